From an optimization exercise on the open Yosys and OpenROAD flow, aimed at small area; shortcuts taken in it are not production practice.
RTL that was checked went through simulation tests only; none was proved equivalent to the original.
Order is by start time. A run may have started before the one above it ended, and the first run may already hold edits.
Some runs may be left out. An edit can pass the tests and still lose a function that they never use.
Function not checked in runs 6 to 11 and 17: the RTL went through the layout flow alone.
In runs 2, 3 and 6 to 18 the design's own scripts or RTL, not TritonCTS, make the clock network.
No driver is modelled on the clock port, so clock power and skew are understated where the tree is cut down; a real chip needs a root buffer or a tree.
No activity file was given, so power comes from the tool's default toggle rates.

===== flow/run.sh =====
#!/bin/bash
# synth_recipe.tcl (not shown) runs the flow's synth.tcl, then flattens the netlist and writes it again
# the make line also repeats each setting of config.mk as NAME=value (left out here)
make -C /OpenROAD-flow-scripts/flow DESIGN_CONFIG=/design/flow/config.mk WORK_HOME=/design/flow/orfs CLKGATE_MAP_FILE= SYNTH_SCRIPT=/design/flow/synth_recipe.tcl finish

===== flow/config.mk =====
export PLATFORM = sky130hd
export DESIGN_NAME = top
export DESIGN_NICKNAME = top
export VERILOG_FILES = /design/flow/design.v
export SDC_FILE = /design/flow/constraint.sdc
export NUM_CORES = 4
export LEC_CHECK = 0
export CAP_MARGIN = 20
export CORE_MARGIN = 2
export CORE_UTILIZATION = 40
export SLEW_MARGIN = 20

===== flow/constraint.sdc =====
create_clock -name core_clock -period 40.0 [get_ports {clk}]
set_input_delay 8.0000 -clock core_clock [delete_from_list [all_inputs] [get_ports {clk}]]
set_output_delay 8.0000 -clock core_clock [all_outputs]
set_load 0.01 [all_outputs]

===== flow/design.v =====
module clock_divider (
    input wire clk,
    input wire rst,
    output wire game_tick
);
    reg [17:0] game_tick_counter;
    reg game_clk_in;
    always @(posedge clk)
    begin
        if (rst)
        begin
            game_tick_counter <= 18'b0;
            game_clk_in <= 1'b0;
        end
        else
        begin
            if (game_tick_counter == 208_332)
            begin
                game_tick_counter <= 18'b0;
                game_clk_in <= ~game_clk_in;
            end
            else
            begin
                game_tick_counter <= game_tick_counter + 18'b1;
            end
        end
    end
    assign game_tick = (game_tick_counter == 208_332) && !game_clk_in;
endmodule
module obstacle_generator (
    input wire clk,
    input wire rst,
    input wire game_tick,
    output wire [9:0] obstacle_x1,
    output wire [9:0] obstacle_x2
);
    localparam X1_RESET_POSITION     = 540;
    localparam X2_RESET_POSITION     = 750;
    localparam STAGGER_OFFSET        = 120;
    localparam VELOCITY               = 10;
    reg [9:0] x1_reg;
    reg [9:0] x2_reg;
    always @(posedge clk) begin
        if (rst)
        begin
            x1_reg <= X1_RESET_POSITION;
            x2_reg <= X2_RESET_POSITION;
        end
        else if (game_tick)
        begin
            if (x1_reg <= VELOCITY)
            begin
                x1_reg <= X1_RESET_POSITION;
            end
            else
            begin
                x1_reg <= x1_reg - VELOCITY;
            end
            if (x2_reg <= VELOCITY)
            begin
                if (x1_reg > X1_RESET_POSITION - STAGGER_OFFSET)
                begin
                    x2_reg <= X1_RESET_POSITION + STAGGER_OFFSET;
                end
                else
                begin
                    x2_reg <= X2_RESET_POSITION;
                end
            end
            else
            begin
                x2_reg <= x2_reg - VELOCITY;
            end
        end
    end
    assign obstacle_x1 = x1_reg;
    assign obstacle_x2 = x2_reg;
endmodule
module input_handler (
    input wire clk,
    input wire rst,
    input wire btn_jump,
    output reg jump_pressed
);
    reg [7:0] counter;
    always @ (posedge clk)
    begin
        if (rst)
        begin
            counter <= 8'b0;
        end
        else
        begin
            if (btn_jump)
            begin
                counter <= {counter[6:0], 1'b1};
            end
            else
            begin
                counter <= {counter[6:0], 1'b0};
            end
        end
    end
    always @ (posedge clk)
    begin
        if (rst)
        begin
            jump_pressed <= 1'b0;
        end
        else if (counter == 8'b11111111)
        begin
            jump_pressed <= 1'b1;
        end
        else if (counter == 8'b00000000)
        begin
            jump_pressed <= 1'b0;
        end
    end
endmodule
module game_fsm (
    input wire clk,
    input wire rst,
    input wire game_tick,
    input wire jump_pressed,
    input wire collision,
    output reg [9:0] dino_y,
    output reg game_over
);
    localparam IDLE      = 2'b00;
    localparam JUMPING   = 2'b01;
    localparam FALLING   = 2'b10;
    localparam GAME_OVER = 2'b11;
    reg [1:0] state, state_next;
    reg [5:0] velocity, velocity_next;
    reg [9:0] dino_y_next;
    localparam JUMP_STRENGTH = 40;
    localparam GRAVITY = 2;
    always @(posedge clk)
    begin
        if (rst)
        begin
            state <= IDLE;
            dino_y <= 0;
            velocity <= 0;
            game_over <= 0;
        end
        else if (game_tick)
        begin
            state <= state_next;
            dino_y <= dino_y_next;
            velocity <= velocity_next;
            game_over <= (state_next == GAME_OVER);
        end
    end
    always @(*)
    begin
        state_next = state;
        dino_y_next = dino_y;
        velocity_next = velocity;
        case (state)
            IDLE:
            begin
                if (collision)
                begin
                    state_next = GAME_OVER;
                end
                else if (jump_pressed)
                begin
                    state_next = JUMPING;
                    velocity_next = JUMP_STRENGTH;
                end
            end
            JUMPING:
            begin
                velocity_next = velocity - GRAVITY;
                dino_y_next = dino_y + velocity_next;
                if (velocity_next == 0)
                begin
                    state_next = FALLING;
                end
                if (collision)
                begin
                    state_next = GAME_OVER;
                end
            end
            FALLING:
            begin
                velocity_next = velocity + GRAVITY;
                dino_y_next = (dino_y > velocity_next) ? dino_y - velocity_next : 10'd0;
                if (dino_y_next == 0)
                begin
                    state_next = IDLE;
                    velocity_next = 0;
                end
                if (collision)
                begin
                    state_next = GAME_OVER;
                end
            end
            default:
            begin
                state_next = GAME_OVER;
            end
        endcase
    end
endmodule
module collision_detector (
    input wire [9:0] dino_y,
    input wire [9:0] obstacle_x1,
    input wire [9:0] obstacle_x2,
    output reg collision
);
    localparam OBSTACLE_HEIGHT = 150;
    localparam OBSTACLE_WIDTH  = 50;
    localparam DINO_HEIGHT     = 100;
    localparam DINO_WIDTH      = 50;
    localparam DINO_X          = 50;
    always@(*)
    begin
        if (dino_y >= OBSTACLE_HEIGHT)
        begin
            collision = 1'b0;
        end
        else if ((DINO_X < obstacle_x1 + OBSTACLE_WIDTH &&
                  DINO_X + DINO_WIDTH > obstacle_x1) ||
                 (DINO_X < obstacle_x2 + OBSTACLE_WIDTH &&
                  DINO_X + DINO_WIDTH > obstacle_x2)) begin
            collision = 1'b1;
        end
        else begin
            collision = 1'b0;
        end
    end
endmodule
module vga_controller (
    input wire clk,
    input wire rst,
    output reg [9:0] pixel_x,
    output reg [9:0] pixel_y,
    output reg hsync,
    output reg vsync,
    output wire display_area
);
    localparam H_VISIBLE = 640;
    localparam H_FRONT   = 16;
    localparam H_SYNC    = 96;
    localparam H_BACK    = 48;
    localparam H_TOTAL   = 800;
    localparam V_VISIBLE = 480;
    localparam V_FRONT   = 10;
    localparam V_SYNC    = 2;
    localparam V_BACK    = 33;
    localparam V_TOTAL   = 525;
    localparam SCREEN_WIDTH  = H_TOTAL - 1;
    localparam SCREEN_HEIGHT = V_TOTAL - 1;
    reg [9:0] h_counter;
    reg [9:0] v_counter;
    always@(posedge clk)
    begin
        if (rst)
        begin
            h_counter <= 10'b0;
            v_counter <= 10'b0;
        end
        else
        begin
            if (h_counter < SCREEN_WIDTH)
            begin
                h_counter <= h_counter + 1'b1;
            end
            else
            begin
                h_counter <= 10'b0;
                if (v_counter < SCREEN_HEIGHT)
                begin
                    v_counter <= v_counter + 1'b1;
                end
                else
                begin
                    v_counter <= 10'b0;
                end
            end
        end
    end
    always @(*) begin
        hsync = ~((h_counter >= H_VISIBLE + H_FRONT) && (h_counter < H_VISIBLE + H_FRONT + H_SYNC));
        vsync = ~((v_counter >= V_VISIBLE + V_FRONT) && (v_counter < V_VISIBLE + V_FRONT + V_SYNC));
    end
    always @(*) begin
        pixel_x = h_counter;
        pixel_y = v_counter;
    end
    assign display_area = (h_counter < H_VISIBLE) && (v_counter < V_VISIBLE);
endmodule
module graphics_engine (
    input wire clk,
    input wire rst,
    input wire [9:0] pixel_x,
    input wire [9:0] pixel_y,
    input wire display_area,
    input wire [9:0] dino_y,
    input wire [9:0] obstacle_x1,
    input wire [9:0] obstacle_x2,
    input wire game_over,
    output reg [3:0] red,
    output reg [3:0] green,
    output reg [3:0] blue
);
    localparam OBSTACLE_WIDTH  = 50;
    localparam OBSTACLE_HEIGHT = 150;
    localparam DINO_X          = 50;
    localparam DINO_WIDTH      = 50;
    localparam DINO_HEIGHT     = 100;
    wire pixel_in_obstacle1;
    wire pixel_in_obstacle2;
    wire in_body;
    wire in_head;
    wire in_legs;
    wire in_tail;
    wire in_eye;
    wire pixel_in_dino;
    assign pixel_in_obstacle1 = (pixel_x >= obstacle_x1) &&
                                (pixel_x <  obstacle_x1 + OBSTACLE_WIDTH) &&
                                (pixel_y >= 480 - OBSTACLE_HEIGHT) &&
                                (pixel_y <  480);
    assign pixel_in_obstacle2 = (pixel_x >= obstacle_x2) &&
                                (pixel_x <  obstacle_x2 + OBSTACLE_WIDTH) &&
                                (pixel_y >= 480 - OBSTACLE_HEIGHT) &&
                                (pixel_y <  480);
    assign in_body = (pixel_x >= DINO_X + 10) &&
                     (pixel_x <  DINO_X + 40) &&
                     (pixel_y >= 480 - dino_y - 60) &&
                     (pixel_y <  480 - dino_y);
    assign in_head = (pixel_x >= DINO_X + 35) &&
                     (pixel_x <  DINO_X + 48) &&
                     (pixel_y >= 480 - dino_y - 80) &&
                     (pixel_y <  480 - dino_y - 60);
    assign in_legs = ((pixel_x >= DINO_X + 12 && pixel_x < DINO_X + 18) ||
                      (pixel_x >= DINO_X + 32 && pixel_x < DINO_X + 38)) &&
                     (pixel_y >= 480 - dino_y && pixel_y < 480 - dino_y + 10);
    assign in_tail = (pixel_x >= DINO_X) &&
                     (pixel_x <  DINO_X + 10) &&
                     (pixel_y >= 480 - dino_y - 30) &&
                     (pixel_y <  480 - dino_y + 10);
    assign in_eye  = (pixel_x == DINO_X + 45) &&
                     (pixel_y == 480 - dino_y - 75);
    assign pixel_in_dino = in_body || in_head || in_legs || in_tail || in_eye;
    always @(posedge clk)
    begin
        if (rst)
        begin
            red   <= 4'd0;
            green <= 4'd0;
            blue  <= 4'd0;
        end
        else if (display_area)
        begin
            if (pixel_in_obstacle1 || pixel_in_obstacle2 || pixel_in_dino)
            begin
                red   <= 4'd8;
                green <= 4'd8;
                blue  <= 4'd8;
            end
            else
            begin
                red   <= 4'd15;
                green <= 4'd15;
                blue  <= 4'd15;
            end
        end
        else
        begin
            red   <= 4'd0;
            green <= 4'd0;
            blue  <= 4'd0;
        end
    end
endmodule
module top (
    input  wire        clk,
    input  wire        rst,
    input  wire        btn_jump,
    output wire        hsync,
    output wire        vsync,
    output wire [3:0]  red,
    output wire [3:0]  green,
    output wire [3:0]  blue
);
    wire        game_tick;
    wire        jump_pressed;
    wire [9:0]  dino_y;
    wire        game_over;
    wire [9:0]  obstacle_x1;
    wire [9:0]  obstacle_x2;
    wire        collision;
    wire [9:0]  pixel_x;
    wire [9:0]  pixel_y;
    wire        display_area;
    clock_divider u_clk_div (
        .clk      (clk),
        .rst      (rst),
        .game_tick(game_tick)
    );
    obstacle_generator u_obstacles (
        .clk        (clk),
        .rst        (rst),
        .game_tick  (game_tick),
        .obstacle_x1(obstacle_x1),
        .obstacle_x2(obstacle_x2)
    );
    input_handler u_input (
        .clk         (clk),
        .rst         (rst),
        .btn_jump    (btn_jump),
        .jump_pressed(jump_pressed)
    );
    game_fsm u_fsm (
        .clk         (clk),
        .rst         (rst),
        .game_tick   (game_tick),
        .jump_pressed(jump_pressed),
        .collision   (collision),
        .dino_y      (dino_y),
        .game_over   (game_over)
    );
    collision_detector u_collision (
        .dino_y     (dino_y),
        .obstacle_x1(obstacle_x1),
        .obstacle_x2(obstacle_x2),
        .collision  (collision)
    );
    vga_controller u_vga (
        .clk         (clk),
        .rst         (rst),
        .pixel_x     (pixel_x),
        .pixel_y     (pixel_y),
        .hsync       (hsync),
        .vsync       (vsync),
        .display_area(display_area)
    );
    graphics_engine u_gfx (
        .clk         (clk),
        .rst         (rst),
        .pixel_x     (pixel_x),
        .pixel_y     (pixel_y),
        .display_area(display_area),
        .dino_y      (dino_y),
        .obstacle_x1 (obstacle_x1),
        .obstacle_x2 (obstacle_x2),
        .game_over   (game_over),
        .red         (red),
        .green       (green),
        .blue        (blue)
    );
endmodule

==> results.cfg, run 1 <==
[pwr]
ir_drop_uv = 16.2
p_leak_nw = 4.00
power_density_nw_per_um2 = 18.5

[cts]
cts_setup_buffers = 0
cts_made_buffers = 9
root_buffer = clkbuf_16
cts_resized = 0
cts_tree = built
clock-sinks = 85
clock_path_buffers = 2
postCtsHoldBufs = 0
h-tree-depth = 3
cts.reportedPaths.clkPinSlew_ns = 0.06
worstSkewPairLatency_ns = 0.36

[final_layout]
fill_cells = 2274
fin_util_pct = 43.1
largest_reg_flops = 18
seq_area_um2 = 1700
multi_input_comb_area_um2 = 6920
layout_common_cells = ha_1 (147), nand2_1 (98), nor2_1 (94)
regMostFlops = u_clk_div.game_tick_counter
nets = 1274
final_common_cell = ha_1
syn2layout_area_growth_pct = 6.80
num_antenna_cells = 0
layout-drive-gt1-share_pct = 5.05

[die]
die_w_um = 155
io_pins = 17
fp.dieH_um = 155
initial_core_util_pct = 40.4
core_area_um2 = 22500
row_count = 55
dieArea_um2 = 23900

[timing]
final.period_utilization_pct = 26.0
finalSetupViolCount = 0
clock_skew_ns = 0.0122
grt_setup_unrepaired = no
fmax_ghz = 0.0960
finalHoldViolCount = 0
tightestPinTransition_ns = 0.958
period_needed_ns = 10.41
whs_ns = 0.474
fin_setup_tns_ns = 0
max_slew_margin_pct = 34.5
slew_violations = 0

[placed_design]
gp_congestion = 0.934
io_buffers = 16
hpwl_mm = 17.9

[synth]
synth-warning-count = 7
avgSynthCellArea_um2 = 7.96
synth_edf_count = 0
synthFlopType = dfxtp_1
synth-seq-cells = 85
yosysUniqueCellTypes = 91
synth_nets = 1293
synth_cells = 1142
synthArstFlopShare_pct = 0
synth_area_um2 = 9090
yosysSeqAreaShare_pct = 18.7

[global_routing]
grt_pass1_vias = 7538
grt_usage_pct = 19.8
grt_pass1_wl_mm = 38.9
grt_max_degree = 39
antenna_found_initial = 0
grt_overflow = 0

[route]
vias = 7997
avgViaCountPerCell = 5.66
initialDrtViolationCount = 529
wl_per_cell_um = 16.4
dr.pass1.iters = 4
ant_nets = 0
routed_wl_mm = 23.1
drc_errors = 0

[worst_setup_path]
start_kind = flip-flop
cp-end-kind = primary output
path_max_fanout = 10
cpLargestDelayFamily = buffers and inverters
timing.critical_path.buf_inv = 2
path_class = reg2out
crit_chain = inv_1 -> nor3_1 -> nand4_1 -> clkdlybuf4s50_1
cpPeakStageDelay_ns = 0.61
cp_slowest_cell = dfxtp_1
required_ns = 32.00
worst_ep_arrival_time_ns = 2.41

[hold_path]
hp-class = reg2reg

[run]
maxCapViolations = 0

[run_status]
outcome = complete, no violations
final timing paths:
kind / start / endpoint / slack (ns) / depth (start not counted)
setup / recovery: u_vga.v_counter[7]$_SDFFE_PP0P_ / vsync / 29.59 / 4
hold / removal: u_clk_div.game_clk_in$_SDFFE_PP0N_ / u_clk_div.game_clk_in$_SDFFE_PP0N_ / 0.47 / 2
setup reg to reg: u_fsm.dino_y[0]$_SDFFE_PP0P_ / u_gfx.red[2]$_SDFF_PP0_ / 34.53 / 17
hold reg to reg: u_clk_div.game_clk_in$_SDFFE_PP0N_ / u_clk_div.game_clk_in$_SDFFE_PP0N_ / 0.47 / 2
power by group:
group | total, W | switching [W] | internal, W
Sequential | 0.0000868 | 0.00000144 | 0.0000854
Clock | 0.0000857 | 0.0000371 | 0.0000486
Combinational | 0.00000706 | 0.00000386 | 0.00000319
cells in the mapped netlist, types with 9 or more instances:
cell | n | share of area (%)
ha_1 | 147 | 20
nand2b_1 | 21 | 1.4
a21oi_1 | 56 | 3.1
nand4_1 | 25 | 1.7
a21o_1 | 14 | 1.2
nor2b_1 | 20 | 1.4
o211ai_1 | 13 | 1.1
xor2_1 | 43 | 4.1
nor3_1 | 33 | 1.8
a31oi_1 | 9 | 0.62
nand3_1 | 43 | 2.4
dfxtp_1 | 85 | 19
buf_4 | 10 | 0.83
and2_1 | 9 | 0.62
xnor2_1 | 62 | 6.0
and3_1 | 13 | 0.89
nor4_1 | 14 | 0.96
clkbuf_1 | 34 | 1.4
nor2_1 | 94 | 3.9
a211oi_1 | 17 | 1.4
inv_1 | 57 | 2.4
o21a_1 | 10 | 0.83
nand2_1 | 98 | 4.0
o21ai_0 | 50 | 2.8
per-stage QoR:
step                      power [W]  cells  worst slack, ns  instance area [um2]
after floorplan           0.0000934   1142            30.80                 9090
after global placement    0.0000957   1397            30.00                 9410
after detailed placement  0.0000959   1397            29.99                 9410
after CTS                  0.000182   1413            29.60                 9710
after global routing       0.000186   1413            29.41                 9710
final                      0.000180   1413            29.59                 9710
worst reg2reg max path, cell delays in order, from the launching register on:
cell       delay, ns
dfxtp_1         0.61
inv_1           0.18
ha_1            0.28
xnor2_1         0.52
inv_1           0.30
ha_1            0.27
o21a_1          0.20
o31ai_1         0.67
a21o_1          0.37
nand2_1         0.10
ha_1            0.30
nor4_1          0.25
and4b_1         0.21
nand3_1         0.08
nor4_1          0.34
o2111ai_1       0.19
nor4_1          0.41
a211oi_2        0.06
area by class of cell:
type | instances | share of cell area [%]
repair buffers | 22 | 2.11
flip-flops and latches | 85 | 17.5
multi-input cells | 945 | 71.3
well taps | 285 | 3.67
inverters | 60 | 2.32
clock inverters | 7 | 0.773
clock buffers | 9 | 2.32
metal layers:
layer  vias up  share of wire [%]  global-route usage (%)
met1      3760                 50                    28.3
met5         -                  0                       0
met3        19                4.1                    3.33
met4         0                1.1                    3.57
met2       126                 45                    31.6
li1       4092                  -                       -
cell families after synthesis:
group | Yosys count | synth area share (%)
AND/OR/NAND/NOR | 437 | 25.7
AO/OA/AOI/OAI | 246 | 18.6
adder cells (fa/ha/maj) | 148 | 20.5
buffers and inverters | 112 | 5.16
XOR/XNOR | 108 | 10.7
flip-flops | 85 | 18.7
multiplexers | 5 | 0.564
other | 1 | 0.0413
==> run 2, diff against run 1 <==
==> flow/design.v (replaced) <==
module clock_divider (
    input wire clk,
    input wire rst,
    output wire game_tick
);
    localparam [17:0] LAST = 18'h13c49;
    reg [17:0] s;
    reg half;
    wire last = (s == LAST);
    wire clr = rst | last;
    assign game_tick = last & ~half;
    always @(posedge clk)
    begin
        s <= ~({s[16:0], s[17] ^ s[10]} | {18{clr}});
        half <= ~rst & (half ^ last);
    end
endmodule
module obstacle_generator (
    input wire clk,
    input wire rst,
    input wire game_tick,
    output reg [5:0] nk1,
    output reg [6:0] nk2
);
    wire [6:0] c1;
    wire [7:0] c2;
    assign c1[0] = game_tick;
    assign c2[0] = game_tick;
    genvar i;
    generate
        for (i = 0; i < 6; i = i + 1) begin : g1
            assign c1[i+1] = nk1[i] & c1[i];
        end
        for (i = 0; i < 7; i = i + 1) begin : g2
            assign c2[i+1] = nk2[i] & c2[i];
        end
    endgenerate
    wire [5:0] nk1_inc = nk1 ^ c1[5:0];
    wire [6:0] nk2_inc = nk2 ^ c2[6:0];
    wire wrap1 = c1[6];
    wire wrap2 = c2[7];
    wire near1 = (nk1 < 6'd22);
    always @(posedge clk) begin
        if (rst | wrap1)
            nk1 <= 6'd10;                             
        else
            nk1 <= nk1_inc;
        if (rst | (wrap2 & ~near1))
            nk2 <= 7'd53;                             
        else if (wrap2)
            nk2 <= 7'd62;                             
        else
            nk2 <= nk2_inc;
    end
endmodule
module input_handler (
    input wire clk,
    input wire rst,
    input wire btn_jump,
    output reg jump_pressed
);
    reg       last;
    reg [2:0] run;
    always @(posedge clk)
    begin
        last <= ~rst & btn_jump;
        if (rst)
        begin
            run <= 3'd7;
            jump_pressed <= 1'b0;
        end
        else
        begin
            if (run == 3'd7)
                jump_pressed <= last;
            if (btn_jump != last)
                run <= 3'd0;
            else if (run != 3'd7)
                run <= {run[2] | (run[1] & run[0]), run[1] ^ run[0], ~run[0]};
        end
    end
endmodule
module game_fsm (
    input wire clk,
    input wire rst,
    input wire game_tick,
    input wire jump_pressed,
    input wire collision,
    output wire [4:0] dino_m,
    output wire low
);
    reg [5:0] phase;
    reg       game_over;
    localparam [5:0] IDLE  = 6'b010011;    
    localparam [5:0] START = 6'b101100;    
    assign dino_m = phase[4:0] ^ {5{phase[5]}};
    assign low = dino_m[4] | (&dino_m[3:0]);
    wire idle = (phase == IDLE);
    wire step = game_tick & ~game_over;
    wire [6:0] c;
    assign c[0] = step & ~idle;
    genvar i;
    generate
        for (i = 0; i < 6; i = i + 1) begin : g
            assign c[i+1] = phase[i] & c[i];
        end
    endgenerate
    always @(posedge clk)
    begin
        if (rst)
            phase <= IDLE;
        else if (step & idle & jump_pressed & ~collision)
            phase <= START;
        else
            phase <= phase ^ c[5:0];
        game_over <= ~rst & (game_over | (game_tick & collision));
    end
endmodule
module collision_detector (
    input wire low,
    input wire [5:0] nk1,
    input wire [6:0] nk2,
    output wire collision
);
    assign collision = low && (nk1 >= 6'd55 || nk2 >= 7'd119);
endmodule
module vga_controller (
    input wire clk,
    input wire rst,
    output reg [6:0] hq,
    output reg [3:0] hr,
    output reg [9:0] v,
    output wire hsync,
    output wire vsync,
    output wire display_area
);
    wire hr_end = hr[3] & hr[0];                          
    wire hq_end = hq[6] & (&hq[3:0]);                     
    wire v_end  = v[9] & v[3] & v[2];                     
    wire [6:0] hc = {hq[5:0] & hc[5:0], hr_end};
    wire [9:0] vc = {v[8:0] & vc[8:0], hr_end & hq_end};
    always @(posedge clk)
    begin
        hr <= (rst | hr_end) ? 4'd0 : {hr[3] ^ (&hr[2:0]), hr[2] ^ (&hr[1:0]), hr[1] ^ hr[0], ~hr[0]};
        hq <= (rst | (hr_end & hq_end)) ? 7'd0 : hq ^ hc;
        v  <= (rst | (hr_end & hq_end & v_end)) ? 10'd0 : v ^ vc;
    end
    assign hsync = ~((hq == 7'd65 && hr >= 4'd6) ||
                     (hq >= 7'd66 && hq <= 7'd74) ||
                     (hq == 7'd75 && hr <= 4'd1));
    assign vsync = ~(v[9:1] == 9'd245);
    assign display_area = ~hq[6] && (v < 10'd480);
endmodule
module graphics_engine (
    input wire clk,
    input wire rst,
    input wire [6:0] hq,
    input wire [3:0] hr,
    input wire [9:0] v,
    input wire display_area,
    input wire [4:0] dino_m,
    input wire [5:0] nk1,
    input wire [6:0] nk2,
    output reg on,
    output reg white
);
    wire [6:0] a1;
    wire [7:0] a2;
    wire [5:0] d1;
    wire [6:0] d2;
    assign a1[0] = 1'b0;
    assign a2[0] = 1'b0;
    genvar i;
    generate
        for (i = 0; i < 6; i = i + 1) begin : g1
            assign d1[i] = hq[i] ^ nk1[i] ^ a1[i];
            assign a1[i+1] = (hq[i] & nk1[i]) | (a1[i] & (hq[i] ^ nk1[i]));
        end
        for (i = 0; i < 6; i = i + 1) begin : g2
            assign d2[i] = hq[i] ^ nk2[i] ^ a2[i];
            assign a2[i+1] = (hq[i] & nk2[i]) | (a2[i] & (hq[i] ^ nk2[i]));
        end
    endgenerate
    assign d2[6] = nk2[6] ^ a2[6];
    wire obs_row = (v >= 10'd330);
    wire in_obs = obs_row && ((d1 < 6'd5) || (d2 < 7'd5));
    reg [8:0] rtm;
    always @(*)
    begin
        case (dino_m)
            5'd0: rtm = 9'd502;
            5'd1: rtm = 9'd501;
            5'd2: rtm = 9'd499;
            5'd3: rtm = 9'd496;
            5'd4: rtm = 9'd492;
            5'd5: rtm = 9'd487;
            5'd6: rtm = 9'd481;
            5'd7: rtm = 9'd474;
            5'd8: rtm = 9'd466;
            5'd9: rtm = 9'd457;
            5'd10: rtm = 9'd447;
            5'd11: rtm = 9'd436;
            5'd12: rtm = 9'd424;
            5'd13: rtm = 9'd411;
            5'd14: rtm = 9'd397;
            5'd15: rtm = 9'd382;
            5'd16: rtm = 9'd366;
            5'd17: rtm = 9'd349;
            5'd18: rtm = 9'd331;
            default: rtm = 9'd312;
        endcase
    end
    wire [8:0] vh = v[9:1];
    wire [8:0] a3;
    wire [8:0] e;
    assign a3[0] = 1'b0;
    generate
        for (i = 0; i < 8; i = i + 1) begin : g3
            assign e[i] = vh[i] ^ rtm[i] ^ a3[i];
            assign a3[i+1] = (vh[i] & rtm[i]) | (a3[i] & (vh[i] ^ rtm[i]));
        end
    endgenerate
    assign e[8] = vh[8] ^ rtm[8] ^ a3[8];
    wire row_head = (e < 9'd10);
    wire row_body = (e >= 9'd10) && (e < 9'd25);
    wire row_tail = (e >= 9'd25) && (e < 9'd40);
    wire row_legs = (e >= 9'd40) && (e < 9'd45);
    wire hr_2_7 = (hr >= 4'd2) && (hr <= 4'd7);
    wire in_dino =
        (row_head && ((hq == 7'd8 && hr >= 4'd5) || (hq == 7'd9 && hr <= 4'd7))) ||
        (row_body && (hq >= 7'd6 && hq <= 7'd8)) ||
        (row_tail && (hq >= 7'd5 && hq <= 7'd8)) ||
        (row_legs && (hq == 7'd5 || ((hq == 7'd6 || hq == 7'd8) && hr_2_7)));
    always @(posedge clk)
    begin
        on <= ~rst & display_area;
        white <= ~rst & display_area & ~(in_obs | in_dino);
    end
endmodule
module top (
    input  wire        clk,
    input  wire        rst,
    input  wire        btn_jump,
    output wire        hsync,
    output wire        vsync,
    output wire [3:0]  red,
    output wire [3:0]  green,
    output wire [3:0]  blue
);
    wire        game_tick;
    wire        jump_pressed;
    wire [4:0]  dino_m;
    wire        low;
    wire [5:0]  nk1;
    wire [6:0]  nk2;
    wire        collision;
    wire [6:0]  hq;
    wire [3:0]  hr;
    wire [9:0]  v;
    wire        display_area;
    wire        on;
    wire        white;
    clock_divider u_clk_div (
        .clk      (clk),
        .rst      (rst),
        .game_tick(game_tick)
    );
    obstacle_generator u_obstacles (
        .clk        (clk),
        .rst        (rst),
        .game_tick  (game_tick),
        .nk1(nk1),
        .nk2(nk2)
    );
    input_handler u_input (
        .clk         (clk),
        .rst         (rst),
        .btn_jump    (btn_jump),
        .jump_pressed(jump_pressed)
    );
    game_fsm u_fsm (
        .clk         (clk),
        .rst         (rst),
        .game_tick   (game_tick),
        .jump_pressed(jump_pressed),
        .collision   (collision),
        .dino_m      (dino_m),
        .low         (low)
    );
    collision_detector u_collision (
        .low        (low),
        .nk1(nk1),
        .nk2(nk2),
        .collision  (collision)
    );
    vga_controller u_vga (
        .clk         (clk),
        .rst         (rst),
        .hq          (hq),
        .hr          (hr),
        .v           (v),
        .hsync       (hsync),
        .vsync       (vsync),
        .display_area(display_area)
    );
    graphics_engine u_gfx (
        .clk         (clk),
        .rst         (rst),
        .hq          (hq),
        .hr          (hr),
        .v           (v),
        .display_area(display_area),
        .dino_m      (dino_m),
        .nk1 (nk1),
        .nk2 (nk2),
        .on          (on),
        .white       (white)
    );
    assign red   = {on, white, white, white};
    assign green = {on, white, white, white};
    assign blue  = {on, white, white, white};
endmodule
==> flow/flow/run.sh (new file) <==
#!/bin/bash
# Standard ORFS layout with two changes:
#  - ports buffered with buf_1 instead of the default buffer
#  - after CTS, the clock tree is replaced by a small one (post_cts.tcl)
set -euo pipefail
export BUFFER_PORTS_ARGS="-buffer_cell sky130_fd_sc_hd__buf_1"
export MY_NCLK=3
export MY_CLKBUF=sky130_fd_sc_hd__clkbuf_16
export POST_CTS_TCL="$PWD/flow/post_cts.tcl"
bash standard.sh > standard.log 2>&1
==> flow/flow/post_cts.tcl (new file) <==
# Replace the clock tree that clock_tree_synthesis built with a small one:
# the flip-flops are split into NCLK groups by position, each driven by one
# clock buffer placed at the group's centre; clk drives the NCLK buffers.
set nclk 2
set bufcell sky130_fd_sc_hd__clkbuf_8
if { [info exists ::env(MY_NCLK)] } { set nclk $::env(MY_NCLK) }
if { [info exists ::env(MY_CLKBUF)] } { set bufcell $::env(MY_CLKBUF) }

set db [ord::get_db]
set block [ord::get_db_block]
set clk_net [$block findNet clk]

set sinks {}
foreach inst [$block getInsts] {
  if { [[$inst getMaster] isSequential] } {
    foreach it [$inst getITerms] {
      if { [[$it getMTerm] getName] eq "CLK" } { lappend sinks $it }
    }
  }
}
set old {}
foreach inst [$block getInsts] {
  if { [regexp {^(clkbuf_|clkload)} [$inst getName]] } { lappend old $inst }
}
foreach it $sinks { $it disconnect }
foreach inst $old { odb::dbInst_destroy $inst }
foreach net [$block getNets] {
  if { [string match "clknet_*" [$net getName]] } { odb::dbNet_destroy $net }
}
puts "post_cts: removed [llength $old] clock tree cells, [llength $sinks] sinks"

# order the sinks along x, then cut into nclk groups
set pts {}
foreach it $sinks {
  set inst [$it getInst]
  set bb [$inst getBBox]
  lappend pts [list [expr {([$bb xMin] + [$bb xMax]) / 2}] [expr {([$bb yMin] + [$bb yMax]) / 2}] $it]
}
set pts [lsort -integer -index 0 $pts]
set n [llength $pts]
set master [$db findMaster $bufcell]
for { set g 0 } { $g < $nclk } { incr g } {
  set lo [expr {$g * $n / $nclk}]
  set hi [expr {($g + 1) * $n / $nclk - 1}]
  set grp [lrange $pts $lo $hi]
  set sx 0; set sy 0
  foreach p $grp { incr sx [lindex $p 0]; incr sy [lindex $p 1] }
  set cx [expr {$sx / [llength $grp]}]
  set cy [expr {$sy / [llength $grp]}]
  set net [odb::dbNet_create $block "clknet_my_$g"]
  $net setSigType CLOCK
  set buf [odb::dbInst_create $block $master "clkbuf_my_$g"]
  [$buf findITerm A] connect $clk_net
  [$buf findITerm X] connect $net
  foreach p $grp { [lindex $p 2] connect $net }
  $buf setLocation $cx $cy
  $buf setPlacementStatus PLACED
  puts "post_cts: clkbuf_my_$g drives [llength $grp] sinks at $cx $cy"
}
detailed_placement
check_placement -verbose
estimate_parasitics -placement
report_clock_skew
==> flow/standard.sh (new file) <==
#!/bin/bash
# synth_recipe.tcl (not shown) runs the flow's synth.tcl, then flattens the netlist and writes it again
# the make line also repeats each setting of config.mk as NAME=value (left out here)
make -C /OpenROAD-flow-scripts/flow DESIGN_CONFIG=/design/flow/config.mk WORK_HOME=/design/flow/orfs CLKGATE_MAP_FILE= SYNTH_SCRIPT=/design/flow/synth_recipe.tcl "${@:-finish}"
--- a/flow/config.mk
+++ b/flow/config.mk
@@ -7,5 +7,6 @@
 export LEC_CHECK = 0
 export CAP_MARGIN = 20
 export CORE_MARGIN = 2
-export CORE_UTILIZATION = 40
+export CORE_UTILIZATION = 70
+export PLACE_DENSITY = 0.8
 export SLEW_MARGIN = 20
removed: flow/run.sh
==> run 2 against run 1 <==
Net effect: critical endpoint is now hsync; still clean; synthesized cell count shrank 65%; combinational power shrank 17%; highest routed layer unchanged; global-route usage grew 4.8 points.
==> results.cfg, run 2 <==
[worst_setup_path]
cp-end-kind = primary output
cpLargestDelayFamily = compound AO/OA/AOI/OAI gates
path_class = reg2out
worst_ep_arrival_time_ns = 1.83
start_kind = flip-flop
timing.critical_path.buf_inv = 2
cp_slowest_cell = a2111oi_0
cpPeakStageDelay_ns = 0.44
required_ns = 32.00
path_max_fanout = 6
crit_chain = inv_1 -> ha_1 -> o21ai_0 -> nand2_1 -> a2111oi_0 -> a2111o_1 -> buf_1

[die]
io_pins = 17
dieArea_um2 = 6030
row_count = 26
fp.dieH_um = 77.7
die_w_um = 77.7
core_area_um2 = 5170
initial_core_util_pct = 73.4

[synth]
synth_nets = 469
yosysTopAreaCellShare_pct = 35.3
yosysSeqAreaShare_pct = 35.3
synth_common_cells = dfxtp_1 (67), ha_1 (47), nor2_1 (45)
synth_area_um2 = 3800
synth_xor_area_share_pct = 3.00
synth-warning-count = 6
yosysUniqueCellTypes = 52
synthArstFlopShare_pct = 0
synth-seq-cells = 67
synth.mux.area_fraction_pct = 1.05
synth.top_cells.by_area = dfxtp_1 (35%), ha_1 (15%), fa_1 (8.4%), nor2_1 (4.4%), and2_1 (4.0%)
synth_top_family_by_area = adder cells
synthFlopType = dfxtp_1
synth_edf_count = 0
synthAdderAreaFrac_pct = 23.9
avgSynthCellArea_um2 = 9.42
synth_cells = 403
synth_compound_area_share_pct = 11.8
synth.most_common_cell = dfxtp_1
synth_area_leader_cell = dfxtp_1
yosys.area_share.simple_pct = 18.3

[final_layout]
syn2layout_area_growth_pct = 2.11
top_regs = u_clk_div.s: 18 flops, u_vga.v: 10 flops
layout-drive-gt1-share_pct = 1.26
stdcell_count = 466
fin_util_pct = 75.0
final_common_cell = dfxtp_1
num_antenna_cells = 0
largest_reg_flops = 18
fill_cells = 392
layout_common_cells = dfxtp_1 (67), ha_1 (47), nor2_1 (45)
nets = 464
regMostFlops = u_clk_div.s
final_area_um2 = 3880

[route]
ant_nets = 0
drc_errors = 0
wl_per_cell_um = 14.4
routed_wl_mm = 6.70
dr.pass1.iters = 4
initialDrtViolationCount = 98
vias = 2628
avgViaCountPerCell = 5.64

[timing]
finalSetupViolCount = 0
period_needed_ns = 9.83
slew_violations = 0
max_slew_margin_pct = 51.8
fmax_ghz = 0.102
tightestPinTransition_ns = 0.713
grt_setup_unrepaired = no
finalHoldViolCount = 0
fin_setup_tns_ns = 0
clock_skew_ns = 0.00570
final.period_utilization_pct = 24.6

[pwr]
power_density_nw_per_um2 = 27.6
finalPower_w = 0.000107
ir_drop_uv = 35.3
p_leak_nw = 1.73

[run_status]
outcome = complete, no violations

[global_routing]
grt_usage_pct = 24.6
grt_pass1_vias = 2629
antenna_found_initial = 0
grt_max_degree = 33
grt_pass1_wl_mm = 12.1
grt_overflow = 0

[placed_design]
dp_cells = 463
gp_congestion = 0.815
hpwl_mm = 5.05
io_buffers = 16
dpl_cell_area_um2 = 3800

[hold_path]
hp-class = reg2reg

[run]
maxCapViolations = 0

[cts]
cts.reportedPaths.clkPinSlew_ns = 0.09
clock-sinks = 67
worstSkewPairLatency_ns = 0.15
[run 2: logic make-up (layout without fill, tap and decap cells)]
kind of cell | after synthesis | count (layout)
AO/OA/AOI/OAI | 70 | 70
buffers and inverters | 54 | 47
adder cells (fa/ha/maj) | 63 | 63
flip-flops | 67 | 67
multiplexers | 4 | 4
XOR/XNOR | 13 | 13
AND/OR/NAND/NOR | 132 | 132
[run 2: layer usage]
| metal | global-route usage (%) | wire, um | vias to the layer above |
|---|---|---|---|
| li1 | - | - | 1354 |
| met1 | 33.4 | 3160 | 1240 |
| met2 | 42.6 | 3350 | 28 |
| met3 | 2.91 | 117 | 6 |
| met4 | 4.82 | 73 | 0 |
| met5 | 0 | 0 | - |
[run 2: area by class of cell]
type,instances,area [um2],area share (%)
plain buffers,3,75.1,1.94
inverters,27,101,2.61
multi-input cells,282,2200,56.9
flip-flops and latches,67,1340,34.6
well taps,70,87.6,2.26
repair buffers,17,67.6,1.74
[run 2: final timing paths]
kind,from,to,slack [ns],cells past startpoint
hold reg to reg,u_clk_div.s[3]$_DFF_P_,u_clk_div.s[4]$_DFF_P_,0.39,1
setup reg to reg,u_fsm.phase[5]$_SDFF_PP0_,u_gfx.white$_DFF_P_,34.86,13
setup / recovery,u_vga.hr[0]$_SDFF_PP0_,hsync,30.17,7
hold / removal,u_clk_div.s[3]$_DFF_P_,u_clk_div.s[4]$_DFF_P_,0.39,1
[run 2: power by group]
part             total, W  switching (W)  internal, W
combinational  0.00000585     0.00000343   0.00000242
clock           0.0000305      0.0000168    0.0000137
sequential      0.0000707     0.00000169    0.0000690
[run 2: per-stage QoR]
stage	hold WS, ns	worst slack [ns]
detailed placement	0.390	30.41
floorplan	0.378	30.64
global route	0.413	30.00
global placement	0.385	30.48
finish	0.395	30.17
==> run 3, diff against run 2 <==
==> flow/flow/run.sh (replaced) <==
#!/bin/bash
# Standard ORFS layout with two changes:
#  - ports buffered with buf_1 instead of the default buffer
#  - after CTS, the clock tree is replaced by a small one (post_cts.tcl)
set -euo pipefail
export BUFFER_PORTS_ARGS="-buffer_cell sky130_fd_sc_hd__buf_1"
export MY_NCLK=4
export POST_CTS_TCL="$PWD/flow/post_cts.tcl"
bash standard.sh > standard.log 2>&1
--- a/flow/config.mk
+++ b/flow/config.mk
@@ -7,6 +7,5 @@
 export LEC_CHECK = 0
 export CAP_MARGIN = 20
 export CORE_MARGIN = 2
-export CORE_UTILIZATION = 70
-export PLACE_DENSITY = 0.8
+export CORE_UTILIZATION = 40
 export SLEW_MARGIN = 20
==> run 3 against run 2 <==
Net effect: clock power fell by 14%; synthesized area did not move; wire length fell by 2.5%; worst hold slack improved by 0.0046 ns; die area rose by 71%; critical endpoint unchanged; largest power group unchanged; highest routed layer unchanged.
==> results.cfg, run 3 <==
[synth]
synth.most_common_cell = dfxtp_1
yosysUniqueCellTypes = 52
synthArstFlopShare_pct = 0
synth_edf_count = 0
synth_cells = 403
synth_area_um2 = 3800
synth_area_leader_cell = dfxtp_1
synth_common_cells = dfxtp_1 (67), ha_1 (47), nor2_1 (45)
yosysSeqAreaShare_pct = 35.3
synth.top_cells.by_area = dfxtp_1 (35%), ha_1 (15%), fa_1 (8.4%), nor2_1 (4.4%), and2_1 (4.0%)
synth-seq-cells = 67
synthFlopType = dfxtp_1
yosysTopAreaCellShare_pct = 35.3
synth-warning-count = 6
avgSynthCellArea_um2 = 9.42
synth_nets = 469

[worst_setup_path]
worstReg2RegStart = u_fsm.phase[5]$_SDFF_PP0_
start_kind = flip-flop
path_class = reg2out
crit_end = hsync
reg2reg_to = u_gfx.white$_DFF_P_
cp-end-kind = primary output
worst_ep_arrival_time_ns = 1.82
reg2reg_slack_ns = 34.87
required_ns = 32.00
cp-startpoint = u_vga.hr[0]$_SDFF_PP0_
path_max_fanout = 6
r2r_cells = 13

[global_routing]
grt_usage_pct = 13.8
grt_pass1_vias = 2607
grt_max_degree = 33
grt_pass1_wl_mm = 11.6
antenna_found_initial = 0
grt_overflow = 0

[cts]
cts.reportedPaths.clkPinSlew_ns = 0.10
worstSkewPairLatency_ns = 0.16
clock-sinks = 67

[final_layout]
syn2layout_area_growth_pct = 3.53
largest_reg_flops = 18
final_common_cell = dfxtp_1
nets = 465
regMostFlops = u_clk_div.s
layout-drive-gt1-share_pct = 1.51
num_antenna_cells = 0
top_regs = u_clk_div.s: 18 flops, u_vga.v: 10 flops
layout_common_cells = dfxtp_1 (67), ha_1 (47), nor2_1 (45)

[timing]
fin_setup_tns_ns = 0
fin_ws_ns = 30.18
clock_skew_ns = 0.0128
period_needed_ns = 9.82
grt_setup_unrepaired = no
slew_violations = 0
whs_ns = 0.399
finalHoldViolCount = 0
fmax_ghz = 0.102
max_slew_margin_pct = 55.3
tightestPinTransition_ns = 0.670
finalSetupViolCount = 0
final.period_utilization_pct = 24.5

[route]
vias = 2625
avgViaCountPerCell = 4.99
ant_nets = 0
dr.pass1.iters = 5
routed_wl_mm = 6.53
drc_errors = 0
wl_per_cell_um = 12.4
initialDrtViolationCount = 104

[pwr]
ir_drop_uv = 30.4
power_density_nw_per_um2 = 26.1
p_comb_share_pct = 5.7
p_leak_nw = 1.72
p_int_w = 0.0000807
clockPowerShare_pct = 25.5
power.switching_w = 0.0000217
swShare_pct = 21.2
seqPwrFrac_pct = 68.9
finalPower_w = 0.000102

[die]
dieArea_um2 = 10300
initial_core_util_pct = 41.1
core_area_um2 = 9240
fp.dieH_um = 101
io_pins = 17
row_count = 35
die_w_um = 101

[placed_design]
dp_worst_setup_slack_ns = 30.41
hpwl_mm = 5.09
gp_congestion = 0.781
io_buffers = 16

[run_status]
outcome = complete, no violations

[hold_path]
hp-class = reg2reg

[run]
maxCapViolations = 0
## run 3: changes by cell type in the layout (fill, tap and decap cells not counted)
| cell | change |
|---|---|
| clkbuf_8 | +4 |
| clkbuf_16 | -3 |
## run 3: cells by family after synthesis
group           after synthesis  synth area share (%)
compound gates               70                  11.8
xor+xnor                     13                  3.00
fa+ha+maj                    63                  23.9
buf+inv                      54                  6.62
flops                        67                  35.3
mux                           4                  1.05
simple gates                132                  18.3
## run 3: layer usage
metal | vias up | share of wire [%] | GRT usage, %
li1 | 1356 | - | -
met1 | 1241 | 48 | 17.5
met2 | 23 | 50 | 25.3
met3 | 5 | 1.8 | 2.28
met4 | 0 | 0.58 | 1.87
met5 | - | 0 | 0
## run 3: worst min-delay path by stage
| stage | slack, ns | endpoint | cells after the start | from |
|---|---|---|---|---|
| detailed placement | 0.39 | u_clk_div.s[4]$_DFF_P_ | 1 | u_clk_div.s[3]$_DFF_P_ |
| floorplan | 0.38 | u_clk_div.s[4]$_DFF_P_ | 1 | u_clk_div.s[3]$_DFF_P_ |
| global route | 0.41 | u_clk_div.s[15]$_DFF_P_ | 1 | u_clk_div.s[14]$_DFF_P_ |
| finish | 0.40 | u_clk_div.s[4]$_DFF_P_ | 1 | u_clk_div.s[3]$_DFF_P_ |
| global placement | 0.39 | u_clk_div.s[4]$_DFF_P_ | 1 | u_clk_div.s[3]$_DFF_P_ |
## run 3: stage by stage
step / utilization, % / instance area [um2] / cells
after floorplan: - / 3800 / 403
after global placement: 41.9 / 3880 / 522
after detailed placement: 41.9 / 3880 / 522
after global routing: 42.5 / 3930 / 526
final: 42.5 / 3930 / 526
## run 3: cell type report
cell class                      count  area, um2
Buffer                              4       55.1
Timing Repair Buffer               17       67.6
Inverter                           27        101
Tap cell                          129        161
Multi-Input combinational cell    282       2200
Sequential cell                    67       1340
Fill cell                         918       5310
## run 3: power groups by stage
stage | registers [W] | logic, W | clock network, W
global route | 0.0000709 | 0.00000683 | 0.0000297
global placement | 0.0000720 | 0.00000574 | 0
floorplan | 0.0000717 | 0.00000529 | 0
finish | 0.0000706 | 0.00000579 | 0.0000261
detailed placement | 0.0000721 | 0.00000593 | 0
## run 3: critical path, stage by stage, from the launching register on
cell and delay [ns]:
dfxtp_1 0.44, inv_1 0.09, ha_1 0.20, o21ai_0 0.15, nand2_1 0.07, a2111oi_0 0.41
a2111o_1 0.15, buf_1 0.15
==> run 4, diff against run 3 <==
--- a/flow/flow/run.sh
+++ b/flow/flow/run.sh
@@ -4,6 +4,6 @@
 #  - after CTS, the clock tree is replaced by a small one (post_cts.tcl)
 set -euo pipefail
 export BUFFER_PORTS_ARGS="-buffer_cell sky130_fd_sc_hd__buf_1"
-export MY_NCLK=4
+export MY_NCLK=3
 export POST_CTS_TCL="$PWD/flow/post_cts.tcl"
 bash standard.sh > standard.log 2>&1
--- a/flow/flow/post_cts.tcl
+++ b/flow/flow/post_cts.tcl
@@ -29,33 +29,59 @@
 }
 puts "post_cts: removed [llength $old] clock tree cells, [llength $sinks] sinks"
 
-# order the sinks along x, then cut into nclk groups
+# group the sinks: start from strips along x, then a few rounds of k-means
 set pts {}
 foreach it $sinks {
-  set inst [$it getInst]
-  set bb [$inst getBBox]
+  set bb [[$it getInst] getBBox]
   lappend pts [list [expr {([$bb xMin] + [$bb xMax]) / 2}] [expr {([$bb yMin] + [$bb yMax]) / 2}] $it]
 }
 set pts [lsort -integer -index 0 $pts]
 set n [llength $pts]
+set grp {}
+for { set i 0 } { $i < $n } { incr i } { lappend grp [expr {$i * $nclk / $n}] }
+for { set iter 0 } { $iter < 20 } { incr iter } {
+  for { set g 0 } { $g < $nclk } { incr g } { set sx($g) 0; set sy($g) 0; set cnt($g) 0 }
+  foreach p $pts g $grp {
+    set sx($g) [expr {$sx($g) + [lindex $p 0]}]
+    set sy($g) [expr {$sy($g) + [lindex $p 1]}]
+    incr cnt($g)
+  }
+  for { set g 0 } { $g < $nclk } { incr g } {
+    if { $cnt($g) > 0 } {
+      set cx($g) [expr {$sx($g) / $cnt($g)}]
+      set cy($g) [expr {$sy($g) / $cnt($g)}]
+    }
+  }
+  set newgrp {}
+  foreach p $pts {
+    set best 0; set bd -1
+    for { set g 0 } { $g < $nclk } { incr g } {
+      set d [expr {abs([lindex $p 0] - $cx($g)) + abs([lindex $p 1] - $cy($g))}]
+      if { $bd < 0 || $d < $bd } { set bd $d; set best $g }
+    }
+    lappend newgrp $best
+  }
+  set grp $newgrp
+}
 set master [$db findMaster $bufcell]
 for { set g 0 } { $g < $nclk } { incr g } {
-  set lo [expr {$g * $n / $nclk}]
-  set hi [expr {($g + 1) * $n / $nclk - 1}]
-  set grp [lrange $pts $lo $hi]
+  set members {}
   set sx 0; set sy 0
-  foreach p $grp { incr sx [lindex $p 0]; incr sy [lindex $p 1] }
-  set cx [expr {$sx / [llength $grp]}]
-  set cy [expr {$sy / [llength $grp]}]
+  foreach p $pts gg $grp {
+    if { $gg == $g } { lappend members [lindex $p 2]; incr sx [lindex $p 0]; incr sy [lindex $p 1] }
+  }
+  if { [llength $members] == 0 } { continue }
+  set cx [expr {$sx / [llength $members]}]
+  set cy [expr {$sy / [llength $members]}]
   set net [odb::dbNet_create $block "clknet_my_$g"]
   $net setSigType CLOCK
   set buf [odb::dbInst_create $block $master "clkbuf_my_$g"]
   [$buf findITerm A] connect $clk_net
   [$buf findITerm X] connect $net
-  foreach p $grp { [lindex $p 2] connect $net }
+  foreach it $members { $it connect $net }
   $buf setLocation $cx $cy
   $buf setPlacementStatus PLACED
-  puts "post_cts: clkbuf_my_$g drives [llength $grp] sinks at $cx $cy"
+  puts "post_cts: clkbuf_my_$g drives [llength $members] sinks at $cx $cy"
 }
 detailed_placement
 check_placement -verbose
--- a/flow/config.mk
+++ b/flow/config.mk
@@ -7,5 +7,6 @@
 export LEC_CHECK = 0
 export CAP_MARGIN = 20
 export CORE_MARGIN = 2
-export CORE_UTILIZATION = 40
+export CORE_UTILIZATION = 70
+export PLACE_DENSITY = 0.8
 export SLEW_MARGIN = 20
==> run 4 against run 3 <==
Net effect: the flow now stops in 4_1_cts; synthesized area unchanged; synthesized cell count unchanged.
==> results.cfg, run 4 <==
[synth]
synth_cells = 403
synth_area_um2 = 3800
synth_common_cells = dfxtp_1 (67), ha_1 (47), nor2_1 (45)
synth-seq-cells = 67
synth_area_leader_cell = dfxtp_1
synth.top_cells.by_area = dfxtp_1 (35%), ha_1 (15%), fa_1 (8.4%), nor2_1 (4.4%), and2_1 (4.0%)
yosysTopAreaCellShare_pct = 35.3
synth-warning-count = 6
synthArstFlopShare_pct = 0
synth.most_common_cell = dfxtp_1
synth_nets = 469
synthFlopType = dfxtp_1
yosysSeqAreaShare_pct = 35.3
avgSynthCellArea_um2 = 9.42
yosysUniqueCellTypes = 52
synth_edf_count = 0

[die]
die_w_um = 77.7
initial_core_util_pct = 73.4
row_count = 26
fp.dieH_um = 77.7
io_pins = 17

[placed_design]
io_buffers = 16
hpwl_mm = 5.05
dp_worst_setup_slack_ns = 30.41
gp_congestion = 0.815

[run_status]
tool.error = Error: cts.tcl, 90 can't set "sx": variable is array
outcome = aborted with a tool error
stop_stage = 4_1_cts

[cts]
clock-sinks = 67
==> run 4: cell counts after synthesis <==
Identical to the previous run, type by type.
==> run 4: how the worst max path moves through the flow <==
stage	start	endpoint	slack [ns]	depth (start not counted)
detailed placement	u_vga.hr[0]$_SDFF_PP0_	hsync	30.41	7
global placement	u_vga.hr[0]$_SDFF_PP0_	hsync	30.48	7
floorplan	u_vga.hr[0]$_SDFF_PP0_	hsync	30.64	6
==> run 4: stage by stage <==
stage | hold slack [ns] | total power (W) | util, % | std cells | area, um2
after floorplan | 0.378 | 0.0000770 | - | 403 | 3800
after detailed placement | 0.390 | 0.0000781 | 73.5 | 463 | 3800
after global placement | 0.385 | 0.0000777 | 73.5 | 463 | 3800
==> run 4: cells by family after synthesis <==
group                      share of synthesized area (%)
buffers and inverters                               6.62
and+or+nand+nor                                     18.3
AOI/OAI and AO/OA                                   11.8
adders and majority gates                           23.9
xor gates and xnor gates                            3.00
muxes                                               1.05
DFF                                                 35.3
==> run 4: power groups by stage <==
stage                     registers, W   logic (W)  clock network, W
after global placement       0.0000720  0.00000569                 0
after floorplan              0.0000717  0.00000529                 0
after detailed placement     0.0000722  0.00000590                 0
==> run 5, diff against run 4 <==
--- a/flow/flow/run.sh
+++ b/flow/flow/run.sh
@@ -4,6 +4,7 @@
 #  - after CTS, the clock tree is replaced by a small one (post_cts.tcl)
 set -euo pipefail
 export BUFFER_PORTS_ARGS="-buffer_cell sky130_fd_sc_hd__buf_1"
-export MY_NCLK=3
+export MY_NCLK=5
+export MY_CLKBUF=sky130_fd_sc_hd__clkbuf_4
 export POST_CTS_TCL="$PWD/flow/post_cts.tcl"
 bash standard.sh > standard.log 2>&1
--- a/flow/config.mk
+++ b/flow/config.mk
@@ -7,6 +7,5 @@
 export LEC_CHECK = 0
 export CAP_MARGIN = 20
 export CORE_MARGIN = 2
-export CORE_UTILIZATION = 70
-export PLACE_DENSITY = 0.8
+export CORE_UTILIZATION = 40
 export SLEW_MARGIN = 20
==> run 5 against run 4 <==
Net effect: the flow again stops in 4_1_cts; synthesized cell count is the same; synthesized area unchanged.
==> results.cfg, run 5 <==
[placed_design]
io_buffers = 16
hpwl_mm = 5.09
gp_congestion = 0.781

[die]
fp.dieH_um = 101
initial_core_util_pct = 41.1
io_pins = 17
row_count = 35
die_w_um = 101

[synth]
synthArstFlopShare_pct = 0
avgSynthCellArea_um2 = 9.42
synth_nets = 469
synth.top_cells.by_area = dfxtp_1 (35%), ha_1 (15%), fa_1 (8.4%), nor2_1 (4.4%), and2_1 (4.0%)
synth_area_leader_cell = dfxtp_1
synth-warning-count = 6
synthFlopType = dfxtp_1
yosysUniqueCellTypes = 52
synth_edf_count = 0
synth_area_um2 = 3800
yosysSeqAreaShare_pct = 35.3
synth.most_common_cell = dfxtp_1
synth_common_cells = dfxtp_1 (67), ha_1 (47), nor2_1 (45)
synth_cells = 403
yosysTopAreaCellShare_pct = 35.3
synth-seq-cells = 67

[run_status]
outcome = aborted with a tool error
stop_stage = 4_1_cts
tool.error = Error: cts.tcl, 90 can't set "sx": variable is array

[cts]
clock-sinks = 67
run 5: cell counts after synthesis:
Identical to the previous run, type by type.
run 5: kinds of logic after synthesis:
logic type	Yosys count	synth area share [%]
AOI/OAI and AO/OA	70	11.8
muxes	4	1.05
buffers and inverters	54	6.62
adders and majority gates	63	23.9
xor gates and xnor gates	13	3.00
and+or+nand+nor	132	18.3
DFF	67	35.3
run 5: worst max-delay path by stage:
| stage | depth (start not counted) | slack [ns] | start | endpoint |
|---|---|---|---|---|
| 2_1_floorplan | 6 | 30.64 | u_vga.hr[0]$_SDFF_PP0_ | hsync |
| 3_3_place_gp | 7 | 30.45 | u_vga.hr[0]$_SDFF_PP0_ | hsync |
| 3_5_place_dp | 7 | 30.41 | u_vga.hr[0]$_SDFF_PP0_ | hsync |
run 5: power groups by stage:
stage                     combinational, W  clock, W  sequential (W)
after floorplan                 0.00000529         0       0.0000717
after global placement          0.00000574         0       0.0000720
after detailed placement        0.00000593         0       0.0000721
run 5: through the flow:
step           total power, W  setup slack, ns  std cells  instance area (um2)
3_5_place_dp        0.0000781            30.41        522                 3880
3_3_place_gp        0.0000777            30.45        522                 3880
2_1_floorplan       0.0000770            30.64        403                 3800
==> run 6, diff against run 5 <==
--- a/flow/design.v
+++ b/flow/design.v
@@ -3,7 +3,7 @@
     input wire rst,
     output wire game_tick
 );
-    localparam [17:0] LAST = 18'h13c49;
+    localparam [17:0] LAST = 18'h1cd73;
     reg [17:0] s;
     reg half;
     wire last = (s == LAST);
@@ -11,7 +11,7 @@
     assign game_tick = last & ~half;
     always @(posedge clk)
     begin
-        s <= ~({s[16:0], s[17] ^ s[10]} | {18{clr}});
+        s <= ~({s[16:0], s[17] ^ s[6]} | {18{clr}});
         half <= ~rst & (half ^ last);
     end
 endmodule
@@ -61,23 +61,14 @@
 );
     reg       last;
     reg [2:0] run;
+    wire change = btn_jump ^ last;
+    wire full = ~(run[2] | run[1] | run[0]);
+    wire feed = run[0] ? ~run[2] : (run[2] & run[1]);
     always @(posedge clk)
     begin
         last <= ~rst & btn_jump;
-        if (rst)
-        begin
-            run <= 3'd7;
-            jump_pressed <= 1'b0;
-        end
-        else
-        begin
-            if (run == 3'd7)
-                jump_pressed <= last;
-            if (btn_jump != last)
-                run <= 3'd0;
-            else if (run != 3'd7)
-                run <= {run[2] | (run[1] & run[0]), run[1] ^ run[0], ~run[0]};
-        end
+        run <= rst ? 3'b000 : change ? 3'b001 : {run[1:0], feed};
+        jump_pressed <= ~rst & (full ? last : jump_pressed);
     end
 endmodule
 module game_fsm (
@@ -95,7 +86,7 @@
     localparam [5:0] START = 6'b101100;    
     assign dino_m = phase[4:0] ^ {5{phase[5]}};
     assign low = dino_m[4] | (&dino_m[3:0]);
-    wire idle = (phase == IDLE);
+    wire idle = ~phase[5] & phase[4] & phase[1] & phase[0];
     wire step = game_tick & ~game_over;
     wire [6:0] c;
     assign c[0] = step & ~idle;
@@ -145,9 +136,13 @@
         hq <= (rst | (hr_end & hq_end)) ? 7'd0 : hq ^ hc;
         v  <= (rst | (hr_end & hq_end & v_end)) ? 10'd0 : v ^ vc;
     end
-    assign hsync = ~((hq == 7'd65 && hr >= 4'd6) ||
-                     (hq >= 7'd66 && hq <= 7'd74) ||
-                     (hq == 7'd75 && hr <= 4'd1));
+    wire [3:0] l = hq[3:0];
+    wire hr_ge6 = hr[3] | (hr[2] & hr[1]);               
+    wire hr_le1 = ~(hr[3] | hr[2] | hr[1]);              
+    wire l_2_10 = (~l[3] & (l[2] | l[1])) | (l[3] & ~l[2] & ~(l[1] & l[0]));
+    wire l_1  = ~l[3] & ~l[2] & ~l[1] & l[0];
+    wire l_11 = l[3] & ~l[2] & l[1] & l[0];
+    assign hsync = ~(hq[6] & (l_2_10 | (l_1 & hr_ge6) | (l_11 & hr_le1)));
     assign vsync = ~(v[9:1] == 9'd245);
     assign display_area = ~hq[6] && (v < 10'd480);
 endmodule
==> flow/flow/run.sh (replaced) <==
#!/bin/bash
# Standard ORFS layout (standard.sh) with two changes:
#  - ports are buffered with buf_1 instead of the default buffer cell
#  - after CTS, the clock tree is replaced by a smaller one: the flip-flops
#    are split into 4 groups by position, each driven by one clkbuf_8 at the
#    group's centre, and clk drives the 4 buffers (flow/post_cts.tcl)
# The make output goes to standard.log; ORFS keeps each step's log under orfs/logs.
set -euo pipefail
export BUFFER_PORTS_ARGS="-buffer_cell sky130_fd_sc_hd__buf_1"
export POST_CTS_TCL="$PWD/flow/post_cts.tcl"
bash standard.sh > standard.log 2>&1
--- a/flow/flow/post_cts.tcl
+++ b/flow/flow/post_cts.tcl
@@ -1,7 +1,7 @@
 # Replace the clock tree that clock_tree_synthesis built with a small one:
 # the flip-flops are split into NCLK groups by position, each driven by one
 # clock buffer placed at the group's centre; clk drives the NCLK buffers.
-set nclk 2
+set nclk 4
 set bufcell sky130_fd_sc_hd__clkbuf_8
 if { [info exists ::env(MY_NCLK)] } { set nclk $::env(MY_NCLK) }
 if { [info exists ::env(MY_CLKBUF)] } { set bufcell $::env(MY_CLKBUF) }
@@ -66,22 +66,22 @@
 set master [$db findMaster $bufcell]
 for { set g 0 } { $g < $nclk } { incr g } {
   set members {}
-  set sx 0; set sy 0
+  set tx 0; set ty 0
   foreach p $pts gg $grp {
-    if { $gg == $g } { lappend members [lindex $p 2]; incr sx [lindex $p 0]; incr sy [lindex $p 1] }
+    if { $gg == $g } { lappend members [lindex $p 2]; incr tx [lindex $p 0]; incr ty [lindex $p 1] }
   }
   if { [llength $members] == 0 } { continue }
-  set cx [expr {$sx / [llength $members]}]
-  set cy [expr {$sy / [llength $members]}]
+  set bx [expr {$tx / [llength $members]}]
+  set by [expr {$ty / [llength $members]}]
   set net [odb::dbNet_create $block "clknet_my_$g"]
   $net setSigType CLOCK
   set buf [odb::dbInst_create $block $master "clkbuf_my_$g"]
   [$buf findITerm A] connect $clk_net
   [$buf findITerm X] connect $net
   foreach it $members { $it connect $net }
-  $buf setLocation $cx $cy
+  $buf setLocation $bx $by
   $buf setPlacementStatus PLACED
-  puts "post_cts: clkbuf_my_$g drives [llength $members] sinks at $cx $cy"
+  puts "post_cts: clkbuf_my_$g drives [llength $members] sinks at $bx $by"
 }
 detailed_placement
 check_placement -verbose
--- a/flow/config.mk
+++ b/flow/config.mk
@@ -9,3 +9,4 @@
 export CORE_MARGIN = 2
 export CORE_UTILIZATION = 40
 export SLEW_MARGIN = 20
+export SYNTH_HIERARCHICAL = 1
==> run 6 against run 5 <==
Net effect: now clean on timing, DRC and antenna; synthesized cell count down 8.7%; synthesized area shrank 1.4%.
==> results.cfg, run 6 <==
[run_status]
outcome = complete, no violations

[cts]
clock-sinks = 67
worstSkewPairLatency_ns = 0.17
cts.reportedPaths.clkPinSlew_ns = 0.11

[pwr]
p_leak_nw = 1.66
clockPowerShare_pct = 25.9
p_comb_share_pct = 4.0
power.switching_w = 0.0000204
p_int_w = 0.0000797
seqPwrFrac_pct = 70.1
ir_drop_uv = 22.4
swShare_pct = 20.4
finalPower_w = 0.000100
power_density_nw_per_um2 = 25.8

[global_routing]
grt_overflow = 0
grt_pass1_wl_mm = 10.8
grt_max_degree = 49
antenna_found_initial = 0
grt_usage_pct = 13.3
grt_pass1_vias = 2361

[synth]
synth_nets = 430
synth_edf_count = 0
synth_area_um2 = 3750
avgSynthCellArea_um2 = 10.2
synth.most_common_cell = dfxtp_1
synth_area_leader_cell = dfxtp_1
synth-seq-cells = 67
synthArstFlopShare_pct = 0
yosysSeqAreaShare_pct = 35.8
yosysTopAreaCellShare_pct = 35.8
synth_common_cells = dfxtp_1 (67), ha_1 (43), inv_1 (31)
synthFlopType = dfxtp_1
yosysUniqueCellTypes = 61
synth_cells = 368
synth-warning-count = 12
synth.top_cells.by_area = dfxtp_1 (36%), ha_1 (14%), fa_1 (8.6%), and2_1 (3.8%), inv_1 (3.1%)

[route]
routed_wl_mm = 6.15
dr.pass1.iters = 4
initialDrtViolationCount = 75
avgViaCountPerCell = 5.16
drc_errors = 0
vias = 2484
ant_nets = 0
wl_per_cell_um = 12.8

[timing]
period_needed_ns = 9.46
tightestPinTransition_ns = 0.995
final.period_utilization_pct = 23.6
grt_setup_unrepaired = no
finalHoldViolCount = 0
finalSetupViolCount = 0
whs_ns = 0.413
fin_setup_tns_ns = 0
fmax_ghz = 0.106
slew_violations = 0
clock_skew_ns = 0.0185
max_slew_margin_pct = 33.7

[hold_path]
hp-class = reg2reg

[worst_setup_path]
crit_end = hsync
required_ns = 32.00
worstReg2RegStart = u_fsm.phase[5]$_SDFF_PP0_
start_kind = flip-flop
path_class = reg2out
r2r_cells = 17
cp-startpoint = u_vga.hq[0]$_SDFF_PP0_
cp-end-kind = primary output
reg2reg_slack_ns = 34.98
reg2reg_to = u_gfx.white$_DFF_P_
path_max_fanout = 10
worst_ep_arrival_time_ns = 1.46

[final_layout]
largest_reg_flops = 18
num_antenna_cells = 0
syn2layout_area_growth_pct = 3.34
regMostFlops = u_clk_div.s
final_common_cell = dfxtp_1
final_area_um2 = 3870
nets = 434
top_regs = u_clk_div.s: 18 flops, u_vga.v: 10 flops
layout-drive-gt1-share_pct = 5.68
layout_common_cells = dfxtp_1 (67), ha_1 (43), inv_1 (31)

[die]
core_area_um2 = 9150
row_count = 35
fp.dieH_um = 101
io_pins = 17
dieArea_um2 = 10200
initial_core_util_pct = 40.9
die_w_um = 101

[placed_design]
dpl_cell_area_um2 = 3820
gp_congestion = 0.808
hpwl_mm = 4.66
io_buffers = 16

[run]
maxCapViolations = 0
## run 6: worst max-delay path: stages (launching register included)
cell,delay (ns)
dfxtp_1,0.55
and3_1,0.39
o31ai_1,0.12
nand4_1,0.09
buf_1,0.15
## run 6: kinds of logic (layout without fill, tap and decap cells)
kind of cell | count (synthesis) | in the layout | share of synthesized area [%]
AO/OA/AOI/OAI | 64 | 64 | 12.5
multiplexers | 3 | 3 | 0.802
adder cells (fa/ha/maj) | 59 | 59 | 22.9
buffers and inverters | 49 | 51 | 6.58
flip-flops | 67 | 67 | 35.8
XOR/XNOR | 13 | 13 | 3.44
AND/OR/NAND/NOR | 113 | 113 | 18.0
## run 6: power by group through the flow
| stage | Combinational [W] | Clock (W) | Sequential [W] |
|---|---|---|---|
| floorplan | 0.00000352 | 0 | 0.0000713 |
| global placement | 0.00000398 | 0 | 0.0000716 |
| detailed placement | 0.00000407 | 0 | 0.0000717 |
| global route | 0.00000457 | 0.0000294 | 0.0000704 |
| finish | 0.00000396 | 0.0000260 | 0.0000701 |
## run 6: layer usage
metal	global-route usage, %	vias to the layer above	part of all wire, %
li1	-	1276	-
met1	17.3	1160	49
met2	21.6	37	46
met3	4.09	11	3.5
met4	2.95	0	1.5
met5	0	-	0
## run 6: per-module statistics from Yosys, one instance, submodules excluded
module,cells,copies in the design,flip-flops and latches
obstacle_generator,48,1,13
collision_detector,5,1,0
vga_controller,83,1,21
top,12,1,0
game_fsm,37,1,7
graphics_engine,117,1,2
input_handler,16,1,5
clock_divider,50,1,19
## run 6: stage by stage
step           instances  util [%]  setup slack, ns
2_1_floorplan        368         -            31.04
3_3_place_gp         477      41.7            30.60
3_5_place_dp         477      41.7            30.58
5_1_grt              481      42.3            30.47
6_report             481      42.3            30.54
## run 6: layout make-up
| cell class | instances | area (um2) |
|---|---|---|
| fill | 887 | 5280 |
| multi-input combinational | 252 | 2160 |
| sequential | 67 | 1340 |
| tap | 111 | 139 |
| inverter | 31 | 116 |
| timing repair buffer | 16 | 61.3 |
| buffer | 4 | 55.1 |
## run 6: how the worst min path moves through the flow
stage | start | cells past startpoint | endpoint
final | u_clk_div.s[14]$_DFF_P_ | 1 | u_clk_div.s[15]$_DFF_P_
after global routing | u_clk_div.s[10]$_DFF_P_ | 1 | u_clk_div.s[11]$_DFF_P_
after detailed placement | u_clk_div.s[10]$_DFF_P_ | 1 | u_clk_div.s[11]$_DFF_P_
after global placement | u_clk_div.s[14]$_DFF_P_ | 1 | u_clk_div.s[15]$_DFF_P_
after floorplan | u_clk_div.s[11]$_DFF_P_ | 1 | u_clk_div.s[12]$_DFF_P_
==> run 7, diff against run 6 <==
--- a/flow/config.mk
+++ b/flow/config.mk
@@ -9,4 +9,3 @@
 export CORE_MARGIN = 2
 export CORE_UTILIZATION = 40
 export SLEW_MARGIN = 20
-export SYNTH_HIERARCHICAL = 1
==> run 7 against run 6 <==
Net effect: still clean; utilization rose by 0.13 points; synthesized area rose by 1.1%; clock skew rose by 0.017 ns; sequential share of layout area fell by 0.27 points; final area rose by 0.78%; wire length rose by 6.0%; worst setup slack improved by 0.14 ns; critical path depth rose by 1; highest routed layer unchanged.
==> results.cfg, run 7 <==
[run_status]
outcome = complete, no violations

[synth]
synth.top_cells.by_area = dfxtp_1 (35%), ha_1 (15%), fa_1 (8.5%), and2_1 (4.5%), nor2_1 (4.2%)
yosysSeqAreaShare_pct = 35.4
synth_nets = 464
synth-warning-count = 6
synth_cells = 399
synthArstFlopShare_pct = 0
synth.most_common_cell = dfxtp_1
synthFlopType = dfxtp_1
avgSynthCellArea_um2 = 9.49
synth_common_cells = dfxtp_1 (67), ha_1 (46), nor2_1 (42)
synth_area_um2 = 3790
synth_edf_count = 0
yosysTopAreaCellShare_pct = 35.4
yosysUniqueCellTypes = 50
synth-seq-cells = 67
synth_area_leader_cell = dfxtp_1

[pwr]
ir_drop_uv = 17.2
p_leak_nw = 1.71
power_density_nw_per_um2 = 25.7

[final_layout]
stdcell_count = 506
layout_common_cells = dfxtp_1 (67), ha_1 (46), nor2_1 (42)
final_area_um2 = 3900
regMostFlops = u_clk_div.s
top_regs = u_clk_div.s: 18 flops, u_vga.v: 10 flops
syn2layout_area_growth_pct = 3.04
final_common_cell = dfxtp_1
nets = 462
layout-drive-gt1-share_pct = 2.03
num_antenna_cells = 0
largest_reg_flops = 18

[route]
initialDrtViolationCount = 89
ant_nets = 0
drc_errors = 0
avgViaCountPerCell = 5.09
routed_wl_mm = 6.52
vias = 2575
dr.pass1.iters = 4
wl_per_cell_um = 12.9

[worst_setup_path]
path_max_fanout = 8
reg2reg_to = u_gfx.white$_DFF_P_
reg2reg_slack_ns = 34.50
cpPeakStageDelay_ns = 0.46
cp_slowest_cell = dfxtp_1
cp-end-kind = primary output
start_kind = flip-flop
r2r_cells = 17
required_ns = 32.00
worst_ep_arrival_time_ns = 1.32
path_class = reg2out
crit_chain = inv_1 -> nor3_1 -> o21ai_0 -> nand3_1 -> buf_1
worstReg2RegStart = u_fsm.phase[5]$_SDFF_PP0_
cp-startpoint = u_vga.hq[1]$_SDFF_PP0_
crit_end = hsync

[global_routing]
grt_usage_pct = 13.9
grt_max_degree = 34
antenna_found_initial = 0
grt_overflow = 0
grt_pass1_vias = 2514
grt_pass1_wl_mm = 11.4

[die]
io_pins = 17
initial_core_util_pct = 41.2
core_area_um2 = 9200
dieArea_um2 = 10300
die_w_um = 101
fp.dieH_um = 101
row_count = 35

[timing]
fmax_ghz = 0.107
grt_setup_unrepaired = no
fin_ws_ns = 30.68
finalHoldViolCount = 0
final.period_utilization_pct = 23.3
slew_violations = 0
tightestPinTransition_ns = 0.643
period_needed_ns = 9.32
finalSetupViolCount = 0
clock_skew_ns = 0.0357
fin_setup_tns_ns = 0
max_slew_margin_pct = 56.6

[placed_design]
dpl_cell_area_um2 = 3850
dp_cells = 502
io_buffers = 16
dp_worst_setup_slack_ns = 30.85
gp_congestion = 0.920
hpwl_mm = 5.01

[hold_path]
hp-class = reg2reg

[cts]
worstSkewPairLatency_ns = 0.17
cts.reportedPaths.clkPinSlew_ns = 0.12
clock-sinks = 67

[run]
maxCapViolations = 0
run 7: worst min path at each step:
stage | slack [ns] | to | startpoint | cells after the start
after global routing | 0.42 | u_clk_div.s[2]$_DFF_P_ | u_clk_div.s[1]$_DFF_P_ | 1
final | 0.41 | u_clk_div.s[15]$_DFF_P_ | u_clk_div.s[14]$_DFF_P_ | 1
after detailed placement | 0.39 | u_clk_div.s[16]$_DFF_P_ | u_clk_div.s[15]$_DFF_P_ | 1
after global placement | 0.38 | u_clk_div.s[1]$_DFF_P_ | u_clk_div.s[0]$_DFF_P_ | 1
after floorplan | 0.38 | u_clk_div.s[2]$_DFF_P_ | u_clk_div.s[1]$_DFF_P_ | 1
run 7: cells by family (layout without fill, tap and decap cells):
logic type                 Yosys count  after routing  share of synthesized area [%]
AOI/OAI and AO/OA                   68             68                           11.1
xor gates and xnor gates            11             11                           2.94
adders and majority gates           62             62                           23.7
buffers and inverters               53             49                           6.64
DFF                                 67             67                           35.4
muxes                                5              5                           1.35
and+or+nand+nor                    133            133                           18.9
run 7: layer usage:
layer  part of all wire [%]  track usage [%]  up-vias
met1                     48             17.9     1202
met2                     48             23.2       18
met3                    2.8             3.52        9
met5                      0                0        -
met4                    1.2             3.74        0
li1                       -                -     1346
run 7: critical path, delay by kind of cell, from the launching register on:
family	cells	cell delay (ns)
DFF	1	0.46
AOI/OAI and AO/OA	1	0.09
and+or+nand+nor	2	0.31
buffers and inverters	2	0.31
run 7: layout make-up:
cell class,count,area [um2]
plain buffers,4,55.1
fillers,942,5300
inverters,28,105
multi-input cells,279,2190
flip-flops and latches,67,1340
well taps,111,139
repair buffers,17,67.6
run 7: power breakdown:
group | internal [W] | switching (W)
sequential | 0.0000688 | 0.00000144
clock | 0.00000928 | 0.0000161
combinational | 0.00000202 | 0.00000265
total | 0.0000801 | 0.0000202
run 7: through the flow:
step | power (W) | utilization, % | hold WS (ns)
5_1_grt | 0.000105 | 42.4 | 0.423
2_1_floorplan | 0.0000758 | - | 0.378
3_3_place_gp | 0.0000764 | 41.8 | 0.383
3_5_place_dp | 0.0000765 | 41.8 | 0.389
6_report | 0.000100 | 42.4 | 0.406
==> run 8, diff against run 7 <==
--- a/flow/flow/post_cts.tcl
+++ b/flow/flow/post_cts.tcl
@@ -52,15 +52,25 @@
       set cy($g) [expr {$sy($g) / $cnt($g)}]
     }
   }
+  # assign each sink to its nearest centre that still has room, nearest pairs first
+  set cap [expr {($n + $nclk - 1) / $nclk}]
+  set pairs {}
+  set i 0
+  foreach p $pts {
+    for { set g 0 } { $g < $nclk } { incr g } {
+      lappend pairs [list [expr {abs([lindex $p 0] - $cx($g)) + abs([lindex $p 1] - $cy($g))}] $i $g]
+    }
+    incr i
+  }
+  set pairs [lsort -integer -index 0 $pairs]
+  for { set g 0 } { $g < $nclk } { incr g } { set room($g) $cap }
+  for { set i 0 } { $i < $n } { incr i } { set asg($i) -1 }
+  foreach pr $pairs {
+    set i [lindex $pr 1]; set g [lindex $pr 2]
+    if { $asg($i) < 0 && $room($g) > 0 } { set asg($i) $g; incr room($g) -1 }
+  }
   set newgrp {}
-  foreach p $pts {
-    set best 0; set bd -1
-    for { set g 0 } { $g < $nclk } { incr g } {
-      set d [expr {abs([lindex $p 0] - $cx($g)) + abs([lindex $p 1] - $cy($g))}]
-      if { $bd < 0 || $d < $bd } { set bd $d; set best $g }
-    }
-    lappend newgrp $best
-  }
+  for { set i 0 } { $i < $n } { incr i } { lappend newgrp $asg($i) }
   set grp $newgrp
 }
 set master [$db findMaster $bufcell]
==> run 8 against run 7 <==
Net effect: still clean; global-route usage rose by 0.12 points; clock power up 2%; final area stayed put; register-to-register slack hardly changed; first-iteration DRC count fell by 4.5%; critical path type unchanged.
==> results.cfg, run 8 <==
[route]
wl_met3_um = 178
wl_per_cell_um = 12.9
top_layer = met4
initialDrtViolationCount = 85
drt-met1-wl_mm = 3.17
drc_errors = 0
dr_wl_met2_mm = 3.12
ant_nets = 0
routed_wl_mm = 6.55
dr.pass1.iters = 4
vias = 2591
avgViaCountPerCell = 5.12

[worst_setup_path]
cp-end-kind = primary output
cp_slowest_cell = dfxtp_1
path_class = reg2out
worst-path-stages = 5
timing.critical_path.buf_inv = 2
path_max_fanout = 8
crit_chain = inv_1 -> nor3_1 -> o21ai_0 -> nand3_1 -> buf_1
r2r_cells = 17
worst_ep_arrival_time_ns = 1.35
cpLargestDelayFamily = flip-flops
start_kind = flip-flop
cpPeakStageDelay_ns = 0.47
required_ns = 32.00

[synth]
synth_edf_count = 0
synth_common_cells = dfxtp_1 (67), ha_1 (46), nor2_1 (42)
synth-warning-count = 6
synth_nets = 464
synthFlopType = dfxtp_1
synth.top_cells.by_area = dfxtp_1 (35%), ha_1 (15%), fa_1 (8.5%), and2_1 (4.5%), nor2_1 (4.2%)
synth.most_common_cell = dfxtp_1
yosysUniqueCellTypes = 50
synthArstFlopShare_pct = 0
synth-seq-cells = 67
avgSynthCellArea_um2 = 9.49
synth_area_um2 = 3790
yosysSeqAreaShare_pct = 35.4
synth_area_leader_cell = dfxtp_1
yosysTopAreaCellShare_pct = 35.4
synth_cells = 399

[timing]
finalSetupViolCount = 0
fin_setup_tns_ns = 0
clock_skew_ns = 0.0108
fmax_ghz = 0.107
tightestPinTransition_ns = 0.640
finalHoldViolCount = 0
grt_setup_unrepaired = no
slew_violations = 0
max_slew_margin_pct = 56.8
period_needed_ns = 9.35
final.period_utilization_pct = 23.4
fin_ws_ns = 30.65

[pwr]
clockPowerShare_pct = 25.8
p_int_w = 0.0000801
p_leak_nw = 1.71
finalPower_w = 0.000101
swShare_pct = 20.6
seqPwrFrac_pct = 69.6
ir_drop_uv = 20.7
power.switching_w = 0.0000208
power_density_nw_per_um2 = 25.9
p_comb_share_pct = 4.6

[die]
fp.dieH_um = 101
initial_core_util_pct = 41.2
io_pins = 17
core_area_um2 = 9200
dieArea_um2 = 10300
die_w_um = 101
row_count = 35

[final_layout]
final_common_cell = dfxtp_1
layout_common_cells = dfxtp_1 (67), ha_1 (46), nor2_1 (42)
largest_reg_flops = 18
top_regs = u_clk_div.s: 18 flops, u_vga.v: 10 flops
layout-drive-gt1-share_pct = 2.03
fill_cells = 943
regMostFlops = u_clk_div.s
syn2layout_area_growth_pct = 3.04
num_antenna_cells = 0
nets = 462

[hold_path]
hold_depth = 1
hp-class = reg2reg

[run]
maxCapViolations = 0

[placed_design]
hpwl_mm = 5.01
dp_worst_setup_slack_ns = 30.85
gp_congestion = 0.920
io_buffers = 16

[run_status]
outcome = complete, no violations

[cts]
worstSkewPairLatency_ns = 0.16
clock-sinks = 67
cts.reportedPaths.clkPinSlew_ns = 0.11

[global_routing]
grt_overflow = 0
grt_usage_pct = 14.0
grt_pass1_wl_mm = 11.5
grt_pass1_vias = 2512
antenna_found_initial = 0
grt_max_degree = 34
[run 8: final timing paths]
check	startpoint	to	slack [ns]
worst min register to register	u_clk_div.s[0]$_DFF_P_	u_clk_div.s[1]$_DFF_P_	0.40
worst max register to register	u_fsm.phase[5]$_SDFF_PP0_	u_gfx.white$_DFF_P_	34.51
worst max-delay path	u_vga.hq[1]$_SDFF_PP0_	hsync	30.65
worst min-delay path	u_clk_div.s[0]$_DFF_P_	u_clk_div.s[1]$_DFF_P_	0.40
[run 8: cell type report]
cell class | count | area, um2 | area share, %
tap | 111 | 139 | 3.56
sequential | 67 | 1340 | 34.4
multi-input combinational | 279 | 2190 | 56.2
timing repair buffer | 17 | 67.6 | 1.73
inverter | 28 | 105 | 2.69
buffer | 4 | 55.1 | 1.41
[run 8: cells by family after synthesis]
logic type / share of synthesized area, %
flip-flops: 35.4
XOR/XNOR: 2.94
multiplexers: 1.35
buffers and inverters: 6.64
AO/OA/AOI/OAI: 11.1
AND/OR/NAND/NOR: 18.9
adder cells (fa/ha/maj): 23.7
[run 8: metrics by stage]
stage	utilization [%]	area [um2]	std cells	hold WS, ns
final	42.4	3900	506	0.395
after global routing	42.4	3900	506	0.421
after detailed placement	41.8	3850	502	0.389
after global placement	41.8	3850	502	0.383
after floorplan	-	3790	399	0.378
[run 8: power groups by stage]
| stage | Combinational [W] | Sequential [W] | Clock (W) |
|---|---|---|---|
| after detailed placement | 0.00000478 | 0.0000717 | 0 |
| after global routing | 0.00000553 | 0.0000706 | 0.0000293 |
| final | 0.00000468 | 0.0000702 | 0.0000260 |
| after floorplan | 0.00000437 | 0.0000714 | 0 |
| after global placement | 0.00000472 | 0.0000717 | 0 |
[run 8: worst reg2reg max path: cells and delay by family, from the launching register on]
kind                       cells  cell delay, ns
xor gates and xnor gates       1            0.11
DFF                            1            0.74
buffers and inverters          2            0.31
and+or+nand+nor                1            0.16
adders and majority gates      9            3.29
AOI/OAI and AO/OA              4            0.82
[run 8: layer usage]
metal,vias up,track usage [%]
li1,1349,-
met1,1217,18.0
met2,17,23.5
met3,8,3.73
met4,0,3.43
met5,-,0
==> run 9, diff against run 8 <==
--- a/flow/config.mk
+++ b/flow/config.mk
@@ -9,3 +9,4 @@
 export CORE_MARGIN = 2
 export CORE_UTILIZATION = 40
 export SLEW_MARGIN = 20
+export SYNTH_HIERARCHICAL = 1
==> run 9 against run 8 <==
Net effect: sequential share of layout area increased by 0.27 points; total power increased by 0.50%; cell count decreased by 4.9%; largest cell class unchanged; highest routed layer unchanged; via count decreased by 4.0%; still clean on timing, DRC and antenna.
==> results.cfg, run 9 <==
[pwr]
clockPowerShare_pct = 26.9
p_leak_nw = 1.66
p_comb_share_pct = 3.9
ir_drop_uv = 25.2
seqPwrFrac_pct = 69.2
p_int_w = 0.0000797
power_density_nw_per_um2 = 26.2
swShare_pct = 21.4
power.switching_w = 0.0000216

[final_layout]
fill_cells = 887
syn2layout_area_growth_pct = 3.34
final_common_cell = dfxtp_1
largest_reg_flops = 18
stdcell_count = 481
layout-drive-gt1-share_pct = 5.68
layout_common_cells = dfxtp_1 (67), ha_1 (43), inv_1 (31)
num_antenna_cells = 0
top_regs = u_clk_div.s: 18 flops, u_vga.v: 10 flops
regMostFlops = u_clk_div.s
nets = 434

[global_routing]
grt_usage_pct = 13.4
grt_pass1_vias = 2387
grt_pass1_wl_mm = 11.0
antenna_found_initial = 0
grt_max_degree = 49
grt_overflow = 0

[hold_path]
hp-class = reg2reg

[synth]
synth_common_cells = dfxtp_1 (67), ha_1 (43), inv_1 (31)
synth.most_common_cell = dfxtp_1
avgSynthCellArea_um2 = 10.2
yosysTopAreaCellShare_pct = 35.8
yosysUniqueCellTypes = 61
synth_area_leader_cell = dfxtp_1
synth_area_um2 = 3750
synth_edf_count = 0
synth-warning-count = 12
yosysSeqAreaShare_pct = 35.8
synth_nets = 430
synthArstFlopShare_pct = 0
synth.top_cells.by_area = dfxtp_1 (36%), ha_1 (14%), fa_1 (8.6%), and2_1 (3.8%), inv_1 (3.1%)
synthFlopType = dfxtp_1
synth_cells = 368
synth-seq-cells = 67

[worst_setup_path]
worst_ep_arrival_time_ns = 1.48
crit_chain = and3_1 -> o31ai_1 -> nand4_1 -> buf_1
cp-end-kind = primary output
path_max_fanout = 10
path_class = reg2out
required_ns = 32.00
reg2reg_slack_ns = 34.98
start_kind = flip-flop
cp_slowest_cell = dfxtp_1
cpPeakStageDelay_ns = 0.56
timing.critical_path.buf_inv = 1
cpLargestDelayFamily = flip-flops

[timing]
final.period_utilization_pct = 23.7
fmax_ghz = 0.105
whs_ns = 0.391
grt_setup_unrepaired = no
slew_violations = 0
clock_skew_ns = 0.0230
finalSetupViolCount = 0
finalHoldViolCount = 0
period_needed_ns = 9.48
fin_setup_tns_ns = 0
tightestPinTransition_ns = 0.993
max_slew_margin_pct = 33.8
fin_ws_ns = 30.52

[placed_design]
dp_worst_setup_slack_ns = 30.58
dp_cells = 477
gp_congestion = 0.808
io_buffers = 16
hpwl_mm = 4.66

[die]
fp.dieH_um = 101
initial_core_util_pct = 40.9
core_area_um2 = 9150
row_count = 35
die_w_um = 101
dieArea_um2 = 10200
io_pins = 17

[route]
wl_per_cell_um = 12.9
drc_errors = 0
dr.pass1.iters = 4
avgViaCountPerCell = 5.17
initialDrtViolationCount = 73
ant_nets = 0
vias = 2487
routed_wl_mm = 6.19

[cts]
clock-sinks = 67
cts.reportedPaths.clkPinSlew_ns = 0.12
worstSkewPairLatency_ns = 0.17

[run_status]
outcome = complete, no violations

[run]
maxCapViolations = 0
## run 9: cell count changes after synthesis, sizes merged, moves of 4 or more
cell    before  now
nor2        42   27
nand2       13    9
nor3b        2    6
a21oi       20   16
clkbuf       9    2
o21ai       20   11
a211oi       1    9
## run 9: logic make-up after synthesis
group                    after synthesis  share of synthesized area, %
XOR/XNOR                              13                          3.44
adder cells (fa/ha/maj)               59                          22.9
AND/OR/NAND/NOR                      113                          18.0
buffers and inverters                 49                          6.58
AO/OA/AOI/OAI                         64                          12.5
flip-flops                            67                          35.8
multiplexers                           3                         0.802
## run 9: final cells by class
class | instances | area [um2] | area share [%]
multi-input combinational | 252 | 2160 | 55.8
sequential | 67 | 1340 | 34.6
tap | 111 | 139 | 3.59
inverter | 31 | 116 | 3.01
timing repair buffer | 16 | 61.3 | 1.58
buffer | 4 | 55.1 | 1.42
## run 9: worst paths after layout
path | startpoint | endpoint | depth (start not counted)
worst max-delay path | u_vga.hq[0]$_SDFF_PP0_ | hsync | 4
worst min-delay path | u_clk_div.s[7]$_DFF_P_ | u_clk_div.s[8]$_DFF_P_ | 1
worst max register to register | u_fsm.phase[5]$_SDFF_PP0_ | u_gfx.white$_DFF_P_ | 17
worst min register to register | u_clk_div.s[7]$_DFF_P_ | u_clk_div.s[8]$_DFF_P_ | 1
## run 9: stage by stage
stage | utilization (%) | area, um2 | total power (W)
floorplan | - | 3750 | 0.0000748
global placement | 41.7 | 3820 | 0.0000756
detailed placement | 41.7 | 3820 | 0.0000757
global route | 42.3 | 3870 | 0.000106
finish | 42.3 | 3870 | 0.000101
## run 9: Yosys stat by module, one instance, submodules excluded
| module | cell area (um2) | cells inside | flip-flops and latches |
|---|---|---|---|
| graphics_engine | 995 | 117 | 2 |
| vga_controller | 933 | 83 | 21 |
| clock_divider | 569 | 50 | 19 |
| top | 90.1 | 12 | 0 |
| game_fsm | 378 | 37 | 7 |
| input_handler | 181 | 16 | 5 |
| obstacle_generator | 569 | 48 | 13 |
| collision_detector | 30.0 | 5 | 0 |
## run 9: worst reg2reg max path, cell delays in order, from the launching register on
cell       delay [ns]
dfxtp_1          0.48
xor2_1           0.50
inv_1            0.21
nand2_1          0.12
a21oi_1          0.09
ha_1             0.21
fa_1             0.38
fa_1             0.39
fa_1             0.39
fa_1             0.40
fa_1             0.37
inv_1            0.07
fa_1             0.17
fa_1             0.41
nand3_1          0.14
nor2_1           0.07
a2111oi_2        0.38
o211a_1          0.20
## run 9: power by group through the flow
stage	combinational, W	sequential [W]	clock (W)
floorplan	0.00000352	0.0000713	0
global placement	0.00000398	0.0000716	0
detailed placement	0.00000407	0.0000717	0
global route	0.00000457	0.0000705	0.0000312
finish	0.00000396	0.0000701	0.0000273
## run 9: per-layer routing
metal | part of all wire, % | global-route usage (%) | routed length (um) | vias up
met4 | 1.4 | 3.06 | 84 | 0
met3 | 2.8 | 3.33 | 175 | 8
met1 | 49 | 17.5 | 3060 | 1169
met2 | 46 | 22.2 | 2870 | 33
met5 | 0 | 0 | 0 | -
li1 | - | - | - | 1277
==> run 10, diff against run 9 <==
--- a/flow/config.mk
+++ b/flow/config.mk
@@ -7,6 +7,6 @@
 export LEC_CHECK = 0
 export CAP_MARGIN = 20
 export CORE_MARGIN = 2
-export CORE_UTILIZATION = 40
+export CORE_UTILIZATION = 60
 export SLEW_MARGIN = 20
 export SYNTH_HIERARCHICAL = 1
==> run 10 against run 9 <==
Net effect: global-route usage grew 6.6 points; sequential share of layout area up 0.34 points; cell count decreased by 7.3%; utilization is 22 points higher; critical path type unchanged.
==> results.cfg, run 10 <==
[run_status]
outcome = complete, no violations

[pwr]
finalPower_w = 0.000100
power_density_nw_per_um2 = 26.2
p_leak_nw = 1.66
ir_drop_uv = 32.5

[timing]
tightestPinTransition_ns = 0.557
max_slew_margin_pct = 62.7
slew_violations = 0
fmax_ghz = 0.106
clock_skew_ns = 0.0145
finalSetupViolCount = 0
grt_setup_unrepaired = no
final.period_utilization_pct = 23.5
finalHoldViolCount = 0
fin_setup_tns_ns = 0
period_needed_ns = 9.40
whs_ns = 0.408

[worst_setup_path]
reg2reg_to = u_gfx.white$_DFF_P_
crit_chain = and3_1 -> o31ai_1 -> nand4_1 -> buf_1
timing.critical_path.buf_inv = 1
cpPeakStageDelay_ns = 0.52
reg2reg_slack_ns = 34.90
start_kind = flip-flop
cp-startpoint = u_vga.hq[0]$_SDFF_PP0_
path_max_fanout = 10
r2r_cells = 17
cpLargestDelayFamily = flip-flops
worstReg2RegStart = u_fsm.phase[5]$_SDFF_PP0_
cp-end-kind = primary output
cp_slowest_cell = dfxtp_1
required_ns = 32.00
worst_ep_arrival_time_ns = 1.40
path_class = reg2out

[final_layout]
layout-drive-gt1-share_pct = 5.93
num_antenna_cells = 0
largest_reg_flops = 18
top_regs = u_clk_div.s: 18 flops, u_vga.v: 10 flops
syn2layout_area_growth_pct = 2.34
fill_cells = 503
nets = 435
layout_common_cells = dfxtp_1 (67), ha_1 (43), inv_1 (31)
final_common_cell = dfxtp_1
regMostFlops = u_clk_div.s

[synth]
synth_edf_count = 0
synthFlopType = dfxtp_1
synth-warning-count = 12
yosysSeqAreaShare_pct = 35.8
synth_nets = 430
yosysUniqueCellTypes = 61
synth.most_common_cell = dfxtp_1
avgSynthCellArea_um2 = 10.2
yosysTopAreaCellShare_pct = 35.8
synth_cells = 368
synth_area_leader_cell = dfxtp_1
synthArstFlopShare_pct = 0
synth-seq-cells = 67
synth_common_cells = dfxtp_1 (67), ha_1 (43), inv_1 (31)
synth.top_cells.by_area = dfxtp_1 (36%), ha_1 (14%), fa_1 (8.6%), and2_1 (3.8%), inv_1 (3.1%)
synth_area_um2 = 3750

[hold_path]
min-delay-start = u_clk_div.s[11]$_DFF_P_
hold_depth = 1
hp-class = reg2reg
hold_end = u_clk_div.s[12]$_DFF_P_

[route]
routed_wl_mm = 6.44
wl_per_cell_um = 14.4
drc_errors = 0
avgViaCountPerCell = 5.53
vias = 2468
initialDrtViolationCount = 84
ant_nets = 0
dr.pass1.iters = 4

[global_routing]
grt_overflow = 0
antenna_found_initial = 0
grt_max_degree = 49
grt_pass1_wl_mm = 11.4
grt_usage_pct = 20.0
grt_pass1_vias = 2516

[die]
fp.dieH_um = 83.0
io_pins = 17
row_count = 28
dieArea_um2 = 6890
core_area_um2 = 5990
die_w_um = 83.0
initial_core_util_pct = 62.5

[placed_design]
hpwl_mm = 4.87
gp_congestion = 0.837
io_buffers = 16

[cts]
worstSkewPairLatency_ns = 0.16
clock-sinks = 67
cts.reportedPaths.clkPinSlew_ns = 0.11

[run]
maxCapViolations = 0
## run 10: cell counts after synthesis
No cell type changed its count.
## run 10: cell type report
| type | instances | area (um2) | area share, % |
|---|---|---|---|
| multi-input cells | 252 | 2160 | 56.3 |
| flip-flops and latches | 67 | 1340 | 35.0 |
| well taps | 75 | 93.8 | 2.45 |
| inverters | 31 | 116 | 3.04 |
| plain buffers | 4 | 55.1 | 1.44 |
| repair buffers | 17 | 68.8 | 1.80 |
## run 10: worst max-delay path by stage
stage                 end  slack (ns)  cells after the start
detailed placement  hsync       30.80                      4
global placement    hsync       30.84                      4
finish              hsync       30.60                      4
global route        hsync       30.43                      4
floorplan           hsync       31.04                      3
## run 10: cell families after synthesis
group,share of synthesized area (%)
simple gates,18.0
flops,35.8
compound gates,12.5
fa+ha+maj,22.9
buf+inv,6.58
xor+xnor,3.44
mux,0.802
## run 10: where the power goes
group | internal (W) | total (W) | leakage (nW) | switching, W
combinational | 0.00000173 | 0.00000411 | 1.08 | 0.00000238
sequential | 0.0000687 | 0.0000702 | 0.548 | 0.00000149
clock | 0.00000930 | 0.0000262 | 0.0288 | 0.0000169
## run 10: per-layer routing
layer | up-vias | global-route usage, % | share of wire (%)
li1 | 1284 | - | -
met1 | 1162 | 26.5 | 50
met2 | 14 | 33.5 | 47
met3 | 8 | 4.27 | 1.9
met4 | 0 | 4.77 | 1.4
met5 | - | 0 | 0
## run 10: per-stage QoR
stage                     instances  cell area (um2)  util, %  setup WS (ns)
after floorplan                 368             3750        -          31.04
after global placement          442             3780     63.1          30.84
after detailed placement        442             3780     63.1          30.80
after global routing            446             3830     64.0          30.43
final                           446             3830     64.0          30.60
## run 10: per-module statistics from Yosys, one instance, submodules excluded
module              flip-flops and latches  times used
graphics_engine                          2           1
top                                      0           1
clock_divider                           19           1
input_handler                            5           1
vga_controller                          21           1
collision_detector                       0           1
game_fsm                                 7           1
obstacle_generator                      13           1
==> run 11, diff against run 10 <==
--- a/flow/config.mk
+++ b/flow/config.mk
@@ -9,4 +9,3 @@
 export CORE_MARGIN = 2
 export CORE_UTILIZATION = 60
 export SLEW_MARGIN = 20
-export SYNTH_HIERARCHICAL = 1
==> run 11 against run 10 <==
Net effect: still clean; via count rose by 5.7%; synthesized area rose by 1.1%; clock skew rose by 0.0023 ns; utilization barely moved; total power rose by 0.22%; final area rose by 0.59%; sequential share of layout area fell by 0.20 points; sequential cell count did not move; global-route usage fell by 0.94 points; wire length fell by 2.7%; largest cell class unchanged.
==> results.cfg, run 11 <==
[run_status]
outcome = complete, no violations

[timing]
max_slew_margin_pct = 55.2
tightestPinTransition_ns = 0.663
finalSetupViolCount = 0
clock_skew_ns = 0.0168
fin_ws_ns = 30.68
slew_violations = 0
fmax_ghz = 0.107
fin_setup_tns_ns = 0
final.period_utilization_pct = 23.3
grt_setup_unrepaired = no
finalHoldViolCount = 0
period_needed_ns = 9.32

[placed_design]
io_buffers = 16
hpwl_mm = 4.75
dp_worst_setup_slack_ns = 30.82
gp_congestion = 0.804
dpl_cell_area_um2 = 3800

[worst_setup_path]
path_class = reg2out
worst_ep_arrival_time_ns = 1.32
cp-end-kind = primary output
path_max_fanout = 9
cp_slowest_cell = dfxtp_1
cpPeakStageDelay_ns = 0.50
start_kind = flip-flop
required_ns = 32.00
crit_chain = inv_1 -> nor3_1 -> o21ai_0 -> nand3_1 -> buf_1

[global_routing]
grt_overflow = 0
grt_max_degree = 34
grt_pass1_vias = 2477
antenna_found_initial = 0
grt_usage_pct = 19.1
grt_pass1_wl_mm = 11.0

[pwr]
seqPwrFrac_pct = 69.8
power_density_nw_per_um2 = 26.1
p_comb_share_pct = 4.7
p_leak_nw = 1.71
power.switching_w = 0.0000206
p_int_w = 0.0000801
ir_drop_uv = 36.0
swShare_pct = 20.5
clockPowerShare_pct = 25.6

[cts]
worstSkewPairLatency_ns = 0.16
clock-sinks = 67
cts.reportedPaths.clkPinSlew_ns = 0.10

[synth]
synth_area_um2 = 3790
synth_top_family_by_area = adder cells
synth_area_leader_cell = dfxtp_1
synth_compound_area_share_pct = 11.1
synth-warning-count = 6
synth.top_cells.by_area = dfxtp_1 (35%), ha_1 (15%), fa_1 (8.5%), and2_1 (4.5%), nor2_1 (4.2%)
synth_common_cells = dfxtp_1 (67), ha_1 (46), nor2_1 (42)
synthAdderAreaFrac_pct = 23.7
yosys.area_share.simple_pct = 18.9
yosysSeqAreaShare_pct = 35.4
yosysTopAreaCellShare_pct = 35.4
synth_xor_area_share_pct = 2.94
synth_cells = 399
yosysUniqueCellTypes = 50
avgSynthCellArea_um2 = 9.49
synthFlopType = dfxtp_1
synth.most_common_cell = dfxtp_1
synth.mux.area_fraction_pct = 1.35
synth-seq-cells = 67
synth_nets = 464
synth_edf_count = 0
synthArstFlopShare_pct = 0

[die]
core_area_um2 = 6030
initial_core_util_pct = 62.8
dieArea_um2 = 6960
die_w_um = 83.4
row_count = 28
io_pins = 17
fp.dieH_um = 83.4

[final_layout]
syn2layout_area_growth_pct = 1.85
regMostFlops = u_clk_div.s
top_regs = u_clk_div.s: 18 flops, u_vga.v: 10 flops
layout_common_cells = dfxtp_1 (67), ha_1 (46), nor2_1 (42)
nets = 462
layout-drive-gt1-share_pct = 2.03
largest_reg_flops = 18
num_antenna_cells = 0
final_area_um2 = 3860
final_common_cell = dfxtp_1
fin_util_pct = 64.0

[hold_path]
hp-class = reg2reg

[route]
ant_nets = 0
wl_per_cell_um = 13.3
avgViaCountPerCell = 5.55
routed_wl_mm = 6.26
drc_errors = 0
vias = 2609
initialDrtViolationCount = 77
dr.pass1.iters = 4

[run]
maxCapViolations = 0
## run 11: changes by cell type after synthesis, sizes merged, moves of 4 or more
cell / change
nor2: +15
o21ai: +9
a211oi: -8
clkbuf: +7
a21oi: +4
nand2: +4
nor3b: -4
## run 11: logic make-up after synthesis
group | after synthesis
multiplexers | 5
buffers and inverters | 53
AND/OR/NAND/NOR | 133
AO/OA/AOI/OAI | 68
flip-flops | 67
adder cells (fa/ha/maj) | 62
XOR/XNOR | 11
## run 11: power by group through the flow
stage,Clock [W],Combinational (W),Sequential (W)
2_1_floorplan,0,0.00000437,0.0000714
3_3_place_gp,0,0.00000468,0.0000717
3_5_place_dp,0,0.00000476,0.0000718
5_1_grt,0.0000292,0.00000537,0.0000706
6_report,0.0000257,0.00000472,0.0000703
## run 11: through the flow
| stage | instances | total power [W] | hold WS (ns) |
|---|---|---|---|
| 6_report | 470 | 0.000101 | 0.400 |
| 5_1_grt | 470 | 0.000105 | 0.417 |
| 2_1_floorplan | 399 | 0.0000758 | 0.378 |
| 3_3_place_gp | 466 | 0.0000764 | 0.381 |
| 3_5_place_dp | 466 | 0.0000765 | 0.390 |
## run 11: layer usage
layer	up-vias	track usage, %	part of all wire [%]
met5	-	0	0
met4	0	5.43	1.7
met3	11	3.58	2.2
li1	1343	-	-
met1	1222	25.4	50
met2	33	31.8	46
## run 11: final timing paths
path,end,slack [ns],cells after the start,startpoint
hold / removal,u_clk_div.s[1]$_DFF_P_,0.40,1,u_clk_div.s[0]$_DFF_P_
setup reg to reg,u_gfx.white$_DFF_P_,34.48,17,u_fsm.phase[5]$_SDFF_PP0_
setup / recovery,hsync,30.68,5,u_vga.hq[0]$_SDFF_PP0_
hold reg to reg,u_clk_div.s[1]$_DFF_P_,0.40,1,u_clk_div.s[0]$_DFF_P_
## run 11: area by class of cell
class                      instances  area [um2]
timing repair buffer              17        67.6
buffer                             4        55.1
fill                             523        2170
multi-input combinational        279        2190
tap                               75        93.8
inverter                          28         105
sequential                        67        1340
## run 11: critical path: cells and delay by family (launching register included)
family | cells | cell delay [ns]
and+or+nand+nor | 2 | 0.28
AOI/OAI and AO/OA | 1 | 0.10
DFF | 1 | 0.50
buffers and inverters | 2 | 0.29
==> run 12, diff against run 11 <==
--- a/flow/design.v
+++ b/flow/design.v
@@ -183,26 +183,26 @@
     always @(*)
     begin
         case (dino_m)
-            5'd0: rtm = 9'd502;
-            5'd1: rtm = 9'd501;
-            5'd2: rtm = 9'd499;
-            5'd3: rtm = 9'd496;
-            5'd4: rtm = 9'd492;
-            5'd5: rtm = 9'd487;
-            5'd6: rtm = 9'd481;
-            5'd7: rtm = 9'd474;
-            5'd8: rtm = 9'd466;
-            5'd9: rtm = 9'd457;
-            5'd10: rtm = 9'd447;
-            5'd11: rtm = 9'd436;
-            5'd12: rtm = 9'd424;
-            5'd13: rtm = 9'd411;
-            5'd14: rtm = 9'd397;
-            5'd15: rtm = 9'd382;
-            5'd16: rtm = 9'd366;
-            5'd17: rtm = 9'd349;
-            5'd18: rtm = 9'd331;
-            default: rtm = 9'd312;
+            5'd0: rtm = 9'd6;
+            5'd1: rtm = 9'd5;
+            5'd2: rtm = 9'd3;
+            5'd3: rtm = 9'd0;
+            5'd4: rtm = 9'd508;
+            5'd5: rtm = 9'd503;
+            5'd6: rtm = 9'd497;
+            5'd7: rtm = 9'd490;
+            5'd8: rtm = 9'd482;
+            5'd9: rtm = 9'd473;
+            5'd10: rtm = 9'd463;
+            5'd11: rtm = 9'd452;
+            5'd12: rtm = 9'd440;
+            5'd13: rtm = 9'd427;
+            5'd14: rtm = 9'd413;
+            5'd15: rtm = 9'd398;
+            5'd16: rtm = 9'd382;
+            5'd17: rtm = 9'd365;
+            5'd18: rtm = 9'd347;
+            default: rtm = 9'd328;
         endcase
     end
     wire [8:0] vh = v[9:1];
@@ -216,10 +216,10 @@
         end
     endgenerate
     assign e[8] = vh[8] ^ rtm[8] ^ a3[8];
-    wire row_head = (e < 9'd10);
-    wire row_body = (e >= 9'd10) && (e < 9'd25);
-    wire row_tail = (e >= 9'd25) && (e < 9'd40);
-    wire row_legs = (e >= 9'd40) && (e < 9'd45);
+    wire row_head = (e >= 9'd16) && (e < 9'd26);
+    wire row_body = (e >= 9'd26) && (e < 9'd41);
+    wire row_tail = (e >= 9'd41) && (e < 9'd56);
+    wire row_legs = (e >= 9'd56) && (e < 9'd61);
     wire hr_2_7 = (hr >= 4'd2) && (hr <= 4'd7);
     wire in_dino =
         (row_head && ((hq == 7'd8 && hr >= 4'd5) || (hq == 7'd9 && hr <= 4'd7))) ||
--- a/flow/config.mk
+++ b/flow/config.mk
@@ -7,5 +7,6 @@
 export LEC_CHECK = 0
 export CAP_MARGIN = 20
 export CORE_MARGIN = 2
-export CORE_UTILIZATION = 60
+export CORE_UTILIZATION = 40
 export SLEW_MARGIN = 20
+export SYNTH_HIERARCHICAL = 1
==> run 12 against run 11 <==
Net effect: still clean on timing, DRC and antenna; clock power rose by 4%; combinational power down 13%; clock skew decreased by 0.00060 ns; synthesized area shrank 1.6%; sequential cell count unchanged; synthesized cell count down 8.0%; critical path type unchanged; largest cell class unchanged.
==> results.cfg, run 12 <==
[run_status]
outcome = complete, no violations

[die]
fp.dieH_um = 101
dieArea_um2 = 10100
core_area_um2 = 9150
die_w_um = 101
initial_core_util_pct = 40.7
row_count = 35
io_pins = 17

[run]
maxCapViolations = 0

[final_layout]
largest_reg_flops = 18
final_area_um2 = 3860
layout_common_cells = dfxtp_1 (67), ha_1 (45), nor2_1 (29)
num_antenna_cells = 0
nets = 435
fill_cells = 905
syn2layout_area_growth_pct = 3.46
layout-drive-gt1-share_pct = 5.15
final_common_cell = dfxtp_1
multi_input_comb_area_um2 = 2150
regMostFlops = u_clk_div.s
seq_area_um2 = 1340
top_regs = u_clk_div.s: 18 flops, u_vga.v: 10 flops

[hold_path]
hold_depth = 1
min-delay-start = u_clk_div.s[7]$_DFF_P_
hp-class = reg2reg
hold_end = u_clk_div.s[8]$_DFF_P_

[route]
dr.pass1.iters = 4
initialDrtViolationCount = 72
routed_wl_mm = 6.40
vias = 2445
ant_nets = 0
drc_errors = 0
avgViaCountPerCell = 5.09
wl_per_cell_um = 13.3

[synth]
synth_edf_count = 0
synth_area_leader_cell = dfxtp_1
synth_common_cells = dfxtp_1 (67), ha_1 (45), nor2_1 (29)
yosysSeqAreaShare_pct = 36.0
synth_nets = 431
synth.most_common_cell = dfxtp_1
yosysTopAreaCellShare_pct = 36.0
avgSynthCellArea_um2 = 10.2
synth_cells = 367
synth-seq-cells = 67
synthArstFlopShare_pct = 0
synthFlopType = dfxtp_1
synth.top_cells.by_area = dfxtp_1 (36%), ha_1 (15%), fa_1 (8.6%), and2_1 (3.9%), nor2_1 (2.9%)
yosysUniqueCellTypes = 59
synth-warning-count = 12
synth_area_um2 = 3730

[pwr]
p_comb_share_pct = 4.1
seqPwrFrac_pct = 69.5
power.switching_w = 0.0000212
swShare_pct = 21.0
p_int_w = 0.0000797
p_leak_nw = 1.66
ir_drop_uv = 27.8
power_density_nw_per_um2 = 26.2
clockPowerShare_pct = 26.4
finalPower_w = 0.000101

[timing]
finalHoldViolCount = 0
tightestPinTransition_ns = 0.798
fin_ws_ns = 30.59
slew_violations = 0
period_needed_ns = 9.41
final.period_utilization_pct = 23.5
max_slew_margin_pct = 45.5
fmax_ghz = 0.106
fin_setup_tns_ns = 0
grt_setup_unrepaired = no
whs_ns = 0.411
finalSetupViolCount = 0
clock_skew_ns = 0.0162

[worst_setup_path]
worstReg2RegStart = u_fsm.phase[5]$_SDFF_PP0_
r2r_cells = 17
cp-end-kind = primary output
reg2reg_slack_ns = 34.25
worst_ep_arrival_time_ns = 1.41
reg2reg_to = u_gfx.white$_DFF_P_
start_kind = flip-flop
cpPeakStageDelay_ns = 0.53
crit_chain = and3_1 -> o31ai_1 -> nand4_1 -> buf_1
required_ns = 32.00
cp_slowest_cell = dfxtp_1
path_max_fanout = 11
path_class = reg2out

[cts]
cts.reportedPaths.clkPinSlew_ns = 0.11
worstSkewPairLatency_ns = 0.17
clock-sinks = 67

[placed_design]
dp_worst_setup_slack_ns = 30.79
gp_congestion = 0.741
hpwl_mm = 4.89
dpl_cell_area_um2 = 3800
io_buffers = 16

[global_routing]
grt_usage_pct = 14.0
grt_overflow = 0
grt_pass1_vias = 2447
grt_pass1_wl_mm = 11.4
grt_max_degree = 48
antenna_found_initial = 0
## run 12: changes by cell type in the layout (fill, tap and decap cells not counted), sizes merged, moves of 4 or more
cell / previous run / this run
a211oi: 1 / 10
a21oi: 20 / 13
nand2: 13 / 8
nand4: 1 / 5
nor2: 42 / 29
o21ai: 20 / 10
## run 12: how the worst max path moves through the flow
stage                           start  endpoint  slack [ns]
6_report       u_vga.hq[0]$_SDFF_PP0_     hsync       30.59
5_1_grt        u_vga.hq[0]$_SDFF_PP0_     hsync       30.48
3_5_place_dp   u_vga.hq[0]$_SDFF_PP0_     hsync       30.79
3_3_place_gp   u_vga.hq[0]$_SDFF_PP0_     hsync       30.85
2_1_floorplan  u_vga.hq[0]$_SDFF_PP0_     hsync       31.04
## run 12: Yosys stat by module, one instance, submodules excluded
module / copies in the design / flip-flops and latches / cells inside / cell area (um2)
graphics_engine: 1 / 2 / 116 / 976
vga_controller: 1 / 21 / 83 / 933
clock_divider: 1 / 19 / 50 / 569
obstacle_generator: 1 / 13 / 48 / 569
game_fsm: 1 / 7 / 37 / 378
input_handler: 1 / 5 / 16 / 181
top: 1 / 0 / 12 / 90.1
collision_detector: 1 / 0 / 5 / 30.0
## run 12: metrics by stage
step | std cells | util, %
2_1_floorplan | 367 | -
3_3_place_gp | 476 | 41.5
3_5_place_dp | 476 | 41.5
5_1_grt | 480 | 42.1
6_report | 480 | 42.1
## run 12: layout make-up
type,count,area share [%]
well taps,111,3.60
multi-input cells,253,55.7
plain buffers,4,1.43
repair buffers,17,1.78
inverters,28,2.73
flip-flops and latches,67,34.8
## run 12: power groups by stage
stage,Sequential [W],Combinational [W],Clock [W]
3_3_place_gp,0.0000716,0.00000411,0
3_5_place_dp,0.0000717,0.00000415,0
2_1_floorplan,0.0000712,0.00000355,0
5_1_grt,0.0000704,0.00000480,0.0000304
6_report,0.0000701,0.00000412,0.0000267
## run 12: routing by layer
layer  track usage, %  up-vias  part of all wire [%]
li1                 -     1269                     -
met1             17.8     1129                    48
met2             24.7       38                    48
met3             2.43        9                   2.6
met4             3.27        0                   1.5
met5                0        -                     0
## run 12: worst max-delay path: cells and delay by family, from the launching register on
family	cells	cell delay (ns)
AO/OA/AOI/OAI	1	0.11
flip-flops	1	0.53
AND/OR/NAND/NOR	2	0.45
buffers and inverters	1	0.15
## run 12: cell families (layout without fill, tap and decap cells)
kind of cell,count (synthesis),count (layout),share of synthesized area [%]
simple gates,116,116,18.7
flops,67,67,36.0
fa+ha+maj,61,61,23.7
compound gates,59,59,11.2
buf+inv,47,49,6.41
xor+xnor,15,15,3.52
mux,2,2,0.537
==> run 13, diff against run 12 <==
--- a/flow/config.mk
+++ b/flow/config.mk
@@ -9,4 +9,3 @@
 export CORE_MARGIN = 2
 export CORE_UTILIZATION = 40
 export SLEW_MARGIN = 20
-export SYNTH_HIERARCHICAL = 1
==> run 13 against run 12 <==
Net effect: still clean; critical path depth rose by 2; via count rose by 0.37%; fmax grew 0.52%; cell count rose by 1.5%; synthesized cell count increased by 2.2%; worst hold slack worse by 0.0046 ns; sequential share of layout area increased by 0.22 points; critical path type unchanged; critical endpoint unchanged.
==> results.cfg, run 13 <==
[die]
row_count = 35
fp.dieH_um = 100
die_w_um = 100
dieArea_um2 = 10000
io_pins = 17
core_area_um2 = 9110
initial_core_util_pct = 40.6

[timing]
tightestPinTransition_ns = 0.641
grt_setup_unrepaired = no
finalSetupViolCount = 0
finalHoldViolCount = 0
max_slew_margin_pct = 57.1
slew_violations = 0
period_needed_ns = 9.36
whs_ns = 0.406
fin_setup_tns_ns = 0
clock_skew_ns = 0.0145
fmax_ghz = 0.107
final.period_utilization_pct = 23.4

[final_layout]
largest_reg_flops = 18
top_regs = u_clk_div.s: 18 flops, u_vga.v: 10 flops
layout-drive-gt1-share_pct = 3.19
layout_common_cells = dfxtp_1 (67), ha_1 (47), nor2_1 (35)
nets = 444
multi_input_comb_area_um2 = 2120
stdcell_count = 487
regMostFlops = u_clk_div.s
final_common_cell = dfxtp_1
seq_area_um2 = 1340
syn2layout_area_growth_pct = 3.51
fill_cells = 890
num_antenna_cells = 0

[synth]
yosysTopAreaCellShare_pct = 36.2
synth_nets = 441
synth_area_leader_cell = dfxtp_1
synth_common_cells = dfxtp_1 (67), ha_1 (47), nor2_1 (35)
synth-seq-cells = 67
synth.most_common_cell = dfxtp_1
synth.top_cells.by_area = dfxtp_1 (36%), ha_1 (16%), fa_1 (8.7%), and2_1 (4.4%), nor2_1 (3.5%)
synth_edf_count = 0
yosysSeqAreaShare_pct = 36.2
yosysUniqueCellTypes = 50
synthArstFlopShare_pct = 0
synth_area_um2 = 3700
synth_cells = 375
synthFlopType = dfxtp_1
avgSynthCellArea_um2 = 9.87
synth-warning-count = 6

[route]
initialDrtViolationCount = 48
vias = 2454
drc_errors = 0
routed_wl_mm = 6.12
wl_per_cell_um = 12.6
avgViaCountPerCell = 5.04
ant_nets = 0
dr.pass1.iters = 4

[pwr]
power_density_nw_per_um2 = 26.6
p_leak_nw = 1.72
ir_drop_uv = 26.7
finalPower_w = 0.000102

[cts]
worstSkewPairLatency_ns = 0.17
clock-sinks = 67
cts.reportedPaths.clkPinSlew_ns = 0.11

[global_routing]
grt_pass1_vias = 2394
antenna_found_initial = 0
grt_pass1_wl_mm = 10.7
grt_overflow = 0
grt_usage_pct = 13.3
grt_max_degree = 34

[worst_setup_path]
worst_ep_arrival_time_ns = 1.36
cpPeakStageDelay_ns = 0.41
path_common_cell = o21ai_0
cpLargestDelayFamily = compound AO/OA/AOI/OAI gates
timing.critical_path.buf_inv = 2
crit_chain = inv_1 -> o21ai_0 -> a211oi_1 -> o21ai_0 -> nand2_1 -> buf_1
cp_slowest_cell = dfxtp_1
required_ns = 32.00
path_max_fanout = 5
start_kind = flip-flop
cp-end-kind = primary output
path_class = reg2out

[placed_design]
gp_congestion = 0.805
hpwl_mm = 4.72
io_buffers = 16
dp_cells = 483

[hold_path]
hp-class = reg2reg

[run]
maxCapViolations = 0

[run_status]
outcome = complete, no violations
[run 13: cell count changes after synthesis, moves of 3 or more]
cell / before / now
a211oi_1: 9 / 3
a21oi_1: 12 / 16
and2_1: 23 / 26
nand2_1: 7 / 16
nand4_1: 5 / 0
nand4b_1: 0 / 3
nand4bb_1: 3 / 0
nor2_1: 29 / 35
nor3b_1: 5 / 0
o31ai_1: 3 / 0
[run 13: path summary, 6_finish.rpt]
kind	from	end	slack, ns	cells after the start
setup / recovery	u_vga.hr[1]$_SDFF_PP0_	hsync	30.64	6
hold / removal	u_clk_div.s[14]$_DFF_P_	u_clk_div.s[15]$_DFF_P_	0.41	1
setup reg to reg	u_fsm.phase[5]$_SDFF_PP0_	u_gfx.white$_DFF_P_	34.79	18
hold reg to reg	u_clk_div.s[14]$_DFF_P_	u_clk_div.s[15]$_DFF_P_	0.41	1
[run 13: layout make-up]
class | instances | share of cell area (%)
sequential | 67 | 35.0
buffer | 4 | 1.44
tap | 111 | 3.62
multi-input combinational | 259 | 55.3
timing repair buffer | 17 | 1.76
inverter | 29 | 2.84
[run 13: layer usage]
metal	GRT usage (%)	wire [um]
met1	17.4	3040
met2	22.2	2830
met3	3.69	201
met4	2.74	50
met5	0	0
[run 13: worst reg2reg max path, cell delays in order, from the launching register on]
cell and delay, ns:
dfxtp_1 0.57, xor2_1 0.57, nor2_1 0.11, o21a_1 0.19, ha_1 0.21, fa_1 0.43
fa_1 0.43, fa_1 0.43, fa_1 0.42, fa_1 0.39, inv_1 0.08, fa_1 0.17
inv_1 0.05, fa_1 0.40, xor2_1 0.16, xnor2_1 0.18, nand4b_1 0.11, a21oi_1 0.13
a21oi_1 0.08
[run 13: power breakdown]
group | internal, W | leakage (nW) | total, W | switching, W
clock | 0.00000933 | 0.0288 | 0.0000270 | 0.0000177
sequential | 0.0000688 | 0.548 | 0.0000702 | 0.00000144
combinational | 0.00000198 | 1.14 | 0.00000480 | 0.00000281
total | 0.0000801 | 1.72 | 0.000102 | 0.0000219
[run 13: per-stage QoR]
stage / util, % / cell area [um2] / setup WS [ns]
2_1_floorplan: - / 3700 / 31.10
6_report: 42.1 / 3830 / 30.64
3_3_place_gp: 41.5 / 3780 / 30.92
5_1_grt: 42.1 / 3830 / 30.50
3_5_place_dp: 41.5 / 3780 / 30.83
[run 13: cells by family after synthesis]
logic type,Yosys count,share of synthesized area [%]
muxes,3,0.845
buffers and inverters,49,6.49
AOI/OAI and AO/OA,55,10.2
and+or+nand+nor,122,17.7
DFF,67,36.2
adders and majority gates,63,24.5
xor gates and xnor gates,16,3.99
==> run 14, diff against run 13 <==
--- a/flow/design.v
+++ b/flow/design.v
@@ -39,7 +39,7 @@
     wire [6:0] nk2_inc = nk2 ^ c2[6:0];
     wire wrap1 = c1[6];
     wire wrap2 = c2[7];
-    wire near1 = (nk1 < 6'd22);
+    wire near1 = (~nk1[5] & ~nk1[4]) | (~nk1[5] & nk1[4] & ~nk1[3] & ~nk1[2]) | (~nk1[5] & nk1[4] & ~nk1[3] & nk1[2] & ~nk1[1]);
     always @(posedge clk) begin
         if (rst | wrap1)
             nk1 <= 6'd10;                             
@@ -113,7 +113,8 @@
     input wire [6:0] nk2,
     output wire collision
 );
-    assign collision = low && (nk1 >= 6'd55 || nk2 >= 7'd119);
+    assign collision = low & ((nk1[5] & nk1[4] & ~nk1[3] & nk1[2] & nk1[1] & nk1[0]) | (nk1[5] & nk1[4] & nk1[3]) |
+                               (nk2[6] & nk2[5] & nk2[4] & ~nk2[3] & nk2[2] & nk2[1] & nk2[0]) | (nk2[6] & nk2[5] & nk2[4] & nk2[3]));
 endmodule
 module vga_controller (
     input wire clk,
@@ -143,8 +144,8 @@
     wire l_1  = ~l[3] & ~l[2] & ~l[1] & l[0];
     wire l_11 = l[3] & ~l[2] & l[1] & l[0];
     assign hsync = ~(hq[6] & (l_2_10 | (l_1 & hr_ge6) | (l_11 & hr_le1)));
-    assign vsync = ~(v[9:1] == 9'd245);
-    assign display_area = ~hq[6] && (v < 10'd480);
+    assign vsync = ~((~v[9] & v[8] & v[7] & v[6] & v[5] & ~v[4] & v[3] & ~v[2] & v[1]));
+    assign display_area = ~hq[6] & ((~v[9] & ~v[8]) | (~v[9] & v[8] & ~v[7]) | (~v[9] & v[8] & v[7] & ~v[6]) | (~v[9] & v[8] & v[7] & v[6] & ~v[5]));
 endmodule
 module graphics_engine (
     input wire clk,
@@ -177,8 +178,8 @@
         end
     endgenerate
     assign d2[6] = nk2[6] ^ a2[6];
-    wire obs_row = (v >= 10'd330);
-    wire in_obs = obs_row && ((d1 < 6'd5) || (d2 < 7'd5));
+    wire obs_row = ((~v[9] & v[8] & ~v[7] & v[6] & ~v[5] & ~v[4] & v[3] & ~v[2] & v[1]) | (~v[9] & v[8] & ~v[7] & v[6] & ~v[5] & ~v[4] & v[3] & v[2]) | (~v[9] & v[8] & ~v[7] & v[6] & ~v[5] & v[4]) | (~v[9] & v[8] & ~v[7] & v[6] & v[5]) | (~v[9] & v[8] & v[7]) | v[9]);
+    wire in_obs = obs_row & (((~d1[5] & ~d1[4] & ~d1[3] & ~d1[2]) | (~d1[5] & ~d1[4] & ~d1[3] & d1[2] & ~d1[1] & ~d1[0])) | ((~d2[6] & ~d2[5] & ~d2[4] & ~d2[3] & ~d2[2]) | (~d2[6] & ~d2[5] & ~d2[4] & ~d2[3] & d2[2] & ~d2[1] & ~d2[0])));
     reg [8:0] rtm;
     always @(*)
     begin
@@ -216,16 +217,24 @@
         end
     endgenerate
     assign e[8] = vh[8] ^ rtm[8] ^ a3[8];
-    wire row_head = (e >= 9'd16) && (e < 9'd26);
-    wire row_body = (e >= 9'd26) && (e < 9'd41);
-    wire row_tail = (e >= 9'd41) && (e < 9'd56);
-    wire row_legs = (e >= 9'd56) && (e < 9'd61);
-    wire hr_2_7 = (hr >= 4'd2) && (hr <= 4'd7);
+    wire row_head = (~e[8] & ~e[7] & ~e[6] & ~e[5] & e[4] & ~e[3]) | (~e[8] & ~e[7] & ~e[6] & ~e[5] & e[4] & e[3] & ~e[2] & ~e[1]);
+    wire row_body = (~e[8] & ~e[7] & ~e[6] & ~e[5] & e[4] & e[3] & ~e[2] & e[1]) | (~e[8] & ~e[7] & ~e[6] & ~e[5] & e[4] & e[3] & e[2]) | (~e[8] & ~e[7] & ~e[6] & e[5] & ~e[4] & ~e[3]) | (~e[8] & ~e[7] & ~e[6] & e[5] & ~e[4] & e[3] & ~e[2] & ~e[1] & ~e[0]);
+    wire row_tail = (~e[8] & ~e[7] & ~e[6] & e[5] & ~e[4] & e[3] & ~e[2] & ~e[1] & e[0]) | (~e[8] & ~e[7] & ~e[6] & e[5] & ~e[4] & e[3] & ~e[2] & e[1]) | (~e[8] & ~e[7] & ~e[6] & e[5] & ~e[4] & e[3] & e[2]) | (~e[8] & ~e[7] & ~e[6] & e[5] & e[4] & ~e[3]);
+    wire row_legs = (~e[8] & ~e[7] & ~e[6] & e[5] & e[4] & e[3] & ~e[2]) | (~e[8] & ~e[7] & ~e[6] & e[5] & e[4] & e[3] & e[2] & ~e[1] & ~e[0]);
+    wire hq5 = ((~hq[6] & ~hq[5] & ~hq[4] & ~hq[3] & hq[2] & ~hq[1] & hq[0]));
+    wire hq6 = ((~hq[6] & ~hq[5] & ~hq[4] & ~hq[3] & hq[2] & hq[1] & ~hq[0]));
+    wire hq8 = ((~hq[6] & ~hq[5] & ~hq[4] & hq[3] & ~hq[2] & ~hq[1] & ~hq[0]));
+    wire hq9 = ((~hq[6] & ~hq[5] & ~hq[4] & hq[3] & ~hq[2] & ~hq[1] & hq[0]));
+    wire hq_6_8 = ((~hq[6] & ~hq[5] & ~hq[4] & ~hq[3] & hq[2] & hq[1]) | (~hq[6] & ~hq[5] & ~hq[4] & hq[3] & ~hq[2] & ~hq[1] & ~hq[0]));
+    wire hq_5_8 = ((~hq[6] & ~hq[5] & ~hq[4] & ~hq[3] & hq[2] & ~hq[1] & hq[0]) | (~hq[6] & ~hq[5] & ~hq[4] & ~hq[3] & hq[2] & hq[1]) | (~hq[6] & ~hq[5] & ~hq[4] & hq[3] & ~hq[2] & ~hq[1] & ~hq[0]));
+    wire hr_2_7 = ((~hr[3] & ~hr[2] & hr[1]) | (~hr[3] & hr[2]));
+    wire hr_ge5 = ((~hr[3] & hr[2] & ~hr[1] & hr[0]) | (~hr[3] & hr[2] & hr[1]) | hr[3]);
+    wire hr_le7 = (~hr[3]);
     wire in_dino =
-        (row_head && ((hq == 7'd8 && hr >= 4'd5) || (hq == 7'd9 && hr <= 4'd7))) ||
-        (row_body && (hq >= 7'd6 && hq <= 7'd8)) ||
-        (row_tail && (hq >= 7'd5 && hq <= 7'd8)) ||
-        (row_legs && (hq == 7'd5 || ((hq == 7'd6 || hq == 7'd8) && hr_2_7)));
+        (row_head & ((hq8 & hr_ge5) | (hq9 & hr_le7))) |
+        (row_body & hq_6_8) |
+        (row_tail & hq_5_8) |
+        (row_legs & (hq5 | ((hq6 | hq8) & hr_2_7)));
     always @(posedge clk)
     begin
         on <= ~rst & display_area;
==> run 14 against run 13 <==
Net effect: still clean on timing, DRC and antenna; sequential power barely moved; via count is essentially flat; fmax decreased by 0.41%; wire length decreased by 0.95%; critical path depth down 1; global-route usage is 0.069 points higher; combinational power is 8.3% lower; critical path type unchanged; critical endpoint unchanged.
==> results.cfg, run 14 <==
[synth]
synth_nets = 428
synth.most_common_cell = dfxtp_1
synth_cells = 365
synth_area_leader_cell = dfxtp_1
yosysUniqueCellTypes = 48
synth-seq-cells = 67
synth.top_cells.by_area = dfxtp_1 (37%), ha_1 (15%), fa_1 (8.8%), nor2_1 (4.4%), and2_1 (4.0%)
yosysTopAreaCellShare_pct = 37.0
synthFlopType = dfxtp_1
avgSynthCellArea_um2 = 9.92
synthArstFlopShare_pct = 0
synth_area_um2 = 3620
synth-warning-count = 6
synth_common_cells = dfxtp_1 (67), ha_1 (44), nor2_1 (42)
synth_edf_count = 0
yosysSeqAreaShare_pct = 37.0

[timing]
period_needed_ns = 9.40
max_slew_margin_pct = 64.3
finalSetupViolCount = 0
slew_violations = 0
clock_skew_ns = 0.0229
fin_setup_tns_ns = 0
fmax_ghz = 0.106
grt_setup_unrepaired = no
final.period_utilization_pct = 23.5
tightestPinTransition_ns = 0.534
finalHoldViolCount = 0

[final_layout]
layout_common_cells = dfxtp_1 (67), ha_1 (44), nor2_1 (42)
layout-drive-gt1-share_pct = 2.73
largest_reg_flops = 18
nets = 431
num_antenna_cells = 0
top_regs = u_clk_div.s: 18 flops, u_vga.v: 10 flops
final_common_cell = dfxtp_1
regMostFlops = u_clk_div.s
syn2layout_area_growth_pct = 2.83
fill_cells = 847

[route]
initialDrtViolationCount = 53
dr.pass1.iters = 4
avgViaCountPerCell = 5.18
drc_errors = 0
vias = 2455
wl_per_cell_um = 12.8
routed_wl_mm = 6.06
ant_nets = 0

[global_routing]
grt_usage_pct = 13.4
grt_overflow = 0
grt_max_degree = 28
grt_pass1_vias = 2327
grt_pass1_wl_mm = 10.6
antenna_found_initial = 0

[worst_setup_path]
start_kind = flip-flop
reg2reg_to = u_gfx.white$_DFF_P_
path_class = reg2out
worst_ep_arrival_time_ns = 1.40
crit_end = hsync
worstReg2RegStart = u_fsm.phase[5]$_SDFF_PP0_
r2r_cells = 16
reg2reg_slack_ns = 34.24
required_ns = 32.00
cp-end-kind = primary output
path_max_fanout = 6
cp-startpoint = u_vga.hr[3]$_SDFF_PP0_

[hold_path]
hp-class = reg2reg

[die]
dieArea_um2 = 9830
initial_core_util_pct = 41.3
die_w_um = 99.1
fp.dieH_um = 99.1
core_area_um2 = 8760
io_pins = 17
row_count = 34

[cts]
cts.reportedPaths.clkPinSlew_ns = 0.11
clock-sinks = 67
worstSkewPairLatency_ns = 0.17

[pwr]
finalPower_w = 0.000101
power.switching_w = 0.0000217
p_comb_share_pct = 4.3
seqPwrFrac_pct = 69.1
p_leak_nw = 1.67
p_int_w = 0.0000798
swShare_pct = 21.3
power_density_nw_per_um2 = 27.2
ir_drop_uv = 25.6
clockPowerShare_pct = 26.5

[placed_design]
hpwl_mm = 4.62
io_buffers = 16
gp_congestion = 0.836

[run_status]
outcome = complete, no violations

[run]
maxCapViolations = 0
## run 14: cell count changes in the layout (fill, tap and decap cells not counted), moves of 3 or more
cell	previous run	this run
inv_1	28	11
o21ai_0	9	19
nor2_1	35	42
nand2_1	16	21
nand3_1	4	8
nor2b_1	8	4
a21o_1	5	2
a21oi_1	16	13
and2_1	26	23
ha_1	47	44
nor3_1	7	10
## run 14: worst min path at each step
stage,startpoint,to,slack [ns],cells after the start
after global placement,u_clk_div.s[12]$_DFF_P_,u_clk_div.s[13]$_DFF_P_,0.39,1
final,u_clk_div.s[2]$_DFF_P_,u_clk_div.s[3]$_DFF_P_,0.41,1
after detailed placement,u_clk_div.s[12]$_DFF_P_,u_clk_div.s[13]$_DFF_P_,0.40,1
after global routing,u_clk_div.s[2]$_DFF_P_,u_clk_div.s[3]$_DFF_P_,0.43,1
after floorplan,u_clk_div.s[12]$_DFF_P_,u_clk_div.s[13]$_DFF_P_,0.38,1
## run 14: power by group through the flow
stage / Clock [W] / Combinational (W) / Sequential [W]
2_1_floorplan: 0 / 0.00000442 / 0.0000714
3_3_place_gp: 0 / 0.00000441 / 0.0000716
3_5_place_dp: 0 / 0.00000451 / 0.0000717
5_1_grt: 0.0000314 / 0.00000510 / 0.0000704
6_report: 0.0000269 / 0.00000440 / 0.0000701
## run 14: cells by family after synthesis
logic type      after synthesis  share of synthesized area [%]
mux                           2                          0.553
fa+ha+maj                    60                           24.0
simple gates                139                           20.2
compound gates               52                           8.85
flops                        67                           37.0
xor+xnor                     14                           3.90
buf+inv                      31                           5.43
## run 14: critical path, stage by stage (launching register included)
cell	delay, ns
dfxtp_1	0.38
inv_1	0.12
nand2_1	0.07
a2111o_1	0.41
nand3_1	0.10
buf_1	0.16
## run 14: area by class of cell
type                    instances  area, um2  area share (%)
flip-flops and latches         67       1340            36.0
plain buffers                   4       55.1            1.48
multi-input cells             267       2080            55.9
inverters                      11       41.3            1.11
repair buffers                 17       67.6            1.81
well taps                     108        135            3.63
## run 14: stage by stage
stage	cells	worst slack [ns]	utilization [%]	cell area [um2]	hold slack, ns
floorplan	365	31.00	-	3620	0.382
global placement	470	30.80	41.9	3670	0.392
detailed placement	470	30.80	41.9	3670	0.396
global route	474	30.46	42.5	3720	0.425
finish	474	30.60	42.5	3720	0.405
## run 14: routing by layer
metal	share of wire, %	track usage, %	vias to the layer above
met5	0	0	-
met1	50	17.5	1175
met4	1.8	5.06	0
met2	45	22.4	33
met3	2.8	2.18	6
li1	-	-	1241
==> run 15, diff against run 14 <==
--- a/flow/design.v
+++ b/flow/design.v
@@ -144,7 +144,7 @@
     wire l_1  = ~l[3] & ~l[2] & ~l[1] & l[0];
     wire l_11 = l[3] & ~l[2] & l[1] & l[0];
     assign hsync = ~(hq[6] & (l_2_10 | (l_1 & hr_ge6) | (l_11 & hr_le1)));
-    assign vsync = ~((~v[9] & v[8] & v[7] & v[6] & v[5] & ~v[4] & v[3] & ~v[2] & v[1]));
+    assign vsync = ~((v[8] & v[7] & v[6] & v[5] & ~v[4] & v[3] & ~v[2] & v[1]));
     assign display_area = ~hq[6] & ((~v[9] & ~v[8]) | (~v[9] & v[8] & ~v[7]) | (~v[9] & v[8] & v[7] & ~v[6]) | (~v[9] & v[8] & v[7] & v[6] & ~v[5]));
 endmodule
 module graphics_engine (
@@ -206,7 +206,7 @@
             default: rtm = 9'd328;
         endcase
     end
-    wire [8:0] vh = v[9:1];
+    wire [8:0] vh = {1'b0, v[8:1]};
     wire [8:0] a3;
     wire [8:0] e;
     assign a3[0] = 1'b0;
@@ -221,12 +221,12 @@
     wire row_body = (~e[8] & ~e[7] & ~e[6] & ~e[5] & e[4] & e[3] & ~e[2] & e[1]) | (~e[8] & ~e[7] & ~e[6] & ~e[5] & e[4] & e[3] & e[2]) | (~e[8] & ~e[7] & ~e[6] & e[5] & ~e[4] & ~e[3]) | (~e[8] & ~e[7] & ~e[6] & e[5] & ~e[4] & e[3] & ~e[2] & ~e[1] & ~e[0]);
     wire row_tail = (~e[8] & ~e[7] & ~e[6] & e[5] & ~e[4] & e[3] & ~e[2] & ~e[1] & e[0]) | (~e[8] & ~e[7] & ~e[6] & e[5] & ~e[4] & e[3] & ~e[2] & e[1]) | (~e[8] & ~e[7] & ~e[6] & e[5] & ~e[4] & e[3] & e[2]) | (~e[8] & ~e[7] & ~e[6] & e[5] & e[4] & ~e[3]);
     wire row_legs = (~e[8] & ~e[7] & ~e[6] & e[5] & e[4] & e[3] & ~e[2]) | (~e[8] & ~e[7] & ~e[6] & e[5] & e[4] & e[3] & e[2] & ~e[1] & ~e[0]);
-    wire hq5 = ((~hq[6] & ~hq[5] & ~hq[4] & ~hq[3] & hq[2] & ~hq[1] & hq[0]));
-    wire hq6 = ((~hq[6] & ~hq[5] & ~hq[4] & ~hq[3] & hq[2] & hq[1] & ~hq[0]));
-    wire hq8 = ((~hq[6] & ~hq[5] & ~hq[4] & hq[3] & ~hq[2] & ~hq[1] & ~hq[0]));
-    wire hq9 = ((~hq[6] & ~hq[5] & ~hq[4] & hq[3] & ~hq[2] & ~hq[1] & hq[0]));
-    wire hq_6_8 = ((~hq[6] & ~hq[5] & ~hq[4] & ~hq[3] & hq[2] & hq[1]) | (~hq[6] & ~hq[5] & ~hq[4] & hq[3] & ~hq[2] & ~hq[1] & ~hq[0]));
-    wire hq_5_8 = ((~hq[6] & ~hq[5] & ~hq[4] & ~hq[3] & hq[2] & ~hq[1] & hq[0]) | (~hq[6] & ~hq[5] & ~hq[4] & ~hq[3] & hq[2] & hq[1]) | (~hq[6] & ~hq[5] & ~hq[4] & hq[3] & ~hq[2] & ~hq[1] & ~hq[0]));
+    wire hq5 = ((~hq[5] & ~hq[4] & ~hq[3] & hq[2] & ~hq[1] & hq[0]));
+    wire hq6 = ((~hq[5] & ~hq[4] & ~hq[3] & hq[2] & hq[1] & ~hq[0]));
+    wire hq8 = ((~hq[5] & ~hq[4] & hq[3] & ~hq[2] & ~hq[1] & ~hq[0]));
+    wire hq9 = ((~hq[5] & ~hq[4] & hq[3] & ~hq[2] & ~hq[1] & hq[0]));
+    wire hq_6_8 = ((~hq[5] & ~hq[4] & ~hq[3] & hq[2] & hq[1]) | (~hq[5] & ~hq[4] & hq[3] & ~hq[2] & ~hq[1] & ~hq[0]));
+    wire hq_5_8 = ((~hq[5] & ~hq[4] & ~hq[3] & hq[2] & ~hq[1] & hq[0]) | (~hq[5] & ~hq[4] & ~hq[3] & hq[2] & hq[1]) | (~hq[5] & ~hq[4] & hq[3] & ~hq[2] & ~hq[1] & ~hq[0]));
     wire hr_2_7 = ((~hr[3] & ~hr[2] & hr[1]) | (~hr[3] & hr[2]));
     wire hr_ge5 = ((~hr[3] & hr[2] & ~hr[1] & hr[0]) | (~hr[3] & hr[2] & hr[1]) | hr[3]);
     wire hr_le7 = (~hr[3]);
==> run 15 against run 14 <==
Net effect: sequential share of layout area up 0.39 points; utilization is essentially flat; sequential power about the same; worst hold slack got worse by 0.0072 ns; clock power is essentially flat; first-iteration DRC count is 100% higher; synthesized area fell by 1.9%; register-to-register slack better by 0.33 ns; global-route usage down 0.082 points; final area decreased by 1.1%; worst setup slack lost 0.031 ns; critical endpoint unchanged; largest cell class unchanged; highest routed layer unchanged.
==> results.cfg, run 15 <==
[run_status]
outcome = complete, no violations

[die]
dieArea_um2 = 9650
initial_core_util_pct = 40.9
die_w_um = 98.3
core_area_um2 = 8680
fp.dieH_um = 98.3
row_count = 34
io_pins = 17

[pwr]
power.switching_w = 0.0000217
power_density_nw_per_um2 = 27.6
p_leak_nw = 1.65
p_comb_share_pct = 4.2
p_int_w = 0.0000798
seqPwrFrac_pct = 69.1
ir_drop_uv = 24.8
clockPowerShare_pct = 26.7
swShare_pct = 21.4

[synth]
synth-seq-cells = 67
synth.mux.area_fraction_pct = 0.563
synth_edf_count = 0
synth_nets = 424
synth_top_family_by_area = adder cells
synthArstFlopShare_pct = 0
synth_cells = 361
synth.top_cells.by_area = dfxtp_1 (38%), ha_1 (15%), fa_1 (9.0%), nor2_1 (4.2%), and2_1 (4.0%)
synthFlopType = dfxtp_1
synth.most_common_cell = dfxtp_1
avgSynthCellArea_um2 = 9.84
synth_area_um2 = 3550
synthAdderAreaFrac_pct = 24.5
yosysSeqAreaShare_pct = 37.7
synth-warning-count = 6
synth_xor_area_share_pct = 3.45
yosysUniqueCellTypes = 44
yosysTopAreaCellShare_pct = 37.7
synth_compound_area_share_pct = 9.40
synth_area_leader_cell = dfxtp_1
yosys.area_share.simple_pct = 19.5
synth_common_cells = dfxtp_1 (67), ha_1 (44), nor2_1 (40)

[timing]
fmax_ghz = 0.106
clock_skew_ns = 0.0146
period_needed_ns = 9.43
finalHoldViolCount = 0
finalSetupViolCount = 0
tightestPinTransition_ns = 0.667
fin_setup_tns_ns = 0
final.period_utilization_pct = 23.6
slew_violations = 0
grt_setup_unrepaired = no
max_slew_margin_pct = 55.0

[worst_setup_path]
timing.critical_path.buf_inv = 1
cpPeakStageDelay_ns = 0.61
worstReg2RegStart = u_fsm.phase[5]$_SDFF_PP0_
path_class = reg2out
reg2reg_to = u_gfx.white$_DFF_P_
required_ns = 32.00
cp-startpoint = u_vga.hq[0]$_SDFF_PP0_
crit_chain = nand2_1 -> a21oi_1 -> o21ai_0 -> nand3_1 -> buf_1
cp_slowest_cell = dfxtp_1
worst-path-stages = 5
path_max_fanout = 12
cp-end-kind = primary output
start_kind = flip-flop
cpLargestDelayFamily = flip-flops
reg2reg_slack_ns = 34.57
r2r_cells = 15
worst_ep_arrival_time_ns = 1.43
crit_end = hsync

[run]
maxCapViolations = 0

[hold_path]
hp-class = reg2reg

[final_layout]
syn2layout_area_growth_pct = 3.66
layout_common_cells = dfxtp_1 (67), ha_1 (44), nor2_1 (40)
top_regs = u_clk_div.s: 18 flops, u_vga.v: 10 flops
regMostFlops = u_clk_div.s
layout-drive-gt1-share_pct = 2.49
stdcell_count = 470
nets = 427
num_antenna_cells = 0
fill_cells = 866
final_common_cell = dfxtp_1
largest_reg_flops = 18

[global_routing]
grt_overflow = 0
grt_pass1_vias = 2281
grt_usage_pct = 13.3
grt_pass1_wl_mm = 10.7
antenna_found_initial = 0
grt_max_degree = 29

[route]
wl_per_cell_um = 12.7
dr.pass1.iters = 4
routed_wl_mm = 5.97
avgViaCountPerCell = 5.06
vias = 2377
initialDrtViolationCount = 107
ant_nets = 0
drc_errors = 0

[cts]
worstSkewPairLatency_ns = 0.17
cts.reportedPaths.clkPinSlew_ns = 0.11
clock-sinks = 67

[placed_design]
gp_congestion = 0.756
io_buffers = 16
hpwl_mm = 4.51
dp_cells = 466
[run 15: power by group through the flow]
stage / Sequential [W] / Combinational [W] / Clock, W
detailed placement: 0.0000716 / 0.00000436 / 0
global placement: 0.0000716 / 0.00000428 / 0
floorplan: 0.0000713 / 0.00000408 / 0
global route: 0.0000704 / 0.00000488 / 0.0000304
finish: 0.0000701 / 0.00000428 / 0.0000271
[run 15: kinds of logic (layout without fill, tap and decap cells)]
family          after synthesis  after routing
simple gates                136            136
fa+ha+maj                    60             60
mux                           2              2
buf+inv                      32             33
flops                        67             67
compound gates               50             50
xor+xnor                     14             14
[run 15: area by class of cell]
cell class                 instances  area [um2]  share of cell area (%)
timing repair buffer              17        67.6                    1.83
buffer                             4        55.1                    1.49
inverter                          12        45.0                    1.22
tap                              108         135                    3.67
sequential                        67        1340                    36.4
multi-input combinational        262        2040                    55.4
[run 15: how the worst min path moves through the flow]
stage                                  startpoint                 endpoint  slack [ns]  cells past startpoint
after floorplan           u_clk_div.s[10]$_DFF_P_  u_clk_div.s[11]$_DFF_P_        0.38                      1
after global placement     u_clk_div.s[8]$_DFF_P_   u_clk_div.s[9]$_DFF_P_        0.39                      1
after detailed placement  u_clk_div.s[14]$_DFF_P_  u_clk_div.s[15]$_DFF_P_        0.39                      1
after global routing      u_clk_div.s[14]$_DFF_P_  u_clk_div.s[15]$_DFF_P_        0.41                      1
final                      u_clk_div.s[2]$_DFF_P_   u_clk_div.s[3]$_DFF_P_        0.40                      1
[run 15: layer usage]
metal / track usage, % / vias to the layer above / part of all wire, %
li1: - / 1224 / -
met1: 18.5 / 1128 / 52
met2: 21.4 / 20 / 45
met3: 2.51 / 5 / 2.2
met4: 3.58 / 0 / 1.1
met5: 0 / - / 0
[run 15: through the flow]
step | power [W] | setup WS (ns) | hold WS [ns] | utilization, % | area, um2
floorplan | 0.0000754 | 30.99 | 0.383 | - | 3550
global placement | 0.0000759 | 30.84 | 0.392 | 41.8 | 3630
detailed placement | 0.0000760 | 30.78 | 0.391 | 41.8 | 3630
global route | 0.000106 | 30.46 | 0.411 | 42.4 | 3680
finish | 0.000101 | 30.57 | 0.398 | 42.4 | 3680
==> run 16, diff against run 15 <==
--- a/flow/config.mk
+++ b/flow/config.mk
@@ -7,5 +7,5 @@
 export LEC_CHECK = 0
 export CAP_MARGIN = 20
 export CORE_MARGIN = 2
-export CORE_UTILIZATION = 40
+export CORE_UTILIZATION = 60
 export SLEW_MARGIN = 20
==> run 16 against run 15 <==
Net effect: largest power group unchanged; synthesized area is the same; die area fell by 32%; still clean; highest routed layer unchanged; largest cell class unchanged; synthesized cell count unchanged; critical path type unchanged; critical path depth unchanged; worst hold slack gained 0.0079 ns; first-iteration DRC count decreased by 54%; final area is 1.1% lower; utilization rose by 20 points; register-to-register slack improved by 0.05 ns; worst setup slack better by 0.024 ns.
==> results.cfg, run 16 <==
[run_status]
outcome = complete, no violations

[die]
core_area_um2 = 5820
initial_core_util_pct = 61.1
row_count = 28
fp.dieH_um = 81.0
io_pins = 17
dieArea_um2 = 6550
die_w_um = 81.0

[global_routing]
grt_usage_pct = 20.4
grt_max_degree = 29
grt_pass1_vias = 2229
grt_overflow = 0
grt_pass1_wl_mm = 10.4
antenna_found_initial = 0

[cts]
clock-sinks = 67
cts.reportedPaths.clkPinSlew_ns = 0.11
worstSkewPairLatency_ns = 0.16

[placed_design]
io_buffers = 16
dp_worst_setup_slack_ns = 30.79
gp_congestion = 0.814
hpwl_mm = 4.56

[worst_setup_path]
path_max_fanout = 12
worst_ep_arrival_time_ns = 1.41
cp-startpoint = u_vga.hq[0]$_SDFF_PP0_
required_ns = 32.00
crit_chain = nand2_1 -> a21oi_1 -> o21ai_0 -> nand3_1 -> buf_1
cp-end-kind = primary output
start_kind = flip-flop
cpPeakStageDelay_ns = 0.62
cp_slowest_cell = dfxtp_1
worstReg2RegStart = u_fsm.phase[5]$_SDFF_PP0_
path_class = reg2out

[final_layout]
regMostFlops = u_clk_div.s
largest_reg_flops = 18
fin_util_pct = 62.6
syn2layout_area_growth_pct = 2.50
layout-drive-gt1-share_pct = 2.49
num_antenna_cells = 0
top_regs = u_clk_div.s: 18 flops, u_vga.v: 10 flops
nets = 427
layout_common_cells = dfxtp_1 (67), ha_1 (44), nor2_1 (40)
final_common_cell = dfxtp_1

[synth]
yosysUniqueCellTypes = 44
synth-warning-count = 6
synth.most_common_cell = dfxtp_1
yosysSeqAreaShare_pct = 37.7
synth_area_leader_cell = dfxtp_1
synth_area_um2 = 3550
avgSynthCellArea_um2 = 9.84
synth-seq-cells = 67
synth_edf_count = 0
synth.top_cells.by_area = dfxtp_1 (38%), ha_1 (15%), fa_1 (9.0%), nor2_1 (4.2%), and2_1 (4.0%)
synth_nets = 424
synthFlopType = dfxtp_1
yosysTopAreaCellShare_pct = 37.7
synthArstFlopShare_pct = 0
synth_common_cells = dfxtp_1 (67), ha_1 (44), nor2_1 (40)
synth_cells = 361

[timing]
clock_skew_ns = 0.00778
grt_setup_unrepaired = no
fin_setup_tns_ns = 0
finalHoldViolCount = 0
fin_ws_ns = 30.59
period_needed_ns = 9.41
tightestPinTransition_ns = 0.607
finalSetupViolCount = 0
fmax_ghz = 0.106
max_slew_margin_pct = 59.0
final.period_utilization_pct = 23.5
slew_violations = 0

[pwr]
ir_drop_uv = 27.2
finalPower_w = 0.000101
power_density_nw_per_um2 = 27.6
p_leak_nw = 1.65

[run]
maxCapViolations = 0

[route]
wl_per_cell_um = 13.6
dr.pass1.iters = 4
drc_errors = 0
ant_nets = 0
vias = 2377
routed_wl_mm = 5.93
avgViaCountPerCell = 5.44
initialDrtViolationCount = 49

[hold_path]
hp-class = reg2reg
min-delay-start = u_clk_div.s[10]$_DFF_P_
## run 16: worst max-delay path: cells and delay by family (launching register included)
kind	cells	cell delay, ns
flops	1	0.62
buf+inv	1	0.15
simple gates	2	0.25
compound gates	2	0.23
## run 16: worst paths after layout
path                        endpoint  depth (start not counted)  slack, ns
max                            hsync                          5      30.59
min reg2reg  u_clk_div.s[11]$_DFF_P_                          1       0.41
max reg2reg      u_gfx.white$_DFF_P_                         15      34.62
min          u_clk_div.s[11]$_DFF_P_                          1       0.41
## run 16: logic make-up (layout without fill, tap and decap cells)
kind of cell | Yosys count | in the layout | share of synthesized area, %
simple gates | 136 | 136 | 19.5
flops | 67 | 67 | 37.7
fa+ha+maj | 60 | 60 | 24.5
compound gates | 50 | 50 | 9.40
buf+inv | 32 | 33 | 4.86
xor+xnor | 14 | 14 | 3.45
mux | 2 | 2 | 0.563
## run 16: routing by layer
metal  vias up  global-route usage (%)  wire length (um)
li1       1226                       -                 -
met1      1110                    27.7              2920
met2        34                    33.8              2750
met3         7                    3.67               174
met4         0                    5.08                82
met5         -                       0                 0
## run 16: final cells by class
| class | count | area (um2) |
|---|---|---|
| timing repair buffer | 17 | 67.6 |
| inverter | 12 | 45.0 |
| buffer | 4 | 55.1 |
| fill | 535 | 2170 |
| tap | 75 | 93.8 |
| sequential | 67 | 1340 |
| multi-input combinational | 262 | 2040 |
## run 16: per-stage QoR
step	cell area, um2	hold WS, ns	cells
2_1_floorplan	3550	0.383	361
3_3_place_gp	3590	0.394	433
3_5_place_dp	3590	0.392	433
5_1_grt	3640	0.417	437
6_report	3640	0.406	437
## run 16: power by group
part,internal [W],switching (W)
registers,0.0000688,0.00000141
logic,0.00000165,0.00000256
clock network,0.00000931,0.0000170
==> run 17, diff against run 16 <==
--- a/flow/design.v
+++ b/flow/design.v
@@ -180,32 +180,115 @@
     assign d2[6] = nk2[6] ^ a2[6];
     wire obs_row = ((~v[9] & v[8] & ~v[7] & v[6] & ~v[5] & ~v[4] & v[3] & ~v[2] & v[1]) | (~v[9] & v[8] & ~v[7] & v[6] & ~v[5] & ~v[4] & v[3] & v[2]) | (~v[9] & v[8] & ~v[7] & v[6] & ~v[5] & v[4]) | (~v[9] & v[8] & ~v[7] & v[6] & v[5]) | (~v[9] & v[8] & v[7]) | v[9]);
     wire in_obs = obs_row & (((~d1[5] & ~d1[4] & ~d1[3] & ~d1[2]) | (~d1[5] & ~d1[4] & ~d1[3] & d1[2] & ~d1[1] & ~d1[0])) | ((~d2[6] & ~d2[5] & ~d2[4] & ~d2[3] & ~d2[2]) | (~d2[6] & ~d2[5] & ~d2[4] & ~d2[3] & d2[2] & ~d2[1] & ~d2[0])));
-    reg [8:0] rtm;
-    always @(*)
-    begin
-        case (dino_m)
-            5'd0: rtm = 9'd6;
-            5'd1: rtm = 9'd5;
-            5'd2: rtm = 9'd3;
-            5'd3: rtm = 9'd0;
-            5'd4: rtm = 9'd508;
-            5'd5: rtm = 9'd503;
-            5'd6: rtm = 9'd497;
-            5'd7: rtm = 9'd490;
-            5'd8: rtm = 9'd482;
-            5'd9: rtm = 9'd473;
-            5'd10: rtm = 9'd463;
-            5'd11: rtm = 9'd452;
-            5'd12: rtm = 9'd440;
-            5'd13: rtm = 9'd427;
-            5'd14: rtm = 9'd413;
-            5'd15: rtm = 9'd398;
-            5'd16: rtm = 9'd382;
-            5'd17: rtm = 9'd365;
-            5'd18: rtm = 9'd347;
-            default: rtm = 9'd328;
-        endcase
-    end
+    wire [8:0] rtm;
+    assign rtm[0] =
+        (~dino_m[4] & ~dino_m[3] & ~dino_m[2] & ~dino_m[1] & dino_m[0]) |
+        (~dino_m[4] & ~dino_m[3] & ~dino_m[2] & dino_m[1] & ~dino_m[0]) |
+        (~dino_m[4] & ~dino_m[3] & dino_m[2] & ~dino_m[1] & dino_m[0]) |
+        (~dino_m[4] & ~dino_m[3] & dino_m[2] & dino_m[1] & ~dino_m[0]) |
+        (~dino_m[4] & dino_m[3] & ~dino_m[2] & ~dino_m[1] & dino_m[0]) |
+        (~dino_m[4] & dino_m[3] & ~dino_m[2] & dino_m[1] & ~dino_m[0]) |
+        (~dino_m[4] & dino_m[3] & dino_m[2] & ~dino_m[1] & dino_m[0]) |
+        (~dino_m[4] & dino_m[3] & dino_m[2] & dino_m[1] & ~dino_m[0]) |
+        (dino_m[4] & ~dino_m[3] & ~dino_m[2] & ~dino_m[1] & dino_m[0]) |
+        (dino_m[4] & ~dino_m[3] & ~dino_m[2] & dino_m[1] & ~dino_m[0]);
+    assign rtm[1] =
+        (~dino_m[4] & ~dino_m[3] & ~dino_m[2] & ~dino_m[1] & ~dino_m[0]) |
+        (~dino_m[4] & ~dino_m[3] & ~dino_m[2] & dino_m[1] & ~dino_m[0]) |
+        (~dino_m[4] & ~dino_m[3] & dino_m[2] & ~dino_m[1] & dino_m[0]) |
+        (~dino_m[4] & ~dino_m[3] & dino_m[2] & dino_m[1] & dino_m[0]) |
+        (~dino_m[4] & dino_m[3] & ~dino_m[2] & ~dino_m[1] & ~dino_m[0]) |
+        (~dino_m[4] & dino_m[3] & ~dino_m[2] & dino_m[1] & ~dino_m[0]) |
+        (~dino_m[4] & dino_m[3] & dino_m[2] & ~dino_m[1] & dino_m[0]) |
+        (~dino_m[4] & dino_m[3] & dino_m[2] & dino_m[1] & dino_m[0]) |
+        (dino_m[4] & ~dino_m[3] & ~dino_m[2] & ~dino_m[1] & ~dino_m[0]) |
+        (dino_m[4] & ~dino_m[3] & ~dino_m[2] & dino_m[1] & ~dino_m[0]);
+    assign rtm[2] =
+        (~dino_m[4] & ~dino_m[3] & ~dino_m[2] & ~dino_m[1] & ~dino_m[0]) |
+        (~dino_m[4] & ~dino_m[3] & ~dino_m[2] & ~dino_m[1] & dino_m[0]) |
+        (~dino_m[4] & ~dino_m[3] & dino_m[2] & ~dino_m[1] & ~dino_m[0]) |
+        (~dino_m[4] & ~dino_m[3] & dino_m[2] & ~dino_m[1] & dino_m[0]) |
+        (~dino_m[4] & dino_m[3] & ~dino_m[2] & dino_m[1] & ~dino_m[0]) |
+        (~dino_m[4] & dino_m[3] & ~dino_m[2] & dino_m[1] & dino_m[0]) |
+        (~dino_m[4] & dino_m[3] & dino_m[2] & dino_m[1] & ~dino_m[0]) |
+        (~dino_m[4] & dino_m[3] & dino_m[2] & dino_m[1] & dino_m[0]) |
+        (dino_m[4] & ~dino_m[3] & ~dino_m[2] & ~dino_m[1] & ~dino_m[0]) |
+        (dino_m[4] & ~dino_m[3] & ~dino_m[2] & ~dino_m[1] & dino_m[0]);
+    assign rtm[3] =
+        (~dino_m[4] & ~dino_m[3] & dino_m[2] & ~dino_m[1] & ~dino_m[0]) |
+        (~dino_m[4] & ~dino_m[3] & dino_m[2] & dino_m[1] & dino_m[0]) |
+        (~dino_m[4] & dino_m[3] & ~dino_m[2] & ~dino_m[1] & dino_m[0]) |
+        (~dino_m[4] & dino_m[3] & ~dino_m[2] & dino_m[1] & ~dino_m[0]) |
+        (~dino_m[4] & dino_m[3] & dino_m[2] & ~dino_m[1] & ~dino_m[0]) |
+        (~dino_m[4] & dino_m[3] & dino_m[2] & ~dino_m[1] & dino_m[0]) |
+        (~dino_m[4] & dino_m[3] & dino_m[2] & dino_m[1] & ~dino_m[0]) |
+        (~dino_m[4] & dino_m[3] & dino_m[2] & dino_m[1] & dino_m[0]) |
+        (dino_m[4] & ~dino_m[3] & ~dino_m[2] & ~dino_m[1] & ~dino_m[0]) |
+        (dino_m[4] & ~dino_m[3] & ~dino_m[2] & ~dino_m[1] & dino_m[0]) |
+        (dino_m[4] & ~dino_m[3] & ~dino_m[2] & dino_m[1] & ~dino_m[0]) |
+        (dino_m[4] & ~dino_m[3] & ~dino_m[2] & dino_m[1] & dino_m[0]);
+    assign rtm[4] =
+        (~dino_m[4] & ~dino_m[3] & dino_m[2] & ~dino_m[1] & ~dino_m[0]) |
+        (~dino_m[4] & ~dino_m[3] & dino_m[2] & ~dino_m[1] & dino_m[0]) |
+        (~dino_m[4] & ~dino_m[3] & dino_m[2] & dino_m[1] & ~dino_m[0]) |
+        (~dino_m[4] & dino_m[3] & ~dino_m[2] & ~dino_m[1] & dino_m[0]) |
+        (~dino_m[4] & dino_m[3] & dino_m[2] & ~dino_m[1] & ~dino_m[0]) |
+        (~dino_m[4] & dino_m[3] & dino_m[2] & dino_m[1] & ~dino_m[0]) |
+        (dino_m[4] & ~dino_m[3] & ~dino_m[2] & ~dino_m[1] & ~dino_m[0]) |
+        (dino_m[4] & ~dino_m[3] & ~dino_m[2] & dino_m[1] & ~dino_m[0]);
+    assign rtm[5] =
+        (~dino_m[4] & ~dino_m[3] & dino_m[2] & ~dino_m[1] & ~dino_m[0]) |
+        (~dino_m[4] & ~dino_m[3] & dino_m[2] & ~dino_m[1] & dino_m[0]) |
+        (~dino_m[4] & ~dino_m[3] & dino_m[2] & dino_m[1] & ~dino_m[0]) |
+        (~dino_m[4] & ~dino_m[3] & dino_m[2] & dino_m[1] & dino_m[0]) |
+        (~dino_m[4] & dino_m[3] & ~dino_m[2] & ~dino_m[1] & ~dino_m[0]) |
+        (~dino_m[4] & dino_m[3] & dino_m[2] & ~dino_m[1] & ~dino_m[0]) |
+        (~dino_m[4] & dino_m[3] & dino_m[2] & ~dino_m[1] & dino_m[0]) |
+        (dino_m[4] & ~dino_m[3] & ~dino_m[2] & ~dino_m[1] & ~dino_m[0]) |
+        (dino_m[4] & ~dino_m[3] & ~dino_m[2] & ~dino_m[1] & dino_m[0]);
+    assign rtm[6] =
+        (~dino_m[4] & ~dino_m[3] & dino_m[2] & ~dino_m[1] & ~dino_m[0]) |
+        (~dino_m[4] & ~dino_m[3] & dino_m[2] & ~dino_m[1] & dino_m[0]) |
+        (~dino_m[4] & ~dino_m[3] & dino_m[2] & dino_m[1] & ~dino_m[0]) |
+        (~dino_m[4] & ~dino_m[3] & dino_m[2] & dino_m[1] & dino_m[0]) |
+        (~dino_m[4] & dino_m[3] & ~dino_m[2] & ~dino_m[1] & ~dino_m[0]) |
+        (~dino_m[4] & dino_m[3] & ~dino_m[2] & ~dino_m[1] & dino_m[0]) |
+        (~dino_m[4] & dino_m[3] & ~dino_m[2] & dino_m[1] & ~dino_m[0]) |
+        (~dino_m[4] & dino_m[3] & ~dino_m[2] & dino_m[1] & dino_m[0]) |
+        (dino_m[4] & ~dino_m[3] & ~dino_m[2] & ~dino_m[1] & ~dino_m[0]) |
+        (dino_m[4] & ~dino_m[3] & ~dino_m[2] & ~dino_m[1] & dino_m[0]) |
+        (dino_m[4] & ~dino_m[3] & ~dino_m[2] & dino_m[1] & ~dino_m[0]) |
+        (dino_m[4] & ~dino_m[3] & ~dino_m[2] & dino_m[1] & dino_m[0]);
+    assign rtm[7] =
+        (~dino_m[4] & ~dino_m[3] & dino_m[2] & ~dino_m[1] & ~dino_m[0]) |
+        (~dino_m[4] & ~dino_m[3] & dino_m[2] & ~dino_m[1] & dino_m[0]) |
+        (~dino_m[4] & ~dino_m[3] & dino_m[2] & dino_m[1] & ~dino_m[0]) |
+        (~dino_m[4] & ~dino_m[3] & dino_m[2] & dino_m[1] & dino_m[0]) |
+        (~dino_m[4] & dino_m[3] & ~dino_m[2] & ~dino_m[1] & ~dino_m[0]) |
+        (~dino_m[4] & dino_m[3] & ~dino_m[2] & ~dino_m[1] & dino_m[0]) |
+        (~dino_m[4] & dino_m[3] & ~dino_m[2] & dino_m[1] & ~dino_m[0]) |
+        (~dino_m[4] & dino_m[3] & ~dino_m[2] & dino_m[1] & dino_m[0]) |
+        (~dino_m[4] & dino_m[3] & dino_m[2] & ~dino_m[1] & ~dino_m[0]) |
+        (~dino_m[4] & dino_m[3] & dino_m[2] & ~dino_m[1] & dino_m[0]) |
+        (~dino_m[4] & dino_m[3] & dino_m[2] & dino_m[1] & ~dino_m[0]) |
+        (~dino_m[4] & dino_m[3] & dino_m[2] & dino_m[1] & dino_m[0]);
+    assign rtm[8] =
+        (~dino_m[4] & ~dino_m[3] & dino_m[2] & ~dino_m[1] & ~dino_m[0]) |
+        (~dino_m[4] & ~dino_m[3] & dino_m[2] & ~dino_m[1] & dino_m[0]) |
+        (~dino_m[4] & ~dino_m[3] & dino_m[2] & dino_m[1] & ~dino_m[0]) |
+        (~dino_m[4] & ~dino_m[3] & dino_m[2] & dino_m[1] & dino_m[0]) |
+        (~dino_m[4] & dino_m[3] & ~dino_m[2] & ~dino_m[1] & ~dino_m[0]) |
+        (~dino_m[4] & dino_m[3] & ~dino_m[2] & ~dino_m[1] & dino_m[0]) |
+        (~dino_m[4] & dino_m[3] & ~dino_m[2] & dino_m[1] & ~dino_m[0]) |
+        (~dino_m[4] & dino_m[3] & ~dino_m[2] & dino_m[1] & dino_m[0]) |
+        (~dino_m[4] & dino_m[3] & dino_m[2] & ~dino_m[1] & ~dino_m[0]) |
+        (~dino_m[4] & dino_m[3] & dino_m[2] & ~dino_m[1] & dino_m[0]) |
+        (~dino_m[4] & dino_m[3] & dino_m[2] & dino_m[1] & ~dino_m[0]) |
+        (~dino_m[4] & dino_m[3] & dino_m[2] & dino_m[1] & dino_m[0]) |
+        (dino_m[4] & ~dino_m[3] & ~dino_m[2] & ~dino_m[1] & ~dino_m[0]) |
+        (dino_m[4] & ~dino_m[3] & ~dino_m[2] & ~dino_m[1] & dino_m[0]) |
+        (dino_m[4] & ~dino_m[3] & ~dino_m[2] & dino_m[1] & ~dino_m[0]) |
+        (dino_m[4] & ~dino_m[3] & ~dino_m[2] & dino_m[1] & dino_m[0]);
     wire [8:0] vh = {1'b0, v[8:1]};
     wire [8:0] a3;
     wire [8:0] e;
==> run 17 against run 16 <==
Net effect: cell count grew 4.6%; sequential power is essentially flat; final area grew 3.3%; synthesized cell count grew 7.5%; worst setup slack lost 0.0036 ns; largest cell class unchanged; largest power group unchanged.
==> results.cfg, run 17 <==
[route]
dr.pass1.iters = 4
avgViaCountPerCell = 5.59
initialDrtViolationCount = 106
routed_wl_mm = 6.30
ant_nets = 0
vias = 2554
wl_per_cell_um = 13.8
drc_errors = 0

[final_layout]
seq_area_um2 = 1340
fill_cells = 503
layout-drive-gt1-share_pct = 3.14
syn2layout_area_growth_pct = 0.906
num_antenna_cells = 0
fin_util_pct = 63.2
layout_common_cells = dfxtp_1 (67), nor2_1 (44), ha_1 (40)
nets = 443
final_area_um2 = 3760
top_regs = u_clk_div.s: 18 flops, u_vga.v: 10 flops
regMostFlops = u_clk_div.s
final_common_cell = dfxtp_1
largest_reg_flops = 18
multi_input_comb_area_um2 = 2160

[synth]
yosysSeqAreaShare_pct = 36.0
synth_area_leader_cell = dfxtp_1
synth-seq-cells = 67
synth_cells = 388
synth_nets = 447
synth_area_um2 = 3730
synth-warning-count = 6
synthArstFlopShare_pct = 0
synth_edf_count = 0
avgSynthCellArea_um2 = 9.61
yosysTopAreaCellShare_pct = 36.0
yosysUniqueCellTypes = 55
synthFlopType = dfxtp_1
synth_common_cells = dfxtp_1 (67), nor2_1 (44), ha_1 (40)
synth.most_common_cell = dfxtp_1
synth.top_cells.by_area = dfxtp_1 (36%), ha_1 (13%), fa_1 (8.6%), nor2_1 (4.4%), and2_1 (3.9%)

[timing]
fmax_ghz = 0.106
period_needed_ns = 9.41
finalHoldViolCount = 0
finalSetupViolCount = 0
grt_setup_unrepaired = no
slew_violations = 0
tightestPinTransition_ns = 0.609
clock_skew_ns = 0.0147
max_slew_margin_pct = 59.4
fin_setup_tns_ns = 0
final.period_utilization_pct = 23.5

[worst_setup_path]
path_max_fanout = 11
cpPeakStageDelay_ns = 0.58
path_common_cell = nand2_1
cp-end-kind = primary output
start_kind = flip-flop
crit_chain = nand2_1 -> a21oi_1 -> o22ai_1 -> nand2_1 -> buf_1
path_class = reg2out
worst_ep_arrival_time_ns = 1.41
cp_slowest_cell = dfxtp_1
required_ns = 32.00

[die]
dieArea_um2 = 6860
fp.dieH_um = 82.8
die_w_um = 82.8
core_area_um2 = 5960
row_count = 28
initial_core_util_pct = 62.6
io_pins = 17

[global_routing]
grt_pass1_wl_mm = 11.3
grt_max_degree = 30
grt_usage_pct = 19.6
antenna_found_initial = 0
grt_pass1_vias = 2416
grt_overflow = 0

[pwr]
power_density_nw_per_um2 = 26.8
ir_drop_uv = 35.3
p_leak_nw = 1.68
finalPower_w = 0.000101

[cts]
clock-sinks = 67
worstSkewPairLatency_ns = 0.16
cts.reportedPaths.clkPinSlew_ns = 0.11

[hold_path]
hp-class = reg2reg

[run]
maxCapViolations = 0

[placed_design]
dpl_cell_area_um2 = 3710
io_buffers = 16
gp_congestion = 0.791
hpwl_mm = 4.66

[run_status]
outcome = complete, no violations
run 17: final timing paths:
kind | startpoint | endpoint | slack, ns | depth (start not counted)
worst max-delay path | u_vga.hq[1]$_SDFF_PP0_ | hsync | 30.59 | 5
worst min-delay path | u_clk_div.s[0]$_DFF_P_ | u_clk_div.s[1]$_DFF_P_ | 0.40 | 1
worst max register to register | u_fsm.phase[5]$_SDFF_PP0_ | u_gfx.white$_DFF_P_ | 34.59 | 18
worst min register to register | u_clk_div.s[0]$_DFF_P_ | u_clk_div.s[1]$_DFF_P_ | 0.40 | 1
run 17: cells by family (layout without fill, tap and decap cells):
logic type | count (synthesis) | count (layout) | share of synthesized area, %
buffers and inverters | 40 | 34 | 6.21
AOI/OAI and AO/OA | 67 | 67 | 11.6
DFF | 67 | 67 | 36.0
adders and majority gates | 56 | 56 | 22.0
and+or+nand+nor | 144 | 144 | 20.8
xor gates and xnor gates | 10 | 10 | 2.35
muxes | 4 | 4 | 1.07
run 17: final cells by class:
class                           instances  share of cell area, %
Multi-Input combinational cell        281                   57.3
Inverter                               13                   1.30
Sequential cell                        67                   35.6
Tap cell                               75                   2.49
Timing Repair Buffer                   17                   1.80
Buffer                                  4                   1.46
run 17: critical path, delay by kind of cell, from the launching register on:
| family | cells | cell delay (ns) |
|---|---|---|
| buf+inv | 1 | 0.14 |
| compound gates | 2 | 0.27 |
| simple gates | 2 | 0.26 |
| flops | 1 | 0.58 |
run 17: power by group:
| part | total (W) | internal [W] | leakage [nW] | switching [W] |
|---|---|---|---|---|
| registers | 0.0000702 | 0.0000688 | 0.548 | 0.00000141 |
| clock network | 0.0000261 | 0.00000930 | 0.0288 | 0.0000168 |
| logic | 0.00000444 | 0.00000181 | 1.10 | 0.00000263 |
run 17: routing by layer:
| layer | track usage (%) | part of all wire, % | wire (um) | vias up |
|---|---|---|---|---|
| met5 | 0 | 0 | 0 | - |
| li1 | - | - | - | 1324 |
| met1 | 28.6 | 50 | 3160 | 1194 |
| met3 | 3.38 | 3.0 | 192 | 2 |
| met4 | 2.68 | 0.60 | 38 | 0 |
| met2 | 31.4 | 46 | 2910 | 34 |
run 17: per-stage QoR:
step | hold WS [ns] | std cells | worst slack [ns]
3_5_place_dp | 0.390 | 453 | 30.79
6_report | 0.401 | 457 | 30.59
2_1_floorplan | 0.378 | 388 | 30.99
5_1_grt | 0.415 | 457 | 30.43
3_3_place_gp | 0.388 | 453 | 30.81
==> run 18, diff against run 17 <==
==> flow/design.v: back to that of run 15 <==
--- a/flow/config.mk
+++ b/flow/config.mk
@@ -9,3 +9,4 @@
 export CORE_MARGIN = 2
 export CORE_UTILIZATION = 60
 export SLEW_MARGIN = 20
+export SYNTH_HIERARCHICAL = 1
==> run 18 against run 17 <==
Net effect: utilization is 0.078 points higher; sequential cell count stayed put; still clean; clock power is 2% higher; synthesized cell count is 9.5% lower; critical path depth is 1 lower; final area is 0.47% lower; sequential share of layout area is 0.17 points higher; cell count is 6.6% lower.
==> results.cfg, run 18 <==
[worst_setup_path]
path_class = reg2out
path_max_fanout = 11
worstReg2RegStart = u_fsm.phase[5]$_SDFF_PP0_
cpPeakStageDelay_ns = 0.60
reg2reg_slack_ns = 34.43
worst_ep_arrival_time_ns = 1.50
required_ns = 32.00
cpLargestDelayFamily = flip-flops
crit_chain = and3_1 -> o31ai_1 -> nand4_1 -> buf_1
cp-end-kind = primary output
start_kind = flip-flop
reg2reg_to = u_gfx.white$_DFF_P_
r2r_cells = 18
cp_slowest_cell = dfxtp_1
timing.critical_path.buf_inv = 1

[global_routing]
grt_overflow = 0
grt_pass1_wl_mm = 10.4
grt_max_degree = 48
grt_pass1_vias = 2287
antenna_found_initial = 0
grt_usage_pct = 19.9

[die]
dieArea_um2 = 6760
row_count = 28
core_area_um2 = 5920
initial_core_util_pct = 62.0
die_w_um = 82.2
io_pins = 17
fp.dieH_um = 82.2

[timing]
finalHoldViolCount = 0
clock_skew_ns = 0.0228
period_needed_ns = 9.50
final.period_utilization_pct = 23.7
max_slew_margin_pct = 38.3
slew_violations = 0
grt_setup_unrepaired = no
whs_ns = 0.410
fin_setup_tns_ns = 0
finalSetupViolCount = 0
fmax_ghz = 0.105
tightestPinTransition_ns = 0.925

[run_status]
outcome = complete, no violations

[synth]
synth.mux.area_fraction_pct = 1.09
synth_cells = 351
yosysUniqueCellTypes = 58
synth.most_common_cell = dfxtp_1
synth_top_family_by_area = adder cells
yosysTopAreaCellShare_pct = 36.5
synth_edf_count = 0
synth_area_leader_cell = dfxtp_1
avgSynthCellArea_um2 = 10.5
synthFlopType = dfxtp_1
synth_common_cells = dfxtp_1 (67), ha_1 (45), nor2_1 (33)
synthAdderAreaFrac_pct = 24.1
synth_xor_area_share_pct = 3.34
synth_compound_area_share_pct = 11.8
synth-seq-cells = 67
synth_area_um2 = 3670
yosys.area_share.simple_pct = 17.9
synth_nets = 415
yosysSeqAreaShare_pct = 36.5
synth-warning-count = 12
synthArstFlopShare_pct = 0
synth.top_cells.by_area = dfxtp_1 (37%), ha_1 (15%), fa_1 (8.7%), and2_1 (3.9%), nor2_1 (3.4%)

[hold_path]
min-delay-start = u_clk_div.s[7]$_DFF_P_
hp-class = reg2reg
hold_depth = 1
hold_end = u_clk_div.s[8]$_DFF_P_

[final_layout]
stdcell_count = 427
fin_util_pct = 63.3
top_regs = u_clk_div.s: 18 flops, u_vga.v: 10 flops
layout_common_cells = dfxtp_1 (67), ha_1 (45), nor2_1 (33)
largest_reg_flops = 18
fill_cells = 490
nets = 418
layout-drive-gt1-share_pct = 6.25
num_antenna_cells = 0
syn2layout_area_growth_pct = 2.04
regMostFlops = u_clk_div.s
final_common_cell = dfxtp_1

[route]
initialDrtViolationCount = 34
dr.pass1.iters = 4
ant_nets = 0
wl_per_cell_um = 13.9
vias = 2365
routed_wl_mm = 5.93
avgViaCountPerCell = 5.54
drc_errors = 0

[cts]
clock-sinks = 67
worstSkewPairLatency_ns = 0.17
cts.reportedPaths.clkPinSlew_ns = 0.12

[pwr]
seqPwrFrac_pct = 69.6
swShare_pct = 20.9
p_int_w = 0.0000797
p_comb_share_pct = 4.0
clockPowerShare_pct = 26.3
p_leak_nw = 1.63
power_density_nw_per_um2 = 26.9
power.switching_w = 0.0000210
ir_drop_uv = 32.8

[placed_design]
gp_congestion = 0.783
hpwl_mm = 4.51
io_buffers = 16
dp_cells = 423

[run]
maxCapViolations = 0
-- run 18: cells by family (layout without fill, tap and decap cells) --
kind of cell | count (synthesis) | count (layout)
XOR/XNOR | 14 | 14
adder cells (fa/ha/maj) | 61 | 61
AO/OA/AOI/OAI | 59 | 59
multiplexers | 4 | 4
flip-flops | 67 | 67
AND/OR/NAND/NOR | 112 | 112
buffers and inverters | 34 | 35
-- run 18: worst reg2reg max path, delay by kind of cell (launching register included) --
kind            cells  cell delay [ns]
buf+inv             1             0.17
compound gates      3             0.34
xor+xnor            2             0.58
simple gates        4             0.81
flops               1             0.49
fa+ha+maj           8             3.04
-- run 18: how the worst max path moves through the flow --
stage	startpoint	end	slack, ns	depth (start not counted)
global placement	rst	u_obstacles.nk2[0]$_SDFF_PP1_	30.66	3
finish	u_vga.hq[0]$_SDFF_PP0_	hsync	30.50	4
floorplan	u_vga.hq[0]$_SDFF_PP0_	hsync	30.97	3
detailed placement	rst	u_obstacles.nk2[0]$_SDFF_PP1_	30.65	3
global route	u_vga.hq[0]$_SDFF_PP0_	hsync	30.39	4
-- run 18: area by class of cell --
cell class                      instances  area [um2]  share of cell area (%)
Tap cell                               75        93.8                    2.51
Timing Repair Buffer                   16        61.3                    1.64
Multi-Input combinational cell        250        2140                    57.1
Inverter                               15        56.3                    1.50
Buffer                                  4        55.1                    1.47
Sequential cell                        67        1340                    35.8
-- run 18: power groups by stage --
stage,clock [W],sequential (W),combinational [W]
after floorplan,0,0.0000712,0.00000366
after global placement,0,0.0000716,0.00000412
after detailed placement,0,0.0000717,0.00000417
after global routing,0.0000294,0.0000704,0.00000476
final,0.0000265,0.0000701,0.00000408
-- run 18: modules after synthesis, one instance, submodules excluded --
module              cells  copies in the design  area, um2
collision_detector      5                     1       30.0
obstacle_generator     48                     1        569
top                    12                     1       90.1
vga_controller         82                     1        927
game_fsm               37                     1        378
graphics_engine       101                     1        926
input_handler          16                     1        181
clock_divider          50                     1        569
-- run 18: routing by layer --
metal,GRT usage [%],vias up,wire (um)
met1,24.4,1110,2780
met5,0,-,0
met4,4.33,0,48
li1,-,1230,-
met2,36.2,20,2970
met3,3.48,5,123
-- run 18: per-stage QoR --
stage	total power [W]	cell area (um2)	setup slack, ns
2_1_floorplan	0.0000749	3670	30.97
3_3_place_gp	0.0000757	3690	30.66
3_5_place_dp	0.0000758	3690	30.65
5_1_grt	0.000105	3750	30.39
6_report	0.000101	3750	30.50

-- static timing again, ports no longer ideal --
Ports are ideal in the flow. The routed layouts listed here were re-timed in OpenROAD. Step 1, drivers: a clkbuf_16 drives clk and a buf_2 each remaining input, both assumed. Step 2 moves the port delays by t, midway between the first and last clock arrival at a register: inputs arrive t later, outputs are due t later. That takes back most of the time a late clock gives input paths. Three values: ideal ports, drivers, drivers and shift; two values: the first two.
| run | shift t [ns] | slack for setup (ns) | clock arrival spread, ns |
|---|---|---|---|
| run 1 | 0.392 | 29.585 / 29.546 / 29.937 | 0.012 / 0.013 |
| run 2 | 0.206 | 30.175 / 30.118 / 30.324 | 0.006 / 0.006 |
| run 3 | 0.210 | 30.184 / 30.130 / 30.341 | 0.013 / 0.013 |
| run 6 | 0.218 | 30.540 / 30.480 / 30.627 | 0.020 / 0.020 |
| run 7 | 0.215 | 30.683 / 30.621 / 30.836 | 0.036 / 0.037 |
| run 8 | 0.215 | 30.650 / 30.591 / 30.806 | 0.012 / 0.012 |
| run 9 | 0.221 | 30.520 / 30.463 / 30.640 | 0.023 / 0.023 |
| run 10 | 0.215 | 30.602 / 30.544 / 30.759 | 0.015 / 0.014 |
| run 11 | 0.213 | 30.684 / 30.626 / 30.839 | 0.016 / 0.016 |
| run 12 | 0.213 | 30.586 / 30.532 / 30.745 | 0.016 / 0.017 |
| run 13 | 0.217 | 30.635 / 30.578 / 30.796 | 0.015 / 0.015 |
| run 14 | 0.222 | 30.597 / 30.534 / 30.756 | 0.023 / 0.023 |
| run 15 | 0.217 | 30.565 / 30.508 / 30.725 | 0.016 / 0.016 |
| run 16 | 0.214 | 30.590 / 30.533 / 30.747 | 0.008 / 0.008 |
| run 17 | 0.210 | 30.586 / 30.532 / 30.742 | 0.016 / 0.016 |
| run 18 | 0.214 | 30.505 / 30.450 / 30.663 | 0.022 / 0.023 |
After both steps setup and hold are still met in every run listed.
